This design comes from an exercise in tuning for small area on the open sky130 flow, not from production work.
Where RTL was checked, it was by simulation tests only, not by an equivalence proof against the original.
Runs are listed by start time; runs that overlapped did not see each other's results, and the first one shown may already differ from the original design.
Not every run is shown, and edits may drop behaviour that the tests do not exercise.
Function not checked in runs 1 and 6: the RTL went through the layout flow alone.
In runs 15 to 17 the design's own scripts or RTL, not TritonCTS, make the clock network.
The clock input has no modelled driver; a real chip could not lean on it and would need a root buffer or a full tree.
No activity file was given, so power comes from the tool's default toggle rates.

## flow/config.mk

```make
export PLATFORM = sky130hd
export DESIGN_NAME = game
export DESIGN_NICKNAME = game
export VERILOG_FILES = /design/flow/design.v
export SDC_FILE = /design/flow/constraint.sdc
export NUM_CORES = 4
export LEC_CHECK = 0
export CAP_MARGIN = 20
export CORE_MARGIN = 2
export CORE_UTILIZATION = 40
export SLEW_MARGIN = 20
```

## flow/constraint.sdc

```tcl
create_clock -name core_clock -period 10.0 [get_ports {CLK}]
set_input_delay 2.0000 -clock core_clock [delete_from_list [all_inputs] [get_ports {CLK}]]
set_output_delay 2.0000 -clock core_clock [all_outputs]
set_load 0.01 [all_outputs]
```

## flow/design.v

```verilog
module game (
    input CLK,
    input RST,
    output LED_R0,
    output LED_R1,
    output LED_R2,
    output LED_R3,
    output LED_R4,
    output LED_R5,
    output LED_R6,
    output LED_R7,
    output LED_C0,
    output LED_C1,
    output LED_C2,
    output LED_C3,
    input BTN_1,
    input BTN_2,
    input BTN_RST
    );
    localparam TICK_BITS = 13;
    reg STOP;
    reg [TICK_BITS-1:0] TICK_COUNTER;
    reg [11:0] COUNTER;
    reg [7:0]  LED_R;
    reg [3:0]  LED_C;
    reg [7:0]  LED_MATRIX [3:0];
    reg [3:0] RESYNC_BTN1;
    reg [3:0] RESYNC_BTN2;
    reg [3:0] RESYNC_BTN_RST;
    reg [7:0] BUCKET_POSITION;
    reg [2:0] EGG_POSITION_X;
    reg [1:0] EGG_POSITION_Y;
    reg [63:0] RND;
    wire       NEW_EGG = (TICK_COUNTER == 0) && (EGG_POSITION_Y == 0);
    wire [2:0] EGG_X   = NEW_EGG ? RND[2:0] : EGG_POSITION_X;
    always@(posedge CLK) begin
        if(RST) begin
            STOP <= 0;
            LED_MATRIX[0] <= 8'h00;
            LED_MATRIX[1] <= 8'h00;
            LED_MATRIX[2] <= 8'h00;
            LED_MATRIX[3] <= 8'h00;
            RESYNC_BTN1 <= 4'h0;
            RESYNC_BTN2 <= 4'h0;
            RESYNC_BTN_RST <= 4'h0;
            BUCKET_POSITION <= 8'h04;
            EGG_POSITION_X <= 3'd0;
            EGG_POSITION_Y <= 2'd0;
            RND <= 64'hA3D0_4F06_B2D4_9087;
        end
        else if(STOP) begin
            RESYNC_BTN1 <= {RESYNC_BTN1[2:0], BTN_1 == 0};
            RESYNC_BTN2 <= {RESYNC_BTN2[2:0], BTN_2 == 0};
            if(~RESYNC_BTN1[3] & RESYNC_BTN1[2]) begin
                if(BUCKET_POSITION != 7) begin
                    LED_MATRIX[3] <= LED_MATRIX[3] >> 1;
                    BUCKET_POSITION <=  BUCKET_POSITION + 1;
                end
            end
            if(~RESYNC_BTN2[3] & RESYNC_BTN2[2]) begin
                if(BUCKET_POSITION != 1) begin
                    LED_MATRIX[3] <= LED_MATRIX[3] << 1;
                    BUCKET_POSITION <= BUCKET_POSITION - 1;
                end
            end
            if(TICK_COUNTER == 0) begin
                LED_MATRIX[0] <= 0;
                LED_MATRIX[1] <= 0;
                LED_MATRIX[2] <= 0;
                if(EGG_POSITION_Y == 0) begin
                    EGG_POSITION_X <= RND[2:0];
                    RND <= (RND >> 1) ^ RND;
                end
                if(EGG_POSITION_Y != 3)
                    LED_MATRIX[EGG_POSITION_Y] <= 8'd1 << EGG_X;
                EGG_POSITION_Y <= EGG_POSITION_Y + 1;
            end
            if(TICK_COUNTER == 0 && EGG_POSITION_Y == 3) begin
                if(!(LED_MATRIX[3] & (8'd1 << EGG_POSITION_X)))
                    STOP <= 0;
            end
        end
        else begin
            LED_MATRIX[0] <= 8'h00;
            LED_MATRIX[1] <= 8'h00;
            LED_MATRIX[2] <= 8'h00;
            LED_MATRIX[3] <= 8'h00;
            RESYNC_BTN_RST <= {RESYNC_BTN_RST[2:0], BTN_RST == 0};
            if(~RESYNC_BTN_RST[3] & RESYNC_BTN_RST[2]) begin
                STOP <= 1;
                LED_MATRIX[3] <= 8'h18;
                BUCKET_POSITION <= 8'h04;
                RND <= 64'hA3D0_4F06_B2D4_9087;
            end
        end
    end
    always@(posedge CLK) begin
        if(RST) begin
            LED_R <= 8'hFF;
            LED_C <= 4'hF;
        end
        else case (COUNTER[11:10])
            2'b00: begin
                LED_R[7:0] <= ~LED_MATRIX[0];
                LED_C[3:0] <= ~4'b0001;
            end
            2'b01: begin
                LED_R[7:0] <= ~LED_MATRIX[1];
                LED_C[3:0] <= ~4'b0010;
            end
            2'b10: begin
                LED_R[7:0] <= ~LED_MATRIX[2];
                LED_C[3:0] <= ~4'b0100;
            end
            2'b11: begin
                LED_R[7:0] <= ~LED_MATRIX[3];
                LED_C[3:0] <= ~4'b1000;
            end
        endcase
    end
    always@(posedge CLK) begin
        if(RST) begin
            COUNTER <= 0;
            TICK_COUNTER <= 0;
        end
        else begin
            COUNTER <= COUNTER + 1;
            TICK_COUNTER <= TICK_COUNTER + 1;
        end
    end
    assign {LED_R7, LED_R6, LED_R5, LED_R4, LED_R3, LED_R2, LED_R1, LED_R0} = LED_R;
    assign {LED_C0, LED_C1, LED_C2, LED_C3} = LED_C;
endmodule
```

## flow/run.sh

```bash
#!/bin/bash
# synth_recipe.tcl (not shown) runs the flow's synth.tcl, then flattens the netlist and writes it again
# the make line also repeats each setting of config.mk as NAME=value (left out here)
make -C /OpenROAD-flow-scripts/flow DESIGN_CONFIG=/design/flow/config.mk WORK_HOME=/design/flow/orfs CLKGATE_MAP_FILE= SYNTH_SCRIPT=/design/flow/synth_recipe.tcl finish
```

==> flow_metrics.py, run 1 <==
metrics = {
    "status": {
        "outcome": "no timing/DRC/antenna violations",
    },
    "synth": {
        "yosys_warnings": 1,
        "synthFlopType": "dfxtp_1",
        "synth_top_family_by_area": "simple AND/OR/NAND/NOR gates",
        "netlist_area_mm2": 0.00693,
        "ys_ff_latch": 159,
        "synth_edf_count": 32,
        "synthCells": 713,
        "synthArstFlopShare_pct": 0,
        "synth-compound-area-share_pct": 7.31,
        "synth_area_per_cell_um2": 9.72,
        "synth_fa_ha_area_share_pct": 1.44,
        "synthSimpleGateAreaFrac_pct": 22.3,
        "synth_cell_type_count": 60,
        "muxShareOfSynthArea_pct": 5.00,
        "syn-num-nets": 726,
        "synth_seq_area_share_pct": 50.5,
        "synth_xor_area_share_pct": 10.1,
    },
    "critical_path": {
        "crit_family": "buffers and inverters",
        "start_kind": "primary input",
        "worstPathArrival_ns": 3.92,
        "crit_path_cell_trace": "buf_2 > nand2b_4 > a311oi_1 > buf_4 > a221oi_1 > a21oi_1",
        "crit_path_end_kind": "flip-flop",
        "crit_required_ns": 10.14,
        "cp_max_fo": 62,
        "critPathKind": "in -> reg",
        "max_stage_delay_ns": 0.77,
        "cp.buffers_inverters": 2,
        "critPathSlowestCell": "buf_2",
    },
    "global_routing": {
        "track_usage_pct": 15.4,
        "antenna_found_initial": 0,
        "grt_max_degree": 84,
        "grt_pass1_vias": 4667,
        "gr-total-overflow": 0,
        "grt_pass1_wl_mm": 22.8,
    },
    "pwr": {
        "p_leak_uw": 0.00269,
        "power_density_mw_per_mm2": 182,
        "vdd.ir_drop.worst_uv": 107,
        "power_uw": 1430,
    },
    "route": {
        "drtAntennaViolNets": 0,
        "drt_iter0_drc": 311,
        "via_per_inst": 5.23,
        "drc": 0,
        "drt-pass1-iter-count": 5,
        "finalWirelength_mm": 13.3,
        "wl_per_cell_um": 14.0,
        "vias": 4956,
    },
    "cts": {
        "root_buffer": "clkbuf_16",
        "clk_latency_ns": 0.43,
        "htreeDepth": 4,
        "path_clk_slew_ns": 0.07,
        "clockBufferDepth": 2,
        "cts_hold_buf": 0,
        "cts_setup_buffers": 0,
        "cts_tree": "yes",
        "clock-sinks": 159,
        "cts_buffers": 17,
        "cts.repair.resized": 0,
    },
    "job": {
        "drv_cap": 0,
    },
    "cells_and_area": {
        "layout.nets": 723,
        "drive_above_1_share_pct": 9.13,
        "finalNonFillerCells": 948,
        "area_growth_pct": 13.1,
        "diodes": 0,
    },
    "place": {
        "place_congestion": 0.795,
        "dp_hpwl_mm": 8.45,
        "io_buffers": 16,
        "dpl_worst_slack_ns": 5.71,
        "dp_cells": 916,
    },
    "timing": {
        "setup_viol": 0,
        "worst_slack_ns": 6.22,
        "tns_ns": 0,
        "hold_viol": 0,
        "skew_ns": 0.0158,
        "fin_hold_ws_ns": 0.443,
        "tightest_slew_ns": 1.03,
        "slew_headroom_pct": 31.0,
        "maxSlewViolCount": 0,
        "fin_crit_ns": 3.78,
        "grt_setup_unrepaired": "no",
        "timing.final.crit_share_pct": 37.8,
        "fmax_mhz": 264,
    },
    "die": {
        "die_h_um": 136,
        "start_util_pct": 40.5,
        "die_w_um": 136,
        "die_area_mm2": 0.0184,
        "row_count": 48,
        "io_pins": 17,
        "core_area_mm2": 0.0171,
    },
    "min_path": {
        "hold_class": "reg -> reg",
    },
}
## through the flow
| stage | cell area, µm² | utilization, % |
|---|---|---|
| floorplan | 6930 | - |
| global placement | 7210 | 42.1 |
| detailed placement | 7210 | 42.1 |
| CTS | 7840 | 45.8 |
| global route | 7840 | 45.8 |
| finish | 7840 | 45.8 |
## area by class of cell
| cell class | count | area (µm²) |
|---|---|---|
| clock buffers | 18 | 450 |
| inverters | 11 | 41.3 |
| clock inverters | 14 | 171 |
| flip-flops and latches | 159 | 3500 |
| multi-input cells | 501 | 3210 |
| fillers | 1600 | 9270 |
| repair buffers | 20 | 185 |
| well taps | 225 | 282 |
## cell usage in the layout, fill, tap and decap left out, drive strengths merged, types with 9 or more instances in the layout
cell	Yosys	routed
a21oi	27	27
inv	11	17
edfxtp	32	32
dfxtp	127	127
nor3	10	10
mux2i	11	11
nor2	108	108
clkbuf	20	18
mux4	10	10
clkdlybuf4s50	0	15
o21ai	13	13
or3	9	9
nand2b	16	16
nand2	52	52
xor2	74	74
nand3	78	78
## synthesized netlist by cell type (all sizes together), types with 4 or more instances
| cell | number | area share, % |
|---|---|---|
| nor2 | 108 | 5.9 |
| inv | 11 | 0.60 |
| mux4 | 10 | 3.2 |
| nand3 | 78 | 5.7 |
| ha | 8 | 1.4 |
| and3 | 4 | 0.36 |
| a31oi | 6 | 0.54 |
| mux2i | 11 | 1.6 |
| o21ai | 13 | 0.94 |
| nor3 | 10 | 0.79 |
| clkbuf | 20 | 1.1 |
| dfxtp | 127 | 37 |
| buf | 22 | 1.6 |
| a211oi | 5 | 0.61 |
| nand2b | 16 | 1.6 |
| edfxtp | 32 | 14 |
| xor2 | 74 | 9.3 |
| a221oi | 7 | 0.88 |
| nand2 | 52 | 2.8 |
| nor4b | 4 | 0.60 |
| nor4 | 7 | 1.0 |
| xnor2 | 6 | 0.76 |
| a21oi | 27 | 1.9 |
| or3 | 9 | 0.81 |
| nand4 | 7 | 0.63 |
## path summary, 6_finish.rpt
path                         start                         end  slack (ns)  depth (start not counted)
max reg2reg        STOP$_SDFF_PP0_  LED_MATRIX[3][3]$_DFFE_PP_        7.15                          6
min          COUNTER[0]$_SDFF_PP0_       COUNTER[0]$_SDFF_PP0_        0.44                          1
max                            RST  LED_MATRIX[3][2]$_DFFE_PP_        6.22                          6
min reg2reg  COUNTER[0]$_SDFF_PP0_       COUNTER[0]$_SDFF_PP0_        0.44                          1
## layer usage
| layer | part of all wire [%] | vias up | GRT usage (%) |
|---|---|---|---|
| met2 | 49 | 100 | 25.0 |
| li1 | - | 2471 | - |
| met5 | 0 | - | 0 |
| met1 | 47 | 2378 | 20.1 |
| met3 | 3.9 | 7 | 3.63 |
| met4 | 0.72 | 0 | 5.27 |
## flip-flops by register name, indices dropped and copies added (netlist names)
name / cells
LED_C: 4
BUCKET_POSITION: 8
TICK_COUNTER: 13
RESYNC_BTN1: 4
STOP: 1
RESYNC_BTN2: 4
EGG_POSITION_Y: 2
RESYNC_BTN_RST: 4
EGG_POSITION_X: 3
RND: 64
LED_MATRIX: 32
COUNTER: 12
LED_R: 8
## logic make-up (layout without fill, tap and decap cells)
| logic type | after synthesis | count (layout) |
|---|---|---|
| simple gates | 315 | 315 |
| flops | 159 | 159 |
| xor+xnor | 80 | 80 |
| compound gates | 76 | 76 |
| buf+inv | 53 | 63 |
| mux | 22 | 22 |
| fa+ha+maj | 8 | 8 |
## power breakdown
| part | switching, µW | internal (µW) |
|---|---|---|
| clock | 285 | 392 |
| sequential | 13.8 | 666 |
| combinational | 51.2 | 23.6 |
| total | 350 | 1080 |
==> run 2, diff against run 1 <==
==> flow/design.v (replaced) <==
module game (
    input CLK,
    input RST,
    output LED_R0,
    output LED_R1,
    output LED_R2,
    output LED_R3,
    output LED_R4,
    output LED_R5,
    output LED_R6,
    output LED_R7,
    output LED_C0,
    output LED_C1,
    output LED_C2,
    output LED_C3,
    input BTN_1,
    input BTN_2,
    input BTN_RST
    );
    reg        RUN, VIS;
    reg [12:0] TICK;         
    reg [2:0]  BASKET;       
    reg [7:0]  EGG;          
    reg [3:0]  SH1, SH2, SHR;    
    reg        IN1, IN2, INR;    
    wire running = RUN & VIS;
    wire blank   = RUN & ~VIS;
    wire tick    = (TICK == 0);
    wire [1:0] row = TICK[11:10];
    reg [2:0] EGG_X;
    always @(*) begin
        case (EGG[7:2])
            6'd0: EGG_X = 3'd7;
            6'd1: EGG_X = 3'd4;
            6'd2: EGG_X = 3'd6;
            6'd3: EGG_X = 3'd5;
            6'd4: EGG_X = 3'd7;
            6'd5: EGG_X = 3'd0;
            6'd6: EGG_X = 3'd4;
            6'd7: EGG_X = 3'd2;
            6'd8: EGG_X = 3'd7;
            6'd9: EGG_X = 3'd4;
            6'd10: EGG_X = 3'd2;
            6'd11: EGG_X = 3'd3;
            6'd12: EGG_X = 3'd6;
            6'd13: EGG_X = 3'd5;
            6'd14: EGG_X = 3'd3;
            6'd15: EGG_X = 3'd2;
            6'd16: EGG_X = 3'd3;
            6'd17: EGG_X = 3'd2;
            6'd18: EGG_X = 3'd7;
            6'd19: EGG_X = 3'd4;
            6'd20: EGG_X = 3'd6;
            6'd21: EGG_X = 3'd5;
            6'd22: EGG_X = 3'd3;
            6'd23: EGG_X = 3'd6;
            6'd24: EGG_X = 3'd1;
            6'd25: EGG_X = 3'd1;
            6'd26: EGG_X = 3'd5;
            6'd27: EGG_X = 3'd3;
            6'd28: EGG_X = 3'd6;
            6'd29: EGG_X = 3'd5;
            6'd30: EGG_X = 3'd3;
            6'd31: EGG_X = 3'd6;
            6'd32: EGG_X = 3'd1;
            6'd33: EGG_X = 3'd1;
            6'd34: EGG_X = 3'd1;
            6'd35: EGG_X = 3'd1;
            6'd36: EGG_X = 3'd1;
            6'd37: EGG_X = 3'd5;
            6'd38: EGG_X = 3'd7;
            6'd39: EGG_X = 3'd4;
            6'd40: EGG_X = 3'd6;
            6'd41: EGG_X = 3'd1;
            6'd42: EGG_X = 3'd1;
            6'd43: EGG_X = 3'd5;
            6'd44: EGG_X = 3'd3;
            6'd45: EGG_X = 3'd6;
            6'd46: EGG_X = 3'd1;
            6'd47: EGG_X = 3'd1;
            6'd48: EGG_X = 3'd5;
            6'd49: EGG_X = 3'd7;
            6'd50: EGG_X = 3'd4;
            6'd51: EGG_X = 3'd6;
            6'd52: EGG_X = 3'd5;
            6'd53: EGG_X = 3'd3;
            6'd54: EGG_X = 3'd6;
            6'd55: EGG_X = 3'd5;
            6'd56: EGG_X = 3'd3;
            6'd57: EGG_X = 3'd6;
            6'd58: EGG_X = 3'd1;
            6'd59: EGG_X = 3'd5;
            6'd60: EGG_X = 3'd7;
            6'd61: EGG_X = 3'd0;
            6'd62: EGG_X = 3'd4;
            6'd63: EGG_X = 3'd2;
        endcase
    end
    wire press1 = ~SH1[3] & SH1[2];      
    wire press2 = ~SH2[3] & SH2[2];      
    wire start  = ~SHR[3] & SHR[2] & ~RUN;
    wire caught = (EGG_X == BASKET) | (EGG_X == BASKET + 3'd1);
    wire lost   = running & tick & (EGG[1:0] == 2'd3) & ~caught;
    always @(posedge CLK) begin
        IN1 <= ~BTN_1;
        IN2 <= ~BTN_2;
        INR <= ~BTN_RST;
        if (RST) begin
            RUN <= 1'b1;
            VIS <= 1'b0;
            TICK <= 13'h1FFF;
            SH1[2:0] <= 3'd0;
            SH2[2:0] <= 3'd0;
            SHR[2:0] <= 3'd0;
        end else begin
            TICK <= TICK + 13'd1;
            RUN <= (running & ~lost) | start;
            VIS <= running | start;
            if (running) begin
                SH1 <= {SH1[2:0], IN1};
                SH2 <= {SH2[2:0], IN2};
            end
            if (~RUN)
                SHR <= {SHR[2:0], INR};
        end
        if (start) begin
            BASKET <= 3'd3;
            EGG <= 8'd0;
        end else if (running) begin
            if (press2 & (BASKET != 3'd6))
                BASKET <= BASKET + 3'd1;
            else if (press1 & (BASKET != 3'd0))
                BASKET <= BASKET - 3'd1;
            if (tick)
                EGG <= EGG + 8'd1;
        end
    end
    wire       egg_on  = running & (EGG[1:0] != 2'd0) & (row == EGG[1:0] - 2'd1);
    wire       bask_on = VIS & (row == 2'd3);
    wire [7:0] egg_row  = 8'd1 << EGG_X;
    wire [7:0] bask_row = 8'd3 << BASKET;
    wire [7:0] LED_R = ~(({8{egg_on}} & egg_row) | ({8{bask_on}} & bask_row));
    wire [3:0] LED_C = blank ? 4'hF : ~(4'd1 << row);
    assign {LED_R7, LED_R6, LED_R5, LED_R4, LED_R3, LED_R2, LED_R1, LED_R0} = LED_R;
    assign {LED_C0, LED_C1, LED_C2, LED_C3} = LED_C;
endmodule
==> run 2 against run 1 <==
  * Still clean
  * Area after synthesis shrank 62%
  * Routed wire length shrank 61%
  * Clock power shrank 81%
  * Die area shrank 60%
  * Highest routed layer unchanged
==> flow_metrics.py, run 2 <==
metrics = {
    "cells_and_area": {
        "diodes": 0,
        "final_common_cell": "dfxtp_1",
        "regMostFlops": "TICK",
        "finalNonFillerCells": 393,
        "area_growth_pct": 11.6,
        "largestRegisters": "TICK (13), EGG (8)",
        "drive_above_1_share_pct": 8.23,
        "largest_reg_flops": 13,
        "layout_common_cells": "dfxtp_1 (41), nand2_1 (26), nor2_1 (23)",
        "layout.nets": 335,
    },
    "synth": {
        "synth_commonest_cells": "dfxtp_1 (41), nand2_1 (26), nor2_1 (23), inv_1 (19), ha_1 (15)",
        "synthSimpleGateAreaFrac_pct": 24.4,
        "muxShareOfSynthArea_pct": 5.73,
        "synth_edf_count": 3,
        "synthCells": 303,
        "synth_top_cell_by_area": "dfxtp_1",
        "synth.top_cell.area_share_pct": 30.8,
        "synth_seq_area_share_pct": 34.2,
        "synthFlopType": "dfxtp_1",
        "synth_xor_area_share_pct": 6.58,
        "syn-num-nets": 323,
        "synthTopCellsByArea": "dfxtp_1 (31%), ha_1 (7.0%), xnor2_1 (3.9%)",
        "synth-compound-area-share_pct": 16.1,
        "synth_area_per_cell_um2": 8.79,
        "yosysMostFrequentCell": "dfxtp_1",
        "ys_ff_latch": 44,
        "yosys_warnings": 1,
        "synth_top_family_by_area": "simple AND/OR/NAND/NOR gates",
        "netlist_area_mm2": 0.00266,
        "synth_fa_ha_area_share_pct": 7.05,
        "synthArstFlopShare_pct": 0,
        "synth_cell_type_count": 57,
    },
    "status": {
        "outcome": "no timing/DRC/antenna violations",
    },
    "timing": {
        "maxSlewViolCount": 0,
        "skew_ns": 0.00876,
        "setup_viol": 0,
        "fin_crit_ns": 4.50,
        "timing.final.crit_share_pct": 45.0,
        "fmax_mhz": 222,
        "slew_headroom_pct": 47.7,
        "tns_ns": 0,
        "hold_viol": 0,
        "grt_setup_unrepaired": "no",
        "tightest_slew_ns": 0.782,
    },
    "cts": {
        "cts_setup_buffers": 0,
        "path_clk_slew_ns": 0.08,
        "cts_hold_buf": 0,
        "htreeDepth": 2,
        "cts_tree": "yes",
        "clockBufferDepth": 2,
        "root_buffer": "clkbuf_8",
        "cts.repair.resized": 0,
        "clock-sinks": 44,
        "cts_buffers": 5,
        "clk_latency_ns": 0.29,
    },
    "route": {
        "vias": 2093,
        "drtAntennaViolNets": 0,
        "wl_met2_mm": 2.39,
        "top_layer": "met4",
        "finalWirelength_mm": 5.16,
        "wl_per_cell_um": 13.1,
        "routedLengthMet1_mm": 2.56,
        "via_per_inst": 5.33,
        "drt_iter0_drc": 147,
        "drt-pass1-iter-count": 4,
        "drc": 0,
        "wl_met3_um": 189,
    },
    "die": {
        "io_pins": 17,
        "row_count": 29,
        "core_area_mm2": 0.00639,
        "die_w_um": 85.6,
        "die_area_mm2": 0.00733,
        "die_h_um": 85.6,
        "start_util_pct": 41.7,
    },
    "job": {
        "drv_cap": 0,
    },
    "critical_path": {
        "start_kind": "flip-flop",
        "critPathKind": "reg -> out",
        "crit_required_ns": 8.00,
        "r2r_slack_ns": 6.89,
        "crit_path_end_kind": "primary output",
        "cp_max_fo": 5,
        "worstPathArrival_ns": 2.50,
    },
    "place": {
        "dp_hpwl_mm": 3.79,
        "place_congestion": 0.802,
        "io_buffers": 16,
        "dp_cells": 385,
    },
    "global_routing": {
        "grt_max_degree": 26,
        "antenna_found_initial": 0,
        "track_usage_pct": 14.7,
        "gr-total-overflow": 0,
        "grt_pass1_wl_mm": 8.96,
        "grt_pass1_vias": 1952,
    },
    "pwr": {
        "p_leak_uw": 0.00121,
        "power_uw": 426,
        "vdd.ir_drop.worst_uv": 113,
        "power_density_mw_per_mm2": 143,
    },
    "min_path": {
        "hold_class": "reg -> reg",
    },
}
run 2: cell types whose count changed after synthesis, moves of 7 or more:
cell | previous run | this run
a21oi_1 | 27 | 14
nand2_1 | 52 | 26
inv_1 | 11 | 19
or3_1 | 9 | 2
dfxtp_1 | 127 | 41
nor2_1 | 107 | 23
ha_1 | 8 | 15
edfxtp_1 | 32 | 3
mux4_2 | 10 | 0
buf_1 | 10 | 1
clkbuf_1 | 20 | 6
nand3_1 | 77 | 14
xor2_1 | 74 | 8
run 2: per-layer routing:
layer | vias up | GRT usage, %
li1 | 1100 | -
met1 | 939 | 20.2
met2 | 50 | 24.0
met3 | 4 | 2.41
met4 | 0 | 3.75
met5 | - | 0
run 2: cell type report:
class                      instances  area, µm²
fill                             607       3410
timing repair buffer              17        168
inverter                          22       95.1
multi-input combinational        225       1590
tap                               77       96.3
clock inverter                     2       35.0
sequential                        44        911
clock buffer                       6       72.6
run 2: kinds of logic after synthesis:
kind of cell	Yosys count
simple gates	113
compound gates	63
flops	44
buf+inv	34
xor+xnor	20
fa+ha+maj	15
mux	14
run 2: final timing paths:
check / startpoint / to / cells after the start
worst max register to register: TICK[0]$_SDFF_PP1_ / EGG_X[2]$_DFF_P_ / 11
worst min register to register: TICK[0]$_SDFF_PP1_ / TICK[0]$_SDFF_PP1_ / 1
worst max-delay path: EGG[0]$_SDFFE_PP0N_ / LED_R3 / 7
worst min-delay path: TICK[0]$_SDFF_PP1_ / TICK[0]$_SDFF_PP1_ / 1
run 2: power by group:
part	leakage, µW	switching (µW)	total (µW)	internal [µW]
Combinational	0.000787	35.9	74.3	38.4
Sequential	0.000364	27.9	221	193
Clock	0.0000552	56.8	131	74.1
run 2: critical path: stages (launching register included):
cell and delay [ns]:
dfxtp_1 0.43, inv_1 0.10, ha_1 0.33, xnor2_1 0.13, nor4_1 0.28, nor2b_1 0.32
a32oi_1 0.14, clkdlybuf4s50_1 0.49
run 2: metrics by stage:
step                cell area (µm²)  hold WS, ns  setup WS, ns  util, %
floorplan                      2660        0.401          6.51        -
global placement               2860        0.419          5.85     44.8
detailed placement             2860        0.425          5.82     44.8
CTS                            2970        0.445          5.48     46.5
global route                   2970        0.458          5.22     46.5
finish                         2970        0.439          5.50     46.5
==> run 3, diff against run 2 <==
==> flow/flow/run.sh (new file) <==
#!/bin/bash
# Standard ORFS layout, except that the combinational logic of the standard
# synthesis netlist is re-mapped by ABC for area before floorplanning.
set -euo pipefail
W=$PWD
R=$W/orfs/results/$FLOW_PLATFORM/game/base
LIB=$FLOW_HOME/platforms/$FLOW_PLATFORM/lib/sky130_fd_sc_hd__tt_025C_1v80.lib

# 1. standard synthesis (netlist only)
bash standard.sh $R/1_2_yosys.v > $W/1_standard_synth.log 2>&1
cp $R/1_2_yosys.v $W/standard_1_2_yosys.v

# 2. area re-mapping of the combinational logic; same don't-use cells as ORFS
DONT_USE=$(grep -o -- '-dont_use [A-Za-z0-9_]*' $W/orfs/logs/$FLOW_PLATFORM/game/base/1_2_yosys.log | sort -u | tr '\n' ' ')
REOPT_LIB=$LIB REOPT_IN=$W/standard_1_2_yosys.v REOPT_OUT=$W/reopt.v \
REOPT_SCRIPT=$W/flow/area.abc REOPT_DONT_USE="$DONT_USE" \
  yosys -c $W/flow/reopt.tcl > $W/2_reopt.log 2>&1
cp $W/reopt.v $R/1_2_yosys.v

# 3. the rest of the standard flow
bash standard.sh > $W/3_standard_layout.log 2>&1
==> flow/flow/area.abc (new file) <==
strash
dch -f
amap
topo
==> flow/flow/reopt.tcl (new file) <==
# Re-map the combinational logic of the standard synthesis netlist for area.
# Registers (and their instance names and cell types) are left untouched.
set lib $::env(REOPT_LIB)
yosys read_liberty -ignore_miss_func $lib
yosys read_verilog $::env(REOPT_IN)
yosys hierarchy -top $::env(FLOW_TOP)
yosys setattr -mod -set keep_hierarchy 1 sky130_fd_sc_hd__*df*
yosys setattr -mod -set keep_hierarchy 1 sky130_fd_sc_hd__conb*
yosys flatten
yosys setattr -mod -set blackbox 1 sky130_fd_sc_hd__*
yosys opt_clean
yosys abc -liberty $lib {*}$::env(REOPT_DONT_USE) -script $::env(REOPT_SCRIPT)
yosys opt_clean -purge
yosys rename -hide w:*.*
yosys opt_clean -purge
yosys stat -liberty $lib
yosys write_verilog -noattr -noexpr -nohex -nodec -selected $::env(REOPT_OUT)
==> flow/standard.sh (new file) <==
#!/bin/bash
# synth_recipe.tcl (not shown) runs the flow's synth.tcl, then flattens the netlist and writes it again
# the make line also repeats each setting of config.mk as NAME=value (left out here)
make -C /OpenROAD-flow-scripts/flow DESIGN_CONFIG=/design/flow/config.mk WORK_HOME=/design/flow/orfs CLKGATE_MAP_FILE= SYNTH_SCRIPT=/design/flow/synth_recipe.tcl "${@:-finish}"
removed: flow/run.sh
==> run 3 against run 2 <==
  * Still clean
  * Clock skew up 0.0024 ns
  * Via count down 2.6%
  * First-iteration DRC count down 35%
  * Utilization up 2.1 points
  * Clock power up 6%
  * Die area down 20%
  * Combinational power down 28%
  * Count of clock-buffer cells in the layout down 1
  * Worst setup slack worse by 0.75 ns
  * Sequential share of layout area up 6.0 points
  * Routed wire length down 8.5%
  * Critical endpoint is now LED_R1
  * Largest cell class unchanged
==> flow_metrics.py, run 3 <==
metrics = {
    "global_routing": {
        "grt_pass1_wl_mm": 8.05,
        "grt_max_degree": 20,
        "track_usage_pct": 16.7,
        "gr-total-overflow": 0,
        "antenna_found_initial": 0,
        "grt_pass1_vias": 1852,
    },
    "die": {
        "core_area_mm2": 0.00511,
        "die_area_mm2": 0.00588,
        "start_util_pct": 41.4,
        "io_pins": 17,
        "die_h_um": 76.7,
        "row_count": 26,
        "die_w_um": 76.7,
    },
    "synth": {
        "synth_area_per_cell_um2": 7.44,
        "syn-num-nets": 289,
        "netlist_area_mm2": 0.00211,
        "yosys_warnings": 1,
        "synthCells": 284,
    },
    "critical_path": {
        "rr_startpoint": "RUN$_SDFF_PP1_",
        "r2r_slack_ns": 5.53,
        "worstReg2RegEnd": "EGG_X[0]$_DFF_P_",
        "max_stage_delay_ns": 0.49,
        "cp_max_fo": 9,
        "critPathSlowestCell": "clkdlybuf4s50_1",
        "start_kind": "flip-flop",
        "critPathKind": "reg -> out",
        "crit_required_ns": 8.00,
        "path_common_cell": "nor2_1",
        "crit_path_end_kind": "primary output",
        "crit_path_cell_trace": "clkinv_1 > nor2_1 > o221ai_1 > a21oi_1 > o21ai_0 > nor2_1 > clkinv_1 > nor2_1 > a21oi_1 > or4_1 > clkdlybuf4s50_1",
        "r2r.worst_path.cells": 17,
        "worstSetupStartpoint": "RUN$_SDFF_PP1_",
        "crit_family": "simple AND/OR/NAND/NOR gates",
        "worstPathArrival_ns": 3.25,
        "cp.buffers_inverters": 3,
    },
    "cts": {
        "cts.repair.resized": 0,
        "cts_buffers": 5,
        "cts_setup_buffers": 0,
        "htreeDepth": 2,
        "clock-sinks": 44,
        "cts_tree": "yes",
        "clockBufferDepth": 2,
        "clk_latency_ns": 0.30,
        "root_buffer": "clkbuf_8",
        "path_clk_slew_ns": 0.09,
        "cts_hold_buf": 0,
    },
    "place": {
        "dpl_worst_slack_ns": 5.10,
        "place_congestion": 0.867,
        "dp_hpwl_mm": 3.56,
        "post_dp_cell_area_mm2": 0.00237,
        "io_buffers": 16,
    },
    "pwr": {
        "combPwrFrac_pct": 13.5,
        "seqPwrFrac_pct": 51.6,
        "p_int_uw": 289,
        "switching_share_pct": 27.3,
        "p_leak_uw": 0.000847,
        "vdd.ir_drop.worst_uv": 67.6,
        "power_density_mw_per_mm2": 160,
        "p_sw_uw": 109,
        "clockPowerShare_pct": 34.9,
    },
    "route": {
        "wl_met2_mm": 2.15,
        "finalWirelength_mm": 4.72,
        "wl_met3_um": 192,
        "routedLengthMet1_mm": 2.31,
        "drt-pass1-iter-count": 4,
        "wl_per_cell_um": 12.5,
        "top_layer": "met4",
        "drt_iter0_drc": 96,
        "drc": 0,
        "via_per_inst": 5.38,
        "drtAntennaViolNets": 0,
        "vias": 2038,
    },
    "min_path": {
        "hold_class": "reg -> reg",
        "hp-start": "TICK[0]$_SDFF_PP1_",
        "min_path_cells": 1,
        "min_to": "TICK[0]$_SDFF_PP1_",
    },
    "cells_and_area": {
        "final_common_cell": "nor2_1",
        "largest_reg_flops": 13,
        "final_area_mm2": 0.00248,
        "drive_above_1_share_pct": 2.91,
        "layout.nets": 313,
        "regMostFlops": "TICK",
        "area_growth_pct": 17.5,
        "layout_common_cells": "nor2_1 (63), clkinv_1 (46), dfxtp_1 (41)",
        "diodes": 0,
        "largestRegisters": "TICK (13), EGG (8)",
        "finalCoreUtilization_pct": 48.6,
    },
    "timing": {
        "worst_slack_ns": 4.75,
        "setup_viol": 0,
        "hold_viol": 0,
        "grt_setup_unrepaired": "no",
        "maxSlewViolCount": 0,
        "fin_hold_ws_ns": 0.428,
        "tns_ns": 0,
        "tightest_slew_ns": 0.775,
        "skew_ns": 0.0112,
        "timing.final.crit_share_pct": 52.5,
        "fin_crit_ns": 5.25,
        "slew_headroom_pct": 48.0,
        "fmax_mhz": 190,
    },
    "job": {
        "drv_cap": 0,
    },
    "status": {
        "outcome": "no timing/DRC/antenna violations",
    },
}
[run 3: worst max path at each step]
stage               endpoint  slack [ns]  depth (start not counted)
floorplan             LED_R1        5.86                         10
global placement      LED_R1        5.19                         11
detailed placement    LED_R1        5.10                         11
CTS                   LED_R1        4.75                         11
global route          LED_R1        4.33                         11
finish                LED_R1        4.75                         11
[run 3: metal layers]
layer / global-route usage (%) / up-vias
met2: 27.1 / 55
met3: 2.47 / 6
met1: 21.7 / 911
met5: 0 / -
met4: 7.82 / 0
li1: - / 1066
[run 3: power groups by stage]
stage          logic (µW)  registers (µW)  clock network [µW]
2_1_floorplan        38.8             205                   0
3_3_place_gp         52.9             209                   0
5_1_grt              61.0             208                 149
4_1_cts              53.4             205                 142
3_5_place_dp         53.2             209                   0
6_report             53.6             205                 139
[run 3: worst register-to-register path, cell delays in order (launching register included)]
cell and delay, ns:
dfxtp_1 0.41, clkinv_1 0.18, nor2_1 0.47, clkinv_1 0.29
nor2_1 0.37, nand3_1 0.18, nor2_1 0.15, clkinv_1 0.10
nor2_1 0.13, clkinv_1 0.13, a21oi_1 0.22, clkinv_1 0.12
nor2_1 0.42, clkinv_1 0.29, nand2_1 0.23, nor2_1 0.08
or4_1 0.39, a31oi_1 0.22
[run 3: through the flow]
stage / total power [µW] / instances
after floorplan: 244 / 284
after global placement: 262 / 371
after detailed placement: 262 / 371
after CTS: 401 / 379
after global routing: 418 / 379
final: 397 / 379
[run 3: final cells by class]
type                       instances  area (µm²)
clock inverter                     3        46.3
fill                             526        2620
multi-input combinational        194        1030
inverter                          46         173
tap                               70        87.6
timing repair buffer              17         168
clock buffer                       5        68.8
sequential                        44         911
==> run 4, diff against run 3 <==
==> flow/flow/run.sh (replaced) <==
#!/bin/bash
# Standard ORFS layout, except that:
#  - the combinational logic of the standard synthesis netlist is re-mapped by
#    ABC for area (several scripts, the smallest result is kept); registers are
#    left as the standard synthesis made them;
#  - ports are buffered with the smallest buffer;
#  - clock tree synthesis uses no dummy loads.
set -euo pipefail
W=$PWD
R=$W/orfs/results/$FLOW_PLATFORM/game/base
LIB=$FLOW_HOME/platforms/$FLOW_PLATFORM/lib/sky130_fd_sc_hd__tt_025C_1v80.lib

# 1. standard synthesis (netlist only)
bash standard.sh $R/1_2_yosys.v > $W/1_standard_synth.log 2>&1
cp $R/1_2_yosys.v $W/standard_1_2_yosys.v

# 2. area re-mapping of the combinational logic; same don't-use cells as ORFS
DONT_USE=$(grep -o -- '-dont_use [A-Za-z0-9_]*' $W/orfs/logs/$FLOW_PLATFORM/game/base/1_2_yosys.log | sort -u | tr '\n' ' ')
best=""; best_area=""
for s in $W/flow/abc*.abc; do
  n=$(basename $s .abc)
  REOPT_LIB=$LIB REOPT_IN=$W/standard_1_2_yosys.v REOPT_OUT=$W/reopt_$n.v \
  REOPT_SCRIPT=$s REOPT_DONT_USE="$DONT_USE" FLOW_TOP=$FLOW_TOP \
    yosys -c $W/flow/reopt.tcl > $W/2_reopt_$n.log 2>&1 || continue
  a=$(grep "Chip area" $W/2_reopt_$n.log | tail -1 | awk '{print $NF}')
  echo "$n $a" >> $W/2_reopt_areas.txt
  if [[ -z "$best" ]] || awk "BEGIN{exit !($a < $best_area)}"; then best=$n; best_area=$a; fi
done
echo "best $best $best_area" >> $W/2_reopt_areas.txt
cp $W/reopt_$best.v $R/1_2_yosys.v

# 3. the rest of the standard flow
export BUFFER_PORTS_ARGS="-buffer_cell sky130_fd_sc_hd__buf_1"
export CTS_ARGS="-sink_clustering_enable -repair_clock_nets -dont_use_dummy_load"
bash standard.sh > $W/3_standard_layout.log 2>&1
==> flow/flow/abc1.abc (new file) <==
strash
dch -f
amap
==> flow/flow/abc2.abc (new file) <==
strash
dc2
dch -f
amap
==> flow/flow/abc3.abc (new file) <==
strash
dc2
dch -f
amap
strash
dc2
dch -f
amap
==> flow/flow/abc4.abc (new file) <==
strash
balance
rewrite
refactor
balance
rewrite
rewrite -z
balance
refactor -z
rewrite -z
balance
dch -f
amap
==> flow/flow/abc5.abc (new file) <==
strash
dc2
dch
amap
removed: flow/flow/area.abc
==> run 4 against run 3 <==
  * Still clean
  * Final area down 8.9%
  * Combinational power increased by 16%
  * Routed wire length is 5.7% lower
  * Synthesized cell count decreased by 3.5%
  * Hold slack worse by 0.00085 ns
  * Final cell count is 3.7% lower
  * Critical path depth decreased by 4
  * Via count fell by 5.3%
  * Utilization shrank 3.4 points
  * Clock skew is 0.014 ns higher
  * First-iteration DRC count rose by 31%
  * Critical endpoint is now LED_R7
==> flow_metrics.py, run 4 <==
metrics = {
    "critical_path": {
        "max_stage_delay_ns": 0.44,
        "rr_startpoint": "TICK[11]$_SDFF_PP1_",
        "cp_max_fo": 10,
        "crit_required_ns": 8.00,
        "r2r_slack_ns": 6.33,
        "crit_family": "simple AND/OR/NAND/NOR gates",
        "path_common_cell": "nor2_1",
        "critPathKind": "reg -> out",
        "start_kind": "flip-flop",
        "worstSetupStartpoint": "RUN$_SDFF_PP1_",
        "worstReg2RegEnd": "EGG_X[0]$_DFF_P_",
        "critPathSlowestCell": "dfxtp_1",
        "cp.buffers_inverters": 2,
        "crit_path_cell_trace": "nand2_1 > nor2_1 > o221ai_1 > nor2_1 > clkinv_1 > o32a_1 > buf_1",
        "crit_path_end_kind": "primary output",
        "worstPathArrival_ns": 2.12,
        "r2r.worst_path.cells": 16,
    },
    "global_routing": {
        "track_usage_pct": 17.1,
        "grt_max_degree": 18,
        "grt_pass1_vias": 1713,
        "grt_pass1_wl_mm": 7.50,
        "antenna_found_initial": 0,
        "gr-total-overflow": 0,
    },
    "cells_and_area": {
        "layout.nets": 302,
        "final_common_cell": "nor2_1",
        "fill_cells": 540,
        "final_area_mm2": 0.00226,
        "drive_above_1_share_pct": 1.69,
        "regMostFlops": "TICK",
        "largest_reg_flops": 13,
        "layout_common_cells": "nor2_1 (61), clkinv_1 (42), dfxtp_1 (41)",
        "diodes": 0,
        "largestRegisters": "TICK (13), EGG (8)",
        "area_growth_pct": 10.6,
    },
    "route": {
        "drt-pass1-iter-count": 4,
        "drt_iter0_drc": 126,
        "via_per_inst": 5.29,
        "wl_per_cell_um": 12.2,
        "vias": 1931,
        "drc": 0,
        "drtAntennaViolNets": 0,
        "finalWirelength_mm": 4.45,
    },
    "pwr": {
        "vdd.ir_drop.worst_uv": 72.3,
        "seqPwrFrac_pct": 56.1,
        "combPwrFrac_pct": 16.9,
        "power_uw": 369,
        "p_int_uw": 260,
        "p_leak_uw": 0.000789,
        "power_density_mw_per_mm2": 163,
        "clockPowerShare_pct": 27.1,
        "switching_share_pct": 29.3,
        "p_sw_uw": 108,
    },
    "timing": {
        "tightest_slew_ns": 0.654,
        "timing.final.crit_share_pct": 41.2,
        "tns_ns": 0,
        "grt_setup_unrepaired": "no",
        "fin_crit_ns": 4.12,
        "skew_ns": 0.0249,
        "fmax_mhz": 243,
        "setup_viol": 0,
        "hold_viol": 0,
        "slew_headroom_pct": 56.0,
        "maxSlewViolCount": 0,
    },
    "min_path": {
        "min_to": "TICK[0]$_SDFF_PP1_",
        "hold_class": "reg -> reg",
        "min_path_cells": 1,
        "hp-start": "TICK[0]$_SDFF_PP1_",
    },
    "status": {
        "outcome": "no timing/DRC/antenna violations",
    },
    "cts": {
        "clk_latency_ns": 0.30,
        "cts_hold_buf": 0,
        "htreeDepth": 2,
        "clockBufferDepth": 2,
        "cts_setup_buffers": 0,
        "path_clk_slew_ns": 0.09,
        "cts_buffers": 5,
        "cts_tree": "yes",
        "cts.repair.resized": 0,
        "clock-sinks": 44,
        "root_buffer": "clkbuf_8",
    },
    "die": {
        "die_w_um": 75.5,
        "io_pins": 17,
        "die_area_mm2": 0.00571,
        "die_h_um": 75.5,
        "row_count": 26,
        "core_area_mm2": 0.00501,
        "start_util_pct": 40.9,
    },
    "job": {
        "drv_cap": 0,
    },
    "synth": {
        "synth_area_per_cell_um2": 7.47,
        "synthCells": 274,
        "yosys_warnings": 1,
        "netlist_area_mm2": 0.00205,
        "syn-num-nets": 279,
    },
    "place": {
        "dp_hpwl_mm": 3.40,
        "place_congestion": 0.868,
        "io_buffers": 16,
        "post_dp_cell_area_mm2": 0.00219,
    },
}
-- run 4: final cells by class --
type | count | area (µm²) | area share [%]
Inverter | 42 | 158 | 6.97
Clock buffer | 5 | 68.8 | 3.04
Timing Repair Buffer | 16 | 60.1 | 2.65
Multi-Input combinational cell | 188 | 978 | 43.2
Sequential cell | 44 | 911 | 40.2
Tap cell | 70 | 87.6 | 3.87
-- run 4: worst max path at each step --
| stage | cells after the start | endpoint | slack [ns] |
|---|---|---|---|
| 6_report | 7 | LED_R7 | 5.88 |
| 5_1_grt | 7 | LED_R6 | 5.70 |
| 4_1_cts | 7 | LED_R7 | 5.85 |
| 3_5_place_dp | 7 | LED_R7 | 6.20 |
| 3_3_place_gp | 7 | LED_R7 | 6.23 |
| 2_1_floorplan | 8 | LED_R6 | 6.57 |
-- run 4: worst reg2reg max path, stage by stage, from the launching register on --
cell and delay (ns):
dfxtp_1 0.37, nor2_1 0.19, clkinv_1 0.11, nor3_1 0.18
nand4_1 0.16, nor3b_1 0.58, nand2_1 0.14, nor2_1 0.16
clkinv_1 0.12, nor2_1 0.13, o21ai_0 0.12, nor2_1 0.44
clkinv_1 0.25, a221oi_1 0.30, a221oi_1 0.08, o311a_1 0.13
a31oi_1 0.13
-- run 4: metal layers --
layer  share of wire, %  up-vias  GRT usage, %
li1                   -     1015             -
met1                 48      860          21.6
met2                 47       46          28.1
met3                4.0       10          3.97
met4                1.8        0          7.21
met5                  0        -             0
-- run 4: through the flow --
stage | hold slack, ns | worst slack (ns) | instances | utilization (%)
6_report | 0.427 | 5.88 | 365 | 45.2
3_5_place_dp | 0.409 | 6.20 | 360 | 43.8
5_1_grt | 0.438 | 5.70 | 365 | 45.2
3_3_place_gp | 0.398 | 6.23 | 360 | 43.8
2_1_floorplan | 0.385 | 6.57 | 274 | -
4_1_cts | 0.425 | 5.85 | 365 | 45.2
-- run 4: power groups by stage --
| stage | logic (µW) | registers (µW) | clock network, µW |
|---|---|---|---|
| 4_1_cts | 62.0 | 207 | 101 |
| 3_3_place_gp | 62.5 | 210 | 0 |
| 5_1_grt | 72.1 | 209 | 110 |
| 3_5_place_dp | 61.7 | 210 | 0 |
| 2_1_floorplan | 48.8 | 206 | 0 |
| 6_report | 62.1 | 207 | 99.8 |
==> run 5, diff against run 4 <==
--- a/flow/flow/run.sh
+++ b/flow/flow/run.sh
@@ -32,4 +32,4 @@
 # 3. the rest of the standard flow
 export BUFFER_PORTS_ARGS="-buffer_cell sky130_fd_sc_hd__buf_1"
-export CTS_ARGS="-sink_clustering_enable -repair_clock_nets -dont_use_dummy_load"
+export CTS_ARGS="-sink_clustering_enable -repair_clock_nets -dont_use_dummy_load -buf_list sky130_fd_sc_hd__clkbuf_16 -root_buf sky130_fd_sc_hd__clkbuf_16 -sink_clustering_size 50 -sink_clustering_max_diameter 200"
 bash standard.sh > $W/3_standard_layout.log 2>&1
==> run 5 against run 4 <==
  * Flip-flop and latch count unchanged
  * Sequential power about the same
  * Final area increased by 2.5%
  * First-iteration DRC count increased by 9.5%
  * Synthesized cell count unchanged
  * Die area unchanged
  * Final cell count unchanged
  * Largest power group unchanged
==> flow_metrics.py, run 5 <==
metrics = {
    "status": {
        "outcome": "no timing/DRC/antenna violations",
    },
    "pwr": {
        "power_density_mw_per_mm2": 180,
        "combPwrFrac_pct": 14.9,
        "clockPowerShare_pct": 35.6,
        "p_sw_uw": 114,
        "p_int_uw": 304,
        "p_leak_uw": 0.000815,
        "switching_share_pct": 27.3,
        "vdd.ir_drop.worst_uv": 83.9,
        "seqPwrFrac_pct": 49.5,
    },
    "critical_path": {
        "worstSetupStartpoint": "RUN$_SDFF_PP1_",
        "critPathKind": "reg -> out",
        "max_stage_delay_ns": 0.43,
        "rr_startpoint": "TICK[11]$_SDFF_PP1_",
        "path_common_cell": "nor2_1",
        "worstReg2RegEnd": "EGG_X[0]$_DFF_P_",
        "critPathSlowestCell": "dfxtp_1",
        "cp.buffers_inverters": 2,
        "crit_family": "simple AND/OR/NAND/NOR gates",
        "crit_path_cell_trace": "nand2_1 > nor2_1 > o221ai_1 > nor2_1 > clkinv_1 > o32a_1 > buf_1",
        "r2r.worst_path.cells": 16,
        "crit_path_end_kind": "primary output",
        "worstPathArrival_ns": 2.08,
        "endpoint": "LED_R7",
        "cp_max_fo": 10,
        "start_kind": "flip-flop",
        "r2r_slack_ns": 6.37,
        "path_depth": 7,
        "crit_required_ns": 8.00,
    },
    "cts": {
        "path_clk_slew_ns": 0.06,
        "clock-sinks": 44,
        "cts_tree": "yes",
        "clockBufferDepth": 2,
        "clk_latency_ns": 0.29,
        "cts_hold_buf": 0,
        "htreeDepth": 2,
        "root_buffer": "clkbuf_16",
        "cts_setup_buffers": 0,
        "cts_buffers": 5,
        "cts.repair.resized": 0,
    },
    "route": {
        "drtAntennaViolNets": 0,
        "drc": 0,
        "drt_iter0_drc": 138,
        "top_layer": "met4",
        "via_per_inst": 5.31,
        "wl_per_cell_um": 12.3,
        "drt-pass1-iter-count": 4,
        "finalWirelength_mm": 4.48,
        "vias": 1938,
        "wl_met3_um": 187,
        "routedLengthMet1_mm": 2.11,
        "wl_met2_mm": 2.09,
    },
    "timing": {
        "grt_setup_unrepaired": "no",
        "hold_viol": 0,
        "skew_ns": 0.0140,
        "fin_crit_ns": 4.08,
        "timing.final.crit_share_pct": 40.8,
        "slew_headroom_pct": 56.0,
        "maxSlewViolCount": 0,
        "setup_viol": 0,
        "tns_ns": 0,
        "tightest_slew_ns": 0.655,
        "fmax_mhz": 245,
    },
    "global_routing": {
        "grt_max_degree": 18,
        "gr-total-overflow": 0,
        "track_usage_pct": 17.2,
        "antenna_found_initial": 0,
        "grt_pass1_vias": 1725,
        "grt_pass1_wl_mm": 7.54,
    },
    "die": {
        "die_h_um": 75.5,
        "io_pins": 17,
        "row_count": 26,
        "start_util_pct": 40.9,
        "die_area_mm2": 0.00571,
        "core_area_mm2": 0.00501,
        "die_w_um": 75.5,
    },
    "cells_and_area": {
        "final_common_cell": "nor2_1",
        "finalCoreUtilization_pct": 46.3,
        "layout_common_cells": "nor2_1 (61), clkinv_1 (42), dfxtp_1 (41)",
        "largest_reg_flops": 13,
        "area_growth_pct": 13.3,
        "seq_area_um2": 911,
        "fill_cells": 532,
        "diodes": 0,
        "drive_above_1_share_pct": 1.69,
        "largestRegisters": "TICK (13), EGG (8)",
        "multiInputGateArea_um2": 978,
        "layout.nets": 302,
        "regMostFlops": "TICK",
    },
    "synth": {
        "netlist_area_mm2": 0.00205,
        "yosys_warnings": 1,
        "syn-num-nets": 279,
        "synthCells": 274,
        "synth_area_per_cell_um2": 7.47,
    },
    "place": {
        "io_buffers": 16,
        "dp_hpwl_mm": 3.40,
        "place_congestion": 0.868,
    },
    "job": {
        "drv_cap": 0,
    },
    "min_path": {
        "hold_class": "reg -> reg",
    },
}
run 5: layer usage:
metal | vias up | track usage, %
li1 | 1013 | -
met1 | 860 | 21.6
met2 | 53 | 28.4
met3 | 12 | 3.97
met4 | 0 | 7.21
met5 | - | 0
run 5: worst min-delay path by stage:
| stage | from | endpoint | slack (ns) | cells after the start |
|---|---|---|---|---|
| after global placement | TICK[0]$_SDFF_PP1_ | TICK[0]$_SDFF_PP1_ | 0.40 | 1 |
| after CTS | TICK[0]$_SDFF_PP1_ | TICK[0]$_SDFF_PP1_ | 0.42 | 1 |
| after floorplan | TICK[0]$_SDFF_PP1_ | TICK[0]$_SDFF_PP1_ | 0.38 | 1 |
| after global routing | TICK[0]$_SDFF_PP1_ | TICK[0]$_SDFF_PP1_ | 0.43 | 1 |
| final | TICK[0]$_SDFF_PP1_ | TICK[0]$_SDFF_PP1_ | 0.42 | 1 |
| after detailed placement | TICK[0]$_SDFF_PP1_ | TICK[0]$_SDFF_PP1_ | 0.41 | 1 |
run 5: layout make-up:
type | count | share of cell area (%)
repair buffers | 16 | 2.59
flip-flops and latches | 44 | 39.3
well taps | 70 | 3.78
inverters | 42 | 6.80
clock buffers | 5 | 5.39
multi-input cells | 188 | 42.2
run 5: stage by stage:
| step | setup WS, ns | hold slack, ns | total power (µW) | cells | area, µm² |
|---|---|---|---|---|---|
| final | 5.92 | 0.424 | 418 | 365 | 2320 |
| after global routing | 5.74 | 0.433 | 441 | 365 | 2320 |
| after CTS | 5.88 | 0.421 | 419 | 365 | 2320 |
| after detailed placement | 6.20 | 0.409 | 272 | 360 | 2190 |
| after global placement | 6.23 | 0.398 | 273 | 360 | 2190 |
| after floorplan | 6.57 | 0.385 | 255 | 274 | 2050 |
run 5: power by group through the flow:
stage / clock (µW) / sequential (µW) / combinational (µW)
2_1_floorplan: 0 / 206 / 48.8
3_3_place_gp: 0 / 210 / 62.5
3_5_place_dp: 0 / 210 / 61.7
4_1_cts: 150 / 207 / 62.1
5_1_grt: 159 / 209 / 72.1
6_report: 149 / 207 / 62.4
==> run 6, diff against run 5 <==
==> flow/design.v (replaced) <==
module game (
    input CLK,
    input RST,
    output LED_R0,
    output LED_R1,
    output LED_R2,
    output LED_R3,
    output LED_R4,
    output LED_R5,
    output LED_R6,
    output LED_R7,
    output LED_C0,
    output LED_C1,
    output LED_C2,
    output LED_C3,
    input BTN_1,
    input BTN_2,
    input BTN_RST
    );
    reg        RUN, VIS;
    reg [2:0]  BASKET;       
    reg [3:0]  SH1, SH2, SHR;    
    reg        IN1, IN2, INR;    
    wire running = RUN & VIS;
    wire blank   = RUN & ~VIS;
    reg [2:0]  UP;
    reg [9:0]  LOW;
    wire low0    = (LOW[8:0] == 9'd0);
    wire low_end = low0 & LOW[9];
    wire tick    = low0 & ~LOW[9] & (UP == 3'd0);
    wire [1:0] row = UP[1:0];
    reg [5:0]  NUM;          
    reg [1:0]  EROW;         
    localparam [63:0] XTAB0 = 64'h1db3de7f6f656919;
    localparam [63:0] XTAB1 = 64'h936a3140d8d7dd95;
    localparam [63:0] XTAB2 = 64'h5adf29e0b4bc335f;
    wire [2:0] EGG_X = {XTAB2[NUM], XTAB1[NUM], XTAB0[NUM]};
    wire press1 = SH1[3] & ~SH1[2];      
    wire press2 = SH2[3] & ~SH2[2];      
    wire start  = SHR[3] & ~SHR[2] & ~RUN;
    wire caught = (EGG_X == BASKET) | (EGG_X == BASKET + 3'd1);
    wire lost   = running & tick & (EROW == 2'd3) & ~caught;
    always @(posedge CLK) begin
        IN1 <= BTN_1;
        IN2 <= BTN_2;
        INR <= BTN_RST;
        if (RST) begin
            RUN <= 1'b1;
            VIS <= 1'b0;
            UP <= 3'd7;
            LOW <= 10'h200;
            SH1[2:0] <= 3'h7;
            SH2[2:0] <= 3'h7;
            SHR[2:0] <= 3'h7;
        end else begin
            LOW <= {LOW[8:0], LOW[9] ^ LOW[6] ^ low0};
            UP <= UP + {2'd0, low_end};
            RUN <= (running & ~lost) | start;
            VIS <= running | start;
            if (running) begin
                SH1 <= {SH1[2:0], IN1};
                SH2 <= {SH2[2:0], IN2};
            end
            if (~RUN)
                SHR <= {SHR[2:0], INR};
        end
        if (start) begin
            BASKET <= 3'd3;
            NUM <= 6'd0;
            EROW <= 2'd0;
        end else if (running) begin
            if (press2 & (BASKET != 3'd6))
                BASKET <= BASKET + 3'd1;
            else if (press1 & (BASKET != 3'd0))
                BASKET <= BASKET - 3'd1;
            if (tick) begin
                EROW <= EROW + 2'd1;
                if (EROW == 2'd3)
                    NUM <= NUM + 6'd1;
            end
        end
    end
    wire       egg_on  = running & (EROW != 2'd0) & (row == EROW - 2'd1);
    wire       bask_on = VIS & (row == 2'd3);
    wire [7:0] egg_row  = 8'd1 << EGG_X;
    wire [7:0] bask_row = 8'd3 << BASKET;
    wire [7:0] LED_R = ~(({8{egg_on}} & egg_row) | ({8{bask_on}} & bask_row));
    wire [3:0] LED_C = blank ? 4'hF : ~(4'd1 << row);
    assign {LED_R7, LED_R6, LED_R5, LED_R4, LED_R3, LED_R2, LED_R1, LED_R0} = LED_R;
    assign {LED_C0, LED_C1, LED_C2, LED_C3} = LED_C;
endmodule
--- a/flow/flow/run.sh
+++ b/flow/flow/run.sh
@@ -32,4 +32,4 @@
 # 3. the rest of the standard flow
 export BUFFER_PORTS_ARGS="-buffer_cell sky130_fd_sc_hd__buf_1"
-export CTS_ARGS="-sink_clustering_enable -repair_clock_nets -dont_use_dummy_load -buf_list sky130_fd_sc_hd__clkbuf_16 -root_buf sky130_fd_sc_hd__clkbuf_16 -sink_clustering_size 50 -sink_clustering_max_diameter 200"
+export CTS_ARGS="-sink_clustering_enable -repair_clock_nets -dont_use_dummy_load"
 bash standard.sh > $W/3_standard_layout.log 2>&1
==> run 6 against run 5 <==
  * Total power shrank 12%
  * Utilization shrank 1.4 points
  * First-iteration DRC count grew 29%
  * Critical path type unchanged
  * Hold slack lost 0.0095 ns
  * Clock skew shrank 0.0023 ns
==> flow_metrics.py, run 6 <==
metrics = {
    "status": {
        "outcome": "no timing/DRC/antenna violations",
    },
    "timing": {
        "fmax_mhz": 194,
        "grt_setup_unrepaired": "no",
        "maxSlewViolCount": 0,
        "hold_viol": 0,
        "slew_headroom_pct": 46.7,
        "setup_viol": 0,
        "fin_crit_ns": 5.17,
        "timing.final.crit_share_pct": 51.7,
        "tightest_slew_ns": 0.800,
        "skew_ns": 0.0117,
        "tns_ns": 0,
    },
    "die": {
        "die_w_um": 72.8,
        "row_count": 25,
        "die_area_mm2": 0.00531,
        "core_area_mm2": 0.00466,
        "die_h_um": 72.8,
        "io_pins": 17,
        "start_util_pct": 40.7,
    },
    "cells_and_area": {
        "layout.nets": 280,
        "final_common_cell": "nor2_1",
        "diodes": 0,
        "regMostFlops": "LOW",
        "layout_common_cells": "nor2_1 (51), clkinv_1 (39), dfxtp_1 (38)",
        "largestRegisters": "LOW (10), NUM (6)",
        "fill_cells": 470,
        "drive_above_1_share_pct": 1.83,
        "area_growth_pct": 10.4,
        "largest_reg_flops": 10,
    },
    "critical_path": {
        "critPathKind": "reg -> out",
        "crit_path_end_kind": "primary output",
        "worstSetupStartpoint": "NUM[3]$_SDFFE_PP0P_",
        "rr_startpoint": "NUM[3]$_SDFFE_PP0P_",
        "worstPathArrival_ns": 3.17,
        "start_kind": "flip-flop",
        "cp_max_fo": 9,
        "crit_required_ns": 8.00,
    },
    "cts": {
        "cts_tree": "yes",
        "clockBufferDepth": 2,
        "clock-sinks": 41,
        "cts_hold_buf": 0,
        "path_clk_slew_ns": 0.07,
        "cts.repair.resized": 0,
        "root_buffer": "clkbuf_8",
        "clk_latency_ns": 0.29,
        "cts_buffers": 5,
        "cts_setup_buffers": 0,
        "htreeDepth": 2,
    },
    "synth": {
        "yosys_warnings": 1,
        "synthCells": 252,
        "synth_area_per_cell_um2": 7.52,
        "syn-num-nets": 257,
        "netlist_area_mm2": 0.00190,
    },
    "global_routing": {
        "track_usage_pct": 16.3,
        "grt_pass1_wl_mm": 6.82,
        "gr-total-overflow": 0,
        "antenna_found_initial": 0,
        "grt_pass1_vias": 1502,
        "grt_max_degree": 17,
    },
    "pwr": {
        "p_leak_uw": 0.000715,
        "power_uw": 367,
        "power_density_mw_per_mm2": 176,
        "vdd.ir_drop.worst_uv": 100,
    },
    "route": {
        "drc": 0,
        "vias": 1806,
        "wl_met2_mm": 1.61,
        "drtAntennaViolNets": 0,
        "wl_met3_um": 252,
        "via_per_inst": 5.52,
        "drt_iter0_drc": 178,
        "top_layer": "met4",
        "wl_per_cell_um": 12.3,
        "finalWirelength_mm": 4.01,
        "drt-pass1-iter-count": 4,
        "routedLengthMet1_mm": 2.05,
    },
    "min_path": {
        "hp-start": "LOW[2]$_SDFF_PP0_",
        "hold_class": "reg -> reg",
    },
    "job": {
        "drv_cap": 0,
    },
    "place": {
        "dp_hpwl_mm": 2.91,
        "place_congestion": 0.942,
        "io_buffers": 16,
    },
}
## run 6: metrics by stage
stage                     std cells  instance area [µm²]  hold slack [ns]  setup slack (ns)  utilization (%)
final                           327                 2090            0.415              4.83             44.9
after global routing            327                 2090            0.442              4.63             44.9
after CTS                       327                 2090            0.415              4.88             44.9
after detailed placement        322                 2020            0.412              5.20             43.4
after global placement          322                 2020            0.412              5.13             43.4
after floorplan                 252                 1900            0.397              5.71                -
## run 6: layout make-up
cell class / count / area (µm²) / share of cell area, %
multi-input cells: 172 / 898 / 42.9
flip-flops and latches: 41 / 851 / 40.7
inverters: 39 / 146 / 7.00
clock buffers: 5 / 68.8 / 3.29
well taps: 54 / 67.6 / 3.23
repair buffers: 16 / 60.1 / 2.87
## run 6: per-layer routing
metal,GRT usage [%],up-vias
met5,0,-
met1,23.5,795
met4,7.82,0
met2,22.7,60
met3,3.87,12
li1,-,939
## run 6: report_power, final
part	switching (µW)	leakage, µW	internal, µW
clock network	49.2	0.0000359	44.9
logic	57.4	0.000345	29.3
registers	11.3	0.000334	175
## run 6: worst paths after layout
kind / slack (ns) / cells past startpoint / endpoint
max reg2reg: 6.69 / 10 / RUN$_SDFF_PP1_
max: 4.83 / 10 / LED_R2
min: 0.41 / 2 / LOW[3]$_SDFF_PP0_
min reg2reg: 0.41 / 2 / LOW[3]$_SDFF_PP0_
## run 6: worst max-delay path, stage by stage, from the launching register on
cell and delay, ns:
dfxtp_1 0.46, clkinv_1 0.28, nor2_1 0.20, a21oi_1 0.09, o311a_1 0.30, or4_1 0.39, o32ai_1 0.34, clkinv_1 0.35
nor3_1 0.28, a21oi_1 0.06, buf_1 0.14
==> run 7, diff against run 6 <==
--- a/flow/design.v
+++ b/flow/design.v
@@ -39,5 +39,5 @@
     wire press2 = SH2[3] & ~SH2[2];      
     wire start  = SHR[3] & ~SHR[2] & ~RUN;
-    wire caught = (EGG_X == BASKET) | (EGG_X == BASKET + 3'd1);
+    wire caught = |((8'd1 << EGG_X) & (8'd3 << BASKET));
     wire lost   = running & tick & (EROW == 2'd3) & ~caught;
     always @(posedge CLK) begin
==> run 7 against run 6 <==
  * Still clean
  * Count of clock-buffer cells in the layout is the same
  * Total power is 11% lower
  * Utilization increased by 1.7 points
  * Routed wire length down 3.1%
  * First-iteration DRC count decreased by 58%
  * Final area fell by 1.6%
  * Clock skew grew 0.0036 ns
  * Synthesized cell count down 4.4%
  * Clock power down 2%
  * Critical endpoint is now LED_R0
  * Largest cell class unchanged
==> flow_metrics.py, run 7 <==
metrics = {
    "die": {
        "die_h_um": 72.3,
        "io_pins": 17,
        "die_area_mm2": 0.00522,
        "start_util_pct": 42.2,
        "row_count": 24,
        "core_area_mm2": 0.00441,
        "die_w_um": 72.3,
    },
    "pwr": {
        "power_density_mw_per_mm2": 158,
        "switching_share_pct": 27.4,
        "p_sw_uw": 89.1,
        "combPwrFrac_pct": 15.5,
        "clockPowerShare_pct": 28.4,
        "p_leak_uw": 0.000679,
        "vdd.ir_drop.worst_uv": 82.1,
        "p_int_uw": 237,
        "seqPwrFrac_pct": 56.1,
    },
    "cells_and_area": {
        "diodes": 0,
        "layout.nets": 269,
        "area_growth_pct": 10.4,
        "fill_cells": 459,
        "finalNonFillerCells": 314,
        "final_area_mm2": 0.00206,
        "drive_above_1_share_pct": 1.91,
        "seq_area_um2": 851,
        "final_common_cell": "nor2_1",
        "largestRegisters": "LOW (10), NUM (6)",
        "largest_reg_flops": 10,
        "regMostFlops": "LOW",
        "layout_common_cells": "nor2_1 (49), dfxtp_1 (38), clkinv_1 (36)",
        "multiInputGateArea_um2": 878,
    },
    "place": {
        "post_dp_cell_area_mm2": 0.00199,
        "place_congestion": 0.875,
        "dp_cells": 309,
        "io_buffers": 16,
        "dp_hpwl_mm": 2.97,
    },
    "global_routing": {
        "antenna_found_initial": 0,
        "track_usage_pct": 16.3,
        "grt_pass1_wl_mm": 6.73,
        "grt_max_degree": 17,
        "grt_pass1_vias": 1523,
        "gr-total-overflow": 0,
    },
    "critical_path": {
        "r2r_slack_ns": 7.05,
        "critPathKind": "reg -> out",
        "max_stage_delay_ns": 0.46,
        "crit_family": "compound AO/OA/AOI/OAI gates",
        "cp_max_fo": 8,
        "start_kind": "flip-flop",
        "crit_required_ns": 8.00,
        "cp.buffers_inverters": 3,
        "critPathSlowestCell": "dfxtp_1",
        "worstPathArrival_ns": 2.78,
        "path_common_cell": "clkinv_1",
        "crit_path_cell_trace": "clkinv_1 > o21ai_0 > o211ai_1 > and4_1 > a31oi_1 > clkinv_1 > o32a_1 > buf_1",
        "crit_path_end_kind": "primary output",
        "rr_startpoint": "NUM[2]$_SDFFE_PP0P_",
        "worstSetupStartpoint": "NUM[2]$_SDFFE_PP0P_",
    },
    "synth": {
        "yosys_warnings": 1,
        "netlist_area_mm2": 0.00186,
        "synth_area_per_cell_um2": 7.74,
        "synthCells": 241,
        "syn-num-nets": 246,
    },
    "timing": {
        "grt_setup_unrepaired": "no",
        "maxSlewViolCount": 0,
        "skew_ns": 0.0153,
        "slew_headroom_pct": 56.7,
        "tightest_slew_ns": 0.649,
        "fmax_mhz": 209,
        "tns_ns": 0,
        "setup_viol": 0,
        "timing.final.crit_share_pct": 47.8,
        "hold_viol": 0,
        "fin_crit_ns": 4.78,
    },
    "route": {
        "wl_met3_um": 184,
        "routedLengthMet1_mm": 1.97,
        "wl_met2_mm": 1.68,
        "via_per_inst": 5.46,
        "drt_iter0_drc": 75,
        "vias": 1716,
        "drtAntennaViolNets": 0,
        "drc": 0,
        "top_layer": "met4",
        "wl_per_cell_um": 12.4,
        "finalWirelength_mm": 3.89,
        "drt-pass1-iter-count": 4,
    },
    "cts": {
        "cts_setup_buffers": 0,
        "clock-sinks": 41,
        "cts_hold_buf": 0,
        "clk_latency_ns": 0.28,
        "cts.repair.resized": 0,
        "path_clk_slew_ns": 0.06,
        "root_buffer": "clkbuf_8",
        "htreeDepth": 2,
        "cts_tree": "yes",
        "clockBufferDepth": 2,
        "cts_buffers": 5,
    },
    "min_path": {
        "hp-start": "LOW[7]$_SDFF_PP0_",
        "hold_class": "reg -> reg",
    },
    "job": {
        "drv_cap": 0,
    },
    "status": {
        "outcome": "no timing/DRC/antenna violations",
    },
}
## run 7: power by group through the flow
stage	combinational, µW	clock (µW)	sequential [µW]
floorplan	39.3	0	184
global placement	50.6	0	186
detailed placement	50.2	0	186
CTS	50.4	96.4	183
global route	57.4	106	184
finish	50.4	92.6	183
## run 7: routing by layer
layer	vias up	track usage [%]
li1	907	-
met1	756	22.3
met2	47	25.2
met3	6	4.31
met4	0	5.24
met5	-	0
## run 7: worst paths after layout
kind / end / depth (start not counted)
max: LED_R0 / 8
min: LOW[8]$_SDFF_PP0_ / 2
max reg2reg: RUN$_SDFF_PP1_ / 11
min reg2reg: LOW[8]$_SDFF_PP0_ / 2
## run 7: worst reg2reg max path: cells and delay by family, from the launching register on
kind                   cells  cell delay [ns]
AND/OR/NAND/NOR            3             0.78
flip-flops                 1             0.46
AO/OA/AOI/OAI              6             1.11
buffers and inverters      2             0.50
## run 7: through the flow
stage               setup slack, ns  hold slack, ns  power [µW]  utilization [%]
floorplan                      6.01           0.398         223                -
global placement               5.44           0.420         237             45.1
detailed placement             5.54           0.426         236             45.1
CTS                            5.23           0.436         329             46.6
global route                   4.89           0.451         347             46.6
finish                         5.22           0.432         326             46.6
## run 7: area by class of cell
cell class / count / area share [%]
Timing Repair Buffer: 16 / 2.92
Tap cell: 52 / 3.16
Clock buffer: 5 / 3.34
Multi-Input combinational cell: 164 / 42.7
Inverter: 36 / 6.57
Sequential cell: 41 / 41.3
==> run 8, diff against run 7 <==
==> flow/flow/abc01.abc (new file) <==
strash
dch -f
amap
==> flow/flow/abc02.abc (new file) <==
strash
dch
amap
==> flow/flow/abc03.abc (new file) <==
strash
dch -f
map -a
==> flow/flow/abc04.abc (new file) <==
strash
amap
==> flow/flow/abc05.abc (new file) <==
strash
dc2
dch -f
amap
==> flow/flow/abc06.abc (new file) <==
strash
dc2
dch
amap
==> flow/flow/abc07.abc (new file) <==
strash
dc2
dch -f
map -a
==> flow/flow/abc08.abc (new file) <==
strash
dc2
amap
==> flow/flow/abc09.abc (new file) <==
strash
dc2
dc2
dch -f
amap
==> flow/flow/abc10.abc (new file) <==
strash
dc2
dc2
dch
amap
==> flow/flow/abc11.abc (new file) <==
strash
dc2
dc2
dch -f
map -a
==> flow/flow/abc12.abc (new file) <==
strash
dc2
dc2
amap
==> flow/flow/abc13.abc (new file) <==
strash
balance
rewrite
refactor
balance
rewrite
rewrite -z
balance
refactor -z
rewrite -z
balance
dch -f
amap
==> flow/flow/abc14.abc (new file) <==
strash
balance
rewrite
refactor
balance
rewrite
rewrite -z
balance
refactor -z
rewrite -z
balance
dch
amap
==> flow/flow/abc15.abc (new file) <==
strash
balance
rewrite
refactor
balance
rewrite
rewrite -z
balance
refactor -z
rewrite -z
balance
dch -f
map -a
==> flow/flow/abc16.abc (new file) <==
strash
balance
rewrite
refactor
balance
rewrite
rewrite -z
balance
refactor -z
rewrite -z
balance
amap
==> flow/flow/abc17.abc (new file) <==
strash
balance
rewrite
refactor
balance
rewrite
rewrite -z
balance
refactor -z
rewrite -z
balance
dc2
dch -f
amap
==> flow/flow/abc18.abc (new file) <==
strash
balance
rewrite
refactor
balance
rewrite
rewrite -z
balance
refactor -z
rewrite -z
balance
dc2
dch
amap
==> flow/flow/abc19.abc (new file) <==
strash
balance
rewrite
refactor
balance
rewrite
rewrite -z
balance
refactor -z
rewrite -z
balance
dc2
dch -f
map -a
==> flow/flow/abc20.abc (new file) <==
strash
balance
rewrite
refactor
balance
rewrite
rewrite -z
balance
refactor -z
rewrite -z
balance
dc2
amap
==> flow/flow/abc21.abc (new file) <==
strash
&get -n
&syn2
&put
dch -f
amap
==> flow/flow/abc22.abc (new file) <==
strash
&get -n
&syn2
&put
dch
amap
==> flow/flow/abc23.abc (new file) <==
strash
&get -n
&syn2
&put
dch -f
map -a
==> flow/flow/abc24.abc (new file) <==
strash
&get -n
&syn2
&put
amap
removed: flow/flow/abc1.abc
removed: flow/flow/abc2.abc
removed: flow/flow/abc3.abc
removed: flow/flow/abc4.abc
removed: flow/flow/abc5.abc
==> run 8 against run 7 <==
  * Final cell count is 0.32% higher
  * Combinational power shrank 28%
  * Final area up 0.18%
  * Critical path type unchanged
  * Critical path depth grew 4
  * Area after synthesis is 0.20% higher
  * Hold slack improved by 0.0025 ns
  * Maximum frequency shrank 2.4%
  * Clock power is 1% higher
  * Synthesized cell count rose by 0.41%
  * Sequential share of layout area decreased by 0.075 points
  * Still clean on timing, DRC and antenna
  * Count of clock-buffer cells in the layout did not move
==> flow_metrics.py, run 8 <==
metrics = {
    "status": {
        "outcome": "no timing/DRC/antenna violations",
    },
    "timing": {
        "maxSlewViolCount": 0,
        "grt_setup_unrepaired": "no",
        "hold_viol": 0,
        "tightest_slew_ns": 1.00,
        "tns_ns": 0,
        "timing.final.crit_share_pct": 49.0,
        "fmax_mhz": 204,
        "fin_hold_ws_ns": 0.434,
        "fin_crit_ns": 4.90,
        "slew_headroom_pct": 32.4,
        "setup_viol": 0,
        "skew_ns": 0.0196,
    },
    "cts": {
        "htreeDepth": 2,
        "cts_buffers": 5,
        "clockBufferDepth": 2,
        "clk_latency_ns": 0.29,
        "cts_hold_buf": 0,
        "cts_setup_buffers": 0,
        "root_buffer": "clkbuf_8",
        "cts.repair.resized": 0,
        "clock-sinks": 41,
        "cts_tree": "yes",
        "path_clk_slew_ns": 0.08,
    },
    "cells_and_area": {
        "final_area_mm2": 0.00206,
        "fill_cells": 453,
        "layout.nets": 270,
        "largest_reg_flops": 10,
        "drive_above_1_share_pct": 1.90,
        "largestRegisters": "LOW (10), NUM (6)",
        "regMostFlops": "LOW",
        "diodes": 0,
        "multiInputGateArea_um2": 897,
        "layout_common_cells": "nor2_1 (53), dfxtp_1 (38), clkinv_1 (32)",
        "area_growth_pct": 10.4,
        "final_common_cell": "nor2_1",
        "finalCoreUtilization_pct": 46.7,
        "seq_area_um2": 851,
    },
    "die": {
        "core_area_mm2": 0.00441,
        "io_pins": 17,
        "row_count": 24,
        "die_area_mm2": 0.00523,
        "start_util_pct": 42.3,
        "die_h_um": 72.3,
        "die_w_um": 72.3,
    },
    "pwr": {
        "power_density_mw_per_mm2": 150,
        "power_uw": 310,
        "p_leak_uw": 0.000694,
        "vdd.ir_drop.worst_uv": 99.5,
    },
    "critical_path": {
        "critPathKind": "reg -> out",
        "crit_path_cell_trace": "clkinv_1 > nor2_1 > nor2_1 > nor2_1 > nor4_1 > or4_1 > o41ai_1 > nor2_1 > clkinv_1 > nor2_1 > nor3_1 > buf_1",
        "cp.buffers_inverters": 3,
        "max_stage_delay_ns": 0.50,
        "cp_max_fo": 9,
        "critPathSlowestCell": "or4_1",
        "crit_family": "simple AND/OR/NAND/NOR gates",
        "crit_required_ns": 8.00,
        "path_common_cell": "nor2_1",
        "crit_path_end_kind": "primary output",
        "start_kind": "flip-flop",
        "worstPathArrival_ns": 2.90,
    },
    "synth": {
        "synth_area_per_cell_um2": 7.72,
        "synthCells": 242,
        "yosys_warnings": 1,
        "netlist_area_mm2": 0.00187,
        "syn-num-nets": 247,
    },
    "global_routing": {
        "track_usage_pct": 16.3,
        "antenna_found_initial": 0,
        "gr-total-overflow": 0,
        "grt_pass1_vias": 1526,
        "grt_max_degree": 17,
        "grt_pass1_wl_mm": 6.77,
    },
    "route": {
        "drt-pass1-iter-count": 4,
        "drt_iter0_drc": 129,
        "wl_per_cell_um": 12.0,
        "wl_met2_mm": 1.48,
        "routedLengthMet1_mm": 1.99,
        "wl_met3_um": 267,
        "vias": 1719,
        "via_per_inst": 5.46,
        "top_layer": "met4",
        "drc": 0,
        "finalWirelength_mm": 3.79,
        "drtAntennaViolNets": 0,
    },
    "place": {
        "io_buffers": 16,
        "place_congestion": 0.959,
        "post_dp_cell_area_mm2": 0.00199,
        "dp_hpwl_mm": 2.79,
    },
    "min_path": {
        "hold_class": "reg -> reg",
    },
    "job": {
        "drv_cap": 0,
    },
}
-- run 8: cell count changes in the layout (fill, tap and decap cells not counted), moves of 3 or more --
cell / before / now
a21oi_1: 4 / 11
a211oi_1: 8 / 5
nor2_1: 49 / 53
o22ai_1: 13 / 9
a221oi_1: 4 / 1
a31oi_1: 6 / 2
clkinv_1: 36 / 32
-- run 8: metal layers --
metal | vias to the layer above | track usage (%)
met5 | - | 0
met4 | 0 | 5.66
met3 | 6 | 5.00
met2 | 67 | 23.4
met1 | 743 | 23.1
li1 | 903 | -
-- run 8: tightest hold or removal path: stages, from the launching register on --
cell      delay, ns
dfxtp_1        0.31
clkinv_1       0.05
nor2_1         0.04
-- run 8: cell type report --
cell class	count	share of cell area [%]
clock buffers	5	3.34
inverters	32	5.83
multi-input cells	169	43.5
flip-flops and latches	41	41.3
well taps	52	3.16
repair buffers	16	2.91
-- run 8: metrics by stage --
stage               std cells  setup WS (ns)
floorplan                 242           5.75
global placement          310           5.55
detailed placement        310           5.43
CTS                       315           5.13
global route              315           4.83
finish                    315           5.10
-- run 8: where the power goes --
group | internal [µW] | switching, µW
clock network | 44.9 | 49.0
registers | 173 | 7.59
logic | 12.5 | 23.8
-- run 8: worst paths after layout --
check	cells after the start	start	slack, ns	endpoint
worst max-delay path	12	NUM[0]$_SDFFE_PP0P_	5.10	LED_R4
worst min-delay path	2	LOW[7]$_SDFF_PP0_	0.43	LOW[8]$_SDFF_PP0_
worst max register to register	12	NUM[0]$_SDFFE_PP0P_	7.04	RUN$_SDFF_PP1_
worst min register to register	2	LOW[7]$_SDFF_PP0_	0.43	LOW[8]$_SDFF_PP0_
==> run 9, diff against run 8 <==
--- a/flow/flow/run.sh
+++ b/flow/flow/run.sh
@@ -32,4 +32,4 @@
 # 3. the rest of the standard flow
 export BUFFER_PORTS_ARGS="-buffer_cell sky130_fd_sc_hd__buf_1"
-export CTS_ARGS="-sink_clustering_enable -repair_clock_nets -dont_use_dummy_load"
+export CTS_ARGS="-repair_clock_nets -dont_use_dummy_load -buf_list sky130_fd_sc_hd__clkbuf_8 -root_buf sky130_fd_sc_hd__clkbuf_8"
 bash standard.sh > $W/3_standard_layout.log 2>&1
==> run 9 against run 8 <==
  * Still clean
  * Combinational power is essentially flat
  * Non-clock buffer count is the same
  * Maximum frequency is the same
  * Clock skew is the same
  * Worst setup slack is the same
  * Critical path type unchanged
  * Critical endpoint unchanged
  * Largest cell class unchanged
==> flow_metrics.py, run 9 <==
metrics = {
    "cells_and_area": {
        "layout.nets": 270,
        "layout_common_cells": "nor2_1 (53), dfxtp_1 (38), clkinv_1 (32)",
        "final_common_cell": "nor2_1",
        "largest_reg_flops": 10,
        "area_growth_pct": 10.4,
        "largestRegisters": "LOW (10), NUM (6)",
        "finalNonFillerCells": 315,
        "finalCoreUtilization_pct": 46.7,
        "diodes": 0,
        "drive_above_1_share_pct": 1.90,
        "regMostFlops": "LOW",
    },
    "critical_path": {
        "rr_startpoint": "NUM[0]$_SDFFE_PP0P_",
        "crit_required_ns": 8.00,
        "cp_max_fo": 9,
        "critPathKind": "reg -> out",
        "worstSetupStartpoint": "NUM[0]$_SDFFE_PP0P_",
        "worstPathArrival_ns": 2.90,
        "crit_path_end_kind": "primary output",
        "start_kind": "flip-flop",
    },
    "global_routing": {
        "gr-total-overflow": 0,
        "grt_pass1_vias": 1526,
        "grt_pass1_wl_mm": 6.77,
        "antenna_found_initial": 0,
        "grt_max_degree": 17,
        "track_usage_pct": 16.3,
    },
    "route": {
        "wl_met2_mm": 1.48,
        "drc": 0,
        "drtAntennaViolNets": 0,
        "vias": 1719,
        "top_layer": "met4",
        "routedLengthMet1_mm": 1.99,
        "drt_iter0_drc": 129,
        "wl_met3_um": 267,
        "via_per_inst": 5.46,
        "drt-pass1-iter-count": 4,
        "finalWirelength_mm": 3.79,
        "wl_per_cell_um": 12.0,
    },
    "timing": {
        "timing.final.crit_share_pct": 49.0,
        "worst_slack_ns": 5.10,
        "maxSlewViolCount": 0,
        "fin_crit_ns": 4.90,
        "grt_setup_unrepaired": "no",
        "skew_ns": 0.0196,
        "fmax_mhz": 204,
        "slew_headroom_pct": 32.4,
        "hold_viol": 0,
        "tns_ns": 0,
        "setup_viol": 0,
        "tightest_slew_ns": 1.00,
    },
    "die": {
        "core_area_mm2": 0.00441,
        "start_util_pct": 42.3,
        "die_w_um": 72.3,
        "die_h_um": 72.3,
        "row_count": 24,
        "io_pins": 17,
        "die_area_mm2": 0.00523,
    },
    "cts": {
        "cts_hold_buf": 0,
        "clock-sinks": 41,
        "cts_setup_buffers": 0,
        "cts_tree": "yes",
        "path_clk_slew_ns": 0.08,
        "clk_latency_ns": 0.29,
        "root_buffer": "clkbuf_8",
        "cts_buffers": 5,
        "clockBufferDepth": 2,
        "htreeDepth": 2,
        "cts.repair.resized": 0,
    },
    "status": {
        "outcome": "no timing/DRC/antenna violations",
    },
    "synth": {
        "synth_area_per_cell_um2": 7.72,
        "netlist_area_mm2": 0.00187,
        "yosys_warnings": 1,
        "synthCells": 242,
        "syn-num-nets": 247,
    },
    "place": {
        "dp_cells": 310,
        "dpl_worst_slack_ns": 5.43,
        "io_buffers": 16,
        "dp_hpwl_mm": 2.79,
        "place_congestion": 0.959,
    },
    "pwr": {
        "power_uw": 310,
        "power_density_mw_per_mm2": 150,
        "p_leak_uw": 0.000694,
        "vdd.ir_drop.worst_uv": 99.5,
    },
    "min_path": {
        "hp-start": "LOW[7]$_SDFF_PP0_",
        "hold_class": "reg -> reg",
    },
    "job": {
        "drv_cap": 0,
    },
}
run 9: layout make-up:
| type | count | area (µm²) |
|---|---|---|
| fill | 453 | 2350 |
| multi-input combinational | 169 | 897 |
| sequential | 41 | 851 |
| inverter | 32 | 120 |
| clock buffer | 5 | 68.8 |
| tap | 52 | 65.1 |
| timing repair buffer | 16 | 60.1 |
run 9: worst max-delay path: stages, from the launching register on:
cell      delay (ns)
dfxtp_1         0.41
clkinv_1        0.25
nor2_1          0.22
nor2_1          0.10
nor2_1          0.19
nor4_1          0.07
or4_1           0.50
o41ai_1         0.20
nor2_1          0.16
clkinv_1        0.12
nor2_1          0.05
nor3_1          0.18
buf_1           0.18
run 9: power by group:
group / switching, µW / internal, µW
registers: 7.59 / 173
clock network: 49.0 / 44.9
logic: 23.8 / 12.5
total: 80.3 / 230
run 9: metal layers:
metal	track usage [%]	vias to the layer above
met5	0	-
met4	5.66	0
met3	5.00	6
met2	23.4	67
met1	23.1	743
li1	-	903
run 9: worst paths after layout:
path,cells past startpoint,slack [ns],end
hold / removal,2,0.43,LOW[8]$_SDFF_PP0_
setup reg to reg,12,7.04,RUN$_SDFF_PP1_
setup / recovery,12,5.10,LED_R4
hold reg to reg,2,0.43,LOW[8]$_SDFF_PP0_
run 9: per-stage QoR:
stage          hold slack [ns]  cell area, µm²
2_1_floorplan            0.398            1870
3_3_place_gp             0.418            1990
3_5_place_dp             0.421            1990
4_1_cts                  0.438            2060
5_1_grt                  0.457            2060
6_report                 0.434            2060
==> run 10, diff against run 9 <==
--- a/flow/design.v
+++ b/flow/design.v
@@ -83,7 +83,8 @@
     wire       egg_on  = running & (EROW != 2'd0) & (row == EROW - 2'd1);
     wire       bask_on = VIS & (row == 2'd3);
-    wire [7:0] egg_row  = 8'd1 << EGG_X;
-    wire [7:0] bask_row = 8'd3 << BASKET;
-    wire [7:0] LED_R = ~(({8{egg_on}} & egg_row) | ({8{bask_on}} & bask_row));
+    wire       show     = egg_on | bask_on;
+    wire [2:0] pos      = bask_on ? BASKET : EGG_X;
+    wire [7:0] pos_row  = 8'd1 << pos;
+    wire [7:0] LED_R = ~({8{show}} & (pos_row | ({8{bask_on}} & {pos_row[6:0], 1'b0})));
     wire [3:0] LED_C = blank ? 4'hF : ~(4'd1 << row);
     assign {LED_R7, LED_R6, LED_R5, LED_R4, LED_R3, LED_R2, LED_R1, LED_R0} = LED_R;
--- a/flow/flow/run.sh
+++ b/flow/flow/run.sh
@@ -32,4 +32,4 @@
 # 3. the rest of the standard flow
 export BUFFER_PORTS_ARGS="-buffer_cell sky130_fd_sc_hd__buf_1"
-export CTS_ARGS="-repair_clock_nets -dont_use_dummy_load -buf_list sky130_fd_sc_hd__clkbuf_8 -root_buf sky130_fd_sc_hd__clkbuf_8"
+export CTS_ARGS="-sink_clustering_enable -repair_clock_nets -dont_use_dummy_load"
 bash standard.sh > $W/3_standard_layout.log 2>&1
==> run 10 against run 9 <==
  * Die area down 1.1%
  * Via count fell by 3.6%
  * Critical path depth down 4
  * Clock power up 0.6%
  * Highest routed layer unchanged
  * Final cell count did not move
  * Sequential share of layout area up 0.43 points
  * Still clean on timing, DRC and antenna
  * Utilization down 0.48 points
  * Maximum frequency is 4.8% lower
  * Area after synthesis decreased by 1.1%
  * Non-clock buffer count did not move
==> flow_metrics.py, run 10 <==
metrics = {
    "critical_path": {
        "critPathSlowestCell": "a2111oi_0",
        "cp.buffers_inverters": 3,
        "worstPathArrival_ns": 3.14,
        "start_kind": "flip-flop",
        "crit_path_end_kind": "primary output",
        "crit_family": "simple AND/OR/NAND/NOR gates",
        "r2r_slack_ns": 6.83,
        "crit_path_cell_trace": "clkinv_1 > nor2_1 > clkinv_1 > a2111oi_0 > nor2b_1 > o21ai_0 > or2_0 > buf_1",
        "critPathKind": "reg -> out",
        "cp_max_fo": 10,
        "crit_required_ns": 8.00,
        "path_common_cell": "clkinv_1",
        "max_stage_delay_ns": 0.64,
    },
    "route": {
        "drt-pass1-iter-count": 4,
        "wl_per_cell_um": 11.9,
        "vias": 1657,
        "drtAntennaViolNets": 0,
        "finalWirelength_mm": 3.76,
        "drc": 0,
        "drt_iter0_drc": 60,
        "via_per_inst": 5.26,
    },
    "cts": {
        "cts_hold_buf": 0,
        "cts_setup_buffers": 0,
        "cts.repair.resized": 0,
        "cts_tree": "yes",
        "htreeDepth": 2,
        "root_buffer": "clkbuf_8",
        "cts_buffers": 5,
        "path_clk_slew_ns": 0.08,
        "clockBufferDepth": 2,
        "clock-sinks": 41,
        "clk_latency_ns": 0.29,
    },
    "status": {
        "outcome": "no timing/DRC/antenna violations",
    },
    "timing": {
        "tightest_slew_ns": 0.735,
        "skew_ns": 0.0139,
        "fmax_mhz": 195,
        "fin_crit_ns": 5.14,
        "tns_ns": 0,
        "hold_viol": 0,
        "fin_hold_ws_ns": 0.423,
        "grt_setup_unrepaired": "no",
        "setup_viol": 0,
        "slew_headroom_pct": 50.6,
        "timing.final.crit_share_pct": 51.4,
        "maxSlewViolCount": 0,
    },
    "cells_and_area": {
        "finalCoreUtilization_pct": 46.2,
        "largest_reg_flops": 10,
        "final_common_cell": "nor2_1",
        "largestRegisters": "LOW (10), NUM (6)",
        "drive_above_1_share_pct": 1.90,
        "diodes": 0,
        "layout_common_cells": "nor2_1 (53), dfxtp_1 (38), clkinv_1 (36)",
        "area_growth_pct": 10.5,
        "regMostFlops": "LOW",
        "layout.nets": 270,
    },
    "global_routing": {
        "grt_max_degree": 17,
        "antenna_found_initial": 0,
        "gr-total-overflow": 0,
        "track_usage_pct": 16.3,
        "grt_pass1_wl_mm": 6.62,
        "grt_pass1_vias": 1517,
    },
    "synth": {
        "syn-num-nets": 247,
        "synth_area_per_cell_um2": 7.63,
        "yosys_warnings": 1,
        "synthCells": 242,
        "netlist_area_mm2": 0.00185,
    },
    "die": {
        "core_area_mm2": 0.00441,
        "io_pins": 17,
        "die_w_um": 71.9,
        "die_area_mm2": 0.00518,
        "row_count": 24,
        "die_h_um": 71.9,
        "start_util_pct": 41.8,
    },
    "pwr": {
        "vdd.ir_drop.worst_uv": 111,
        "p_leak_uw": 0.000668,
        "power_density_mw_per_mm2": 157,
    },
    "min_path": {
        "hold_class": "reg -> reg",
    },
    "job": {
        "drv_cap": 0,
    },
    "place": {
        "place_congestion": 0.859,
        "io_buffers": 16,
        "dp_hpwl_mm": 2.82,
    },
}
## run 10: layer usage
metal  share of wire (%)  track usage, %  vias up
met5                   0               0        -
met4                 1.7            6.08        0
met3                 4.3            4.58        7
met2                  43            24.6       33
met1                  51            22.3      721
li1                    -               -      896
## run 10: per-stage QoR
stage	instances	power, µW	setup WS (ns)	cell area [µm²]
global placement	310	229	5.33	1970
CTS	315	323	4.85	2040
detailed placement	310	229	5.22	1970
finish	315	320	4.86	2040
floorplan	242	217	5.85	1850
global route	315	339	4.46	2040
## run 10: worst paths after layout
| check | startpoint | cells past startpoint | end |
|---|---|---|---|
| min | LOW[0]$_SDFF_PP0_ | 2 | LOW[1]$_SDFF_PP0_ |
| min reg2reg | LOW[0]$_SDFF_PP0_ | 2 | LOW[1]$_SDFF_PP0_ |
| max | RUN$_SDFF_PP1_ | 8 | LED_R0 |
| max reg2reg | RUN$_SDFF_PP1_ | 12 | NUM[5]$_SDFFE_PP0P_ |
## run 10: final cells by class
cell class	count	area, µm²
Fill cell	443	2370
Tap cell	52	65.1
Multi-Input combinational cell	165	861
Timing Repair Buffer	16	60.1
Sequential cell	41	851
Clock buffer	5	68.8
Inverter	36	135
## run 10: worst reg2reg max path, delay by kind of cell (launching register included)
family / cells / cell delay, ns
simple gates: 9 / 1.77
buf+inv: 2 / 0.62
flops: 1 / 0.39
compound gates: 1 / 0.29
## run 10: where the power goes
group          switching [µW]  internal (µW)
Sequential               7.13            173
Combinational            29.0           15.9
Clock                    49.6           44.9
Total                    85.7            234
==> run 11, diff against run 10 <==
==> flow/flow/run.sh (replaced) <==
#!/bin/bash
# Standard ORFS layout, except that:
#  - the combinational logic of the standard synthesis netlist is re-mapped by
#    ABC for area (each script of flow/scripts.txt is tried, the smallest
#    result that is proven equivalent is kept); registers are left as the
#    standard synthesis made them;
#  - ports are buffered with the smallest buffer;
#  - clock tree synthesis uses no dummy loads.
set -euo pipefail
W=$PWD
R=$W/orfs/results/$FLOW_PLATFORM/game/base
LIB=$FLOW_HOME/platforms/$FLOW_PLATFORM/lib/sky130_fd_sc_hd__tt_025C_1v80.lib

# 1. standard synthesis (netlist only)
bash standard.sh $R/1_2_yosys.v > $W/1_standard_synth.log 2>&1
cp $R/1_2_yosys.v $W/standard_1_2_yosys.v

# 2. area re-mapping of the combinational logic; same don't-use cells as ORFS
export REOPT_LIB=$LIB REOPT_IN=$W/standard_1_2_yosys.v FLOW_TOP
export REOPT_DONT_USE=$(grep -o -- '-dont_use [A-Za-z0-9_]*' $W/orfs/logs/$FLOW_PLATFORM/game/base/1_2_yosys.log | sort -u | tr '\n' ' ')
mkdir -p $W/reopt
awk -v d=$W/reopt 'BEGIN{n=0; f=sprintf("%s/s%03d.abc",d,n)} /^#/{close(f); n++; f=sprintf("%s/s%03d.abc",d,n); next} {print > f}' $W/flow/scripts.txt
ls $W/reopt/s*.abc | xargs -P ${NUM_CORES:-4} -I{} bash -c \
  'REOPT_SCRIPT={} REOPT_OUT={}.v yosys -c '$W'/flow/reopt.tcl > {}.log 2>&1 || true'
for s in $W/reopt/s*.abc; do
  a=$( (grep "Chip area" $s.log 2>/dev/null || true) | tail -1 | awk '{print $NF}')
  if [[ -n "$a" && -s $s.v ]]; then echo "$a $(basename $s .abc)"; fi
done | sort -k1,1n -k2,2 > $W/2_reopt_areas.txt
# keep the smallest result that is proven equivalent to the standard netlist
best=""
while read -r a n; do
  if EQ_GOLD=$W/standard_1_2_yosys.v EQ_GATE=$W/reopt/$n.abc.v \
       yosys -c $W/flow/eqchk.tcl > $W/reopt/$n.eq.log 2>&1; then
    best=$n; break
  fi
done < $W/2_reopt_areas.txt
if [[ -n "$best" ]]; then
  echo "chosen $best" >> $W/2_reopt_areas.txt
  cp $W/reopt/$best.abc.v $R/1_2_yosys.v
  cat $W/reopt/$best.abc.log $W/reopt/$best.eq.log > $W/2_reopt_best.log
  touch $R/1_2_yosys.v
fi

# 3. the rest of the standard flow
export BUFFER_PORTS_ARGS="-buffer_cell sky130_fd_sc_hd__buf_1"
export CTS_ARGS="-sink_clustering_enable -repair_clock_nets -dont_use_dummy_load"
bash standard.sh > $W/3_standard_layout.log 2>&1
==> flow/flow/eqchk.tcl (new file) <==
# Check that a re-mapped netlist does what the standard synthesis netlist does
# (registers are paired by name).
set lib $::env(REOPT_LIB)
yosys read_liberty -ignore_miss_func $lib
yosys read_verilog $::env(EQ_GOLD)
yosys rename $::env(FLOW_TOP) eq_gold
yosys read_verilog $::env(EQ_GATE)
yosys rename $::env(FLOW_TOP) eq_gate
yosys hierarchy -check
yosys flatten eq_gold eq_gate
yosys opt_clean
yosys equiv_make eq_gold eq_gate eq_miter
yosys hierarchy -top eq_miter
yosys equiv_simple -seq 2
yosys equiv_induct
yosys equiv_status -assert
==> flow/flow/scripts.txt (new file) <==
strash
dch -f
amap
#
strash
dch
amap
#
strash
dch -f
map -a
#
strash
amap
#
strash
dc2
dch -f
amap
#
strash
dc2
dch
amap
#
strash
dc2
dch -f
map -a
#
strash
dc2
amap
#
strash
dc2
dc2
dch -f
amap
#
strash
dc2
dc2
dch
amap
#
strash
dc2
dc2
dch -f
map -a
#
strash
dc2
dc2
amap
#
strash
balance
rewrite
refactor
balance
rewrite
rewrite -z
balance
refactor -z
rewrite -z
balance
dch -f
amap
#
strash
balance
rewrite
refactor
balance
rewrite
rewrite -z
balance
refactor -z
rewrite -z
balance
dch
amap
#
strash
balance
rewrite
refactor
balance
rewrite
rewrite -z
balance
refactor -z
rewrite -z
balance
dch -f
map -a
#
strash
balance
rewrite
refactor
balance
rewrite
rewrite -z
balance
refactor -z
rewrite -z
balance
amap
#
strash
balance
rewrite
refactor
balance
rewrite
rewrite -z
balance
refactor -z
rewrite -z
balance
dc2
dch -f
amap
#
strash
balance
rewrite
refactor
balance
rewrite
rewrite -z
balance
refactor -z
rewrite -z
balance
dc2
dch
amap
#
strash
balance
rewrite
refactor
balance
rewrite
rewrite -z
balance
refactor -z
rewrite -z
balance
dc2
dch -f
map -a
#
strash
balance
rewrite
refactor
balance
rewrite
rewrite -z
balance
refactor -z
rewrite -z
balance
dc2
amap
#
strash
&get -n
&syn2
&put
dch -f
amap
#
strash
&get -n
&syn2
&put
dch
amap
#
strash
&get -n
&syn2
&put
dch -f
map -a
#
strash
&get -n
&syn2
&put
amap
#
strash
rewrite -z
resub -z
&get -n
&synch2
&put
balance
rewrite
&get -n
&syn2
&put
dch -f
amap
#
strash
&get -n
&dc2
&put
balance
&get -n
&syn2
&put
refactor
balance
rewrite
dch -f
map -a
#
strash
rewrite
refactor
rewrite
&get -n
&syn2
&put
resub -z
balance
&get -n
&dc2
&put
dch -f
amap
#
strash
&get -n
&synch2
&put
&get -n
&synch2
&put
&get -n
&dc2
&put
balance
dch -f
map -a
#
strash
refactor
dch -f
amap
#
strash
refactor -z
resub -z
rewrite -z
dch -f
amap
#
strash
&get -n
&syn2
&put
&get -n
&synch2
&put
rewrite -z
rewrite
&get -n
&dc2
&put
dch
amap
#
strash
rewrite
&get -n
&syn2
&put
&get -n
&syn3
&put
rewrite
&get -n
&dc2
&put
balance
dch
amap
#
strash
&get -n
&synch2
&put
&get -n
&syn2
&put
resub -z
resub
dc2
&get -n
&dc2
&put
dc2
resub
dch -f
amap -m
#
strash
rewrite -z
&get -n
&syn3
&put
refactor
rewrite
dch -f
amap -m
#
strash
resub
&get -n
&syn3
&put
dc2
refactor -z
&get -n
&dc2
&put
rewrite
rewrite
&get -n
&syn2
&put
dch -f
map -a
#
strash
resub
rewrite -z
dc2
dch -f
map -a
#
strash
&get -n
&synch2
&put
dch -f
amap
#
strash
resub
&get -n
&syn3
&put
resub
&get -n
&dc2
&put
dc2
&get -n
&dc2
&put
dch -f
map -a
#
strash
rewrite
refactor -z
dch -f
map -a
#
strash
balance
&get -n
&syn3
&put
dch -f
amap -m
#
strash
refactor -z
&get -n
&syn3
&put
resub -z
&get -n
&synch2
&put
resub
balance
dc2
resub
dch
amap
#
strash
dc2
balance
dch
amap
#
strash
rewrite -z
&get -n
&syn3
&put
refactor
resub -z
resub -z
dch -f
map -a
#
strash
rewrite -z
dc2
dch -f
map -a
#
strash
rewrite -z
resub -z
&get -n
&syn2
&put
refactor -z
&get -n
&syn3
&put
dch -f
map -a
#
strash
&get -n
&synch2
&put
resub -z
refactor
rewrite -z
rewrite
rewrite -z
dch
amap
#
strash
&get -n
&synch2
&put
refactor
balance
dc2
dch
amap
#
strash
refactor -z
balance
rewrite -z
resub -z
&get -n
&syn2
&put
dch -f
amap -m
#
strash
rewrite -z
&get -n
&syn3
&put
&get -n
&syn2
&put
&get -n
&dc2
&put
&get -n
&synch2
&put
&get -n
&synch2
&put
dch -f
amap
#
strash
&get -n
&synch2
&put
&get -n
&syn2
&put
resub -z
resub -z
resub -z
resub -z
rewrite
dc2
dch -f
map -a
#
strash
refactor
dch -f
amap
#
strash
dc2
rewrite -z
rewrite
resub
dch -f
amap
#
strash
balance
&get -n
&dc2
&put
dch
amap
#
strash
resub
&get -n
&dc2
&put
dch -f
amap
#
strash
refactor
&get -n
&dc2
&put
dch -f
map -a
#
strash
&get -n
&synch2
&put
refactor -z
resub
dch -f
amap -m
#
strash
rewrite
rewrite
dc2
dc2
dc2
dc2
refactor -z
rewrite
dch
amap
#
strash
&get -n
&syn3
&put
resub
dch -f
amap -m
#
strash
&get -n
&syn3
&put
rewrite -z
&get -n
&syn2
&put
balance
refactor
&get -n
&syn2
&put
resub
rewrite -z
dch -f
amap
#
strash
&get -n
&synch2
&put
rewrite
&get -n
&syn3
&put
refactor -z
&get -n
&syn2
&put
dch -f
amap -m
#
strash
resub
refactor
&get -n
&syn2
&put
dch -f
amap -m
#
strash
&get -n
&dc2
&put
refactor
refactor
resub -z
dch
amap
#
strash
&get -n
&syn2
&put
dc2
resub
&get -n
&syn3
&put
dch -f
amap
#
strash
refactor -z
dch -f
map -a
#
strash
refactor
&get -n
&syn3
&put
&get -n
&dc2
&put
resub
dc2
dch -f
amap -m
#
strash
rewrite
refactor
rewrite
refactor
dc2
refactor
dch -f
amap -m
#
strash
dc2
&get -n
&dc2
&put
&get -n
&dc2
&put
balance
dch -f
map -a
#
strash
&get -n
&synch2
&put
rewrite
&get -n
&synch2
&put
rewrite
resub -z
&get -n
&syn3
&put
dch
amap
#
strash
rewrite -z
resub -z
&get -n
&synch2
&put
resub
rewrite
&get -n
&syn3
&put
resub -z
dc2
dch -f
map -a
#
strash
&get -n
&syn3
&put
rewrite -z
dch
amap
#
strash
balance
rewrite -z
&get -n
&dc2
&put
dch -f
map -a
#
strash
&get -n
&dc2
&put
&get -n
&dc2
&put
dc2
dch -f
amap -m
#
strash
&get -n
&syn2
&put
&get -n
&syn2
&put
rewrite -z
dch -f
amap
#
strash
&get -n
&syn3
&put
dch -f
amap
#
strash
resub -z
refactor
refactor
dch -f
amap
#
strash
refactor
refactor -z
&get -n
&syn2
&put
refactor
&get -n
&dc2
&put
dch -f
amap -m
#
strash
&get -n
&syn2
&put
resub -z
rewrite -z
balance
&get -n
&syn3
&put
dch -f
amap -m
#
strash
&get -n
&synch2
&put
&get -n
&dc2
&put
&get -n
&syn2
&put
resub -z
&get -n
&syn2
&put
rewrite -z
&get -n
&syn2
&put
rewrite -z
dch -f
amap
#
strash
rewrite -z
&get -n
&dc2
&put
balance
rewrite -z
rewrite -z
rewrite -z
dc2
&get -n
&dc2
&put
dch -f
amap
#
strash
resub
dch -f
map -a
#
strash
&get -n
&syn2
&put
balance
dch
amap
#
strash
refactor -z
balance
rewrite
&get -n
&syn2
&put
dch -f
map -a
#
strash
rewrite
dch -f
map -a
#
strash
&get -n
&dc2
&put
&get -n
&syn2
&put
&get -n
&dc2
&put
&get -n
&syn2
&put
refactor
&get -n
&syn3
&put
dch -f
amap -m
#
strash
&get -n
&deepsyn -T 40 -S 1
&put
strash
dch -f
amap
#
strash
&get -n
&deepsyn -T 40 -S 2
&put
strash
dch -f
amap
#
strash
&get -n
&deepsyn -T 40 -S 3
&put
strash
dch -f
amap
#
strash
&get -n
&deepsyn -T 40 -S 4
&put
strash
dch -f
amap
#
removed: flow/flow/abc01.abc
removed: flow/flow/abc02.abc
removed: flow/flow/abc03.abc
removed: flow/flow/abc04.abc
removed: flow/flow/abc05.abc
removed: flow/flow/abc06.abc
removed: flow/flow/abc07.abc
removed: flow/flow/abc08.abc
removed: flow/flow/abc09.abc
removed: flow/flow/abc10.abc
removed: flow/flow/abc11.abc
removed: flow/flow/abc12.abc
removed: flow/flow/abc13.abc
removed: flow/flow/abc14.abc
removed: flow/flow/abc15.abc
removed: flow/flow/abc16.abc
removed: flow/flow/abc17.abc
removed: flow/flow/abc18.abc
removed: flow/flow/abc19.abc
removed: flow/flow/abc20.abc
removed: flow/flow/abc21.abc
removed: flow/flow/abc22.abc
removed: flow/flow/abc23.abc
removed: flow/flow/abc24.abc
==> run 11 against run 10 <==
  * Area after synthesis is 0.81% lower
  * Synthesized cell count shrank 5.0%
  * Largest cell class unchanged
  * Largest power group unchanged
  * Highest routed layer unchanged
  * Via count fell by 2.3%
  * Total power rose by 15%
==> flow_metrics.py, run 11 <==
metrics = {
    "global_routing": {
        "grt_max_degree": 15,
        "antenna_found_initial": 0,
        "grt_pass1_vias": 1399,
        "met3_usage_pct": 3.38,
        "grt_pass1_wl_mm": 6.13,
        "grt_use_met2_pct": 22.6,
        "grt.busiest_layer": "met2",
        "grtUsageMet1_pct": 20.4,
        "gr-total-overflow": 0,
        "track_usage_pct": 15.1,
    },
    "pwr": {
        "vdd.ir_drop.worst_uv": 95.3,
        "switching_share_pct": 31.0,
        "p_leak_uw": 0.000677,
        "p_int_uw": 254,
        "seqPwrFrac_pct": 50.2,
        "power_density_mw_per_mm2": 181,
        "power_uw": 369,
        "p_sw_uw": 114,
        "clockPowerShare_pct": 25.3,
        "combPwrFrac_pct": 24.5,
    },
    "cts": {
        "clockBufferDepth": 2,
        "clk_latency_ns": 0.29,
        "cts.repair.resized": 0,
        "root_buffer": "clkbuf_8",
        "cts_hold_buf": 0,
        "clock-sinks": 41,
        "cts_setup_buffers": 0,
        "htreeDepth": 2,
        "cts_tree": "yes",
        "path_clk_slew_ns": 0.07,
        "cts_buffers": 5,
    },
    "min_path": {
        "hold_class": "reg -> reg",
        "hp-start": "LOW[1]$_SDFF_PP0_",
    },
    "synth": {
        "yosys_warnings": 1,
        "syn-num-nets": 235,
        "synth_area_per_cell_um2": 7.96,
        "netlist_area_mm2": 0.00183,
        "synthCells": 230,
    },
    "place": {
        "dp_hpwl_mm": 2.71,
        "post_dp_cell_area_mm2": 0.00196,
        "place_congestion": 0.923,
        "io_buffers": 16,
    },
    "critical_path": {
        "cp.buffers_inverters": 4,
        "max_stage_delay_ns": 0.50,
        "start_kind": "flip-flop",
        "critPathKind": "reg -> out",
        "crit_family": "compound AO/OA/AOI/OAI gates",
        "worstPathArrival_ns": 3.44,
        "crit_required_ns": 8.00,
        "path_common_cell": "clkinv_1",
        "rr_startpoint": "NUM[0]$_SDFFE_PP0P_",
        "critPathSlowestCell": "a2111oi_0",
        "crit_path_end_kind": "primary output",
        "crit_path_cell_trace": "clkinv_1 > nor2_1 > o21ai_0 > nor4_1 > a221oi_1 > o32a_1 > a2111oi_0 > clkinv_1 > o22ai_1 > clkinv_1 > or3_1 > buf_1",
        "worstSetupStartpoint": "NUM[0]$_SDFFE_PP0P_",
        "cp_max_fo": 9,
    },
    "cells_and_area": {
        "area_growth_pct": 11.0,
        "final_area_mm2": 0.00203,
        "regMostFlops": "LOW",
        "drive_above_1_share_pct": 2.38,
        "diodes": 0,
        "layout_common_cells": "nor2_1 (45), dfxtp_1 (38), clkinv_1 (32)",
        "largestRegisters": "LOW (10), NUM (6)",
        "largest_reg_flops": 10,
        "layout.nets": 259,
        "fill_cells": 444,
        "final_common_cell": "nor2_1",
    },
    "timing": {
        "skew_ns": 0.0152,
        "grt_setup_unrepaired": "no",
        "fin_crit_ns": 5.44,
        "setup_viol": 0,
        "slew_headroom_pct": 56.6,
        "tightest_slew_ns": 0.635,
        "timing.final.crit_share_pct": 54.4,
        "hold_viol": 0,
        "maxSlewViolCount": 0,
        "tns_ns": 0,
        "fmax_mhz": 184,
    },
    "route": {
        "wl_per_cell_um": 12.0,
        "drc": 0,
        "finalWirelength_mm": 3.64,
        "via_per_inst": 5.33,
        "drtAntennaViolNets": 0,
        "drt-pass1-iter-count": 4,
        "vias": 1619,
        "drt_iter0_drc": 113,
    },
    "job": {
        "drv_cap": 0,
    },
    "die": {
        "row_count": 24,
        "die_area_mm2": 0.00514,
        "io_pins": 17,
        "die_w_um": 71.7,
        "die_h_um": 71.7,
        "start_util_pct": 41.8,
        "core_area_mm2": 0.00438,
    },
    "status": {
        "outcome": "no timing/DRC/antenna violations",
    },
}
[run 11: power groups by stage]
| stage | registers [µW] | logic (µW) | clock network [µW] |
|---|---|---|---|
| floorplan | 186 | 70.0 | 0 |
| global placement | 188 | 89.2 | 0 |
| detailed placement | 188 | 89.5 | 0 |
| CTS | 185 | 89.8 | 96.6 |
| global route | 186 | 103 | 105 |
| finish | 185 | 90.5 | 93.1 |
[run 11: through the flow]
| step | worst slack, ns | hold WS, ns | util (%) | cells |
|---|---|---|---|---|
| 6_report | 4.56 | 0.422 | 46.4 | 304 |
| 4_1_cts | 4.57 | 0.425 | 46.4 | 304 |
| 5_1_grt | 4.02 | 0.460 | 46.4 | 304 |
| 3_3_place_gp | 5.06 | 0.417 | 44.8 | 299 |
| 2_1_floorplan | 5.35 | 0.397 | - | 230 |
| 3_5_place_dp | 4.89 | 0.410 | 44.8 | 299 |
[run 11: per-layer routing]
layer / vias to the layer above / wire (µm)
li1: 856 / -
met3: 8 / 174
met5: - / 0
met2: 39 / 1580
met4: 0 / 82
met1: 716 / 1810
[run 11: worst paths after layout]
path                                          end  slack [ns]  cells past startpoint
worst max-delay path                       LED_R7        4.56                     12
worst min-delay path            LOW[2]$_SDFF_PP0_        0.42                      2
worst max register to register     RUN$_SDFF_PP1_        6.98                     12
worst min register to register  LOW[2]$_SDFF_PP0_        0.42                      2
[run 11: final cells by class]
type | count | area, µm² | area share [%]
clock buffers | 5 | 68.8 | 3.38
inverters | 32 | 120 | 5.91
multi-input cells | 157 | 861 | 42.3
flip-flops and latches | 41 | 851 | 41.8
well taps | 52 | 65.1 | 3.20
repair buffers | 17 | 67.6 | 3.32
[run 11: worst reg2reg max path, stage by stage (launching register included)]
cell       delay [ns]
dfxtp_1          0.37
clkinv_1         0.22
nor2_1           0.26
o21ai_0          0.15
nor4_1           0.18
a221oi_1         0.12
o32a_1           0.30
a2111oi_0        0.50
clkinv_1         0.23
nor2_1           0.18
nor4b_1          0.07
nor3_1           0.21
o21ai_0          0.12
==> run 12, diff against run 11 <==
--- a/flow/design.v
+++ b/flow/design.v
@@ -18,10 +18,11 @@
     input BTN_RST
     );
-    reg        RUN, VIS;
-    reg [2:0]  BASKET;       
+    reg        RUN;
+    reg [2:0]  BASKET;
     reg [3:0]  SH1, SH2, SHR;    
     reg        IN1, IN2, INR;    
-    wire running = RUN & VIS;
-    wire blank   = RUN & ~VIS;
+    wire nobask  = (BASKET == 3'd7);
+    wire running = RUN & ~nobask;
+    wire blank   = RUN & nobask;
     reg [2:0]  UP;
     reg [9:0]  LOW;
@@ -47,5 +48,5 @@
         if (RST) begin
             RUN <= 1'b1;
-            VIS <= 1'b0;
+            BASKET <= 3'd7;
             UP <= 3'd7;
             LOW <= 10'h200;
@@ -57,5 +58,4 @@
             UP <= UP + {2'd0, low_end};
             RUN <= (running & ~lost) | start;
-            VIS <= running | start;
             if (running) begin
                 SH1 <= {SH1[2:0], IN1};
@@ -65,13 +65,19 @@
                 SHR <= {SHR[2:0], INR};
         end
+        if (~RST) begin
+            if (start)
+                BASKET <= 3'd3;
+            else if (running) begin
+                if (press2 & (BASKET != 3'd6))
+                    BASKET <= BASKET + 3'd1;
+                else if (press1 & (BASKET != 3'd0))
+                    BASKET <= BASKET - 3'd1;
+            end else
+                BASKET <= 3'd7;
+        end
         if (start) begin
-            BASKET <= 3'd3;
             NUM <= 6'd0;
             EROW <= 2'd0;
         end else if (running) begin
-            if (press2 & (BASKET != 3'd6))
-                BASKET <= BASKET + 3'd1;
-            else if (press1 & (BASKET != 3'd0))
-                BASKET <= BASKET - 3'd1;
             if (tick) begin
                 EROW <= EROW + 2'd1;
@@ -82,5 +88,5 @@
     end
     wire       egg_on  = running & (EROW != 2'd0) & (row == EROW - 2'd1);
-    wire       bask_on = VIS & (row == 2'd3);
+    wire       bask_on = ~nobask & (row == 2'd3);
     wire       show     = egg_on | bask_on;
     wire [2:0] pos      = bask_on ? BASKET : EGG_X;
--- a/flow/flow/eqchk.tcl
+++ b/flow/flow/eqchk.tcl
@@ -1,4 +1,4 @@
-# Check that a re-mapped netlist does what the standard synthesis netlist does
-# (registers are paired by name).
+# Check that a re-mapped netlist does what the standard synthesis netlist does.
+# Only ports and register instances (same names in both) are paired.
 set lib $::env(REOPT_LIB)
 yosys read_liberty -ignore_miss_func $lib
@@ -8,4 +8,8 @@
 yosys rename $::env(FLOW_TOP) eq_gate
 yosys hierarchy -check
+foreach m {eq_gold eq_gate} {
+  yosys rename -hide $m/w:* $m/x:* %d
+  yosys rename -hide $m/c:* $m/t:sky130_fd_sc_hd__*df* %d
+}
 yosys flatten eq_gold eq_gate
 yosys opt_clean
==> run 12 against run 11 <==
  * Still clean on timing, DRC and antenna
  * Final cell count decreased by 0.33%
  * First-iteration DRC count is 21% lower
  * Maximum frequency grew 8.9%
  * Area after synthesis decreased by 0.27%
  * Die area fell by 0.25%
  * Total power down 5.9%
  * Sequential power down 2%
  * Synthesized cell count stayed put
  * Final area down 0.62%
  * Global-route usage up 1.0 points
  * Clock skew down 0.0034 ns
  * Largest cell class unchanged
  * Largest power group unchanged
==> flow_metrics.py, run 12 <==
metrics = {
    "pwr": {
        "vdd.ir_drop.worst_uv": 91.5,
        "power_density_mw_per_mm2": 172,
        "p_leak_uw": 0.000689,
        "power_uw": 347,
    },
    "cells_and_area": {
        "drive_above_1_share_pct": 1.99,
        "layout_common_cells": "nor2_1 (38), dfxtp_1 (37), clkinv_1 (31)",
        "largestRegisters": "LOW (10), NUM (6)",
        "layout.nets": 258,
        "largest_reg_flops": 10,
        "diodes": 0,
        "regMostFlops": "LOW",
        "final_common_cell": "nor2_1",
        "area_growth_pct": 10.6,
    },
    "global_routing": {
        "grt_pass1_wl_mm": 6.74,
        "track_usage_pct": 16.1,
        "gr-total-overflow": 0,
        "antenna_found_initial": 0,
        "grt_max_degree": 14,
        "grt_pass1_vias": 1531,
    },
    "critical_path": {
        "start_kind": "flip-flop",
        "critPathKind": "reg -> out",
        "worstReg2RegEnd": "RUN$_SDFF_PP1_",
        "crit_path_cell_trace": "clkinv_1 > nor3_1 > nor2_1 > o32ai_1 > nor4_1 > nor4_1 > clkinv_1 > or3_1 > o22a_1 > buf_1",
        "r2r_slack_ns": 7.02,
        "worstPathArrival_ns": 2.99,
        "r2r.worst_path.cells": 14,
        "crit_path_end_kind": "primary output",
        "cp_max_fo": 8,
        "crit_required_ns": 8.00,
        "max_stage_delay_ns": 0.49,
        "critPathSlowestCell": "dfxtp_1",
        "rr_startpoint": "NUM[0]$_SDFFE_PP0P_",
    },
    "route": {
        "via_per_inst": 5.59,
        "drt_iter0_drc": 89,
        "drc": 0,
        "wl_per_cell_um": 12.4,
        "vias": 1695,
        "drtAntennaViolNets": 0,
        "drt-pass1-iter-count": 4,
        "finalWirelength_mm": 3.77,
    },
    "cts": {
        "clk_latency_ns": 0.29,
        "clock-sinks": 40,
        "htreeDepth": 2,
        "cts_tree": "yes",
        "cts_setup_buffers": 0,
        "cts.repair.resized": 0,
        "cts_buffers": 5,
        "cts_hold_buf": 0,
        "root_buffer": "clkbuf_8",
        "path_clk_slew_ns": 0.07,
        "clockBufferDepth": 2,
    },
    "die": {
        "die_h_um": 71.6,
        "io_pins": 17,
        "core_area_mm2": 0.00438,
        "row_count": 24,
        "die_area_mm2": 0.00512,
        "start_util_pct": 41.7,
        "die_w_um": 71.6,
    },
    "synth": {
        "synthCells": 230,
        "netlist_area_mm2": 0.00183,
        "yosys_warnings": 1,
        "synth_area_per_cell_um2": 7.94,
        "syn-num-nets": 235,
    },
    "min_path": {
        "hold_class": "reg -> reg",
        "min_to": "LOW[6]$_SDFF_PP0_",
        "min_path_cells": 1,
        "hp-start": "LOW[5]$_SDFF_PP0_",
    },
    "timing": {
        "fmax_mhz": 200,
        "tightest_slew_ns": 0.767,
        "fin_hold_ws_ns": 0.446,
        "skew_ns": 0.0118,
        "grt_setup_unrepaired": "no",
        "fin_crit_ns": 4.99,
        "slew_headroom_pct": 48.8,
        "worst_slack_ns": 5.01,
        "timing.final.crit_share_pct": 49.9,
        "setup_viol": 0,
        "tns_ns": 0,
        "maxSlewViolCount": 0,
        "hold_viol": 0,
    },
    "place": {
        "io_buffers": 16,
        "dpl_worst_slack_ns": 5.32,
        "dp_hpwl_mm": 2.82,
        "place_congestion": 0.820,
    },
    "job": {
        "drv_cap": 0,
    },
    "status": {
        "outcome": "no timing/DRC/antenna violations",
    },
}
-- run 12: metrics by stage --
step | area [µm²] | std cells | utilization [%]
after floorplan | 1830 | 230 | -
after global placement | 1950 | 298 | 44.5
after detailed placement | 1950 | 298 | 44.5
after CTS | 2020 | 303 | 46.1
after global routing | 2020 | 303 | 46.1
final | 2020 | 303 | 46.1
-- run 12: report_power, final --
group / leakage (µW) / switching [µW] / total [µW] / internal [µW]
sequential: 0.000327 / 10.5 / 181 / 170
clock: 0.0000359 / 47.2 / 92.1 / 44.9
combinational: 0.000326 / 49.5 / 74.1 / 24.6
total: 0.000689 / 107 / 347 / 240
-- run 12: worst max-delay path by stage --
stage / startpoint / end / slack [ns] / cells after the start
2_1_floorplan: NUM[0]$_SDFFE_PP0P_ / LED_R0 / 5.69 / 9
3_3_place_gp: NUM[0]$_SDFFE_PP0P_ / LED_R0 / 5.38 / 10
3_5_place_dp: NUM[0]$_SDFFE_PP0P_ / LED_R0 / 5.32 / 10
4_1_cts: NUM[0]$_SDFFE_PP0P_ / LED_R0 / 4.99 / 10
5_1_grt: NUM[0]$_SDFFE_PP0P_ / LED_R0 / 4.66 / 10
6_report: NUM[0]$_SDFFE_PP0P_ / LED_R0 / 5.01 / 10
-- run 12: cell type report --
| type | count | area, µm² |
|---|---|---|
| Inverter | 31 | 116 |
| Tap cell | 52 | 65.1 |
| Sequential cell | 40 | 831 |
| Fill cell | 450 | 2360 |
| Timing Repair Buffer | 16 | 60.1 |
| Multi-Input combinational cell | 159 | 880 |
| Clock buffer | 5 | 68.8 |
-- run 12: metal layers --
layer	GRT usage, %	vias up	part of all wire [%]
li1	-	872	-
met1	22.6	770	49
met2	24.1	46	44
met3	3.94	7	5.4
met4	6.29	0	1.6
met5	0	-	0
-- run 12: worst max-delay path, delay by kind of cell (launching register included) --
kind / cells / cell delay (ns)
and+or+nand+nor: 5 / 1.29
buffers and inverters: 3 / 0.55
DFF: 1 / 0.49
AOI/OAI and AO/OA: 2 / 0.39
==> run 13, diff against run 12 <==
--- a/flow/flow/run.sh
+++ b/flow/flow/run.sh
@@ -31,5 +31,5 @@
 while read -r a n; do
   if EQ_GOLD=$W/standard_1_2_yosys.v EQ_GATE=$W/reopt/$n.abc.v \
-       yosys -c $W/flow/eqchk.tcl > $W/reopt/$n.eq.log 2>&1; then
+       timeout 300 yosys -c $W/flow/eqchk.tcl > $W/reopt/$n.eq.log 2>&1; then
     best=$n; break
   fi
==> run 13 against run 12 <==
  * Synthesized cell count unchanged
  * Critical path type unchanged
  * Clock power is essentially flat
  * Routed wire length is the same
  * Register-to-register slack about the same
  * Largest power group unchanged
==> flow_metrics.py, run 13 <==
metrics = {
    "route": {
        "via_per_inst": 5.59,
        "drc": 0,
        "drt_iter0_drc": 89,
        "vias": 1695,
        "wl_met2_mm": 1.65,
        "wl_met3_um": 205,
        "drtAntennaViolNets": 0,
        "wl_per_cell_um": 12.4,
        "top_layer": "met4",
        "finalWirelength_mm": 3.77,
        "routedLengthMet1_mm": 1.85,
        "drt-pass1-iter-count": 4,
    },
    "critical_path": {
        "cp_max_fo": 8,
        "critPathSlowestCell": "dfxtp_1",
        "r2r.worst_path.cells": 14,
        "cp.buffers_inverters": 3,
        "max_stage_delay_ns": 0.49,
        "worstPathArrival_ns": 2.99,
        "rr_startpoint": "NUM[0]$_SDFFE_PP0P_",
        "critPathKind": "reg -> out",
        "endpoint": "LED_R0",
        "crit_path_cell_trace": "clkinv_1 > nor3_1 > nor2_1 > o32ai_1 > nor4_1 > nor4_1 > clkinv_1 > or3_1 > o22a_1 > buf_1",
        "crit_required_ns": 8.00,
        "crit_family": "simple AND/OR/NAND/NOR gates",
        "start_kind": "flip-flop",
        "worstReg2RegEnd": "RUN$_SDFF_PP1_",
        "r2r_slack_ns": 7.02,
        "path_depth": 10,
        "crit_path_end_kind": "primary output",
        "worstSetupStartpoint": "NUM[0]$_SDFFE_PP0P_",
    },
    "min_path": {
        "hold_class": "reg -> reg",
        "hp-start": "LOW[5]$_SDFF_PP0_",
    },
    "pwr": {
        "power_uw": 347,
        "power_density_mw_per_mm2": 172,
        "vdd.ir_drop.worst_uv": 91.5,
        "p_leak_uw": 0.000689,
    },
    "place": {
        "dpl_worst_slack_ns": 5.32,
        "dp_hpwl_mm": 2.82,
        "io_buffers": 16,
        "dp_cells": 298,
        "place_congestion": 0.820,
    },
    "cells_and_area": {
        "area_growth_pct": 10.6,
        "layout_common_cells": "nor2_1 (38), dfxtp_1 (37), clkinv_1 (31)",
        "largestRegisters": "LOW (10), NUM (6)",
        "regMostFlops": "LOW",
        "final_common_cell": "nor2_1",
        "largest_reg_flops": 10,
        "diodes": 0,
        "finalNonFillerCells": 303,
        "drive_above_1_share_pct": 1.99,
        "layout.nets": 258,
    },
    "timing": {
        "slew_headroom_pct": 48.8,
        "fin_hold_ws_ns": 0.446,
        "tns_ns": 0,
        "grt_setup_unrepaired": "no",
        "timing.final.crit_share_pct": 49.9,
        "fin_crit_ns": 4.99,
        "fmax_mhz": 200,
        "skew_ns": 0.0118,
        "worst_slack_ns": 5.01,
        "setup_viol": 0,
        "hold_viol": 0,
        "maxSlewViolCount": 0,
        "tightest_slew_ns": 0.767,
    },
    "synth": {
        "yosys_warnings": 1,
        "synthCells": 230,
        "netlist_area_mm2": 0.00183,
        "synth_area_per_cell_um2": 7.94,
        "syn-num-nets": 235,
    },
    "cts": {
        "clockBufferDepth": 2,
        "cts_tree": "yes",
        "clock-sinks": 40,
        "cts_setup_buffers": 0,
        "htreeDepth": 2,
        "cts_hold_buf": 0,
        "cts.repair.resized": 0,
        "cts_buffers": 5,
        "clk_latency_ns": 0.29,
        "root_buffer": "clkbuf_8",
        "path_clk_slew_ns": 0.07,
    },
    "die": {
        "core_area_mm2": 0.00438,
        "die_area_mm2": 0.00512,
        "die_w_um": 71.6,
        "start_util_pct": 41.7,
        "io_pins": 17,
        "die_h_um": 71.6,
        "row_count": 24,
    },
    "job": {
        "drv_cap": 0,
    },
    "global_routing": {
        "grt_pass1_wl_mm": 6.74,
        "track_usage_pct": 16.1,
        "antenna_found_initial": 0,
        "grt_max_degree": 14,
        "grt_pass1_vias": 1531,
        "gr-total-overflow": 0,
    },
    "status": {
        "outcome": "no timing/DRC/antenna violations",
    },
}
[run 13: cell counts in the layout (fill, tap and decap cells not counted)]
No cell type changed its count.
[run 13: power by group]
group / leakage, µW / internal (µW) / switching [µW]
registers: 0.000327 / 170 / 10.5
logic: 0.000326 / 24.6 / 49.5
clock network: 0.0000359 / 44.9 / 47.2
[run 13: cell type report]
cell class	instances	area [µm²]
fillers	450	2360
well taps	52	65.1
multi-input cells	159	880
inverters	31	116
repair buffers	16	60.1
clock buffers	5	68.8
flip-flops and latches	40	831
[run 13: stage by stage]
step	instance area, µm²	util, %
after floorplan	1830	-
after global placement	1950	44.5
after detailed placement	1950	44.5
after CTS	2020	46.1
after global routing	2020	46.1
final	2020	46.1
[run 13: per-layer routing]
metal / vias to the layer above / global-route usage (%)
li1: 872 / -
met1: 770 / 22.6
met2: 46 / 24.1
met3: 7 / 3.94
met4: 0 / 6.29
met5: - / 0
[run 13: worst min path at each step]
stage               cells past startpoint                   to
finish                                  1    LOW[6]$_SDFF_PP0_
global route                            1    LOW[6]$_SDFF_PP0_
CTS                                     1    LOW[6]$_SDFF_PP0_
detailed placement                      1  SH2[0]$_SDFFE_PP1P_
global placement                        1    LOW[9]$_SDFF_PP1_
floorplan                               1    LOW[9]$_SDFF_PP1_
==> run 14, diff against run 13 <==
--- a/flow/design.v
+++ b/flow/design.v
@@ -41,5 +41,5 @@
     wire start  = SHR[3] & ~SHR[2] & ~RUN;
     wire caught = |((8'd1 << EGG_X) & (8'd3 << BASKET));
-    wire lost   = running & tick & (EROW == 2'd3) & ~caught;
+    wire lost   = running & tick & (EROW == 2'd2) & ~caught;
     always @(posedge CLK) begin
         IN1 <= BTN_1;
@@ -78,14 +78,14 @@
         if (start) begin
             NUM <= 6'd0;
-            EROW <= 2'd0;
+            EROW <= 2'd3;
         end else if (running) begin
             if (tick) begin
                 EROW <= EROW + 2'd1;
-                if (EROW == 2'd3)
+                if (EROW == 2'd2)
                     NUM <= NUM + 6'd1;
             end
         end
     end
-    wire       egg_on  = running & (EROW != 2'd0) & (row == EROW - 2'd1);
+    wire       egg_on  = running & (row != 2'd3) & (row == EROW);
     wire       bask_on = ~nobask & (row == 2'd3);
     wire       show     = egg_on | bask_on;
==> run 14 against run 13 <==
  * Area after synthesis decreased by 0.68%
  * First-iteration DRC count increased by 65%
  * Critical path depth did not move
  * Final area decreased by 0.62%
  * Via count fell by 4.4%
  * Combinational power rose by 16%
  * Flip-flop and latch count unchanged
  * Clock power grew 0.5%
==> flow_metrics.py, run 14 <==
metrics = {
    "critical_path": {
        "start_kind": "flip-flop",
        "path_depth": 10,
        "critPathSlowestCell": "dfxtp_1",
        "cp.buffers_inverters": 5,
        "crit_family": "compound AO/OA/AOI/OAI gates",
        "worstPathArrival_ns": 3.21,
        "crit_path_end_kind": "primary output",
        "r2r.worst_path.cells": 12,
        "crit_required_ns": 8.00,
        "worstReg2RegEnd": "RUN$_SDFF_PP1_",
        "cp_max_fo": 9,
        "max_stage_delay_ns": 0.47,
        "crit_path_cell_trace": "clkinv_1 > nor2_1 > clkinv_1 > o32a_1 > o21ai_0 > clkinv_1 > o21ai_0 > clkinv_1 > or3_1 > buf_1",
        "path_common_cell": "clkinv_1",
        "critPathKind": "reg -> out",
        "rr_startpoint": "NUM[1]$_SDFFE_PP0P_",
        "r2r_slack_ns": 7.23,
    },
    "min_path": {
        "hold_class": "reg -> reg",
        "hp-start": "LOW[4]$_SDFF_PP0_",
        "min_to": "LOW[5]$_SDFF_PP0_",
        "min_path_cells": 2,
    },
    "cts": {
        "htreeDepth": 2,
        "cts.repair.resized": 0,
        "cts_setup_buffers": 0,
        "clk_latency_ns": 0.28,
        "clock-sinks": 40,
        "clockBufferDepth": 2,
        "cts_buffers": 5,
        "cts_tree": "yes",
        "cts_hold_buf": 0,
        "root_buffer": "clkbuf_8",
        "path_clk_slew_ns": 0.07,
    },
    "timing": {
        "skew_ns": 0.0119,
        "slew_headroom_pct": 56.1,
        "timing.final.crit_share_pct": 52.1,
        "fmax_mhz": 192,
        "tightest_slew_ns": 0.656,
        "fin_hold_ws_ns": 0.418,
        "fin_crit_ns": 5.21,
        "maxSlewViolCount": 0,
        "setup_viol": 0,
        "tns_ns": 0,
        "hold_viol": 0,
        "grt_setup_unrepaired": "no",
    },
    "synth": {
        "yosys_warnings": 1,
        "netlist_area_mm2": 0.00181,
        "synth_area_per_cell_um2": 7.85,
        "syn-num-nets": 236,
        "synthCells": 231,
    },
    "cells_and_area": {
        "final_area_mm2": 0.00201,
        "regMostFlops": "LOW",
        "finalCoreUtilization_pct": 46.1,
        "drive_above_1_share_pct": 1.98,
        "largest_reg_flops": 10,
        "layout.nets": 259,
        "final_common_cell": "nor2_1",
        "largestRegisters": "LOW (10), NUM (6)",
        "area_growth_pct": 10.7,
        "diodes": 0,
        "layout_common_cells": "nor2_1 (45), dfxtp_1 (37), clkinv_1 (34)",
    },
    "route": {
        "via_per_inst": 5.33,
        "drc": 0,
        "finalWirelength_mm": 3.72,
        "wl_per_cell_um": 12.2,
        "drt_iter0_drc": 147,
        "drt-pass1-iter-count": 4,
        "drtAntennaViolNets": 0,
        "vias": 1621,
    },
    "place": {
        "place_congestion": 0.810,
        "dp_hpwl_mm": 2.82,
        "post_dp_cell_area_mm2": 0.00194,
        "io_buffers": 16,
    },
    "die": {
        "start_util_pct": 41.7,
        "row_count": 24,
        "core_area_mm2": 0.00435,
        "die_w_um": 71.3,
        "die_h_um": 71.3,
        "io_pins": 17,
        "die_area_mm2": 0.00509,
    },
    "global_routing": {
        "grt_pass1_vias": 1489,
        "gr-total-overflow": 0,
        "track_usage_pct": 16.4,
        "grt_pass1_wl_mm": 6.65,
        "antenna_found_initial": 0,
        "grt_max_degree": 15,
    },
    "pwr": {
        "p_leak_uw": 0.000676,
        "power_uw": 363,
        "vdd.ir_drop.worst_uv": 100,
        "power_density_mw_per_mm2": 181,
    },
    "job": {
        "drv_cap": 0,
    },
    "status": {
        "outcome": "no timing/DRC/antenna violations",
    },
}
==> run 14: metrics by stage <==
stage                     setup slack (ns)  cells
after floorplan                       5.47    231
after global placement                5.19    299
after detailed placement              5.10    299
after CTS                             4.79    304
after global routing                  4.39    304
final                                 4.79    304
==> run 14: worst register-to-register path, cell delays in order, from the launching register on <==
cell and delay, ns:
dfxtp_1 0.47, clkinv_1 0.16, nor2_1 0.20, clkinv_1 0.11, o32a_1 0.35, o21ai_0 0.35, nor2_1 0.09, o21ai_0 0.22
or2_0 0.20, nor2_1 0.07, a211oi_1 0.23, nor4_1 0.07, a31oi_1 0.17
==> run 14: final cells by class <==
| cell class | count | area (µm²) |
|---|---|---|
| timing repair buffer | 16 | 60.1 |
| multi-input combinational | 157 | 856 |
| tap | 52 | 65.1 |
| inverter | 34 | 128 |
| clock buffer | 5 | 68.8 |
| sequential | 40 | 831 |
| fill | 427 | 2350 |
==> run 14: power breakdown <==
group          total (µW)  switching (µW)  internal [µW]
Sequential            184            11.7            173
Clock                92.6            47.7           44.9
Combinational        85.7            56.5           29.3
Total                 363             116            247
==> run 14: worst max-delay path by stage <==
stage                             start      to  slack (ns)
finish              NUM[1]$_SDFFE_PP0P_  LED_R2        4.79
global route        NUM[1]$_SDFFE_PP0P_  LED_R2        4.39
CTS                 NUM[1]$_SDFFE_PP0P_  LED_R2        4.79
detailed placement  NUM[1]$_SDFFE_PP0P_  LED_R2        5.10
global placement    NUM[1]$_SDFFE_PP0P_  LED_R2        5.19
floorplan           NUM[1]$_SDFFE_PP0P_  LED_R0        5.47
==> run 14: per-layer routing <==
| metal | GRT usage [%] | vias up | part of all wire [%] |
|---|---|---|---|
| met4 | 5.66 | 0 | 0.67 |
| met2 | 25.8 | 43 | 45 |
| met5 | 0 | - | 0 |
| li1 | - | 865 | - |
| met3 | 4.22 | 2 | 5.2 |
| met1 | 21.9 | 711 | 49 |
==> run 15, diff against run 14 <==
--- a/flow/flow/run.sh
+++ b/flow/flow/run.sh
@@ -6,5 +6,6 @@
 #    standard synthesis made them;
 #  - ports are buffered with the smallest buffer;
-#  - clock tree synthesis uses no dummy loads.
+#  - the clock tree is four clock buffers, one per cluster of registers,
+#    driven by the clock port (pre_cts.tcl, post_cts.tcl).
 set -euo pipefail
 W=$PWD
@@ -44,4 +45,6 @@
 # 3. the rest of the standard flow
 export BUFFER_PORTS_ARGS="-buffer_cell sky130_fd_sc_hd__buf_1"
-export CTS_ARGS="-sink_clustering_enable -repair_clock_nets -dont_use_dummy_load"
+export CTS_ARGS="-clk_nets CLK -repair_clock_nets -dont_use_dummy_load"
+export PRE_CTS_TCL=$W/flow/pre_cts.tcl
+export POST_CTS_TCL=$W/flow/post_cts.tcl
 bash standard.sh > $W/3_standard_layout.log 2>&1
==> flow/flow/manclk.tcl (new file) <==
# Drive the register clock pins from a few clock buffers, one per cluster of
# registers (k-means on their positions), each placed at its cluster's centre.
proc manual_clock_buffers { master_name nbuf } {
  set block [ord::get_db_block]
  set net [$block findNet CLK]
  set master [[ord::get_db] findMaster $master_name]
  set its {}
  foreach it [$net getITerms] {
    set loc [[$it getInst] getLocation]
    lappend its [list $it [lindex $loc 0] [lindex $loc 1]]
  }
  set its [lsort -real -index 1 $its]
  set n [llength $its]
  # initial centres: spread along x
  set cx {}; set cy {}
  for {set k 0} {$k < $nbuf} {incr k} {
    set e [lindex $its [expr {int(($k + 0.5) * $n / $nbuf)}]]
    lappend cx [lindex $e 1]; lappend cy [lindex $e 2]
  }
  for {set iter 0} {$iter < 20} {incr iter} {
    set asg {}
    foreach e $its {
      set best 0; set bd 1e30
      for {set k 0} {$k < $nbuf} {incr k} {
        set d [expr {abs([lindex $e 1] - [lindex $cx $k]) + abs([lindex $e 2] - [lindex $cy $k])}]
        if {$d < $bd} {set bd $d; set best $k}
      }
      lappend asg $best
    }
    set ncx {}; set ncy {}
    for {set k 0} {$k < $nbuf} {incr k} {
      set sx 0; set sy 0; set m 0
      foreach e $its a $asg { if {$a == $k} { set sx [expr {$sx + [lindex $e 1]}]; set sy [expr {$sy + [lindex $e 2]}]; incr m } }
      if {$m > 0} { lappend ncx [expr {$sx / $m}]; lappend ncy [expr {$sy / $m}] } else { lappend ncx [lindex $cx $k]; lappend ncy [lindex $cy $k] }
    }
    set cx $ncx; set cy $ncy
  }
  for {set k 0} {$k < $nbuf} {incr k} {
    set inst [odb::dbInst_create $block $master clkbuf_manual_$k]
    set newnet [odb::dbNet_create $block clknet_manual_$k]
    $newnet setSigType CLOCK
    set m 0
    foreach e $its a $asg {
      if {$a == $k} { set it [lindex $e 0]; $it disconnect; $it connect $newnet; incr m }
    }
    [$inst findITerm A] connect $net
    [$inst findITerm X] connect $newnet
    $inst setLocation [expr {int([lindex $cx $k])}] [expr {int([lindex $cy $k])}]
    $inst setPlacementStatus PLACED
    puts "manual clock buffer $k ($master_name) drives $m clock pins"
  }
}

# Remove the buffers that clock_tree_synthesis put on the clock port's net, so
# that the port drives the manual clock buffers directly.
proc remove_port_clock_buffers { } {
  set block [ord::get_db_block]
  set clk [$block findNet CLK]
  set removed 0
  foreach inst [$block getInsts] {
    set name [$inst getName]
    if {![string match "clkbuf_*_CLK" $name] && ![string match "clkbuf_*_f_CLK" $name]} { continue }
    set out [[$inst findITerm X] getNet]
    [$inst findITerm A] disconnect
    [$inst findITerm X] disconnect
    if {$out != "NULL"} {
      foreach it [$out getITerms] { $it disconnect; $it connect $clk }
      odb::dbNet_destroy $out
    }
    odb::dbInst_destroy $inst
    incr removed
  }
  puts "removed $removed clock tree buffers from the port's net"
}
==> flow/flow/post_cts.tcl (new file) <==
# clock_tree_synthesis (run on the port's net only) buffers the port's net
# to the four clock buffers; remove those buffers again.
source [file join [file dirname [info script]] manclk.tcl]
remove_port_clock_buffers
==> flow/flow/pre_cts.tcl (new file) <==
# Clock tree: the clock port drives four clock buffers, each driving the
# registers of one cluster (see manclk.tcl).
source [file join [file dirname [info script]] manclk.tcl]
manual_clock_buffers sky130_fd_sc_hd__clkbuf_4 4
==> run 15 against run 14 <==
  * Combinational power barely moved
  * Critical path depth did not move
  * Utilization fell by 0.89 points
  * Flip-flop and latch count did not move
  * Largest power group unchanged
  * Still clean on timing, DRC and antenna
  * Largest cell class unchanged
  * Hold slack improved by 0.0034 ns
==> flow_metrics.py, run 15 <==
metrics = {
    "cells_and_area": {
        "final_common_cell": "nor2_1",
        "layout_common_cells": "nor2_1 (45), dfxtp_1 (37), clkinv_1 (34)",
        "largestRegisters": "LOW (10), NUM (6)",
        "drive_above_1_share_pct": 1.59,
        "regMostFlops": "LOW",
        "area_growth_pct": 8.55,
        "seq_area_um2": 831,
        "layout.nets": 258,
        "multiInputGateArea_um2": 856,
        "diodes": 0,
        "largest_reg_flops": 10,
        "fill_cells": 429,
    },
    "status": {
        "outcome": "no timing/DRC/antenna violations",
    },
    "route": {
        "wl_per_cell_um": 12.1,
        "drtAntennaViolNets": 0,
        "drt-pass1-iter-count": 4,
        "finalWirelength_mm": 3.67,
        "via_per_inst": 5.33,
        "drc": 0,
        "drt_iter0_drc": 154,
        "vias": 1616,
    },
    "timing": {
        "fin_crit_ns": 5.11,
        "slew_headroom_pct": 56.4,
        "tns_ns": 0,
        "maxSlewViolCount": 0,
        "skew_ns": 0.00445,
        "fmax_mhz": 196,
        "grt_setup_unrepaired": "no",
        "hold_viol": 0,
        "worst_slack_ns": 4.89,
        "setup_viol": 0,
        "tightest_slew_ns": 0.652,
        "timing.final.crit_share_pct": 51.1,
    },
    "synth": {
        "netlist_area_mm2": 0.00181,
        "synthCells": 231,
        "syn-num-nets": 236,
        "yosys_warnings": 1,
        "synth_area_per_cell_um2": 7.85,
    },
    "cts": {
        "path_clk_slew_ns": 0.10,
        "clk_latency_ns": 0.16,
    },
    "critical_path": {
        "worstSetupStartpoint": "NUM[1]$_SDFFE_PP0P_",
        "critPathKind": "reg -> out",
        "r2r_slack_ns": 7.23,
        "start_kind": "flip-flop",
        "crit_path_end_kind": "primary output",
        "rr_startpoint": "NUM[1]$_SDFFE_PP0P_",
        "crit_required_ns": 8.00,
        "worstPathArrival_ns": 3.11,
        "cp_max_fo": 9,
    },
    "global_routing": {
        "grt_max_degree": 15,
        "antenna_found_initial": 0,
        "grt_pass1_wl_mm": 6.55,
        "grt_pass1_vias": 1478,
        "track_usage_pct": 15.9,
        "gr-total-overflow": 0,
    },
    "pwr": {
        "p_int_uw": 221,
        "seqPwrFrac_pct": 56.3,
        "p_leak_uw": 0.000658,
        "clockPowerShare_pct": 17.4,
        "switching_share_pct": 32.4,
        "p_sw_uw": 106,
        "power_density_mw_per_mm2": 166,
        "vdd.ir_drop.worst_uv": 94.2,
        "combPwrFrac_pct": 26.2,
    },
    "job": {
        "drv_cap": 0,
    },
    "place": {
        "dp_hpwl_mm": 2.82,
        "dpl_worst_slack_ns": 5.10,
        "place_congestion": 0.810,
        "io_buffers": 16,
    },
    "die": {
        "core_area_mm2": 0.00435,
        "io_pins": 17,
        "row_count": 24,
        "start_util_pct": 41.7,
        "die_area_mm2": 0.00509,
        "die_w_um": 71.3,
        "die_h_um": 71.3,
    },
    "min_path": {
        "hold_class": "reg -> reg",
        "hp-start": "LOW[3]$_SDFF_PP0_",
    },
}
==> run 15: path summary, 6_finish.rpt <==
check	to	cells after the start
max	LED_R2	10
min	LOW[4]$_SDFF_PP0_	2
max reg2reg	RUN$_SDFF_PP1_	12
min reg2reg	LOW[4]$_SDFF_PP0_	2
==> run 15: critical path: stages, from the launching register on <==
cell and delay, ns:
dfxtp_1 0.49, clkinv_1 0.16, nor2_1 0.20, clkinv_1 0.11, o32a_1 0.35, o21ai_0 0.35, clkinv_1 0.15, o21ai_0 0.42
clkinv_1 0.20, or3_1 0.38, buf_1 0.14
==> run 15: routing by layer <==
| metal | up-vias | part of all wire, % | track usage, % |
|---|---|---|---|
| met5 | - | 0 | 0 |
| met4 | 0 | 0.98 | 3.77 |
| met3 | 4 | 5.6 | 3.80 |
| met2 | 42 | 43 | 25.5 |
| met1 | 706 | 50 | 21.8 |
| li1 | 864 | - | - |
==> run 15: per-stage QoR <==
stage / std cells / cell area, µm² / total power, µW / hold WS (ns) / util [%]
final: 303 / 1970 / 327 / 0.422 / 45.2
after global routing: 303 / 1970 / 350 / 0.451 / 45.2
after detailed placement: 299 / 1940 / 272 / 0.410 / 44.5
after global placement: 299 / 1940 / 273 / 0.410 / 44.5
after floorplan: 231 / 1810 / 253 / 0.397 / -
==> run 15: power by group through the flow <==
| stage | combinational, µW | clock, µW | sequential, µW |
|---|---|---|---|
| after floorplan | 67.7 | 0 | 185 |
| after global placement | 84.7 | 0 | 188 |
| after detailed placement | 84.3 | 0 | 188 |
| after global routing | 99.4 | 64.9 | 186 |
| final | 85.8 | 57.0 | 184 |
==> run 15: final cells by class <==
class,count,area share (%)
multi-input combinational,157,43.5
sequential,40,42.2
inverter,34,6.48
tap,52,3.30
timing repair buffer,16,3.05
buffer,4,1.52
==> run 16, diff against run 15 <==
--- a/flow/flow/scripts.txt
+++ b/flow/flow/scripts.txt
@@ -877,5 +877,5 @@
 strash
 &get -n
-&deepsyn -T 40 -S 1
+&deepsyn -T 240 -S 1
 &put
 strash
@@ -885,5 +885,5 @@
 strash
 &get -n
-&deepsyn -T 40 -S 2
+&deepsyn -T 240 -S 2
 &put
 strash
@@ -893,5 +893,5 @@
 strash
 &get -n
-&deepsyn -T 40 -S 3
+&deepsyn -T 240 -S 3
 &put
 strash
@@ -901,5 +901,5 @@
 strash
 &get -n
-&deepsyn -T 40 -S 4
+&deepsyn -T 240 -S 4
 &put
 strash
==> run 16 against run 15 <==
  * Largest power group unchanged
  * First-iteration DRC count down 2.6%
  * Routed wire length down 2.9%
  * Largest cell class is now sequential cells
  * Total power down 9.0%
  * Utilization down 0.53 points
  * Highest routed layer is now met3
  * Clock power up 2%
  * Critical path type unchanged
==> flow_metrics.py, run 16 <==
metrics = {
    "timing": {
        "hold_viol": 0,
        "worst_slack_ns": 4.88,
        "fin_hold_ws_ns": 0.416,
        "tightest_slew_ns": 0.567,
        "maxSlewViolCount": 0,
        "slew_headroom_pct": 61.2,
        "fmax_mhz": 195,
        "setup_viol": 0,
        "fin_crit_ns": 5.12,
        "grt_setup_unrepaired": "no",
        "timing.final.crit_share_pct": 51.2,
        "skew_ns": 0.00773,
        "tns_ns": 0,
    },
    "die": {
        "die_w_um": 70.7,
        "io_pins": 17,
        "start_util_pct": 41.1,
        "core_area_mm2": 0.00432,
        "die_area_mm2": 0.00499,
        "die_h_um": 70.7,
        "row_count": 24,
    },
    "cells_and_area": {
        "diodes": 0,
        "layout_common_cells": "nor2_1 (43), dfxtp_1 (37), clkinv_1 (31)",
        "final_common_cell": "nor2_1",
        "largestRegisters": "LOW (10), NUM (6)",
        "final_area_mm2": 0.00193,
        "area_growth_pct": 8.73,
        "largest_reg_flops": 10,
        "finalCoreUtilization_pct": 44.7,
        "regMostFlops": "LOW",
        "layout.nets": 255,
        "drive_above_1_share_pct": 1.61,
    },
    "global_routing": {
        "track_usage_pct": 15.0,
        "gr-total-overflow": 0,
        "grt_max_degree": 14,
        "antenna_found_initial": 0,
        "grt_pass1_wl_mm": 6.11,
        "grt_pass1_vias": 1380,
    },
    "route": {
        "routedLengthMet1_mm": 1.86,
        "finalWirelength_mm": 3.56,
        "via_per_inst": 5.35,
        "drt-pass1-iter-count": 4,
        "drc": 0,
        "wl_per_cell_um": 11.9,
        "wl_met3_um": 178,
        "wl_met2_mm": 1.52,
        "drtAntennaViolNets": 0,
        "vias": 1604,
        "top_layer": "met3",
        "drt_iter0_drc": 150,
    },
    "pwr": {
        "seqPwrFrac_pct": 60.9,
        "switching_share_pct": 29.2,
        "power_density_mw_per_mm2": 154,
        "p_int_uw": 211,
        "clockPowerShare_pct": 19.5,
        "vdd.ir_drop.worst_uv": 92.0,
        "p_sw_uw": 87.0,
        "p_leak_uw": 0.000671,
        "combPwrFrac_pct": 19.6,
    },
    "job": {
        "drv_cap": 0,
    },
    "cts": {
        "clk_latency_ns": 0.16,
        "path_clk_slew_ns": 0.11,
    },
    "critical_path": {
        "start_kind": "flip-flop",
        "crit_path_end_kind": "primary output",
        "worstSetupStartpoint": "NUM[2]$_SDFFE_PP0P_",
        "crit_required_ns": 8.00,
        "worstPathArrival_ns": 3.12,
        "critPathKind": "reg -> out",
        "rr_startpoint": "NUM[2]$_SDFFE_PP0P_",
        "cp_max_fo": 7,
    },
    "synth": {
        "syn-num-nets": 233,
        "synth_area_per_cell_um2": 7.80,
        "netlist_area_mm2": 0.00178,
        "synthCells": 228,
        "yosys_warnings": 1,
    },
    "place": {
        "dp_hpwl_mm": 2.65,
        "post_dp_cell_area_mm2": 0.00190,
        "place_congestion": 0.880,
        "dpl_worst_slack_ns": 5.04,
        "io_buffers": 16,
    },
    "min_path": {
        "hold_class": "reg -> reg",
        "hp-start": "LOW[2]$_SDFF_PP0_",
    },
    "status": {
        "outcome": "no timing/DRC/antenna violations",
    },
}
## run 16: path summary, 6_finish.rpt
kind / cells past startpoint / end / slack (ns)
max: 12 / LED_R7 / 4.88
min reg2reg: 2 / LOW[3]$_SDFF_PP0_ / 0.42
max reg2reg: 12 / RUN$_SDFF_PP1_ / 7.16
min: 2 / LOW[3]$_SDFF_PP0_ / 0.42
## run 16: per-stage QoR
| step | total power, µW | instances |
|---|---|---|
| 2_1_floorplan | 227 | 228 |
| 3_3_place_gp | 243 | 296 |
| 3_5_place_dp | 242 | 296 |
| 5_1_grt | 316 | 300 |
| 6_report | 298 | 300 |
## run 16: routing by layer
layer  track usage, %  up-vias
met1             21.3      713
met4             4.19        0
li1                 -      842
met2             22.9       49
met3             3.85        0
met5                0        -
## run 16: area by class of cell
type,count,area [µm²]
plain buffers,4,30.0
fillers,467,2390
inverters,31,116
multi-input cells,157,831
flip-flops and latches,40,831
well taps,52,65.1
repair buffers,16,60.1
## run 16: power groups by stage
stage / clock [µW] / sequential, µW / combinational, µW
final: 58.0 / 181 / 58.2
after detailed placement: 0 / 184 / 57.5
after global placement: 0 / 185 / 57.8
after floorplan: 0 / 182 / 44.9
after global routing: 66.5 / 183 / 66.5
## run 16: critical path: stages (launching register included)
cell and delay [ns]:
dfxtp_1 0.45, clkinv_1 0.22, nor3_1 0.27, nor3_1 0.11
a2111oi_0 0.58, clkinv_1 0.18, nor2_1 0.15, o41ai_1 0.11
or2_0 0.27, o21ai_0 0.12, o21ai_0 0.14, or2_0 0.23
buf_1 0.13
==> run 17, diff against run 16 <==
==> flow/flow/run.sh (replaced) <==
#!/bin/bash
# Standard ORFS layout, except that:
#  - the combinational logic of the standard synthesis netlist is re-mapped by
#    ABC for area (see step 2); registers are left as the standard
#    synthesis made them;
#  - ports are buffered with the smallest buffer;
#  - the clock tree is four clock buffers, one per cluster of registers,
#    driven by the clock port (pre_cts.tcl, post_cts.tcl).
set -euo pipefail
W=$PWD
R=$W/orfs/results/$FLOW_PLATFORM/game/base
LIB=$FLOW_HOME/platforms/$FLOW_PLATFORM/lib/sky130_fd_sc_hd__tt_025C_1v80.lib

# 1. standard synthesis (netlist only)
bash standard.sh $R/1_2_yosys.v > $W/1_standard_synth.log 2>&1
cp $R/1_2_yosys.v $W/standard_1_2_yosys.v

# 2. area re-mapping of the combinational logic; same don't-use cells as ORFS.
# Round 1 maps the standard netlist with every script of flow/scripts.txt;
# round 2 maps round 1's result again with the scripts that are not deepsyn
# runs. A result is used only if it is proven equivalent to the standard
# netlist.
export REOPT_LIB=$LIB FLOW_TOP
export REOPT_DONT_USE=$(grep -o -- '-dont_use [A-Za-z0-9_]*' $W/orfs/logs/$FLOW_PLATFORM/game/base/1_2_yosys.log | sort -u | tr '\n' ' ')
remap() {  # remap <input netlist> <folder> <all|quick>; prints "<area> <netlist>" of the best
  local in=$1 d=$2 mode=$3
  mkdir -p $d
  awk -v d=$d 'BEGIN{n=0; f=sprintf("%s/s%03d.abc",d,n)} /^#/{close(f); n++; f=sprintf("%s/s%03d.abc",d,n); next} {print > f}' $W/flow/scripts.txt
  if [[ $mode == quick ]]; then (grep -l deepsyn $d/s*.abc || true) | xargs -r rm -f; fi
  ls $d/s*.abc | xargs -P ${NUM_CORES:-4} -I{} bash -c \
    'REOPT_IN='$in' REOPT_SCRIPT={} REOPT_OUT={}.v yosys -c '$W'/flow/reopt.tcl > {}.log 2>&1 || true'
  for s in $d/s*.abc; do
    a=$( (grep "Chip area" $s.log 2>/dev/null || true) | tail -1 | awk '{print $NF}')
    if [[ -n "$a" && -s $s.v ]]; then echo "$a $(basename $s .abc)"; fi
  done | sort -k1,1n -k2,2 > $d/areas.txt
  while read -r a n; do
    if EQ_GOLD=$W/standard_1_2_yosys.v EQ_GATE=$d/$n.abc.v \
         timeout 300 yosys -c $W/flow/eqchk.tcl > $d/$n.eq.log 2>&1; then
      echo "chosen $n" >> $d/areas.txt
      cat $d/$n.abc.log $d/$n.eq.log > $d/best.log
      echo "$a $d/$n.abc.v"
      return
    fi
  done < $d/areas.txt
}
r1=$(remap $W/standard_1_2_yosys.v $W/reopt all)
best=""; best_area=""
if [[ -n "$r1" ]]; then
  best_area=${r1%% *}; best=${r1#* }
  r2=$(remap $best $W/reopt2 quick)
  if [[ -n "$r2" ]] && awk "BEGIN{exit !(${r2%% *} < $best_area)}"; then
    best_area=${r2%% *}; best=${r2#* }
  fi
fi
echo "round 1: $r1" > $W/2_reopt_chosen.txt
echo "round 2: ${r2:-}" >> $W/2_reopt_chosen.txt
echo "used: $best $best_area" >> $W/2_reopt_chosen.txt
if [[ -n "$best" ]]; then
  cp $best $R/1_2_yosys.v
  touch $R/1_2_yosys.v
fi

# 3. the rest of the standard flow
export BUFFER_PORTS_ARGS="-buffer_cell sky130_fd_sc_hd__buf_1"
export CTS_ARGS="-clk_nets CLK -repair_clock_nets -dont_use_dummy_load"
export PRE_CTS_TCL=$W/flow/pre_cts.tcl
export POST_CTS_TCL=$W/flow/post_cts.tcl
bash standard.sh > $W/3_standard_layout.log 2>&1
==> run 17 against run 16 <==
  * Utilization unchanged
  * Worst setup slack unchanged
  * Clock skew unchanged
  * Sequential power about the same
  * Combinational power about the same
  * Hold slack unchanged
  * Critical path type unchanged
==> flow_metrics.py, run 17 <==
metrics = {
    "critical_path": {
        "critPathKind": "reg -> out",
        "cp_max_fo": 7,
        "crit_path_cell_trace": "clkinv_1 > nor3_1 > nor3_1 > a2111oi_0 > clkinv_1 > nor2_1 > o41ai_1 > or2_0 > o21ai_0 > o21ai_0 > or2_0 > buf_1",
        "start_kind": "flip-flop",
        "crit_family": "simple AND/OR/NAND/NOR gates",
        "cp.buffers_inverters": 3,
        "crit_path_end_kind": "primary output",
        "critPathSlowestCell": "a2111oi_0",
        "max_stage_delay_ns": 0.58,
        "crit_required_ns": 8.00,
        "worstPathArrival_ns": 3.12,
    },
    "cells_and_area": {
        "diodes": 0,
        "finalCoreUtilization_pct": 44.7,
        "area_growth_pct": 8.73,
        "layout_common_cells": "nor2_1 (43), dfxtp_1 (37), clkinv_1 (31)",
        "largest_reg_flops": 10,
        "finalNonFillerCells": 300,
        "largestRegisters": "LOW (10), NUM (6)",
        "regMostFlops": "LOW",
        "final_common_cell": "nor2_1",
        "drive_above_1_share_pct": 1.61,
        "layout.nets": 255,
        "fill_cells": 467,
    },
    "place": {
        "dp_cells": 296,
        "dp_hpwl_mm": 2.65,
        "dpl_worst_slack_ns": 5.04,
        "place_congestion": 0.880,
        "io_buffers": 16,
    },
    "global_routing": {
        "gr-total-overflow": 0,
        "grt_pass1_vias": 1380,
        "track_usage_pct": 15.0,
        "grt_pass1_wl_mm": 6.11,
        "grt_max_degree": 14,
        "antenna_found_initial": 0,
    },
    "status": {
        "outcome": "no timing/DRC/antenna violations",
    },
    "timing": {
        "slew_headroom_pct": 61.2,
        "fin_hold_ws_ns": 0.416,
        "grt_setup_unrepaired": "no",
        "setup_viol": 0,
        "fin_crit_ns": 5.12,
        "fmax_mhz": 195,
        "tightest_slew_ns": 0.567,
        "worst_slack_ns": 4.88,
        "skew_ns": 0.00773,
        "maxSlewViolCount": 0,
        "hold_viol": 0,
        "timing.final.crit_share_pct": 51.2,
        "tns_ns": 0,
    },
    "route": {
        "vias": 1604,
        "via_per_inst": 5.35,
        "drt_iter0_drc": 150,
        "finalWirelength_mm": 3.56,
        "drc": 0,
        "wl_per_cell_um": 11.9,
        "drtAntennaViolNets": 0,
        "drt-pass1-iter-count": 4,
    },
    "cts": {
        "clk_latency_ns": 0.16,
        "path_clk_slew_ns": 0.11,
    },
    "die": {
        "io_pins": 17,
        "row_count": 24,
        "core_area_mm2": 0.00432,
        "start_util_pct": 41.1,
        "die_w_um": 70.7,
        "die_h_um": 70.7,
        "die_area_mm2": 0.00499,
    },
    "pwr": {
        "power_density_mw_per_mm2": 154,
        "p_leak_uw": 0.000671,
        "vdd.ir_drop.worst_uv": 92.0,
    },
    "synth": {
        "netlist_area_mm2": 0.00178,
        "synthCells": 228,
        "yosys_warnings": 1,
        "syn-num-nets": 233,
        "synth_area_per_cell_um2": 7.80,
    },
    "job": {
        "drv_cap": 0,
    },
    "min_path": {
        "hold_class": "reg -> reg",
    },
}
## run 17: layer usage
layer | share of wire, % | GRT usage (%) | up-vias | wire, µm
met1 | 52 | 21.3 | 713 | 1860
met2 | 43 | 22.9 | 49 | 1520
met5 | 0 | 0 | - | 0
li1 | - | - | 842 | -
met3 | 5.0 | 3.85 | 0 | 178
met4 | 0 | 4.19 | 0 | 0
## run 17: layout make-up
cell class	instances	area, µm²	area share (%)
Buffer	4	30.0	1.55
Sequential cell	40	831	43.0
Tap cell	52	65.1	3.37
Inverter	31	116	6.02
Timing Repair Buffer	16	60.1	3.11
Multi-Input combinational cell	157	831	43.0
## run 17: worst paths after layout
kind | slack (ns) | depth (start not counted) | startpoint | end
setup reg to reg | 7.16 | 12 | NUM[2]$_SDFFE_PP0P_ | RUN$_SDFF_PP1_
setup / recovery | 4.88 | 12 | NUM[2]$_SDFFE_PP0P_ | LED_R7
hold / removal | 0.42 | 2 | LOW[2]$_SDFF_PP0_ | LOW[3]$_SDFF_PP0_
hold reg to reg | 0.42 | 2 | LOW[2]$_SDFF_PP0_ | LOW[3]$_SDFF_PP0_
## run 17: stage by stage
step / power [µW] / cell area (µm²)
floorplan: 227 / 1780
global placement: 243 / 1900
detailed placement: 242 / 1900
global route: 316 / 1930
finish: 298 / 1930
## run 17: tightest hold or removal path, cell delays in order, from the launching register on
cell	delay [ns]
dfxtp_1	0.31
clkinv_1	0.05
nor2_1	0.03
## run 17: power breakdown
part / internal, µW / switching (µW) / total, µW
sequential: 171 / 9.98 / 181
combinational: 20.0 / 38.2 / 58.2
clock: 19.2 / 38.8 / 58.0
total: 211 / 87.0 / 298

static timing again, ports no longer ideal:
The flow's constraints put no driver on any port. The routed layouts listed below were extracted and timed again, unchanged, in two steps.
Step 1 assumes that a clkbuf_16 drives the clock port and a buf_2 every other input.
Step 2 times the ports against the registers' clock, not the clock port: input delays grow and output delays shrink by t, the midpoint of the rising clock arrivals with the driver on.
Three values: no drivers, after step 1, after step 2; two values: the first two.
run	t, ns	setup slack, ns	cell pins on the clock port's net
run 1	0.462	6.218 / 6.229 / 5.767	1
run 2	0.308	5.496 / 5.472 / 5.781	1
run 3	0.323	4.747 / 4.720 / 5.043	1
run 4	0.319	5.878 / 5.852 / 6.171	1
run 5	0.311	5.916 / 5.885 / 6.196	1
run 6	0.308	4.833 / 4.810 / 5.118	1
run 7	0.303	5.219 / 5.193 / 5.496	1
run 8	0.309	5.103 / 5.078 / 5.387	1
run 9	0.309	5.103 / 5.078 / 5.387	1
run 10	0.309	4.859 / 4.834 / 5.143	1
run 11	0.308	4.563 / 4.538 / 4.846	1
run 12	0.303	5.005 / 4.982 / 5.285	1
run 13	0.303	5.005 / 4.982 / 5.285	1
run 14	0.301	4.787 / 4.761 / 5.062	1
run 15	0.201	4.891 / 4.848 / 5.049	4
run 16	0.201	4.880 / 4.840 / 5.041	4
run 17	0.201	4.880 / 4.840 / 5.041	4
After both steps every run listed still meets setup and hold. The setup slack of run 1, which loses most, moves by +0.011 ns with the drivers and by -0.451 ns with both steps.
